Background: an optimization exercise with open tools, aiming at small area. Do not read the settings as production practice.
The RTL was checked by simulation tests, not by an equivalence proof against the original design.
The runs stand in the order in which they began. Some may have run side by side, so a run need not build on the results above it, and the first need not be the original design.
The series may have gaps, and a smaller design here may also do less where the tests do not look.
No driver is modelled on the clock port, so clocking that relies on it looks cheaper here than on a real chip.

==> design.v <==
`default_nettype none
module pong(
	input logic clk_50M,
	input logic rst,
	input logic [16:0] sw,
	input logic [3:0] btns_b,
	output logic [17:0] ledr,
	output logic [8:0] ledg,
    output logic HS, VS,
    output logic [23:0] VGA_RGB,
    output logic VGA_clk,
    output logic VGA_blank
);
	logic [3:0] btns;
	assign btns = ~btns_b;
	logic clk;
	assign clk = clk_50M;
	logic lpad_up_btn, lpad_dn_btn;
	logic rpad_up_btn, rpad_dn_btn;
	logic do_stripes;
	logic put_into_play;
	assign lpad_dn_btn = btns[3];
	assign lpad_up_btn = btns[2];
	assign rpad_dn_btn = btns[1];
	assign rpad_up_btn = btns[0];
	assign put_into_play = sw[0];
	assign do_stripes = sw[16];
	logic in_play, in_play_n;
	logic [2:0] lpad_score, lpad_score_n;
	logic [2:0] rpad_score, rpad_score_n;
	logic [9:0] ball_pos_x, ball_pos_x_n;
	logic [9:0] ball_pos_y, ball_pos_y_n;
	logic ball_dir_x, ball_dir_x_n;
	logic ball_dir_y, ball_dir_y_n;
	logic [25:0] game_period, game_period_n;
	logic [25:0] cycle_count, cycle_count_n;
	logic [9:0] lpad_pos, lpad_pos_n;
	logic [9:0] rpad_pos, rpad_pos_n;
	logic [9:0] lpad_min, lpad_max;
	logic [9:0] rpad_min, rpad_max;
	assign lpad_min = lpad_pos;
	assign lpad_max = lpad_pos+10'd40;
	assign rpad_min = rpad_pos;
	assign rpad_max = rpad_pos+10'd40;
	logic do_update;
	assign do_update = (cycle_count == game_period);
	assign ledg = 'b0;
	assign ledr[2:0] = rpad_score;
	assign ledr[5:3] = lpad_score;
	assign ledr[17:6] = 'b0;
	logic display_done;  
	logic [9:0] vga_row;
	logic [9:0] vga_col;
	logic clk_25M;
    logic [2:0] stripes_color;
	vga v(.display_done(display_done), .HS(HS), .VS(VS), .VGA_clk(VGA_clk), .VGA_blank(VGA_blank),
	      .vga_row(vga_row), .vga_col(vga_col), .clk_25M(clk_25M), .clk_50M(clk_50M), .rst(rst));
	stripes s(.vga_color(stripes_color), .vga_row(vga_row), .vga_col(vga_col));
	logic in_lpad_ver, in_lpad_hor;
	logic in_rpad_ver, in_rpad_hor;
	logic in_ball_ver, in_ball_hor;
	logic in_lpad, in_rpad, in_ball;
	range_check #(.W(10)) lpad_ver_rc(.is_between(in_lpad_ver), .val(vga_row), .low(lpad_min), .high(lpad_max));
	range_check #(.W(10)) lpad_hor_rc(.is_between(in_lpad_hor), .val(vga_col), .low(10'd10-4'd5), .high(10'd10));
	range_check #(.W(10)) rpad_ver_rc(.is_between(in_rpad_ver), .val(vga_row), .low(rpad_min), .high(rpad_max));
	range_check #(.W(10)) rpad_hor_rc(.is_between(in_rpad_hor), .val(vga_col), .low(10'd629-4'd5), .high(10'd629));
	range_check #(.W(10)) ball_ver_rc(.is_between(in_ball_ver), .val(vga_row), .low(ball_pos_y), .high(ball_pos_y+4'd10));
	range_check #(.W(10)) ball_hor_rc(.is_between(in_ball_hor), .val(vga_col), .low(ball_pos_x), .high(ball_pos_x+4'd10));
	assign in_lpad = in_lpad_ver & in_lpad_hor;
	assign in_rpad = in_rpad_ver & in_rpad_hor;
	assign in_ball = in_ball_ver & in_ball_hor;
	always_comb begin
		VGA_RGB = 24'b0;
		if(do_stripes) begin
			VGA_RGB = {stripes_color[2], 7'b0, stripes_color[1], 7'b0, stripes_color[0], 7'b0};
		end else begin
			if(in_lpad)
				VGA_RGB = 24'hFF_FF_FF;
			if(in_rpad)
				VGA_RGB = 24'hFF_FF_FF;
			if(in_ball)
				VGA_RGB = 24'hFF_FF_FF;
		end
	end
	ff_ar #(.W(1), .RV(1'b0)) in_play_ff(.q(in_play), .d(in_play_n), .clk(clk), .rst(rst));
	ff_ar #(.W(26), .RV(26'd1000)) game_period_reg(.q(game_period), .d(game_period_n), .clk(clk), .rst(rst));
	ff_ar #(.W(26), .RV(26'd0)) cycle_count_reg(.q(cycle_count), .d(cycle_count_n), .clk(clk), .rst(rst));
	ff_ar #(.W(3)) lpad_score_reg(.q(lpad_score), .d(lpad_score_n), .clk(clk), .rst(rst));
	ff_ar #(.W(3)) rpad_score_reg(.q(rpad_score), .d(rpad_score_n), .clk(clk), .rst(rst));
	ff_ar #(.W(10), .RV((10'd640 >> 1))) ball_pos_x_reg(.q(ball_pos_x), .d(ball_pos_x_n), .clk(clk), .rst(rst));
	ff_ar #(.W(10), .RV((10'd480 >> 1))) ball_pos_y_reg(.q(ball_pos_y), .d(ball_pos_y_n), .clk(clk), .rst(rst));
	ff_ar #(.W(1), .RV(1'b0)) ball_dir_x_ff(.q(ball_dir_x), .d(ball_dir_x_n), .clk(clk), .rst(rst));
	ff_ar #(.W(1), .RV(1'b0  )) ball_dir_y_ff(.q(ball_dir_y), .d(ball_dir_y_n), .clk(clk), .rst(rst));
	ff_ar #(.W(10), .RV((10'd240-(10'd40>>1)))) lpad_pos_reg(.q(lpad_pos), .d(lpad_pos_n), .clk(clk), .rst(rst));
	ff_ar #(.W(10), .RV((10'd240-(10'd40>>1)))) rpad_pos_reg(.q(rpad_pos), .d(rpad_pos_n), .clk(clk), .rst(rst));
	logic ball_hit_lpad;
	logic ball_hit_rpad;
	logic ball_hit_pad;
	logic ball_off_top;
	logic ball_off_bottom;
	logic ball_off_left;
	logic ball_off_right;
	logic ball_off_sides;
	logic ball_off_wall;
	assign ball_hit_lpad = (ball_pos_x == 10'd10) & (ball_pos_y >= lpad_pos) & (ball_pos_y <= (lpad_pos+10'd40));
	assign ball_hit_rpad = ((ball_pos_x + 4'd10) == (10'd629-4'd5)) & (ball_pos_y >= rpad_pos) & (ball_pos_y <= (rpad_pos+10'd40));
	assign ball_hit_pad = ball_hit_lpad | ball_hit_rpad;
	assign ball_off_top     = (ball_pos_y == 10'd0)                ? 1'b1 : 1'b0;
	assign ball_off_bottom  = (ball_pos_y == 10'd480-10'd1)  ? 1'b1 : 1'b0;
	assign ball_off_left    = (ball_pos_x == 10'd0)               ? 1'b1 : 1'b0;
	assign ball_off_right   = (ball_pos_x == 10'd640-10'd1) ? 1'b1 : 1'b0;
	assign ball_off_sides   = ball_off_left | ball_off_right;
	assign ball_off_wall    = ball_off_top | ball_off_bottom;
	always_comb begin
		in_play_n = in_play;
		if(do_update) begin
			if(in_play & ball_off_sides)
				in_play_n = 1'b0;
			if(~in_play & put_into_play)
				in_play_n = 1'b1;
		end
	end
	assign game_period_n = (do_update & ball_off_sides) ? game_period - (game_period >> 3) : game_period;
	assign cycle_count_n = (do_update) ? 26'd0 : (cycle_count + 1'd1);
	assign lpad_score_n = (do_update & ball_off_right) ? lpad_score + 1'b1 : lpad_score;
	assign rpad_score_n = (do_update & ball_off_left) ? rpad_score + 1'b1 : rpad_score;
	always_comb begin
		ball_pos_x_n = ball_pos_x;
		ball_pos_y_n = ball_pos_y;
		if(do_update) begin
			if(ball_off_sides) begin
				ball_pos_x_n = (10'd640 >> 1);
				ball_pos_y_n = (10'd480 >> 1);
			end
			else begin
				if(in_play) begin
					if(ball_dir_x_n == 1'b1)
						ball_pos_x_n = ball_pos_x+1'd1;
					if(ball_dir_x_n == 1'b0)
						ball_pos_x_n = ball_pos_x-1'd1;
					if(ball_dir_y_n == 1'b1)
						ball_pos_y_n = ball_pos_y+1'd1;
					if(ball_dir_y_n == 1'b0)
						ball_pos_y_n = ball_pos_y-1'd1;
				end
			end
		end
	end
	assign ball_dir_x_n = (do_update & (ball_hit_pad | ball_off_sides))?  ~ball_dir_x : ball_dir_x;
	assign ball_dir_y_n = (do_update & ball_off_wall)?                    ~ball_dir_y : ball_dir_y;
	always_comb begin
		lpad_pos_n = lpad_pos;
		if(do_update & in_play) begin
			case({lpad_up_btn,lpad_dn_btn})
				2'b00: lpad_pos_n = lpad_pos;
				2'b01: lpad_pos_n = lpad_pos + 1'b1;
				2'b10: lpad_pos_n = lpad_pos - 1'b1;
				default: lpad_pos_n = lpad_pos;
			endcase
			if(lpad_pos_n <= 'd0)
				lpad_pos_n = lpad_pos;
			if(lpad_pos_n+10'd40 >= 10'd480)
				lpad_pos_n = lpad_pos;
		end
	end
	always_comb begin
		rpad_pos_n = rpad_pos;
		if(do_update & in_play) begin
			case({rpad_up_btn,rpad_dn_btn})
				2'b00: rpad_pos_n = rpad_pos;
				2'b01: rpad_pos_n = rpad_pos + 1'b1;
				2'b10: rpad_pos_n = rpad_pos - 1'b1;
				default: rpad_pos_n = rpad_pos;
			endcase
			if(rpad_pos_n <= 'd0)
				rpad_pos_n = rpad_pos;
			if(rpad_pos_n+10'd40 >= 10'd480)
				rpad_pos_n = rpad_pos;
		end
	end
endmodule
module ff_ar #(parameter W=1, RV={W{1'b0}}) (
	input logic [W-1:0] d,
	output logic [W-1:0] q,
	input logic clk, rst);
	always_ff @(posedge clk, posedge rst) begin
		if(rst)
			q <= RV;
		else
			q <= d;
	end
endmodule
module vga(
    output logic display_done,
    output logic HS, VS,
    output logic VGA_clk,
    output logic VGA_blank,
    output logic [9:0] vga_row,
    output logic [9:0] vga_col,
    output logic clk_25M,
    input logic clk_50M, rst);
    logic clr_clk, clr_line, inc_line;
    logic HS_b, VS_b;
    logic [9:0] clk_cnt;
    logic [9:0] line_cnt;
    logic max_line;
    logic clr_line_50M;
    assign display_done = clr_line && ~clr_line_50M;
    always @(posedge clk_50M, posedge rst) begin
        if(rst)    clr_line_50M <= 1'b0;
        else        clr_line_50M <= clr_line;
    end
    assign HS = ~HS_b;
    assign VS = ~VS_b;
    assign clr_clk = inc_line;
    assign clr_line = clr_clk && max_line;
    always_ff @(posedge clk_50M, posedge rst) begin
        if(rst)    clk_25M <= 1'b0;
        else        clk_25M <= ~clk_25M;
    end
    logic HS_porch_b, VS_porch_b;
    range_check #(10) VS_portch_rc(.is_between(VS_porch_b), .val(vga_row), .low(10'd0), .high(10'd480-1'b1));
    range_check #(10) HS_portch_rc(.is_between(HS_porch_b), .val(vga_col), .low(10'd0), .high(10'd640-1'b1));
    assign VGA_blank = ~(~HS_porch_b | ~VS_porch_b);  
    assign VGA_clk = ~clk_25M;
    logic pix_en;
    assign pix_en = ~clk_25M;
    counter #(10,10'd0) clk_counter(.cnt(clk_cnt), .clk(clk_50M), .rst(rst), .inc(pix_en), .clr(clr_clk & pix_en));
    counter #(10,10'd0) line_counter(.cnt(line_cnt), .clk(clk_50M), .rst(rst), .inc(inc_line & pix_en), .clr(clr_line & pix_en));
    compare #(10) cmp_clk(.eq(inc_line), .aGT(), .bGT(), .a(clk_cnt), .b(((10'd96 + 10'd48)+10'd640+10'd16)-1'b1));
    compare #(10) cmp_line(.eq(max_line), .aGT(), .bGT(), .a(line_cnt), .b(((10'd2 + 10'd29)+10'd480+10'd10)-1'b1));
    range_check #(10) HS_rc(.is_between(HS_b), .val(clk_cnt), .low(10'd0), .high(10'd96-1'b1));
    addSub #(10) col_offset(.result(vga_col), .z(), .n(), .a(clk_cnt), .b((10'd96 + 10'd48)), .add(1'b0));
    range_check #(10) VS_rc(.is_between(VS_b), .val(line_cnt), .low(10'd0), .high(10'd2-1'b1));
    addSub #(10) row_offset(.result(vga_row), .z(), .n(), .a(line_cnt), .b((10'd2 + 10'd29)), .add(1'b0));
endmodule
module stripes(
    output logic [2:0] vga_color,
    input logic [9:0] vga_row,
    input logic [9:0] vga_col);
    logic black, blue, green, cyan, red, purple, yellow, white;
    range_check #(10) black_rc    (black, vga_col,10'd0,  10'd79);
    range_check #(10) blue_rc     (blue,  vga_col,10'd80, 10'd159);
    range_check #(10) green_rc    (green, vga_col,10'd160,10'd239);
    range_check #(10) cyan_rc     (cyan,  vga_col,10'd240,10'd319);
    range_check #(10) red_rc      (red,   vga_col,10'd320,10'd399);
    range_check #(10) purple_rc   (purple,vga_col,10'd400,10'd479);
    range_check #(10) yellow_rc   (yellow,vga_col,10'd480,10'd559);
    range_check #(10) white_rc    (white, vga_col,10'd560,10'd639);
    assign vga_color[2] = red | purple | yellow | white;
    assign vga_color[1] = green | cyan | yellow | white;
    assign vga_color[0] = blue | cyan | purple | white;
endmodule
module compare
    #(parameter W=1) (
    output logic eq, aGT, bGT,
    input logic [W-1:0] a, b);
    assign eq = (a == b) ? 1'b1 : 1'b0;
    assign aGT = (a > b) ? 1'b1 : 1'b0;
    assign bGT = (b > a) ? 1'b1 : 1'b0;
endmodule
module addSub
    #(parameter W=1) (
    output logic [W-1:0] result,
    output logic z, n,
    input logic [W-1:0] a, b,
    input logic add);
    assign result = (add) ? (a+b) : (a-b);
    assign z = (result == 0) ? 1'b1 : 1'b0;
    assign n = result[W-1];
endmodule
module range_check
    #(parameter W=1) (
    output logic is_between,
    input logic [W-1:0] val, low, high);
    assign is_between = ((val >= low) && (val <= high)) ? 1'b1 : 1'b0;
endmodule
module counter #(parameter W=8, RV={W{1'b0}}) (
    output logic [W-1:0] cnt,
    input logic clr, inc,
    input logic clk, rst);
    logic [W-1:0] count_d;
    logic en;
    assign count_d = (clr) ? RV : (cnt+1'b1);
    assign en = inc || clr;
    ff_ar_en #(W, RV) count(.q(cnt), .d(count_d), .en(en), .clk(clk), .rst(rst));
endmodule
module ff_ar_en #(parameter W=1, RV={W{1'b0}}) (
    output logic [W-1:0] q,
    input logic [W-1:0] d,
    input logic en, clk, rst);
    logic [W-1:0] mux_out;
    assign mux_out = (en) ? d : q;
    ff_ar #(W,RV) ff(.q(q), .d(mux_out), .clk(clk), .rst(rst));
endmodule
==> run.sh <==
#!/bin/bash
# synth_recipe.tcl (not shown) runs the flow's synth.tcl, then flattens the netlist and writes it again
# the make line also repeats each setting of config.mk as NAME=value (left out here)
make -C /OpenROAD-flow-scripts/flow DESIGN_CONFIG=/design/flow/config.mk WORK_HOME=/design/flow/orfs CLKGATE_MAP_FILE= SYNTH_SCRIPT=/design/flow/synth_recipe.tcl finish
==> config.mk <==
export PLATFORM = sky130hd
export DESIGN_NAME = pong
export DESIGN_NICKNAME = pong
export VERILOG_FILES = /design/flow/design.v
export SDC_FILE = /design/flow/constraint.sdc
export NUM_CORES = 4
export LEC_CHECK = 0
export CAP_MARGIN = 20
export CORE_MARGIN = 2
export CORE_UTILIZATION = 40
export SLEW_MARGIN = 20
==> constraint.sdc <==
create_clock -name core_clock -period 20.0 [get_ports {clk_50M}]
set_input_delay 4.0000 -clock core_clock [delete_from_list [all_inputs] [get_ports {clk_50M}]]
set_output_delay 4.0000 -clock core_clock [all_outputs]
set_load 0.01 [all_outputs]
==> results of run 1 <==
[state kept, by name, indices dropped and copies added, names as in the netlist, 3 cells and up]
register,cells
cycle_count_reg.q,26
game_period_reg.q,26
ball_pos_x_reg.q,10
ball_pos_y_reg.q,10
lpad_pos_reg.q,10
rpad_pos_reg.q,10
v.clk_counter.count.ff.q,10
v.line_counter.count.ff.q,10
lpad_score_reg.q,3
rpad_score_reg.q,3
[layout make-up]
cell class	count	area share [%]
Sequential cell	122	22.4
Clock buffer	18	3.19
Timing Repair Buffer	46	3.25
Clock inverter	14	0.999
Inverter	107	2.93
Multi-Input combinational cell	1192	63.6
Tap cell	402	3.65
[stage by stage]
stage / setup WS, ns / std cells
finish: 9.20 / 1901
global route: 9.23 / 1901
CTS: 9.35 / 1901
detailed placement: 9.35 / 1869
global placement: 9.43 / 1869
floorplan: 9.90 / 1496
[per-layer routing]
layer	GRT usage [%]	up-vias	share of wire [%]
met2	31.6	136	46
met3	2.49	24	2.4
met4	4.49	0	1.3
li1	-	5303	-
met1	26.0	5042	50
met5	0	-	0
[logic make-up (layout without fill, tap and decap cells)]
group	count (synthesis)	count (layout)	share of synthesized area (%)
and+or+nand+nor	450	450	18.7
AOI/OAI and AO/OA	377	377	19.9
buffers and inverters	182	185	6.79
adders and majority gates	179	179	17.9
xor gates and xnor gates	140	140	10.0
DFF	122	122	24.4
muxes	25	25	2.20
other	1	21	0.0297
[synth_stat cells (5+ instances only)]
cell	number
a211oi_1	15
a21o_1	50
a21oi_1	73
a22o_1	5
a22oi_1	7
a31o_2	5
a31oi_1	16
a41oi_1	5
and2_1	13
and3_1	20
and4_1	6
buf_2	6
buf_4	44
clkbuf_1	23
dfrtp_1	100
dfstp_2	22
ha_1	170
inv_1	105
maj3_1	5
mux2_1	5
mux2_2	9
mux2i_1	9
nand2_1	109
nand2b_1	16
nand3_1	41
nand4_1	29
nor2_1	93
nor2b_1	17
nor3_1	29
nor3b_1	8
nor4_1	18
o2111ai_1	6
o21a_1	19
o21ai_0	97
o21ai_1	6
o21bai_1	13
o22ai_1	6
o31ai_1	6
or2_2	5
or3_1	14
xnor2_1	73
xor2_1	64
[path summary, 6_finish.rpt]
| path | slack [ns] | depth (start not counted) | end | start |
|---|---|---|---|---|
| worst max-delay path | 9.20 | 7 | VGA_RGB[7] | sw[16] |
| worst min-delay path | 0.48 | 1 | lpad_score_reg.q[2] | lpad_score_reg.q[2] |
| worst max register to register | 15.29 | 14 | lpad_pos_reg.q[1] | lpad_pos_reg.q[0] |
| min in group asynchronous | 4.06 | 2 | lpad_score_reg.q[0] | rst |
| worst min register to register | 0.48 | 1 | lpad_score_reg.q[2] | lpad_score_reg.q[2] |
| max in group asynchronous | 14.56 | 3 | v.clk_counter.count.ff.q[6] | rst |
[worst reg2reg max path, stage by stage, from the launching register on]
cell and delay [ns]:
dfrtp_1 0.50, fa_1 0.52, a211oi_2 0.30, o21bai_1 0.11, a21oi_1 0.15, mux2_2 0.40, nor4b_2 0.27, nand3_1 0.25
mux2_2 0.33, ha_1 0.24, or4b_1 0.46, o21a_1 0.15, a31oi_4 0.39, nand3_2 0.18, mux2_1 0.35
==> flow_summary.yaml, run 1 <==
finish:
  diodes: 0
  ff_latch_area_um2: 3080
  layout-drive-gt1-share_pct: 6.94
  fill_cells: 3068
  fin_nets: 1683
  final_cell_mix: "170 x ha_1, 109 x nand2_1, 104 x inv_1"
  multi_input_area_um2: 8770
  syn_to_final_growth_pct: 9.31
  final_core_util_pct: 44.0
  final_common_cell: "ha_1"
  fin_area_um2: 13800
synth:
  synthArstFlopShare_pct: 100
  synthTopCellsByArea: "dfrtp_1 20%, ha_1 17%, xnor2_1 5.1%, dfstp_2 4.6%, xor2_1 4.4%"
  synth-seq-area-share_pct: 24.4
  synth-edff-count: 0
  synth_cell_types: 95
  synthFlopType: "dfrtp_1"
  synthCells: 1476
  yosys_warnings: 10
  synth_seq_cells: 122
  syn_area_um2: 12600
  synth_top_area_share_pct: 19.8
  synth_top_cell_by_area: "dfrtp_1"
  syn_area_per_cell_um2: 8.54
route:
  drc: 0
  avgViaCountPerCell: 5.53
  drtIter0Drc: 714
  ant_nets: 0
  vias: 10505
  wl_per_cell_um: 16.0
  drt_wl_total_um: 30400
  firstDrtPassIters: 5
sta:
  slew_viol_final: 0
  rsz0062_at_grt: "no"
  hold_viol_final: 0
  fmax_mhz: 92.6
  setup_viol: 0
  slew_headroom_pct: 31.8
  fin_hold_ws_ns: 0.476
  fin_skew_ns: 0.0116
  finalCritPeriodShare_pct: 54.0
  setup_tns_ns: 0
  worstMarginPinSlew_ns: 1.02
  post-route-min-period_ns: 10.80
clock_tree:
  cts_tree: "done"
  root_buffer: "clkbuf_16"
  clk_latency_ns: 0.43
  cts_made_buffers: 17
  post_cts_resized: 0
  cts_buffer_depth: 2
  clkTransAtPathRegs_ns: 0.06
  post-cts-setup-buffers: 0
  cts_hold_buf: 0
  htree_num_levels: 4
  cts.sinks: 122
global_route:
  antenna_found_initial: 0
  grt.total_usage_pct: 18.9
  grt_max_degree: 65
  grt_pass1_vias: 10101
  grt_pass1_wl_um: 51400
  grt_overflow: 0
setup_path:
  crit_buf_inv: 3
  crit_chain: "clkdlybuf4s50_1, nor4_1, o221ai_1, o311ai_2, buf_4, o21bai_1, clkdlybuf4s50_1"
  cp_top_family: "buffers and inverters"
  required_ns: 16.00
  crit_path_end_kind: "output pin"
  path_class: "primary input to output pin"
  slowest_stage: "nor4_1"
  startpoint_type: "primary input"
  crit_fanout: 24
  slowest_delay_ns: 0.77
  worstPathArrival_ns: 6.80
  crit_top_cell: "clkdlybuf4s50_1"
outcome:
  status: "timing/DRC/antenna clean"
floorplan:
  start_util_pct: 40.3
  fp-row-count: 65
  die_y_um: 182
  core_area_um2: 31300
  top_level_ports: 78
  die_area_um2: 33000
  die_x_um: 182
placed_design:
  hpwl_um: 22600
  gp_congestion: 0.835
  place_area_um2: 13200
  portBuffers: 41
worst_hold_path:
  hold_path.class: "flop to flop"
flow_run:
  maxCapViolCount: 0
Power of run 1 is not shown: the default activity estimate is doubtful for this run.
==> run 2, diff against run 1 <==
==> design.v (replaced) <==
`default_nettype none
module pong(
	input logic clk_50M,
	input logic rst,
	input logic [16:0] sw,
	input logic [3:0] btns_b,
	output logic [17:0] ledr,
	output logic [8:0] ledg,
    output logic HS, VS,
    output logic [23:0] VGA_RGB,
    output logic VGA_clk,
    output logic VGA_blank
);
	logic clk;
	assign clk = clk_50M;
	logic       clk_25M;
	logic [9:0] hc, vc;
	logic       in_play;
	logic [2:0] lscore, rscore;
	logic [9:0] bx;
	logic [8:1] by_h;
	logic       dir_x, dir_y;
	logic [9:0] period, cnt;
	logic [8:0] lp, rp;
	logic [8:0] by;
	assign by = {by_h, ~bx[0]};
	assign ledg = 9'b0;
	assign ledr = {12'b0, lscore, rscore};
	logic h_end, v_end;
	assign h_end = (hc == 10'd799);
	assign v_end = (vc == 10'd520);
	always_ff @(posedge clk, posedge rst) begin
		if (rst) begin
			clk_25M <= 1'b0;
			hc <= 10'd0;
			vc <= 10'd0;
		end else begin
			clk_25M <= ~clk_25M;
			if (~clk_25M) begin
				hc <= h_end ? 10'd0 : hc + 10'd1;
				if (h_end)
					vc <= v_end ? 10'd0 : vc + 10'd1;
			end
		end
	end
	assign VGA_clk = ~clk_25M;
	assign HS = (hc > 10'd95);
	assign VS = (vc > 10'd1);
	assign VGA_blank = (hc >= 10'd144) & (hc <= 10'd783) & (vc >= 10'd31) & (vc <= 10'd510);
	logic [2:0] stripe;
	always_comb begin
		stripe = 3'd0;
		if (hc >= 10'd144 && hc <= 10'd783) begin
			if      (hc >= 10'd704) stripe = 3'd7;
			else if (hc >= 10'd624) stripe = 3'd6;
			else if (hc >= 10'd544) stripe = 3'd5;
			else if (hc >= 10'd464) stripe = 3'd4;
			else if (hc >= 10'd384) stripe = 3'd3;
			else if (hc >= 10'd304) stripe = 3'd2;
			else if (hc >= 10'd224) stripe = 3'd1;
			else                    stripe = 3'd0;
		end
	end
	logic [2:0] stripes_color;
	assign stripes_color = {stripe[2], stripe[1], stripe[0]};
	logic [9:0] dhx, dpv, dbv;
	logic [8:0] psel;
	assign psel = hc[9] ? rp : lp;
	assign dhx = hc - bx;
	assign dpv = vc - {1'b0, psel};
	assign dbv = vc - {1'b0, by};
	logic pad_hor, in_pad, in_ball, white;
	assign pad_hor = (hc >= 10'd149 && hc <= 10'd154) || (hc >= 10'd768 && hc <= 10'd773);
	assign in_pad = pad_hor & (dpv <= 10'd40);
	assign in_ball = (dhx <= 10'd10) & (dbv <= 10'd10);
	assign white = in_pad | in_ball;
	always_comb begin
		if (sw[16])
			VGA_RGB = {stripes_color[2], 7'b0, stripes_color[1], 7'b0, stripes_color[0], 7'b0};
		else
			VGA_RGB = {24{white}};
	end
	logic upd;
	assign upd = (cnt == 10'd0);
	logic off_left, off_right, off_sides, off_top, off_bottom, off_wall;
	assign off_left   = (bx == 10'd144);
	assign off_right  = (bx == 10'd783);
	assign off_sides  = off_left | off_right;
	assign off_top    = (by == 9'd31);
	assign off_bottom = (by == 9'd510);
	assign off_wall   = off_top | off_bottom;
	logic [8:0] hsel, dhit;
	assign hsel = bx[9] ? rp : lp;
	assign dhit = by - hsel;
	logic hit_pad;
	assign hit_pad = ((bx == 10'd154) | (bx == 10'd758)) & (dhit <= 9'd40);
	logic dir_x_n, dir_y_n;
	assign dir_x_n = (upd & (hit_pad | off_sides)) ? ~dir_x : dir_x;
	assign dir_y_n = (upd & off_wall) ? ~dir_y : dir_y;
	logic [9:0] period_n;
	assign period_n = off_sides ? period - {3'b0, period[9:3]} : period;
	logic lbtn_dn, lbtn_up, rbtn_dn, rbtn_up;
	assign lbtn_dn = ~btns_b[3];
	assign lbtn_up = ~btns_b[2];
	assign rbtn_dn = ~btns_b[1];
	assign rbtn_up = ~btns_b[0];
	always_ff @(posedge clk, posedge rst) begin
		if (rst) begin
			in_play <= 1'b0;
			lscore <= 3'd0;
			rscore <= 3'd0;
			bx <= 10'd464;
			by_h <= 8'd135;
			dir_x <= 1'b0;
			dir_y <= 1'b0;
			period <= 10'd1000;
			cnt <= 10'd1000;
			lp <= 9'd251;
			rp <= 9'd251;
		end else begin
			cnt <= upd ? period_n : cnt - 10'd1;
			if (upd) begin
				dir_x <= dir_x_n;
				dir_y <= dir_y_n;
				period <= period_n;
				if (off_right) lscore <= lscore + 3'd1;
				if (off_left)  rscore <= rscore + 3'd1;
				if (in_play) begin
					if (off_sides) in_play <= 1'b0;
				end else if (sw[0])
					in_play <= 1'b1;
				if (off_sides) begin
					bx <= 10'd464;
					by_h <= 8'd135;
				end else if (in_play) begin
					bx <= dir_x_n ? bx + 10'd1 : bx - 10'd1;
					by_h <= dir_y_n ? by_h + {7'd0, by[0]} : by_h - {7'd0, ~by[0]};
				end
				if (in_play) begin
					if (lbtn_dn & ~lbtn_up & (lp <= 9'd469)) lp <= lp + 9'd1;
					if (lbtn_up & ~lbtn_dn & (lp >= 9'd33))  lp <= lp - 9'd1;
					if (rbtn_dn & ~rbtn_up & (rp <= 9'd469)) rp <= rp + 9'd1;
					if (rbtn_up & ~rbtn_dn & (rp >= 9'd33))  rp <= rp - 9'd1;
				end
			end
		end
	end
endmodule
==> run 2 against run 1 <==
  * Worst setup slack got worse by 0.20 ns
  * Clock skew fell by 0.0058 ns
  * Synthesized cell count fell by 38%
  * Critical endpoint is now VGA_RGB[12]
==> flow_summary.yaml, run 2 <==
global_route:
  grt_overflow: 0
  grt_max_degree: 56
  grt_pass1_vias: 5985
  grt_pass1_wl_um: 29900
  grt.total_usage_pct: 18.0
  antenna_found_initial: 0
sta:
  slew_viol_final: 0
  fmax_mhz: 90.9
  rsz0062_at_grt: "no"
  setup_viol: 0
  fin_skew_ns: 0.00583
  setup_tns_ns: 0
  slew_headroom_pct: 47.1
  worstMarginPinSlew_ns: 0.774
  post-route-min-period_ns: 11.01
  hold_viol_final: 0
  finalCritPeriodShare_pct: 55.0
flow_run:
  maxCapViolCount: 0
worst_hold_path:
  hold_path.class: "flop to flop"
finish:
  fin_nets: 1029
  final_cell_mix: "82 x inv_1, 77 x ha_1, 72 x o21ai_0"
  layout-drive-gt1-share_pct: 9.16
  final_common_cell: "inv_1"
  diodes: 0
  syn_to_final_growth_pct: 9.20
floorplan:
  top_level_ports: 78
  fp-row-count: 50
  core_area_um2: 18900
  start_util_pct: 41.1
  die_y_um: 143
  die_x_um: 143
  die_area_um2: 20500
synth:
  synth_cell_types: 78
  synth-seq-area-share_pct: 28.3
  synthArstFlopShare_pct: 100
  synth_seq_cells: 86
  synth-edff-count: 0
  synthCells: 913
  synth_top_cell_by_area: "dfrtp_1"
  yosys-top-cells-count: "83 x inv_1, 77 x ha_1, 72 x o21ai_0"
  synth_top_area_share_pct: 16.8
  syn_area_um2: 7770
  yosys_warnings: 1
  synthTopCellsByArea: "dfrtp_1 17%, ha_1 12%, dfstp_2 12%, o21ai_0 4.6%, xnor2_1 4.6%"
  synthMostInstantiatedCell: "inv_1"
  syn_area_per_cell_um2: 8.51
  synthFlopType: "dfrtp_1"
clock_tree:
  clkTransAtPathRegs_ns: 0.07
  post-cts-setup-buffers: 0
  post_cts_resized: 0
  clk_latency_ns: 0.35
  cts_hold_buf: 0
  cts.sinks: 86
  root_buffer: "clkbuf_16"
  cts_buffer_depth: 2
  cts_made_buffers: 9
  cts_tree: "done"
  htree_num_levels: 3
placed_design:
  hpwl_um: 12700
  gp_congestion: 0.799
  portBuffers: 41
setup_path:
  required_ns: 16.00
  slowest_stage: "clkdlybuf4s50_1"
  startpoint_type: "primary input"
  slowest_delay_ns: 0.64
  crit_path_end_kind: "output pin"
  worstPathArrival_ns: 7.01
  path_class: "primary input to output pin"
  crit_fanout: 21
  crit_chain: "clkdlybuf4s50_1, a221o_1, a2111oi_0, o211ai_1, a2111oi_0, a41oi_1, inv_1, clkdlybuf4s50_1"
route:
  ant_nets: 0
  drt_wl_total_um: 17200
  vias: 6213
  avgViaCountPerCell: 5.23
  drc: 0
  drtIter0Drc: 259
  wl_per_cell_um: 14.4
  firstDrtPassIters: 4
outcome:
  status: "timing/DRC/antenna clean"
run 2: cell count changes after synthesis, moves of 25 or more:
| cell | previous run | this run |
|---|---|---|
| ha_1 | 170 | 77 |
| dfrtp_1 | 100 | 52 |
| nor2_1 | 93 | 48 |
| xor2_1 | 64 | 23 |
| nand2_1 | 109 | 69 |
| a21o_1 | 50 | 11 |
| xnor2_1 | 73 | 41 |
| o21ai_0 | 97 | 72 |
run 2: layer usage:
layer  part of all wire, %  global-route usage, %  vias up  routed length, µm
met1                    51                   25.9     2935               8790
met5                     0                      0        -                  0
li1                      -                      -     3190                  -
met3                   2.6                   2.57       11                454
met2                    45                   28.5       77               7740
met4                   1.1                   4.33        0                181
run 2: worst paths after layout:
kind	depth (start not counted)	from	end	slack, ns
worst max-delay path	8	sw[16]	VGA_RGB[12]	8.99
worst min-delay path	1	rscore[2]	rscore[2]	0.47
worst max register to register	16	bx[9]	bx[6]	15.12
worst min register to register	1	rscore[2]	rscore[2]	0.47
max in group asynchronous	3	rst	vc[3]	14.83
min in group asynchronous	2	rst	cnt[1]	4.00
run 2: area by class of cell:
type	instances	area (µm²)
well taps	260	325
clock inverters	5	61.3
multi-input cells	697	4880
clock buffers	11	264
inverters	83	313
repair buffers	46	448
fillers	1907	10400
flip-flops and latches	86	2190
run 2: logic make-up (layout without fill, tap and decap cells):
| logic type | Yosys count | in the layout | share of synthesized area, % |
|---|---|---|---|
| XOR/XNOR | 65 | 65 | 7.57 |
| AO/OA/AOI/OAI | 231 | 231 | 18.2 |
| buffers and inverters | 150 | 145 | 10.0 |
| other | 1 | 21 | 0.0483 |
| flip-flops | 86 | 86 | 28.3 |
| multiplexers | 28 | 28 | 3.67 |
| AND/OR/NAND/NOR | 269 | 269 | 18.3 |
| adder cells (fa/ha/maj) | 83 | 83 | 13.9 |
run 2: critical path: cells and delay by family:
family	cells	cell delay [ns]
AOI/OAI and AO/OA	5	1.45
buffers and inverters	3	1.55
run 2: metrics by stage:
stage               area (µm²)  util, %  setup slack (ns)  std cells  hold slack (ns)
finish                    8480     44.9              8.99       1188            0.470
global route              8480     44.9              8.66       1188            0.497
CTS                       8480     44.9              8.92       1188            0.476
detailed placement        8160     43.2              8.89       1172            0.462
global placement          8160     43.2              9.03       1172            0.461
floorplan                 7840        -             10.18        933            0.444
Power of run 2 is not shown: the default activity estimate is doubtful for this run.
==> run 3, diff against run 2 <==
--- a/config.mk
+++ b/config.mk
@@ -7,5 +7,5 @@
 export LEC_CHECK = 0
 export CAP_MARGIN = 20
 export CORE_MARGIN = 2
-export CORE_UTILIZATION = 40
+export CORE_UTILIZATION = 70
 export SLEW_MARGIN = 20
==> run 3 against run 2 <==
  * Core utilization grew 31 points
  * Still clean
  * Clock skew grew 0.0025 ns
  * Count of clock-buffer cells in the layout grew 1
  * Hold slack gained 0.0061 ns
  * Wire length grew 0.73%
==> flow_summary.yaml, run 3 <==
outcome:
  status: "timing/DRC/antenna clean"
clock_tree:
  htree_num_levels: 3
  cts.sinks: 86
  cts_tree: "done"
  cts_hold_buf: 0
  cts_made_buffers: 9
  post_cts_resized: 0
  clk_latency_ns: 0.38
  cts_buffer_depth: 2
  clkTransAtPathRegs_ns: 0.09
  post-cts-setup-buffers: 0
  root_buffer: "clkbuf_8"
synth:
  synth_top_area_share_pct: 16.8
  synth-seq-area-share_pct: 28.3
  synthArstFlopShare_pct: 100
  synthTopCellsByArea: "dfrtp_1 17%, ha_1 12%, dfstp_2 12%, o21ai_0 4.6%, xnor2_1 4.6%"
  syn_area_um2: 7770
  synth_top_cell_by_area: "dfrtp_1"
  syn_area_per_cell_um2: 8.51
  synthFlopType: "dfrtp_1"
  yosys_warnings: 1
  synth-edff-count: 0
  yosys-top-cells-count: "83 x inv_1, 77 x ha_1, 72 x o21ai_0"
  synthCells: 913
  synth_seq_cells: 86
  synth_cell_types: 78
  synthMostInstantiatedCell: "inv_1"
global_route:
  grt_pass1_wl_um: 29100
  grt.total_usage_pct: 30.5
  grt_max_degree: 51
  antenna_found_initial: 0
  grt_overflow: 0
  grt_pass1_vias: 6238
sta:
  fin_skew_ns: 0.00834
  hold_viol_final: 0
  setup_ws_ns: 8.96
  finalCritPeriodShare_pct: 55.2
  worstMarginPinSlew_ns: 0.874
  slew_headroom_pct: 41.3
  setup_tns_ns: 0
  slew_viol_final: 0
  fmax_mhz: 90.6
  setup_viol: 0
  rsz0062_at_grt: "no"
  post-route-min-period_ns: 11.04
setup_path:
  crit_path_end_kind: "output pin"
  worstPathArrival_ns: 7.04
  r2r_setup_slack_ns: 14.81
  crit_fanout: 21
  startpoint_type: "primary input"
  rr_endpoint: "bx[6]"
  required_ns: 16.00
  path_class: "primary input to output pin"
  r2r_cells: 15
  r2r_start: "bx[9]"
finish:
  syn_to_final_growth_pct: 5.46
  fin_nets: 1027
  fin_area_um2: 8190
  layout-drive-gt1-share_pct: 8.86
  final_common_cell: "inv_1"
  fill_cells: 791
  diodes: 0
  final_cell_mix: "82 x inv_1, 77 x ha_1, 72 x o21ai_0"
route:
  drtIter0Drc: 524
  drc: 0
  avgViaCountPerCell: 6.12
  wl_per_cell_um: 16.2
  firstDrtPassIters: 5
  ant_nets: 0
  vias: 6528
  drt_wl_total_um: 17300
worst_hold_path:
  hold_path.class: "flop to flop"
  min_to: "lscore[2]"
  hp-start: "lscore[2]"
  whs_path_depth: 1
floorplan:
  die_x_um: 109
  core_area_um2: 10800
  start_util_pct: 71.7
  die_area_um2: 12000
  fp-row-count: 38
  die_y_um: 109
  top_level_ports: 78
placed_design:
  gp_congestion: 0.894
  portBuffers: 41
  hpwl_um: 12900
  place_area_um2: 7990
  dp_worst_setup_slack_ns: 8.90
flow_run:
  maxCapViolCount: 0
## run 3: kinds of logic after synthesis
kind of cell	share of synthesized area (%)
AND/OR/NAND/NOR	18.3
AO/OA/AOI/OAI	18.2
buffers and inverters	10.0
flip-flops	28.3
adder cells (fa/ha/maj)	13.9
XOR/XNOR	7.57
multiplexers	3.67
other	0.0483
## run 3: worst max-delay path by stage
stage | startpoint | to
after floorplan | sw[16] | VGA_RGB[10]
after global placement | sw[16] | VGA_RGB[10]
after detailed placement | sw[16] | VGA_RGB[6]
after CTS | sw[16] | VGA_RGB[6]
after global routing | sw[16] | VGA_RGB[6]
final | sw[16] | VGA_RGB[6]
## run 3: worst max-delay path: stages
cell and delay (ns):
clkdlybuf4s50_1 0.48, a221o_1 0.27, a2111oi_0 0.29, o211ai_1 0.14, a2111oi_0 0.45, a41oi_1 0.33, inv_1 0.45, clkdlybuf4s50_1 0.64
## run 3: per-layer routing
| metal | wire length, µm | global-route usage [%] | up-vias | share of wire [%] |
|---|---|---|---|---|
| li1 | - | - | 3182 | - |
| met1 | 7790 | 40.2 | 3109 | 45 |
| met2 | 8350 | 51.7 | 201 | 48 |
| met3 | 794 | 3.44 | 36 | 4.6 |
| met4 | 355 | 11.3 | 0 | 2.1 |
| met5 | 0 | 0 | - | 0 |
## run 3: stage by stage
stage	instances	util [%]	hold WS [ns]
3_5_place_dp	1050	73.7	0.468
3_3_place_gp	1050	73.7	0.461
2_1_floorplan	933	-	0.444
4_1_cts	1066	75.6	0.482
5_1_grt	1066	75.6	0.504
6_report	1066	75.6	0.476
## run 3: area by class of cell
class	count	area (µm²)	area share [%]
Tap cell	140	175	2.14
Inverter	83	313	3.82
Multi-Input combinational cell	697	4880	59.5
Sequential cell	86	2190	26.8
Timing Repair Buffer	44	433	5.28
Clock inverter	4	45.0	0.550
Clock buffer	12	155	1.89
Power of run 3 is not shown: the default activity estimate is doubtful for this run.
==> run 4, diff against run 3 <==
--- a/design.v
+++ b/design.v
@@ -26,9 +26,15 @@
 	assign by = {by_h, ~bx[0]};
 	assign ledg = 9'b0;
 	assign ledr = {12'b0, lscore, rscore};
+	function automatic [9:0] step(input [9:0] v, input en, input down);
+		logic [9:0] t;
+		t[0] = en;
+		for (int i = 1; i < 10; i++) t[i] = t[i-1] & (v[i-1] ^ down);
+		step = v ^ t;
+	endfunction
 	logic h_end, v_end;
-	assign h_end = (hc == 10'd799);
-	assign v_end = (vc == 10'd520);
+	assign h_end = hc[9] & hc[8] & (&hc[4:0]);
+	assign v_end = vc[9] & vc[3];
 	always_ff @(posedge clk, posedge rst) begin
 		if (rst) begin
 			clk_25M <= 1'b0;
@@ -36,11 +42,8 @@
 			vc <= 10'd0;
 		end else begin
 			clk_25M <= ~clk_25M;
-			if (~clk_25M) begin
-				hc <= h_end ? 10'd0 : hc + 10'd1;
-				if (h_end)
-					vc <= v_end ? 10'd0 : vc + 10'd1;
-			end
+			hc <= (~clk_25M & h_end) ? 10'd0 : step(hc, ~clk_25M, 1'b0);
+			vc <= (~clk_25M & h_end & v_end) ? 10'd0 : step(vc, ~clk_25M & h_end, 1'b0);
 		end
 	end
 	assign VGA_clk = ~clk_25M;
@@ -81,7 +84,7 @@
 			VGA_RGB = {24{white}};
 	end
 	logic upd;
-	assign upd = (cnt == 10'd0);
+	assign upd = ~|cnt;
 	logic off_left, off_right, off_sides, off_top, off_bottom, off_wall;
 	assign off_left   = (bx == 10'd144);
 	assign off_right  = (bx == 10'd783);
@@ -104,6 +107,12 @@
 	assign lbtn_up = ~btns_b[2];
 	assign rbtn_dn = ~btns_b[1];
 	assign rbtn_up = ~btns_b[0];
+	logic [9:0] lp_s, rp_s, bx_s, by_s, cnt_s;
+	assign lp_s = step({1'b0, lp}, upd & in_play & ((lbtn_dn & ~lbtn_up & (lp != 9'd470)) | (lbtn_up & ~lbtn_dn & (lp != 9'd32))), lbtn_up);
+	assign rp_s = step({1'b0, rp}, upd & in_play & ((rbtn_dn & ~rbtn_up & (rp != 9'd470)) | (rbtn_up & ~rbtn_dn & (rp != 9'd32))), rbtn_up);
+	assign bx_s = step(bx, upd & in_play, ~dir_x_n);
+	assign by_s = step({1'b0, by}, upd & in_play, ~dir_y_n);
+	assign cnt_s = step(cnt, 1'b1, 1'b1);
 	always_ff @(posedge clk, posedge rst) begin
 		if (rst) begin
 			in_play <= 1'b0;
@@ -118,7 +127,16 @@
 			lp <= 9'd251;
 			rp <= 9'd251;
 		end else begin
-			cnt <= upd ? period_n : cnt - 10'd1;
+			cnt <= upd ? period_n : cnt_s;
+			lp <= lp_s[8:0];
+			rp <= rp_s[8:0];
+			if (upd & off_sides) begin
+				bx <= 10'd464;
+				by_h <= 8'd135;
+			end else begin
+				bx <= bx_s;
+				by_h <= by_s[8:1];
+			end
 			if (upd) begin
 				dir_x <= dir_x_n;
 				dir_y <= dir_y_n;
@@ -129,19 +147,6 @@
 					if (off_sides) in_play <= 1'b0;
 				end else if (sw[0])
 					in_play <= 1'b1;
-				if (off_sides) begin
-					bx <= 10'd464;
-					by_h <= 8'd135;
-				end else if (in_play) begin
-					bx <= dir_x_n ? bx + 10'd1 : bx - 10'd1;
-					by_h <= dir_y_n ? by_h + {7'd0, by[0]} : by_h - {7'd0, ~by[0]};
-				end
-				if (in_play) begin
-					if (lbtn_dn & ~lbtn_up & (lp <= 9'd469)) lp <= lp + 9'd1;
-					if (lbtn_up & ~lbtn_dn & (lp >= 9'd33))  lp <= lp - 9'd1;
-					if (rbtn_dn & ~rbtn_up & (rp <= 9'd469)) rp <= rp + 9'd1;
-					if (rbtn_up & ~rbtn_dn & (rp >= 9'd33))  rp <= rp - 9'd1;
-				end
 			end
 		end
 	end
==> run 4 against run 3 <==
  * Die area is 6.9% lower
  * Core utilization is 0.56 points lower
  * Design area shrank 7.2%
  * Synthesized cell count fell by 9.4%
  * Worst setup slack worse by 0.069 ns
  * Largest cell class unchanged
  * Sequential cell count stayed put
  * Still clean on timing, DRC and antenna
  * Critical path depth up 2
  * Clock skew is 0.00066 ns higher
  * Wire length decreased by 11%
  * First-iteration DRC count fell by 50%
==> flow_summary.yaml, run 4 <==
finish:
  final_common_cell: "ha_1"
  syn_to_final_growth_pct: 5.50
  diodes: 0
  fin_nets: 923
  final_cell_mix: "71 x ha_1, 61 x inv_1, 61 x nor2_1"
  layout-drive-gt1-share_pct: 8.54
sta:
  post-route-min-period_ns: 11.11
  fin_skew_ns: 0.00901
  fmax_mhz: 90.0
  rsz0062_at_grt: "no"
  hold_viol_final: 0
  finalCritPeriodShare_pct: 55.6
  setup_tns_ns: 0
  slew_viol_final: 0
  worstMarginPinSlew_ns: 0.857
  setup_viol: 0
  slew_headroom_pct: 42.7
setup_path:
  worstPathArrival_ns: 7.11
  startpoint_type: "primary input"
  startpoint: "sw[16]"
  crit_chain: "clkdlybuf4s50_1, a221o_1, a21oi_1, o21ai_0, a2111oi_0, o311ai_0, nor4_1, a41oi_1, inv_1, clkdlybuf4s50_1"
  required_ns: 16.00
  crit_end: "VGA_RGB[18]"
  slowest_delay_ns: 0.64
  r2r_start: "bx[9]"
  cp_top_family: "buffers and inverters"
  path_class: "primary input to output pin"
  crit_top_cell: "clkdlybuf4s50_1"
  slowest_stage: "clkdlybuf4s50_1"
  rr_endpoint: "bx[3]"
  crit_buf_inv: 3
  r2r_setup_slack_ns: 15.91
  crit_path_end_kind: "output pin"
  worstSetupPathDepth: 10
  crit_fanout: 21
  r2r_cells: 11
global_route:
  grt_pass1_wl_um: 26300
  antenna_found_initial: 0
  grt_pass1_vias: 5603
  grt.total_usage_pct: 29.5
  grt_max_degree: 61
  grt_overflow: 0
route:
  ant_nets: 0
  vias: 5862
  drtIter0Drc: 263
  firstDrtPassIters: 5
  drt_wl_total_um: 15400
  drc: 0
  avgViaCountPerCell: 6.06
  wl_per_cell_um: 15.9
synth:
  syn_area_um2: 7210
  synthArstFlopShare_pct: 100
  synth_cell_types: 73
  synth_top_area_share_pct: 18.1
  synth_top_cell_by_area: "dfrtp_1"
  synth_seq_cells: 86
  synthTopCellsByArea: "dfrtp_1 18%, dfstp_2 12%, ha_1 12%, xnor2_1 4.5%, buf_4 4.3%"
  synth-seq-area-share_pct: 30.4
  yosys_warnings: 1
  yosys-top-cells-count: "71 x ha_1, 62 x inv_1, 61 x nor2_1"
  synthFlopType: "dfrtp_1"
  syn_area_per_cell_um2: 8.72
  synthCells: 827
  synth-edff-count: 0
  synthMostInstantiatedCell: "ha_1"
clock_tree:
  clkTransAtPathRegs_ns: 0.08
  cts.sinks: 86
  htree_num_levels: 3
  post_cts_resized: 0
  root_buffer: "clkbuf_8"
  cts_tree: "done"
  cts_buffer_depth: 2
  clk_latency_ns: 0.38
  cts_hold_buf: 0
  cts_made_buffers: 9
  post-cts-setup-buffers: 0
placed_design:
  portBuffers: 41
  gp_congestion: 0.927
  hpwl_um: 11600
floorplan:
  top_level_ports: 78
  core_area_um2: 10100
  die_y_um: 105
  start_util_pct: 71.1
  fp-row-count: 37
  die_x_um: 105
  die_area_um2: 11100
flow_run:
  maxCapViolCount: 0
outcome:
  status: "timing/DRC/antenna clean"
worst_hold_path:
  hold_path.class: "flop to flop"
-- run 4: cell count changes after synthesis, moves of 6 or more --
cell	previous run	this run
clkbuf_1	15	30
nor3b_1	7	1
nor4_1	2	10
a21boi_0	8	1
o22ai_1	9	1
inv_1	83	62
ha_1	77	71
nor2b_1	13	25
nor2_1	48	61
a21oi_1	71	49
o21ai_0	72	41
nand2_1	69	44
-- run 4: how the worst min path moves through the flow --
stage / slack (ns) / startpoint / cells after the start / endpoint
2_1_floorplan: 0.42 / cnt[0] / 1 / cnt[0]
6_report: 0.44 / clk_25M / 1 / clk_25M
3_5_place_dp: 0.43 / clk_25M / 1 / clk_25M
4_1_cts: 0.44 / clk_25M / 1 / clk_25M
3_3_place_gp: 0.43 / cnt[0] / 1 / cnt[0]
5_1_grt: 0.47 / clk_25M / 1 / clk_25M
-- run 4: cell families (layout without fill, tap and decap cells) --
logic type | Yosys count | in the layout | share of synthesized area (%)
AOI/OAI and AO/OA | 166 | 166 | 14.9
xor gates and xnor gates | 63 | 63 | 7.76
adders and majority gates | 75 | 75 | 13.3
buffers and inverters | 140 | 124 | 9.70
DFF | 86 | 86 | 30.4
muxes | 34 | 34 | 4.91
other | 1 | 21 | 0.0520
and+or+nand+nor | 262 | 262 | 19.0
-- run 4: through the flow --
step                hold WS, ns  instance area [µm²]  utilization [%]  setup slack (ns)  instances
global placement          0.429                 7440             73.4              8.99        951
floorplan                 0.417                 7280                -             10.14        847
CTS                       0.445                 7600             75.0              8.87        967
detailed placement        0.432                 7440             73.4              8.89        951
global route              0.472                 7600             75.0              8.47        967
finish                    0.444                 7600             75.0              8.89        967
-- run 4: layout make-up --
| type | instances | area (µm²) |
|---|---|---|
| clock buffers | 11 | 131 |
| clock inverters | 5 | 36.3 |
| fillers | 755 | 2530 |
| inverters | 63 | 243 |
| multi-input cells | 621 | 4390 |
| flip-flops and latches | 86 | 2190 |
| well taps | 136 | 170 |
| repair buffers | 45 | 440 |
-- run 4: routing by layer --
layer  global-route usage, %  vias up  part of all wire, %
met1                    39.2     2809                   44
met3                    4.51       28                  4.7
li1                        -     2865                    -
met4                    12.4        0                  2.4
met5                       0        -                    0
met2                    48.0      160                   48
Power of run 4 is not shown: the default activity estimate is doubtful for this run.
==> run 5, diff against run 4 <==
--- a/config.mk
+++ b/config.mk
@@ -7,5 +7,6 @@
 export LEC_CHECK = 0
 export CAP_MARGIN = 20
 export CORE_MARGIN = 2
-export CORE_UTILIZATION = 70
+export CORE_UTILIZATION = 85
+export PLACE_DENSITY = 0.9
 export SLEW_MARGIN = 20
==> run 5 against run 4 <==
  * Still clean
  * Wire length grew 24%
  * Non-clock buffer count shrank 2
  * Hold slack gained 0.017 ns
  * Count of clock-buffer cells in the layout shrank 2
  * Critical path depth is the same
  * Sequential cell count is the same
  * Die area shrank 17%
  * First-iteration DRC count grew to 2.8 times the previous value
  * Fmax shrank 0.94%
  * Critical endpoint is now VGA_RGB[22]
==> flow_summary.yaml, run 5 <==
synth:
  synth-edff-count: 0
  synth_seq_cells: 86
  synth_top_cell_by_area: "dfrtp_1"
  syn_area_per_cell_um2: 8.72
  synth-seq-area-share_pct: 30.4
  synthArstFlopShare_pct: 100
  synth_cell_types: 73
  synthTopCellsByArea: "dfrtp_1 18%, dfstp_2 12%, ha_1 12%, xnor2_1 4.5%, buf_4 4.3%"
  synth_top_area_share_pct: 18.1
  synthFlopType: "dfrtp_1"
  synthCells: 827
  synthMostInstantiatedCell: "ha_1"
  yosys-top-cells-count: "71 x ha_1, 62 x inv_1, 61 x nor2_1"
  yosys_warnings: 1
  syn_area_um2: 7210
outcome:
  status: "timing/DRC/antenna clean"
sta:
  setup_viol: 0
  slew_viol_final: 0
  worstMarginPinSlew_ns: 0.992
  rsz0062_at_grt: "no"
  hold_viol_final: 0
  fmax_mhz: 89.1
  finalCritPeriodShare_pct: 56.1
  slew_headroom_pct: 33.3
  fin_skew_ns: 0.0179
  setup_tns_ns: 0
  post-route-min-period_ns: 11.22
setup_path:
  worstSetupPathDepth: 10
  rr_endpoint: "bx[3]"
  crit_fanout: 21
  r2r_setup_slack_ns: 15.68
  crit_top_cell: "clkdlybuf4s50_1"
  slowest_stage: "clkdlybuf4s50_1"
  startpoint_type: "primary input"
  startpoint: "sw[16]"
  worstPathArrival_ns: 7.22
  crit_buf_inv: 3
  crit_chain: "clkdlybuf4s50_1, a221o_1, a21oi_1, o21ai_0, a2111oi_0, o311ai_0, nor4_1, a41oi_1, inv_1, clkdlybuf4s50_1"
  required_ns: 16.00
  slowest_delay_ns: 0.65
  path_class: "primary input to output pin"
  crit_path_end_kind: "output pin"
  cp_top_family: "buffers and inverters"
  r2r_cells: 11
  r2r_start: "bx[9]"
floorplan:
  core_area_um2: 8220
  die_area_um2: 9230
  fp-row-count: 33
  top_level_ports: 78
  start_util_pct: 87.7
  die_x_um: 96.1
  die_y_um: 96.1
clock_tree:
  htree_num_levels: 3
  root_buffer: "clkbuf_8"
  cts_made_buffers: 9
  cts_hold_buf: 0
  post-cts-setup-buffers: 0
  cts_tree: "done"
  clk_latency_ns: 0.38
  clkTransAtPathRegs_ns: 0.09
  cts.sinks: 86
  cts_buffer_depth: 2
  post_cts_resized: 0
finish:
  final_common_cell: "ha_1"
  fin_nets: 921
  layout-drive-gt1-share_pct: 8.56
  final_cell_mix: "71 x ha_1, 61 x inv_1, 61 x nor2_1"
  syn_to_final_growth_pct: 5.22
  multi_input_area_um2: 4390
  diodes: 0
  fill_cells: 327
  ff_latch_area_um2: 2190
global_route:
  grt_max_degree: 66
  grt_pass1_wl_um: 30400
  grt_overflow: 0
  antenna_found_initial: 0
  grt_pass1_vias: 6509
  grt.total_usage_pct: 42.8
flow_run:
  maxCapViolCount: 0
route:
  wl_per_cell_um: 20.5
  firstDrtPassIters: 6
  drt_wl_total_um: 19100
  avgViaCountPerCell: 7.09
  drtIter0Drc: 741
  drc: 0
  vias: 6619
  ant_nets: 0
worst_hold_path:
  hp-start: "clk_25M"
  min_to: "clk_25M"
  hold_path.class: "flop to flop"
  whs_path_depth: 1
placed_design:
  hpwl_um: 13100
  portBuffers: 41
  gp_congestion: 0.917
## run 5: cell type report
class                      count  area share (%)
multi-input combinational    621            57.9
clock buffer                   9            1.63
timing repair buffer          43            5.61
clock inverter                 7            1.02
sequential                    86            28.9
tap                          105            1.73
inverter                      63            3.20
## run 5: metal layers
| layer | GRT usage, % | part of all wire (%) | vias up |
|---|---|---|---|
| met3 | 10.7 | 9.4 | 133 |
| met2 | 71.9 | 49 | 512 |
| li1 | - | - | 2862 |
| met1 | 49.4 | 36 | 3112 |
| met5 | 0 | 0 | - |
| met4 | 24.8 | 5.3 | 0 |
## run 5: cell families (layout without fill, tap and decap cells)
group,after synthesis,count (layout),share of synthesized area [%]
buffers and inverters,140,122,9.70
adder cells (fa/ha/maj),75,75,13.3
AO/OA/AOI/OAI,166,166,14.9
flip-flops,86,86,30.4
other,1,21,0.0520
AND/OR/NAND/NOR,262,262,19.0
XOR/XNOR,63,63,7.76
multiplexers,34,34,4.91
## run 5: worst max-delay path by stage
| stage | end | slack [ns] |
|---|---|---|
| after floorplan | VGA_RGB[10] | 10.14 |
| after global placement | VGA_RGB[17] | 9.04 |
| after detailed placement | VGA_RGB[22] | 8.89 |
| after CTS | VGA_RGB[22] | 8.87 |
| after global routing | VGA_RGB[8] | 8.54 |
| final | VGA_RGB[22] | 8.78 |
## run 5: stage by stage
stage          utilization [%]  hold slack [ns]  setup slack [ns]  cells  instance area, µm²
3_3_place_gp              89.9            0.430              9.04    918                7380
5_1_grt                   92.3            0.479              8.54    934                7580
2_1_floorplan                -            0.417             10.14    847                7280
3_5_place_dp              89.9            0.439              8.89    918                7380
4_1_cts                   92.3            0.462              8.87    934                7580
6_report                  92.3            0.461              8.78    934                7580
Power of run 5 is not shown: the default activity estimate is doubtful for this run.
==> run 6, diff against run 5 <==
==> flow/run.sh (new file) <==
#!/bin/bash
# The standard ORFS layout, except that synthesis maps the logic with an
# area-oriented ABC script and leaves adders to ABC (no full/half-adder
# extraction). All output goes to standard.log; ORFS keeps per-step logs
# under orfs/logs.
set -euo pipefail
here=$(pwd)
export AREA_ABC_SCRIPT=$here/flow/area.abc
bash standard.sh SYNTH_SCRIPT=$here/flow/synth.tcl ADDER_MAP_FILE= finish > standard.log 2>&1
==> flow/area.abc (new file) <==
strash
&get -n
&fraig -x
&put
scorr
dc2
balance -l
resub -K 6 -l
rewrite -l
resub -K 6 -N 2 -l
refactor -l
resub -K 8 -l
balance -l
resub -K 8 -N 2 -l
rewrite -l
resub -K 10 -l
rewrite -z -l
resub -K 10 -N 2 -l
balance -l
resub -K 12 -l
refactor -z -l
resub -K 12 -N 2 -l
rewrite -z -l
balance -l
strash
&get -n
&dch -f
&nf -R 1000
&put
==> flow/synth.tcl (new file) <==
# The standard synthesis (synth_recipe.tcl), with ABC run on an area-oriented
# script instead of ORFS's delay-oriented one. Everything before ABC, and so
# every register's name and cell, is unchanged.
proc synth {args} { yosys synth -nofsm -noshare {*}$args }
proc abc {args} {
  set i [lsearch -exact $args -script]
  if { $i >= 0 } { set args [lreplace $args [expr {$i+1}] [expr {$i+1}] $::env(AREA_ABC_SCRIPT)] }
  yosys abc {*}$args
}
source $::env(SCRIPTS_DIR)/synth.tcl
# left out here: clear keep_hierarchy, flatten, clean up, hide names made inside functions, write 1_2_yosys.v
==> standard.sh (new file) <==
#!/bin/bash
# synth_recipe.tcl (not shown) runs the flow's synth.tcl, then flattens the netlist and writes it again
# the make line also repeats each setting of config.mk as NAME=value (left out here)
make -C /OpenROAD-flow-scripts/flow DESIGN_CONFIG=/design/flow/config.mk WORK_HOME=/design/flow/orfs CLKGATE_MAP_FILE= SYNTH_SCRIPT=/design/flow/synth_recipe.tcl "${@:-finish}"
--- a/config.mk
+++ b/config.mk
@@ -7,6 +7,5 @@
 export LEC_CHECK = 0
 export CAP_MARGIN = 20
 export CORE_MARGIN = 2
-export CORE_UTILIZATION = 85
-export PLACE_DENSITY = 0.9
+export CORE_UTILIZATION = 70
 export SLEW_MARGIN = 20
removed: run.sh
==> run 6 against run 5 <==
  * Critical endpoint is now VGA_RGB[14]
  * Clock skew down 0.0087 ns
  * Hold slack better by 0.016 ns
  * Fmax up 15%
  * Non-clock buffer count up 1
  * Critical path type unchanged
==> flow_summary.yaml, run 6 <==
sta:
  finalCritPeriodShare_pct: 48.8
  fmax_mhz: 103
  setup_tns_ns: 0
  worstMarginPinSlew_ns: 0.793
  hold_viol_final: 0
  rsz0062_at_grt: "no"
  setup_viol: 0
  slew_headroom_pct: 46.9
  slew_viol_final: 0
  fin_skew_ns: 0.00914
  post-route-min-period_ns: 9.75
floorplan:
  die_y_um: 95.6
  start_util_pct: 71.9
  fp-row-count: 33
  die_area_um2: 9140
  die_x_um: 95.6
  core_area_um2: 8180
  top_level_ports: 78
synth:
  synth-seq-area-share_pct: 37.3
  synth_fa_ha_area_share_pct: 0.511
  synth_compound_area_share_pct: 18.5
  synthSimpleGateAreaFrac_pct: 20.4
  yosys_warnings: 1
  synth_top_family_by_area: "simple AND/OR/NAND/NOR gates"
  synthFlopType: "dfrtp_1"
  synthArstFlopShare_pct: 100
  synth_xor_area_share_pct: 13.1
  syn_area_um2: 5880
  synth_top_area_share_pct: 22.1
  synthTopCellsByArea: "dfrtp_1 22%, dfstp_2 15%, xnor2_1 7.7%, o21ai_0 6.6%, xor2_1 5.4%"
  synth_cell_types: 50
  synth_seq_cells: 86
  synthCells: 702
  yosys-top-cells-count: "77 x o21ai_0, 74 x nand2_1, 63 x nor2_1"
  synthMuxAreaShare_pct: 3.26
  syn_area_per_cell_um2: 8.37
  synthMostInstantiatedCell: "o21ai_0"
  synth-edff-count: 0
  synth_top_cell_by_area: "dfrtp_1"
global_route:
  grt_max_degree: 87
  grt_pass1_wl_um: 21400
  antenna_found_initial: 0
  grt.total_usage_pct: 29.6
  grt_pass1_vias: 4759
  grt_overflow: 0
setup_path:
  path_class: "primary input to output pin"
  startpoint_type: "primary input"
  r2r_cells: 23
  required_ns: 16.00
  worstPathArrival_ns: 5.75
  crit_fanout: 21
  crit_path_end_kind: "output pin"
clock_tree:
  root_buffer: "clkbuf_8"
  post-cts-setup-buffers: 0
  cts_made_buffers: 9
  cts_hold_buf: 0
  cts_tree: "done"
  post_cts_resized: 0
  cts.sinks: 86
  clkTransAtPathRegs_ns: 0.09
  clk_latency_ns: 0.37
  cts_buffer_depth: 2
  htree_num_levels: 3
finish:
  syn_to_final_growth_pct: 9.13
  final_cell_mix: "77 x o21ai_0, 74 x nand2_1, 63 x nor2_1"
  layout-drive-gt1-share_pct: 7.29
  final_common_cell: "o21ai_0"
  diodes: 0
  fill_cells: 589
  fin_nets: 759
  fin_area_um2: 6410
placed_design:
  portBuffers: 41
  place_area_um2: 6210
  gp_congestion: 0.914
  hpwl_um: 9250
route:
  drtIter0Drc: 277
  drt_wl_total_um: 12800
  ant_nets: 0
  wl_per_cell_um: 15.2
  firstDrtPassIters: 5
  vias: 5155
  drc: 0
  avgViaCountPerCell: 6.09
outcome:
  status: "timing/DRC/antenna clean"
worst_hold_path:
  whs_path_depth: 1
  hold_path.class: "flop to flop"
flow_run:
  maxCapViolCount: 0
run 6: changes by cell type after synthesis, moves of 7 or more:
cell and change:
ha_1 -71, inv_1 -62, o21ai_0 +36, clkbuf_1 -30, nand2_1 +30, clkinv_1 +25, xnor2_1 +15, nor2b_1 -13
xor2_1 +11, mux2i_1 -10, nand2b_1 +7, o211ai_1 +7
run 6: cells by family after synthesis:
logic type	Yosys count
AOI/OAI and AO/OA	184
xor gates and xnor gates	88
adders and majority gates	3
buffers and inverters	66
DFF	86
muxes	19
other	1
and+or+nand+nor	255
run 6: path summary, 6_finish.rpt:
| path | slack [ns] | endpoint | startpoint |
|---|---|---|---|
| max in group asynchronous | 15.32 | vc[0] | rst |
| min in group asynchronous | 4.15 | lscore[1] | rst |
| worst max-delay path | 10.25 | VGA_RGB[14] | sw[16] |
| worst min-delay path | 0.48 | lscore[2] | lscore[2] |
| worst min register to register | 0.48 | lscore[2] | lscore[2] |
| worst max register to register | 13.93 | bx[9] | bx[9] |
run 6: final cells by class:
type,instances,area [µm²],area share (%)
Clock inverter,5,37.5,0.585
Timing Repair Buffer,44,437,6.81
Clock buffer,11,163,2.54
Sequential cell,86,2190,34.2
Multi-Input combinational cell,570,3360,52.3
Inverter,25,95.1,1.48
Tap cell,105,131,2.05
run 6: through the flow:
step / util (%) / hold slack, ns / worst slack, ns / cells
finish: 78.5 / 0.477 / 10.25 / 846
global route: 78.5 / 0.502 / 10.12 / 846
CTS: 78.4 / 0.480 / 10.24 / 846
detailed placement: 76.0 / 0.465 / 10.23 / 830
global placement: 76.0 / 0.459 / 10.32 / 830
floorplan: - / 0.445 / 11.24 / 722
run 6: critical path, cell delays in order:
cell and delay (ns):
clkdlybuf4s50_1 0.49, a21o_1 0.20, clkinv_1 0.42, clkdlybuf4s50_1 0.64
run 6: layer usage:
layer | vias to the layer above | GRT usage, % | share of wire [%] | routed length (µm)
met2 | 176 | 49.5 | 49 | 6230
met5 | - | 0 | 0 | 0
met3 | 33 | 4.98 | 5.4 | 699
met1 | 2442 | 38.6 | 44 | 5610
met4 | 0 | 10.8 | 2.2 | 288
li1 | 2504 | - | - | -
Power of run 6 is not shown: the default activity estimate is doubtful for this run.
==> run 7, diff against run 6 <==
==> flow/run.sh (replaced) <==
#!/bin/bash
# The standard ORFS layout, except that:
#  - synthesis maps the logic with an area-oriented ABC script and leaves
#    adders to ABC (no full/half-adder extraction); registers are unchanged;
#  - each port gets the smallest buffer (buf_1) instead of the default;
#  - the clock tree is built from clkbuf_8 cells without dummy loads.
# All output goes to standard.log; ORFS keeps per-step logs under orfs/logs.
set -euo pipefail
here=$(pwd)
export AREA_ABC_SCRIPT=$here/flow/area.abc
export BUFFER_PORTS_ARGS="-buffer_cell sky130_fd_sc_hd__buf_1"
export CTS_ARGS="-sink_clustering_enable -repair_clock_nets -buf_list sky130_fd_sc_hd__clkbuf_8 -dont_use_dummy_load"
bash standard.sh SYNTH_SCRIPT=$here/flow/synth.tcl ADDER_MAP_FILE= finish > standard.log 2>&1
==> run 7 against run 6 <==
  * Highest routed layer unchanged
  * Critical endpoint is now VGA_RGB[9]
  * Non-clock buffer count up 1
  * Sequential share of layout area increased by 1.8 points
  * Register-to-register slack improved by 0.13 ns
  * Design area fell by 5.1%
  * Core utilization decreased by 4.0 points
  * Area after synthesis unchanged
  * Synthesized cell count unchanged
==> flow_summary.yaml, run 7 <==
sta:
  worstMarginPinSlew_ns: 0.794
  slew_headroom_pct: 46.9
  hold_viol_final: 0
  post-route-min-period_ns: 8.97
  finalCritPeriodShare_pct: 44.9
  rsz0062_at_grt: "no"
  slew_viol_final: 0
  fmax_mhz: 111
  setup_viol: 0
  fin_skew_ns: 0.0305
  setup_tns_ns: 0
clock_tree:
  post_cts_resized: 0
  cts.sinks: 86
  cts_tree: "done"
  cts_hold_buf: 0
  cts_buffer_depth: 2
  clkTransAtPathRegs_ns: 0.09
  cts_made_buffers: 9
  root_buffer: "clkbuf_8"
  htree_num_levels: 3
  post-cts-setup-buffers: 0
  clk_latency_ns: 0.37
placed_design:
  place_inst: 831
  portBuffers: 41
  hpwl_um: 9350
  place_area_um2: 5960
  gp_congestion: 0.910
route:
  vias: 5080
  drtIter0Drc: 313
  drc: 0
  firstDrtPassIters: 5
  wl_per_cell_um: 15.4
  avgViaCountPerCell: 6.05
  drt_wl_total_um: 12900
  ant_nets: 0
finish:
  ff_latch_area_um2: 2190
  final_core_util_pct: 74.5
  diodes: 0
  layoutNonFillerInstCount: 840
  fill_cells: 660
  fin_nets: 760
  final_common_cell: "o21ai_0"
  syn_to_final_growth_pct: 3.60
  multi_input_area_um2: 3360
  layout-drive-gt1-share_pct: 6.53
  final_cell_mix: "77 x o21ai_0, 74 x nand2_1, 63 x nor2_1"
  fin_area_um2: 6090
synth:
  yosys_warnings: 1
  yosys-top-cells-count: "77 x o21ai_0, 74 x nand2_1, 63 x nor2_1"
  synth_cell_types: 50
  synthMostInstantiatedCell: "o21ai_0"
  synth-seq-area-share_pct: 37.3
  synthCells: 702
  synthFlopType: "dfrtp_1"
  syn_area_per_cell_um2: 8.37
  syn_area_um2: 5880
  synthArstFlopShare_pct: 100
  synth_top_area_share_pct: 22.1
  synth-edff-count: 0
  synth_seq_cells: 86
  synthTopCellsByArea: "dfrtp_1 22%, dfstp_2 15%, xnor2_1 7.7%, o21ai_0 6.6%, xor2_1 5.4%"
  synth_top_cell_by_area: "dfrtp_1"
global_route:
  grt_pass1_vias: 4798
  grt_overflow: 0
  grt_max_degree: 87
  grt_pass1_wl_um: 21600
  antenna_found_initial: 0
  grt.total_usage_pct: 29.9
setup_path:
  startpoint: "sw[16]"
  startpoint_type: "primary input"
  r2r_start: "bx[9]"
  required_ns: 16.00
  worstPathArrival_ns: 4.97
  path_class: "primary input to output pin"
  crit_path_end_kind: "output pin"
  crit_fanout: 21
flow_run:
  maxCapViolCount: 0
worst_hold_path:
  hold_path.class: "flop to flop"
  hp-start: "rscore[2]"
floorplan:
  die_x_um: 95.6
  top_level_ports: 78
  start_util_pct: 71.9
  die_y_um: 95.6
  die_area_um2: 9140
  fp-row-count: 33
  core_area_um2: 8180
outcome:
  status: "timing/DRC/antenna clean"
## run 7: cell type report
cell class | instances | share of cell area [%]
well taps | 105 | 2.16
inverters | 25 | 1.56
multi-input cells | 570 | 55.1
clock buffers | 9 | 2.03
repair buffers | 45 | 3.08
flip-flops and latches | 86 | 36.0
## run 7: logic make-up (layout without fill, tap and decap cells)
family,count (synthesis),after routing,share of synthesized area (%)
compound gates,184,184,18.5
fa+ha+maj,3,3,0.511
mux,19,19,3.26
xor+xnor,88,88,13.1
other cells,1,21,0.0638
simple gates,255,255,20.4
buf+inv,66,79,6.83
flops,86,86,37.3
## run 7: metrics by stage
stage	setup WS, ns	hold WS, ns
final	11.03	0.481
after global routing	10.91	0.505
after CTS	11.04	0.483
after detailed placement	11.03	0.467
after global placement	11.06	0.459
after floorplan	11.24	0.445
## run 7: worst paths after layout
check	depth (start not counted)	end	slack (ns)
min	1	rscore[2]	0.48
max reg2reg	23	bx[9]	14.06
min reg2reg	1	rscore[2]	0.48
max in group asynchronous	3	vc[4]	15.63
min in group asynchronous	3	lscore[1]	3.82
max	4	VGA_RGB[9]	11.03
## run 7: worst max-delay path: stages
cell	delay, ns
buf_1	0.11
a21o_1	0.21
clkinv_1	0.40
buf_1	0.25
## run 7: per-layer routing
metal | global-route usage (%) | routed length (µm) | up-vias
li1 | - | - | 2493
met1 | 39.0 | 5750 | 2416
met2 | 50.3 | 6390 | 153
met3 | 6.01 | 637 | 18
met4 | 8.81 | 147 | 0
met5 | 0 | 0 | -
Power of run 7 is not shown: the default activity estimate is doubtful for this run.
==> run 8, diff against run 7 <==
==> flow/run.sh (replaced) <==
#!/bin/bash
# The standard ORFS layout, except that:
#  - synthesis maps the logic with several area-oriented ABC scripts, keeps
#    the smallest result, and leaves adders to ABC (no full/half-adder
#    extraction); the registers are those of the standard synthesis;
#  - each port gets the smallest buffer (buf_1) instead of the default;
#  - the clock tree is built without dummy loads.
# All output goes to standard.log; ORFS keeps per-step logs under orfs/logs.
set -euo pipefail
here=$(pwd)
export AREA_ABC_SCRIPTS="$(ls $here/flow/abc_*.script | tr '\n' ' ')"
export BUFFER_PORTS_ARGS="-buffer_cell sky130_fd_sc_hd__buf_1"
export CTS_ARGS="-sink_clustering_enable -repair_clock_nets -buf_list sky130_fd_sc_hd__clkbuf_8 -dont_use_dummy_load"
bash standard.sh SYNTH_SCRIPT=$here/flow/synth.tcl ADDER_MAP_FILE= finish > standard.log 2>&1
==> flow/abc_e2.script (new file) <==
strash
&get -n
&fraig -x
&put
scorr
dc2
balance -l
resub -K 6 -l
rewrite -l
resub -K 6 -N 2 -l
refactor -l
resub -K 8 -l
balance -l
resub -K 8 -N 2 -l
rewrite -l
resub -K 10 -l
rewrite -z -l
resub -K 10 -N 2 -l
balance -l
resub -K 12 -l
refactor -z -l
resub -K 12 -N 2 -l
rewrite -z -l
balance -l
strash
&get -n
&dch -f
&nf -R 1000
&put
==> flow/abc_e3.script (new file) <==
strash
&get -n
&fraig -x
&put
scorr
dc2
balance -l
resub -K 6 -l
rewrite -l
resub -K 6 -N 2 -l
refactor -l
resub -K 8 -l
balance -l
resub -K 8 -N 2 -l
rewrite -l
resub -K 10 -l
rewrite -z -l
resub -K 10 -N 2 -l
balance -l
resub -K 12 -l
refactor -z -l
resub -K 12 -N 2 -l
rewrite -z -l
balance -l
balance -l
resub -K 6 -l
rewrite -l
resub -K 6 -N 2 -l
refactor -l
resub -K 8 -l
balance -l
resub -K 8 -N 2 -l
rewrite -l
resub -K 10 -l
rewrite -z -l
resub -K 10 -N 2 -l
balance -l
resub -K 12 -l
refactor -z -l
resub -K 12 -N 2 -l
rewrite -z -l
balance -l
strash
&get -n
&dch -f
&nf -R 1000
&put
==> flow/abc_g5.script (new file) <==
strash
&get -n
&fraig -x
&put
scorr
dc2
balance -l
resub -K 6 -l
rewrite -l
resub -K 6 -N 2 -l
refactor -l
resub -K 8 -l
balance -l
resub -K 8 -N 2 -l
rewrite -l
resub -K 10 -l
rewrite -z -l
resub -K 10 -N 2 -l
balance -l
resub -K 12 -l
refactor -z -l
resub -K 12 -N 2 -l
rewrite -z -l
balance -l
balance -l
resub -K 6 -l
rewrite -l
resub -K 6 -N 2 -l
refactor -l
resub -K 8 -l
balance -l
resub -K 8 -N 2 -l
rewrite -l
resub -K 10 -l
rewrite -z -l
resub -K 10 -N 2 -l
balance -l
resub -K 12 -l
refactor -z -l
resub -K 12 -N 2 -l
rewrite -z -l
balance -l
balance -l
resub -K 6 -l
rewrite -l
resub -K 6 -N 2 -l
refactor -l
resub -K 8 -l
balance -l
resub -K 8 -N 2 -l
rewrite -l
resub -K 10 -l
rewrite -z -l
resub -K 10 -N 2 -l
balance -l
resub -K 12 -l
refactor -z -l
resub -K 12 -N 2 -l
rewrite -z -l
balance -l
strash
&get -n
&dch -f
&nf -R 1000
&put
==> flow/abc_h1.script (new file) <==
strash
&get -n
&fraig -x
&put
scorr
dc2
balance -l
resub -K 6 -l
rewrite -l
resub -K 6 -N 2 -l
refactor -l
resub -K 8 -l
balance -l
resub -K 8 -N 2 -l
rewrite -l
resub -K 10 -l
rewrite -z -l
resub -K 10 -N 2 -l
balance -l
resub -K 12 -l
refactor -z -l
resub -K 12 -N 2 -l
rewrite -z -l
balance -l
strash
dch -f
amap -m
==> flow/abc_h2.script (new file) <==
strash
&get -n
&fraig -x
&put
scorr
dc2
balance -l
resub -K 6 -l
rewrite -l
resub -K 6 -N 2 -l
refactor -l
resub -K 8 -l
balance -l
resub -K 8 -N 2 -l
rewrite -l
resub -K 10 -l
rewrite -z -l
resub -K 10 -N 2 -l
balance -l
resub -K 12 -l
refactor -z -l
resub -K 12 -N 2 -l
rewrite -z -l
balance -l
strash
dch -f
amap -F 4 -A 8
==> flow/abc_h3.script (new file) <==
strash
&get -n
&fraig -x
&put
scorr
dc2
balance -l
resub -K 6 -l
rewrite -l
resub -K 6 -N 2 -l
refactor -l
resub -K 8 -l
balance -l
resub -K 8 -N 2 -l
rewrite -l
resub -K 10 -l
rewrite -z -l
resub -K 10 -N 2 -l
balance -l
resub -K 12 -l
refactor -z -l
resub -K 12 -N 2 -l
rewrite -z -l
balance -l
strash
dch -f
amap -m -F 4 -A 8
==> flow/abc_h4.script (new file) <==
strash
&get -n
&fraig -x
&put
scorr
dc2
balance -l
resub -K 6 -l
rewrite -l
resub -K 6 -N 2 -l
refactor -l
resub -K 8 -l
balance -l
resub -K 8 -N 2 -l
rewrite -l
resub -K 10 -l
rewrite -z -l
resub -K 10 -N 2 -l
balance -l
resub -K 12 -l
refactor -z -l
resub -K 12 -N 2 -l
rewrite -z -l
balance -l
balance -l
resub -K 6 -l
rewrite -l
resub -K 6 -N 2 -l
refactor -l
resub -K 8 -l
balance -l
resub -K 8 -N 2 -l
rewrite -l
resub -K 10 -l
rewrite -z -l
resub -K 10 -N 2 -l
balance -l
resub -K 12 -l
refactor -z -l
resub -K 12 -N 2 -l
rewrite -z -l
balance -l
strash
dch -f
amap
==> flow/abc_h8.script (new file) <==
strash
&get -n
&fraig -x
&put
scorr
dc2
balance -l
resub -K 6 -l
rewrite -l
resub -K 6 -N 2 -l
refactor -l
resub -K 8 -l
balance -l
resub -K 8 -N 2 -l
rewrite -l
resub -K 10 -l
rewrite -z -l
resub -K 10 -N 2 -l
balance -l
resub -K 12 -l
refactor -z -l
resub -K 12 -N 2 -l
rewrite -z -l
balance -l
strash
amap
==> flow/synth.tcl (replaced) <==
# The standard synthesis (synth_recipe.tcl), except for the ABC step: the
# logic is mapped with each of the area-oriented ABC scripts listed in
# AREA_ABC_SCRIPTS and the smallest result is kept. Everything before ABC,
# and so every register's name and cell, is unchanged.
proc synth {args} { yosys synth -nofsm -noshare {*}$args }
proc abc {args} {
  set i [lsearch -exact $args -script]
  set lib [lindex $::env(LIB_FILES) 0]
  set stat_file $::env(OBJECTS_DIR)/abc_area_pick.txt
  yosys design -save pre_abc
  set best_area ""
  set best_script ""
  foreach script $::env(AREA_ABC_SCRIPTS) {
    yosys design -load pre_abc
    yosys abc {*}[lreplace $args [expr {$i+1}] [expr {$i+1}] $script]
    yosys tee -q -o $stat_file stat -liberty $lib
    set fh [open $stat_file r]; set txt [read $fh]; close $fh
    regexp {Chip area for module[^:]*:\s*([0-9.]+)} $txt -> area
    puts "ABC script $script: area $area"
    if { $best_area eq "" || $area < $best_area } { set best_area $area; set best_script $script }
  }
  puts "ABC script picked: $best_script ($best_area)"
  yosys design -load pre_abc
  yosys abc {*}[lreplace $args [expr {$i+1}] [expr {$i+1}] $best_script]
}
source $::env(SCRIPTS_DIR)/synth.tcl
# left out here: clear keep_hierarchy, flatten, clean up, hide names made inside functions, write 1_2_yosys.v
removed: flow/area.abc
==> run 8 against run 7 <==
  * Still clean on timing, DRC and antenna
  * Sequential share of layout area up 1.3 points
  * Register-to-register slack worse by 0.64 ns
  * Clock skew up 0.00070 ns
  * Core utilization up 0.75 points
  * Cell count up 4.5%
  * Design area down 3.5%
  * Die area down 3.2%
  * Via count up 11%
  * Hold slack worse by 0.014 ns
  * First-iteration DRC count up 47%
  * Wire length up 5.2%
  * Critical endpoint is now VGA_RGB[23]
  * Largest cell class unchanged
  * Highest routed layer unchanged
==> flow_summary.yaml, run 8 <==
setup_path:
  crit_chain: "buf_1, nor2_1, clkinv_1, o21ai_0, buf_1"
  crit_top_cell: "buf_1"
  worstPathArrival_ns: 5.39
  crit_fanout: 22
  slowest_delay_ns: 0.74
  rr_endpoint: "bx[8]"
  path_class: "primary input to output pin"
  startpoint_type: "primary input"
  r2r_cells: 33
  cp_top_family: "simple AND/OR/NAND/NOR gates"
  r2r_setup_slack_ns: 13.42
  crit_buf_inv: 3
  crit_path_end_kind: "output pin"
  r2r_start: "cnt[0]"
  slowest_stage: "nor2_1"
  required_ns: 16.00
route:
  drt_wl_total_um: 13600
  firstDrtPassIters: 5
  drc: 0
  avgViaCountPerCell: 6.41
  vias: 5624
  drtIter0Drc: 460
  wl_per_cell_um: 15.5
  ant_nets: 0
global_route:
  grt_overflow: 0
  grt.total_usage_pct: 32.8
  grt_max_degree: 87
  grt_pass1_wl_um: 23500
  grt_pass1_vias: 5297
  antenna_found_initial: 0
synth:
  syn_area_per_cell_um2: 7.62
  synth-edff-count: 0
  synthCells: 745
  synthArstFlopShare_pct: 100
  syn_area_um2: 5680
  yosys-top-cells-count: "116 x clkinv_1, 105 x nor2_1, 71 x o21ai_0"
  synthMostInstantiatedCell: "clkinv_1"
  synth_seq_cells: 86
  synth_cell_types: 40
  synthFlopType: "dfrtp_1"
  synth-seq-area-share_pct: 38.6
  synth_top_area_share_pct: 22.9
  synth_top_cell_by_area: "dfrtp_1"
  yosys_warnings: 1
  synthTopCellsByArea: "dfrtp_1 23%, dfstp_2 16%, clkinv_1 7.7%, nor2_1 6.9%, o22ai_1 6.3%"
placed_design:
  portBuffers: 41
  hpwl_um: 10000
  dp_worst_setup_slack_ns: 10.59
  gp_congestion: 0.926
finish:
  diodes: 0
  syn_to_final_growth_pct: 3.39
  final_common_cell: "clkinv_1"
  fill_cells: 595
  final_cell_mix: "115 x clkinv_1, 105 x nor2_1, 71 x o21ai_0"
  layout-drive-gt1-share_pct: 5.93
  fin_nets: 801
clock_tree:
  clkTransAtPathRegs_ns: 0.08
  post-cts-setup-buffers: 0
  clk_latency_ns: 0.36
  post_cts_resized: 0
  cts_made_buffers: 9
  htree_num_levels: 3
  cts_hold_buf: 0
  cts.sinks: 86
  cts_tree: "done"
  root_buffer: "clkbuf_8"
  cts_buffer_depth: 2
flow_run:
  maxCapViolCount: 0
floorplan:
  top_level_ports: 78
  die_y_um: 94.1
  start_util_pct: 72.8
  die_x_um: 94.1
  fp-row-count: 32
  core_area_um2: 7810
  die_area_um2: 8850
sta:
  hold_viol_final: 0
  worstMarginPinSlew_ns: 1.03
  rsz0062_at_grt: "no"
  setup_tns_ns: 0
  finalCritPeriodShare_pct: 46.9
  slew_headroom_pct: 31.0
  post-route-min-period_ns: 9.39
  setup_viol: 0
  fmax_mhz: 107
  fin_skew_ns: 0.0312
  slew_viol_final: 0
  setup_ws_ns: 10.61
worst_hold_path:
  hold_path.class: "flop to flop"
  hp-start: "rscore[2]"
  whs_path_depth: 1
  min_to: "rscore[2]"
outcome:
  status: "timing/DRC/antenna clean"
run 8: cell count changes in the layout (fill, tap and decap cells not counted), moves of 12 or more:
cell and change:
a211oi_1 +12, nor2_1 +42, o221ai_1 +26, o22ai_1 +54, xnor2_1 -52, nand2b_1 -16, clkinv_1 +91, xor2_1 -35
nand2_1 -29, mux2i_1 -18, nand3_1 -12
run 8: final cells by class:
type                            count  area [µm²]  share of cell area [%]
Tap cell                          102         128                    2.17
Clock buffer                        9         124                    2.11
Inverter                          116         437                    7.44
Multi-Input combinational cell    522        2820                    48.0
Timing Repair Buffer               43         173                    2.94
Sequential cell                    86        2190                    37.4
run 8: how the worst max path moves through the flow:
stage               cells past startpoint          end   start  slack, ns
global route                            5  VGA_RGB[15]  sw[16]      10.35
floorplan                               3  VGA_RGB[23]  sw[16]      10.74
CTS                                     5  VGA_RGB[15]  sw[16]      10.58
detailed placement                      5  VGA_RGB[15]  sw[16]      10.59
finish                                  5  VGA_RGB[23]  sw[16]      10.61
global placement                        5   VGA_RGB[7]  sw[16]      10.69
run 8: cells by family (layout without fill, tap and decap cells):
| family | count (synthesis) | in the layout | share of synthesized area [%] |
|---|---|---|---|
| xor+xnor | 1 | 1 | 0.154 |
| compound gates | 289 | 289 | 31.9 |
| other cells | 1 | 21 | 0.0660 |
| buf+inv | 157 | 168 | 13.1 |
| simple gates | 211 | 211 | 16.1 |
| flops | 86 | 86 | 38.6 |
run 8: per-stage QoR:
stage | utilization [%] | hold slack, ns | cells | cell area [µm²]
global placement | 73.6 | 0.449 | 869 | 5750
global route | 75.2 | 0.487 | 878 | 5870
CTS | 75.2 | 0.469 | 878 | 5870
finish | 75.2 | 0.467 | 878 | 5870
detailed placement | 73.6 | 0.457 | 869 | 5750
floorplan | - | 0.455 | 765 | 5760
run 8: metal layers:
metal | up-vias | part of all wire (%) | track usage, %
met1 | 2586 | 42 | 43.2
met3 | 28 | 7.6 | 5.14
met4 | 0 | 1.9 | 13.9
met5 | - | 0 | 0
li1 | 2725 | - | -
met2 | 285 | 48 | 54.0
Power of run 8 is not shown: the default activity estimate is doubtful for this run.
==> run 9, diff against run 8 <==
--- a/design.v
+++ b/design.v
@@ -17,11 +17,17 @@
 	logic [9:0] hc, vc;
 	logic       in_play;
 	logic [2:0] lscore, rscore;
-	logic [9:0] bx;
-	logic [8:1] by_h;
+	logic [9:0] bx, bx_q;
+	logic [8:1] by_h, by_h_q;
 	logic       dir_x, dir_y;
-	logic [9:0] period, cnt;
-	logic [8:0] lp, rp;
+	logic [9:0] period, cnt, period_q, cnt_q;
+	logic [8:0] lp, rp, lp_q, rp_q;
+	assign bx = bx_q ^ 10'd464;
+	assign by_h = by_h_q ^ 8'd135;
+	assign period = period_q ^ 10'd1000;
+	assign cnt = cnt_q ^ 10'd1000;
+	assign lp = lp_q ^ 9'd251;
+	assign rp = rp_q ^ 9'd251;
 	logic [8:0] by;
 	assign by = {by_h, ~bx[0]};
 	assign ledg = 9'b0;
@@ -118,29 +124,29 @@
 			in_play <= 1'b0;
 			lscore <= 3'd0;
 			rscore <= 3'd0;
-			bx <= 10'd464;
-			by_h <= 8'd135;
+			bx_q <= 10'd0;
+			by_h_q <= 8'd0;
 			dir_x <= 1'b0;
 			dir_y <= 1'b0;
-			period <= 10'd1000;
-			cnt <= 10'd1000;
-			lp <= 9'd251;
-			rp <= 9'd251;
+			period_q <= 10'd0;
+			cnt_q <= 10'd0;
+			lp_q <= 9'd0;
+			rp_q <= 9'd0;
 		end else begin
-			cnt <= upd ? period_n : cnt_s;
-			lp <= lp_s[8:0];
-			rp <= rp_s[8:0];
+			cnt_q <= (upd ? period_n : cnt_s) ^ 10'd1000;
+			lp_q <= lp_s[8:0] ^ 9'd251;
+			rp_q <= rp_s[8:0] ^ 9'd251;
 			if (upd & off_sides) begin
-				bx <= 10'd464;
-				by_h <= 8'd135;
+				bx_q <= 10'd0;
+				by_h_q <= 8'd0;
 			end else begin
-				bx <= bx_s;
-				by_h <= by_s[8:1];
+				bx_q <= bx_s ^ 10'd464;
+				by_h_q <= by_s[8:1] ^ 8'd135;
 			end
 			if (upd) begin
 				dir_x <= dir_x_n;
 				dir_y <= dir_y_n;
-				period <= period_n;
+				period_q <= period_n ^ 10'd1000;
 				if (off_right) lscore <= lscore + 3'd1;
 				if (off_left)  rscore <= rscore + 3'd1;
 				if (in_play) begin
==> run 9 against run 8 <==
  * Still clean on timing, DRC and antenna
  * Hold slack improved by 0.0019 ns
  * Area after synthesis is 0.77% lower
  * Clock skew up 0.0014 ns
  * Count of clock-buffer cells in the layout unchanged
  * Sequential cell count did not move
  * Cell count is 0.23% higher
  * Global-route usage down 0.66 points
  * Design area down 0.62%
  * Core utilization is 0.079 points lower
==> flow_summary.yaml, run 9 <==
sta:
  rsz0062_at_grt: "no"
  slew_headroom_pct: 49.0
  fmax_mhz: 109
  worstMarginPinSlew_ns: 0.765
  fin_skew_ns: 0.0325
  hold_viol_final: 0
  post-route-min-period_ns: 9.17
  setup_tns_ns: 0
  setup_viol: 0
  finalCritPeriodShare_pct: 45.9
  slew_viol_final: 0
setup_path:
  startpoint: "sw[16]"
  crit_chain: "buf_1, nor2_2, clkinv_1, o21ai_0, buf_1"
  slowest_stage: "nor2_2"
  crit_buf_inv: 3
  required_ns: 16.00
  worstPathArrival_ns: 5.17
  slowest_delay_ns: 0.56
  startpoint_type: "primary input"
  crit_path_end_kind: "output pin"
  r2r_start: "bx_q[9]"
  crit_top_cell: "buf_1"
  path_class: "primary input to output pin"
  cp_top_family: "simple AND/OR/NAND/NOR gates"
  crit_fanout: 22
finish:
  final_cell_mix: "126 x nor2_1, 97 x clkinv_1, 86 x dfrtp_1"
  layout-drive-gt1-share_pct: 1.80
  fin_area_um2: 5840
  diodes: 0
  final_common_cell: "nor2_1"
  fin_nets: 803
  syn_to_final_growth_pct: 3.55
synth:
  synth_top_cell_by_area: "dfrtp_1"
  synthMostInstantiatedCell: "nor2_1"
  synthCells: 747
  synthFlopType: "dfrtp_1"
  synth-seq-area-share_pct: 38.2
  synthArstFlopShare_pct: 100
  yosys_warnings: 1
  synth_seq_cells: 86
  synth_top_area_share_pct: 38.2
  syn_area_um2: 5640
  synth_cell_types: 38
  yosys-top-cells-count: "127 x nor2_1, 98 x clkinv_1, 86 x dfrtp_1"
  synth-edff-count: 0
  syn_area_per_cell_um2: 7.55
  synthTopCellsByArea: "dfrtp_1 38%, nor2_1 8.5%, o21ai_0 6.8%, clkinv_1 6.5%, o22ai_1 6.1%"
placed_design:
  place_area_um2: 5700
  gp_congestion: 0.895
  portBuffers: 41
  hpwl_um: 10100
global_route:
  antenna_found_initial: 0
  grt.total_usage_pct: 32.2
  grt_max_degree: 87
  grt_pass1_vias: 5045
  grt_overflow: 0
  grt_pass1_wl_um: 22700
worst_hold_path:
  hp-start: "rscore[2]"
  hold_path.class: "flop to flop"
route:
  ant_nets: 0
  drc: 0
  vias: 5643
  wl_per_cell_um: 15.5
  drt_wl_total_um: 13600
  drtIter0Drc: 460
  firstDrtPassIters: 6
  avgViaCountPerCell: 6.41
clock_tree:
  clkTransAtPathRegs_ns: 0.07
  cts.sinks: 86
  post-cts-setup-buffers: 0
  root_buffer: "clkbuf_8"
  cts_tree: "done"
  htree_num_levels: 3
  clk_latency_ns: 0.37
  cts_made_buffers: 9
  cts_hold_buf: 0
  cts_buffer_depth: 2
  post_cts_resized: 0
floorplan:
  die_x_um: 93.7
  core_area_um2: 7770
  fp-row-count: 32
  die_area_um2: 8790
  top_level_ports: 78
  start_util_pct: 72.6
  die_y_um: 93.7
flow_run:
  maxCapViolCount: 0
outcome:
  status: "timing/DRC/antenna clean"
-- run 9: changes by cell type in the layout (fill, tap and decap cells not counted), sizes merged, moves of 7 or more --
cell	change
nor3	-7
clkinv	-18
dfstp	-34
dfrtp	+34
nor2	+22
o221ai	-7
-- run 9: path summary, 6_finish.rpt --
path / end / slack [ns] / cells past startpoint
worst max register to register: bx_q[8] / 14.13 / 29
worst min register to register: rscore[2] / 0.47 / 1
max in group asynchronous: by_h_q[4] / 15.65 / 3
worst max-delay path: VGA_RGB[7] / 10.83 / 5
min in group asynchronous: cnt_q[8] / 3.82 / 3
worst min-delay path: rscore[2] / 0.47 / 1
-- run 9: per-layer routing --
metal | share of wire [%] | vias to the layer above | wire (µm) | global-route usage (%)
met5 | 0 | - | 0 | 0
met4 | 1.8 | 0 | 240 | 10.3
met1 | 42 | 2621 | 5780 | 44.5
li1 | - | 2728 | - | -
met2 | 47 | 261 | 6370 | 51.9
met3 | 9.0 | 33 | 1220 | 5.38
-- run 9: through the flow --
stage	cells	hold slack, ns	util, %	setup WS [ns]
2_1_floorplan	767	0.454	-	10.76
3_3_place_gp	871	0.449	73.4	10.59
3_5_place_dp	871	0.462	73.4	10.50
4_1_cts	880	0.470	75.0	10.49
5_1_grt	880	0.499	75.1	10.65
6_report	880	0.469	75.1	10.83
-- run 9: logic make-up after synthesis --
kind of cell           count (synthesis)  share of synthesized area [%]
and+or+nand+nor                      240                           18.5
AOI/OAI and AO/OA                    281                           31.3
buffers and inverters                139                           12.0
DFF                                   86                           38.2
other                                  1                         0.0665
-- run 9: final cells by class --
type | count | area [µm²]
multi-input combinational | 542 | 2890
sequential | 86 | 2150
fill | 614 | 1930
inverter | 98 | 369
timing repair buffer | 43 | 173
tap | 102 | 128
clock buffer | 9 | 124
Power of run 9 is not shown: the default activity estimate is doubtful for this run.
==> run 10, diff against run 9 <==
--- a/flow/run.sh
+++ b/flow/run.sh
@@ -1,6 +1,7 @@
 #!/bin/bash
 # The standard ORFS layout, except that:
-#  - synthesis maps the logic with several area-oriented ABC scripts, keeps
+#  - synthesis maps the logic with several area-oriented ABC scripts (some
+#    using &deepsyn with a time limit), keeps
 #    the smallest result, and leaves adders to ABC (no full/half-adder
 #    extraction); the registers are those of the standard synthesis;
 #  - each port gets the smallest buffer (buf_1) instead of the default;
==> flow/abc_ds1.script (new file) <==
strash
&get -n
&fraig -x
&put
scorr
dc2
&get -n
&deepsyn -T 20 -S 1
&put
strash
dch -f
amap -m -F 4 -A 8
==> flow/abc_ds2.script (new file) <==
strash
&get -n
&fraig -x
&put
scorr
dc2
&get -n
&deepsyn -T 20 -S 2
&put
strash
dch -f
amap -m -F 4 -A 8
==> flow/abc_ds3.script (new file) <==
strash
&get -n
&fraig -x
&put
scorr
dc2
&get -n
&deepsyn -T 20 -S 3
&put
strash
dch -f
amap -m -F 4 -A 8
==> flow/abc_ds4.script (new file) <==
strash
&get -n
&fraig -x
&put
scorr
dc2
&get -n
&deepsyn -T 20 -S 4
&put
strash
dch -f
amap -m -F 4 -A 8
==> flow/abc_ds5.script (new file) <==
strash
&get -n
&fraig -x
&put
scorr
dc2
&get -n
&deepsyn -T 20 -S 5
&put
strash
dch -f
amap -m -F 4 -A 8
==> flow/abc_ds6.script (new file) <==
strash
&get -n
&fraig -x
&put
scorr
dc2
&get -n
&deepsyn -T 20 -S 6
&put
strash
dch -f
amap -m -F 4 -A 8
--- a/flow/synth.tcl
+++ b/flow/synth.tcl
@@ -12,16 +12,21 @@
   set best_script ""
   foreach script $::env(AREA_ABC_SCRIPTS) {
     yosys design -load pre_abc
-    yosys abc {*}[lreplace $args [expr {$i+1}] [expr {$i+1}] $script]
+    if { [catch { yosys abc {*}[lreplace $args [expr {$i+1}] [expr {$i+1}] $script] } err] } {
+      puts "ABC script $script failed: $err"
+      continue
+    }
     yosys tee -q -o $stat_file stat -liberty $lib
     set fh [open $stat_file r]; set txt [read $fh]; close $fh
     regexp {Chip area for module[^:]*:\s*([0-9.]+)} $txt -> area
     puts "ABC script $script: area $area"
-    if { $best_area eq "" || $area < $best_area } { set best_area $area; set best_script $script }
+    if { $best_area eq "" || $area < $best_area } {
+      set best_area $area; set best_script $script
+      yosys design -save best_abc
+    }
   }
   puts "ABC script picked: $best_script ($best_area)"
-  yosys design -load pre_abc
-  yosys abc {*}[lreplace $args [expr {$i+1}] [expr {$i+1}] $best_script]
+  yosys design -load best_abc
 }
 source $::env(SCRIPTS_DIR)/synth.tcl
 # left out here: clear keep_hierarchy, flatten, clean up, hide names made inside functions, write 1_2_yosys.v
==> run 10 against run 9 <==
  * Sequential cell count unchanged
  * Clock skew grew 0.00059 ns
  * Still clean on timing, DRC and antenna
  * Design area shrank 3.0%
  * Critical path depth unchanged
  * Register-to-register slack lost 0.29 ns
  * Sequential share of layout area rose by 1.1 points
  * Area after synthesis decreased by 2.9%
  * Worst setup slack better by 0.016 ns
==> flow_summary.yaml, run 10 <==
synth:
  yosys-top-cells-count: "117 x nor2_1, 104 x clkinv_1, 86 x dfrtp_1"
  synthFlopType: "dfrtp_1"
  synth_cell_types: 44
  syn_area_per_cell_um2: 7.68
  synth_top_area_share_pct: 39.3
  synthCells: 713
  synthTopCellsByArea: "dfrtp_1 39%, nor2_1 8.0%, clkinv_1 7.1%, buf_4 5.6%, o21ai_0 5.5%"
  syn_area_um2: 5480
  yosys_warnings: 1
  synth-seq-area-share_pct: 39.3
  synth_seq_cells: 86
  synth_top_cell_by_area: "dfrtp_1"
  synthMostInstantiatedCell: "nor2_1"
  synth-edff-count: 0
  synthArstFlopShare_pct: 100
finish:
  fill_cells: 635
  diodes: 0
  layout-drive-gt1-share_pct: 1.62
  final_cell_mix: "116 x nor2_1, 103 x clkinv_1, 86 x dfrtp_1"
  fin_nets: 768
  syn_to_final_growth_pct: 3.43
  final_common_cell: "nor2_1"
  fin_area_um2: 5660
clock_tree:
  post-cts-setup-buffers: 0
  clk_latency_ns: 0.37
  post_cts_resized: 0
  clkTransAtPathRegs_ns: 0.07
  root_buffer: "clkbuf_8"
  cts_made_buffers: 9
  cts_buffer_depth: 2
  cts_tree: "done"
  htree_num_levels: 3
  cts_hold_buf: 0
  cts.sinks: 86
route:
  drc: 0
  vias: 5338
  drtIter0Drc: 502
  wl_per_cell_um: 15.7
  ant_nets: 0
  firstDrtPassIters: 5
  avgViaCountPerCell: 6.32
  drt_wl_total_um: 13300
sta:
  finalCritPeriodShare_pct: 45.8
  post-route-min-period_ns: 9.16
  fin_skew_ns: 0.0331
  setup_tns_ns: 0
  hold_viol_final: 0
  worstMarginPinSlew_ns: 0.968
  slew_viol_final: 0
  slew_headroom_pct: 34.6
  rsz0062_at_grt: "no"
  fmax_mhz: 109
  setup_viol: 0
placed_design:
  portBuffers: 41
  hpwl_um: 9740
  place_area_um2: 5530
  gp_congestion: 0.937
global_route:
  grt.total_usage_pct: 32.4
  antenna_found_initial: 0
  grt_overflow: 0
  grt_pass1_wl_um: 22600
  grt_max_degree: 87
  grt_pass1_vias: 4875
outcome:
  status: "timing/DRC/antenna clean"
setup_path:
  path_class: "primary input to output pin"
  crit_path_end_kind: "output pin"
  required_ns: 16.00
  startpoint_type: "primary input"
  crit_fanout: 22
  worstPathArrival_ns: 5.16
floorplan:
  die_area_um2: 8550
  top_level_ports: 78
  die_y_um: 92.4
  start_util_pct: 71.6
  fp-row-count: 32
  die_x_um: 92.4
  core_area_um2: 7650
flow_run:
  maxCapViolCount: 0
worst_hold_path:
  hold_path.class: "flop to flop"
==> run 10: worst paths after layout <==
check	startpoint	endpoint	slack, ns	cells past startpoint
setup / recovery	sw[16]	VGA_RGB[15]	10.84	5
hold / removal	lscore[2]	lscore[2]	0.47	1
setup reg to reg	cnt_q[0]	bx_q[9]	13.84	23
hold reg to reg	lscore[2]	lscore[2]	0.47	1
max in group asynchronous	rst	rscore[2]	15.60	3
min in group asynchronous	rst	cnt_q[0]	3.81	3
==> run 10: worst max-delay path: stages <==
cell,delay [ns]
buf_1,0.10
nor2_2,0.53
clkinv_1,0.22
o21ai_0,0.13
buf_1,0.17
==> run 10: layer usage <==
| layer | part of all wire, % | global-route usage (%) | up-vias |
|---|---|---|---|
| li1 | - | - | 2571 |
| met1 | 43 | 44.0 | 2506 |
| met2 | 48 | 52.8 | 229 |
| met3 | 6.7 | 4.96 | 32 |
| met4 | 2.1 | 12.4 | 0 |
| met5 | 0 | 0 | - |
==> run 10: metrics by stage <==
step	hold WS, ns	util [%]	setup slack, ns	std cells
final	0.473	74.1	10.84	845
after global routing	0.504	74.1	10.68	845
after CTS	0.477	74.0	10.47	845
after detailed placement	0.467	72.3	10.46	836
after global placement	0.429	72.3	10.65	836
after floorplan	0.417	-	10.76	733
==> run 10: logic make-up (layout without fill, tap and decap cells) <==
group                     count (synthesis)  in the layout  share of synthesized area (%)
and+or+nand+nor                         239            239                           18.9
AOI/OAI and AO/OA                       239            239                           28.5
buffers and inverters                   145            155                           12.8
DFF                                      86             86                           39.3
xor gates and xnor gates                  3              3                          0.480
other                                     1             21                         0.0685
==> run 10: final cells by class <==
| type | count | area (µm²) | share of cell area (%) |
|---|---|---|---|
| clock buffer | 9 | 124 | 2.19 |
| tap | 102 | 128 | 2.25 |
| multi-input combinational | 502 | 2700 | 47.7 |
| sequential | 86 | 2150 | 38.0 |
| timing repair buffer | 42 | 165 | 2.92 |
| inverter | 104 | 392 | 6.92 |
Power of run 10 is not shown: the default activity estimate is doubtful for this run.
==> run 11, diff against run 10 <==
==> flow/run.sh (replaced) <==
#!/bin/bash
# The standard ORFS layout, except that:
#  - synthesis maps the logic with several area-oriented ABC scripts, keeps
#    the smallest result, and leaves adders to ABC (no full/half-adder
#    extraction); the registers are those of the standard synthesis;
#  - each port gets the smallest buffer (buf_1) instead of the default;
#  - the clock tree is built without dummy loads.
# All output goes to standard.log; ORFS keeps per-step logs under orfs/logs.
set -euo pipefail
here=$(pwd)
export AREA_ABC_SCRIPTS="$(ls $here/flow/abc_*.script | tr '\n' ' ')"
export BUFFER_PORTS_ARGS="-buffer_cell sky130_fd_sc_hd__buf_1"
export CTS_ARGS="-sink_clustering_enable -repair_clock_nets -buf_list sky130_fd_sc_hd__clkbuf_16 -dont_use_dummy_load"
bash standard.sh SYNTH_SCRIPT=$here/flow/synth.tcl ADDER_MAP_FILE= finish > standard.log 2>&1
--- a/flow/synth.tcl
+++ b/flow/synth.tcl
@@ -12,21 +12,16 @@
   set best_script ""
   foreach script $::env(AREA_ABC_SCRIPTS) {
     yosys design -load pre_abc
-    if { [catch { yosys abc {*}[lreplace $args [expr {$i+1}] [expr {$i+1}] $script] } err] } {
-      puts "ABC script $script failed: $err"
-      continue
-    }
+    yosys abc {*}[lreplace $args [expr {$i+1}] [expr {$i+1}] $script]
     yosys tee -q -o $stat_file stat -liberty $lib
     set fh [open $stat_file r]; set txt [read $fh]; close $fh
     regexp {Chip area for module[^:]*:\s*([0-9.]+)} $txt -> area
     puts "ABC script $script: area $area"
-    if { $best_area eq "" || $area < $best_area } {
-      set best_area $area; set best_script $script
-      yosys design -save best_abc
-    }
+    if { $best_area eq "" || $area < $best_area } { set best_area $area; set best_script $script }
   }
   puts "ABC script picked: $best_script ($best_area)"
-  yosys design -load best_abc
+  yosys design -load pre_abc
+  yosys abc {*}[lreplace $args [expr {$i+1}] [expr {$i+1}] $best_script]
 }
 source $::env(SCRIPTS_DIR)/synth.tcl
 # left out here: clear keep_hierarchy, flatten, clean up, hide names made inside functions, write 1_2_yosys.v
removed: flow/abc_ds1.script
removed: flow/abc_ds2.script
removed: flow/abc_ds3.script
removed: flow/abc_ds4.script
removed: flow/abc_ds5.script
removed: flow/abc_ds6.script
==> run 11 against run 10 <==
  * Still clean
  * Hold slack lost 0.0057 ns
  * Worst setup slack lost 0.0041 ns
  * Global-route usage grew 0.38 points
  * Highest routed layer unchanged
==> flow_summary.yaml, run 11 <==
floorplan:
  die_x_um: 93.7
  start_util_pct: 72.6
  top_level_ports: 78
  die_area_um2: 8790
  fp-row-count: 32
  die_y_um: 93.7
  core_area_um2: 7770
synth:
  synth_top_area_share_pct: 38.2
  syn_area_um2: 5640
  synth_top_cell_by_area: "dfrtp_1"
  syn_area_per_cell_um2: 7.55
  synthMostInstantiatedCell: "nor2_1"
  synth-edff-count: 0
  synthArstFlopShare_pct: 100
  yosys-top-cells-count: "127 x nor2_1, 98 x clkinv_1, 86 x dfrtp_1"
  synthCells: 747
  synth-seq-area-share_pct: 38.2
  synthFlopType: "dfrtp_1"
  synth_seq_cells: 86
  synth_cell_types: 38
  synthTopCellsByArea: "dfrtp_1 38%, nor2_1 8.5%, o21ai_0 6.8%, clkinv_1 6.5%, o22ai_1 6.1%"
  yosys_warnings: 1
clock_tree:
  cts_hold_buf: 0
  htree_num_levels: 3
  clkTransAtPathRegs_ns: 0.05
  cts.sinks: 86
  root_buffer: "clkbuf_16"
  post_cts_resized: 0
  post-cts-setup-buffers: 0
  cts_tree: "done"
  cts_made_buffers: 9
  cts_buffer_depth: 2
  clk_latency_ns: 0.34
setup_path:
  required_ns: 16.00
  startpoint_type: "primary input"
  crit_fanout: 22
  path_class: "primary input to output pin"
  worstPathArrival_ns: 5.16
  crit_path_end_kind: "output pin"
route:
  drtIter0Drc: 471
  firstDrtPassIters: 6
  avgViaCountPerCell: 6.49
  ant_nets: 0
  wl_per_cell_um: 15.7
  drc: 0
  drt_wl_total_um: 13800
  vias: 5713
sta:
  hold_viol_final: 0
  worstMarginPinSlew_ns: 0.771
  setup_viol: 0
  rsz0062_at_grt: "no"
  setup_tns_ns: 0
  fmax_mhz: 109
  fin_skew_ns: 0.0177
  post-route-min-period_ns: 9.16
  slew_headroom_pct: 48.6
  finalCritPeriodShare_pct: 45.8
  setup_ws_ns: 10.84
  slew_viol_final: 0
global_route:
  antenna_found_initial: 0
  grt_max_degree: 87
  grt_pass1_wl_um: 23100
  grt.total_usage_pct: 32.8
  grt_overflow: 0
  grt_pass1_vias: 5127
placed_design:
  dp_worst_setup_slack_ns: 10.50
  portBuffers: 41
  hpwl_um: 10100
  gp_congestion: 0.895
  place_area_um2: 5700
flow_run:
  maxCapViolCount: 0
finish:
  layout-drive-gt1-share_pct: 1.80
  diodes: 0
  fin_area_um2: 5940
  fin_nets: 803
  final_core_util_pct: 76.4
  syn_to_final_growth_pct: 5.35
  final_common_cell: "nor2_1"
  final_cell_mix: "126 x nor2_1, 97 x clkinv_1, 86 x dfrtp_1"
worst_hold_path:
  hold_path.class: "flop to flop"
outcome:
  status: "timing/DRC/antenna clean"
==> run 11: cell count changes in the layout (fill, tap and decap cells not counted), sizes merged, moves of 4 or more <==
cell	change
clkinv	-6
nor3	-18
o32ai	-4
a21oi	+17
a31oi	-4
a211oi	-6
o22ai	+18
o21ai	+17
o221ai	+7
nor2b	+5
nand3	-5
nor2	+10
==> run 11: cell families (layout without fill, tap and decap cells) <==
family	after synthesis	after routing	synth area share, %
AOI/OAI and AO/OA	281	281	31.3
and+or+nand+nor	240	240	18.5
buffers and inverters	139	150	12.0
DFF	86	86	38.2
other	1	21	0.0665
==> run 11: cell type report <==
class / instances / area [µm²]
Inverter: 98 / 369
Sequential cell: 86 / 2150
Timing Repair Buffer: 43 / 173
Tap cell: 102 / 128
Multi-Input combinational cell: 542 / 2890
Fill cell: 589 / 1830
Clock buffer: 9 / 225
==> run 11: worst paths after layout <==
kind                            from          to  slack, ns  cells past startpoint
setup reg to reg             bx_q[9]     bx_q[8]      14.03                     29
max in group asynchronous        rst       vc[6]      15.62                      3
hold reg to reg            lscore[2]   lscore[2]       0.47                      1
setup / recovery              sw[16]  VGA_RGB[7]      10.84                      5
hold / removal             lscore[2]   lscore[2]       0.47                      1
min in group asynchronous        rst     lp_q[0]       3.83                      3
==> run 11: stage by stage <==
step / std cells / hold WS (ns)
after floorplan: 767 / 0.454
after global placement: 871 / 0.449
after detailed placement: 871 / 0.462
after CTS: 880 / 0.472
after global routing: 880 / 0.490
final: 880 / 0.467
==> run 11: critical path: stages <==
cell,delay [ns]
buf_1,0.09
nor2_2,0.56
clkinv_1,0.22
o21ai_0,0.12
buf_1,0.18
==> run 11: routing by layer <==
layer | vias up | share of wire, % | GRT usage, %
li1 | 2729 | - | -
met1 | 2683 | 42 | 44.9
met2 | 262 | 47 | 53.5
met3 | 39 | 7.9 | 5.38
met4 | 0 | 2.3 | 10.4
met5 | - | 0 | 0
Power of run 11 is not shown: the default activity estimate is doubtful for this run.
==> run 12, diff against run 11 <==
--- a/design.v
+++ b/design.v
@@ -17,19 +17,20 @@
 	logic [9:0] hc, vc;
 	logic       in_play;
 	logic [2:0] lscore, rscore;
-	logic [9:0] bx, bx_q;
-	logic [8:1] by_h, by_h_q;
+	logic [9:0] bx_q;
+	logic [8:1] by_q;
 	logic       dir_x, dir_y;
-	logic [9:0] period, cnt, period_q, cnt_q;
-	logic [8:0] lp, rp, lp_q, rp_q;
+	logic [9:0] period_q, cnt_q;
+	logic [8:0] lp_q, rp_q;
+	logic       upd_d, pv_r, hit_r;
+	logic [9:0] bx, period, cnt;
+	logic [8:0] by, lp, rp;
 	assign bx = bx_q ^ 10'd464;
-	assign by_h = by_h_q ^ 8'd135;
+	assign by = {by_q ^ 8'd135, ~bx[0]};
 	assign period = period_q ^ 10'd1000;
 	assign cnt = cnt_q ^ 10'd1000;
 	assign lp = lp_q ^ 9'd251;
 	assign rp = rp_q ^ 9'd251;
-	logic [8:0] by;
-	assign by = {by_h, ~bx[0]};
 	assign ledg = 9'b0;
 	assign ledr = {12'b0, lscore, rscore};
 	function automatic [9:0] step(input [9:0] v, input en, input down);
@@ -38,20 +39,11 @@
 		for (int i = 1; i < 10; i++) t[i] = t[i-1] & (v[i-1] ^ down);
 		step = v ^ t;
 	endfunction
+	logic upd;
+	assign upd = ~|cnt;
 	logic h_end, v_end;
 	assign h_end = hc[9] & hc[8] & (&hc[4:0]);
 	assign v_end = vc[9] & vc[3];
-	always_ff @(posedge clk, posedge rst) begin
-		if (rst) begin
-			clk_25M <= 1'b0;
-			hc <= 10'd0;
-			vc <= 10'd0;
-		end else begin
-			clk_25M <= ~clk_25M;
-			hc <= (~clk_25M & h_end) ? 10'd0 : step(hc, ~clk_25M, 1'b0);
-			vc <= (~clk_25M & h_end & v_end) ? 10'd0 : step(vc, ~clk_25M & h_end, 1'b0);
-		end
-	end
 	assign VGA_clk = ~clk_25M;
 	assign HS = (hc > 10'd95);
 	assign VS = (vc > 10'd1);
@@ -70,27 +62,28 @@
 			else                    stripe = 3'd0;
 		end
 	end
-	logic [2:0] stripes_color;
-	assign stripes_color = {stripe[2], stripe[1], stripe[0]};
-	logic [9:0] dhx, dpv, dbv;
-	logic [8:0] psel;
-	assign psel = hc[9] ? rp : lp;
+	logic [9:0] dhx, dbv;
 	assign dhx = hc - bx;
-	assign dpv = vc - {1'b0, psel};
 	assign dbv = vc - {1'b0, by};
-	logic pad_hor, in_pad, in_ball, white;
+	logic in_ball;
+	assign in_ball = (dhx <= 10'd10) & (dbv <= 10'd10);
+	logic pad_hor, job_pic, sub_le;
+	logic [8:0] sub_a, sub_b, sub_d;
 	assign pad_hor = (hc >= 10'd149 && hc <= 10'd154) || (hc >= 10'd768 && hc <= 10'd773);
-	assign in_pad = pad_hor & (dpv <= 10'd40);
-	assign in_ball = (dhx <= 10'd10) & (dbv <= 10'd10);
+	assign job_pic = pad_hor & (clk_25M | upd_d);
+	assign sub_a = job_pic ? vc[8:0] : by;
+	assign sub_b = (job_pic ? hc[9] : bx[9]) ? rp : lp;
+	assign sub_d = sub_a - sub_b;
+	assign sub_le = (sub_d <= 9'd40);
+	logic in_pad, white;
+	assign in_pad = pad_hor & (job_pic ? sub_le : pv_r);
 	assign white = in_pad | in_ball;
 	always_comb begin
 		if (sw[16])
-			VGA_RGB = {stripes_color[2], 7'b0, stripes_color[1], 7'b0, stripes_color[0], 7'b0};
+			VGA_RGB = {stripe[2], 7'b0, stripe[1], 7'b0, stripe[0], 7'b0};
 		else
 			VGA_RGB = {24{white}};
 	end
-	logic upd;
-	assign upd = ~|cnt;
 	logic off_left, off_right, off_sides, off_top, off_bottom, off_wall;
 	assign off_left   = (bx == 10'd144);
 	assign off_right  = (bx == 10'd783);
@@ -98,11 +91,8 @@
 	assign off_top    = (by == 9'd31);
 	assign off_bottom = (by == 9'd510);
 	assign off_wall   = off_top | off_bottom;
-	logic [8:0] hsel, dhit;
-	assign hsel = bx[9] ? rp : lp;
-	assign dhit = by - hsel;
 	logic hit_pad;
-	assign hit_pad = ((bx == 10'd154) | (bx == 10'd758)) & (dhit <= 9'd40);
+	assign hit_pad = ((bx == 10'd154) | (bx == 10'd758)) & (job_pic ? hit_r : sub_le);
 	logic dir_x_n, dir_y_n;
 	assign dir_x_n = (upd & (hit_pad | off_sides)) ? ~dir_x : dir_x;
 	assign dir_y_n = (upd & off_wall) ? ~dir_y : dir_y;
@@ -121,11 +111,28 @@
 	assign cnt_s = step(cnt, 1'b1, 1'b1);
 	always_ff @(posedge clk, posedge rst) begin
 		if (rst) begin
+			clk_25M <= 1'b0;
+			hc <= 10'd0;
+			vc <= 10'd0;
+			upd_d <= 1'b0;
+			pv_r <= 1'b0;
+			hit_r <= 1'b0;
+		end else begin
+			clk_25M <= ~clk_25M;
+			hc <= (~clk_25M & h_end) ? 10'd0 : step(hc, ~clk_25M, 1'b0);
+			vc <= (~clk_25M & h_end & v_end) ? 10'd0 : step(vc, ~clk_25M & h_end, 1'b0);
+			upd_d <= upd;
+			if (job_pic) pv_r <= sub_le;
+			else         hit_r <= sub_le;
+		end
+	end
+	always_ff @(posedge clk, posedge rst) begin
+		if (rst) begin
 			in_play <= 1'b0;
 			lscore <= 3'd0;
 			rscore <= 3'd0;
 			bx_q <= 10'd0;
-			by_h_q <= 8'd0;
+			by_q <= 8'd0;
 			dir_x <= 1'b0;
 			dir_y <= 1'b0;
 			period_q <= 10'd0;
@@ -138,10 +145,10 @@
 			rp_q <= rp_s[8:0] ^ 9'd251;
 			if (upd & off_sides) begin
 				bx_q <= 10'd0;
-				by_h_q <= 8'd0;
+				by_q <= 8'd0;
 			end else begin
 				bx_q <= bx_s ^ 10'd464;
-				by_h_q <= by_s[8:1] ^ 8'd135;
+				by_q <= by_s[8:1] ^ 8'd135;
 			end
 			if (upd) begin
 				dir_x <= dir_x_n;
==> flow/run.sh (replaced) <==
#!/bin/bash
# The standard ORFS layout, except that:
#  - synthesis maps the logic with several area-oriented ABC scripts (some
#    using &deepsyn with a time limit), keeps
#    the smallest result, and leaves adders to ABC (no full/half-adder
#    extraction); the registers are those of the standard synthesis;
#  - each port gets the smallest buffer (buf_1) instead of the default;
#  - the clock tree is built without dummy loads.
# All output goes to standard.log; ORFS keeps per-step logs under orfs/logs.
set -euo pipefail
here=$(pwd)
export AREA_ABC_SCRIPTS="$(ls $here/flow/abc_*.script | tr '\n' ' ')"
export BUFFER_PORTS_ARGS="-buffer_cell sky130_fd_sc_hd__buf_1"
export CTS_ARGS="-sink_clustering_enable -repair_clock_nets -buf_list sky130_fd_sc_hd__clkbuf_8 -dont_use_dummy_load"
bash standard.sh SYNTH_SCRIPT=$here/flow/synth.tcl ADDER_MAP_FILE= finish > standard.log 2>&1
==> flow/abc_ds1.script (new file) <==
strash
&get -n
&fraig -x
&put
scorr
dc2
&get -n
&deepsyn -T 20 -S 1
&put
strash
dch -f
amap -m -F 4 -A 8
==> flow/abc_ds2.script (new file) <==
strash
&get -n
&fraig -x
&put
scorr
dc2
&get -n
&deepsyn -T 20 -S 2
&put
strash
dch -f
amap -m -F 4 -A 8
==> flow/abc_ds3.script (new file) <==
strash
&get -n
&fraig -x
&put
scorr
dc2
&get -n
&deepsyn -T 20 -S 3
&put
strash
dch -f
amap -m -F 4 -A 8
==> flow/abc_ds4.script (new file) <==
strash
&get -n
&fraig -x
&put
scorr
dc2
&get -n
&deepsyn -T 20 -S 4
&put
strash
dch -f
amap -m -F 4 -A 8
==> flow/abc_ds5.script (new file) <==
strash
&get -n
&fraig -x
&put
scorr
dc2
&get -n
&deepsyn -T 20 -S 5
&put
strash
dch -f
amap -m -F 4 -A 8
==> flow/abc_ds6.script (new file) <==
strash
&get -n
&fraig -x
&put
scorr
dc2
&get -n
&deepsyn -T 20 -S 6
&put
strash
dch -f
amap -m -F 4 -A 8
--- a/flow/synth.tcl
+++ b/flow/synth.tcl
@@ -12,16 +12,21 @@
   set best_script ""
   foreach script $::env(AREA_ABC_SCRIPTS) {
     yosys design -load pre_abc
-    yosys abc {*}[lreplace $args [expr {$i+1}] [expr {$i+1}] $script]
+    if { [catch { yosys abc {*}[lreplace $args [expr {$i+1}] [expr {$i+1}] $script] } err] } {
+      puts "ABC script $script failed: $err"
+      continue
+    }
     yosys tee -q -o $stat_file stat -liberty $lib
     set fh [open $stat_file r]; set txt [read $fh]; close $fh
     regexp {Chip area for module[^:]*:\s*([0-9.]+)} $txt -> area
     puts "ABC script $script: area $area"
-    if { $best_area eq "" || $area < $best_area } { set best_area $area; set best_script $script }
+    if { $best_area eq "" || $area < $best_area } {
+      set best_area $area; set best_script $script
+      yosys design -save best_abc
+    }
   }
   puts "ABC script picked: $best_script ($best_area)"
-  yosys design -load pre_abc
-  yosys abc {*}[lreplace $args [expr {$i+1}] [expr {$i+1}] $best_script]
+  yosys design -load best_abc
 }
 source $::env(SCRIPTS_DIR)/synth.tcl
 # left out here: clear keep_hierarchy, flatten, clean up, hide names made inside functions, write 1_2_yosys.v
==> run 12 against run 11 <==
  * Critical path type is now flop to output pin
  * Still clean
  * Design area shrank 5.5%
  * Via count decreased by 10%
  * Global-route usage down 2.1 points
  * Sequential cell count rose by 3
  * Largest cell class unchanged
  * Clock skew up 0.016 ns
==> flow_summary.yaml, run 12 <==
outcome:
  status: "timing/DRC/antenna clean"
sta:
  fin_skew_ns: 0.0342
  post-route-min-period_ns: 10.83
  worstMarginPinSlew_ns: 0.989
  fmax_mhz: 92.4
  hold_viol_final: 0
  setup_tns_ns: 0
  setup_viol: 0
  rsz0062_at_grt: "no"
  slew_viol_final: 0
  slew_headroom_pct: 33.8
  finalCritPeriodShare_pct: 54.1
global_route:
  grt.total_usage_pct: 30.7
  grt_pass1_wl_um: 21000
  grt_max_degree: 90
  grt_pass1_vias: 4612
  antenna_found_initial: 0
  grt_overflow: 0
worst_hold_path:
  whs_path_depth: 1
  hp-start: "cnt_q[0]"
  hold_path.class: "flop to flop"
  min_to: "cnt_q[0]"
synth:
  synth_cell_types: 44
  yosys-top-cells-count: "114 x nor2_1, 105 x clkinv_1, 89 x dfrtp_1"
  synthCells: 696
  synth_top_area_share_pct: 41.1
  synthTopCellsByArea: "dfrtp_1 41%, nor2_1 7.9%, clkinv_1 7.3%, o21ai_0 6.0%, buf_4 5.7%"
  synthMostInstantiatedCell: "nor2_1"
  synth-seq-area-share_pct: 41.1
  yosys_warnings: 1
  synth_seq_cells: 89
  synth_top_cell_by_area: "dfrtp_1"
  syn_area_um2: 5420
  syn_area_per_cell_um2: 7.79
  synthArstFlopShare_pct: 100
  synthFlopType: "dfrtp_1"
  synth-edff-count: 0
route:
  drc: 0
  top_layer_used: "met4"
  drtIter0Drc: 387
  m1WireLength_um: 5610
  met3WireLength_um: 695
  wl_per_cell_um: 14.9
  vias: 5134
  avgViaCountPerCell: 6.19
  firstDrtPassIters: 5
  ant_nets: 0
  drt_wl_total_um: 12400
  wl_met2_um: 5830
floorplan:
  die_y_um: 92.0
  core_area_um2: 7610
  fp-row-count: 32
  start_util_pct: 71.2
  die_area_um2: 8460
  top_level_ports: 78
  die_x_um: 92.0
setup_path:
  r2r_cells: 30
  r2r_start: "hc[8]"
  path_class: "flop to output pin"
  rr_endpoint: "bx_q[9]"
  crit_path_end_kind: "output pin"
  startpoint_type: "flop"
  r2r_setup_slack_ns: 12.85
  required_ns: 16.00
  worstPathArrival_ns: 6.83
  crit_fanout: 22
placed_design:
  place_inst: 820
  gp_congestion: 0.911
  hpwl_um: 9290
  portBuffers: 41
finish:
  layoutNonFillerInstCount: 829
  final_common_cell: "nor2_1"
  fin_nets: 752
  fill_cells: 606
  final_cell_mix: "114 x nor2_1, 104 x clkinv_1, 89 x dfrtp_1"
  syn_to_final_growth_pct: 3.55
  diodes: 0
  layout-drive-gt1-share_pct: 1.65
clock_tree:
  cts_made_buffers: 9
  cts.sinks: 89
  clkTransAtPathRegs_ns: 0.10
  cts_buffer_depth: 2
  post_cts_resized: 0
  cts_hold_buf: 0
  post-cts-setup-buffers: 0
  root_buffer: "clkbuf_8"
  cts_tree: "done"
  htree_num_levels: 3
  clk_latency_ns: 0.38
flow_run:
  maxCapViolCount: 0
==> run 12: changes by cell type in the layout (fill, tap and decap cells not counted), moves of 6 or more <==
| cell | before | now |
|---|---|---|
| nor3_1 | 13 | 30 |
| o22ai_1 | 55 | 38 |
| nor2_1 | 126 | 114 |
| o21ai_0 | 77 | 65 |
| a21oi_1 | 55 | 44 |
| clkbuf_16 | 9 | 0 |
| clkbuf_8 | 0 | 9 |
| nand2_1 | 47 | 39 |
| clkinv_1 | 97 | 104 |
| nor4_1 | 11 | 5 |
==> run 12: routing by layer <==
metal	vias up	track usage, %
met2	217	49.1
met3	28	3.37
met1	2378	44.3
met5	-	0
li1	2511	-
met4	0	9.95
==> run 12: worst max path at each step <==
stage,end,cells after the start,from,slack (ns)
2_1_floorplan,VGA_RGB[15],20,hc[8],10.49
5_1_grt,VGA_RGB[23],23,hc[8],8.50
3_5_place_dp,VGA_RGB[7],23,hc[8],9.66
3_3_place_gp,VGA_RGB[7],23,hc[8],9.93
6_report,VGA_RGB[7],23,hc[8],9.17
4_1_cts,VGA_RGB[7],23,hc[8],9.24
==> run 12: cell type report <==
| cell class | instances | area [µm²] | share of cell area, % |
|---|---|---|---|
| Multi-Input combinational cell | 481 | 2570 | 45.7 |
| Tap cell | 102 | 128 | 2.27 |
| Sequential cell | 89 | 2230 | 39.7 |
| Timing Repair Buffer | 43 | 173 | 3.08 |
| Clock buffer | 9 | 124 | 2.21 |
| Inverter | 105 | 395 | 7.04 |
==> run 12: critical path: stages (launching register included) <==
cell and delay (ns):
dfrtp_1 0.49, clkinv_1 0.15, nand4_1 0.20, o22ai_1 0.21, a21oi_1 0.15, o21a_1 0.22, o21ai_0 0.12, buf_4 0.24
clkinv_1 0.31, o22ai_1 0.76, clkinv_1 0.45, o22ai_1 0.29, nor2_1 0.10, a21oi_1 0.24, a21oi_1 0.13, nor2_1 0.10
a21oi_1 0.05, or4_1 0.58, o21ai_0 0.24, a21oi_1 0.12, nor2_1 0.76, clkinv_1 0.23, o21ai_0 0.14, buf_1 0.17
==> run 12: cell families after synthesis <==
| kind of cell | after synthesis | synth area share (%) |
|---|---|---|
| AOI/OAI and AO/OA | 237 | 27.9 |
| and+or+nand+nor | 221 | 17.7 |
| xor gates and xnor gates | 2 | 0.323 |
| DFF | 89 | 41.1 |
| other | 1 | 0.0692 |
| buffers and inverters | 146 | 13.0 |
==> run 12: stage by stage <==
step	util, %	worst slack (ns)	hold WS [ns]	area, µm²
global placement	72.1	9.93	0.430	5490
detailed placement	72.1	9.66	0.443	5490
global route	73.8	8.50	0.464	5610
floorplan	-	10.49	0.417	5500
CTS	73.7	9.24	0.458	5610
finish	73.8	9.17	0.461	5610
Power of run 12 is not shown: the default activity estimate is doubtful for this run.
==> run 13, diff against run 12 <==
--- a/design.v
+++ b/design.v
@@ -97,7 +97,7 @@
 	assign dir_x_n = (upd & (hit_pad | off_sides)) ? ~dir_x : dir_x;
 	assign dir_y_n = (upd & off_wall) ? ~dir_y : dir_y;
 	logic [9:0] period_n;
-	assign period_n = off_sides ? period - {3'b0, period[9:3]} : period;
+	assign period_n = period - ({3'b0, period[9:3]} & {10{off_sides & upd}});
 	logic lbtn_dn, lbtn_up, rbtn_dn, rbtn_up;
 	assign lbtn_dn = ~btns_b[3];
 	assign lbtn_up = ~btns_b[2];
@@ -119,8 +119,8 @@
 			hit_r <= 1'b0;
 		end else begin
 			clk_25M <= ~clk_25M;
-			hc <= (~clk_25M & h_end) ? 10'd0 : step(hc, ~clk_25M, 1'b0);
-			vc <= (~clk_25M & h_end & v_end) ? 10'd0 : step(vc, ~clk_25M & h_end, 1'b0);
+			hc <= step(hc, ~clk_25M, 1'b0) & ~{{2{~clk_25M & h_end}}, 2'b0, ~clk_25M & h_end, 5'b0};
+			vc <= step(vc, ~clk_25M & h_end, 1'b0) & ~{~clk_25M & h_end & v_end, 5'b0, ~clk_25M & h_end & v_end, 2'b0, ~clk_25M & h_end & v_end};
 			upd_d <= upd;
 			if (job_pic) pv_r <= sub_le;
 			else         hit_r <= sub_le;
@@ -140,7 +140,8 @@
 			lp_q <= 9'd0;
 			rp_q <= 9'd0;
 		end else begin
-			cnt_q <= (upd ? period_n : cnt_s) ^ 10'd1000;
+			period_q <= period_n ^ 10'd1000;
+			cnt_q <= (cnt_s & (period_n | {10{~upd}})) ^ 10'd1000;   
 			lp_q <= lp_s[8:0] ^ 9'd251;
 			rp_q <= rp_s[8:0] ^ 9'd251;
 			if (upd & off_sides) begin
@@ -153,7 +154,6 @@
 			if (upd) begin
 				dir_x <= dir_x_n;
 				dir_y <= dir_y_n;
-				period_q <= period_n ^ 10'd1000;
 				if (off_right) lscore <= lscore + 3'd1;
 				if (off_left)  rscore <= rscore + 3'd1;
 				if (in_play) begin
==> run 13 against run 12 <==
  * Still clean
  * Wire length decreased by 3.1%
  * Fmax up 2.4%
  * Design area is 0.18% lower
  * Sequential cell count unchanged
  * Global-route usage shrank 1.0 points
  * Sequential share of layout area grew 0.071 points
  * Critical path type unchanged
==> flow_summary.yaml, run 13 <==
outcome:
  status: "timing/DRC/antenna clean"
finish:
  layout-drive-gt1-share_pct: 1.77
  fin_nets: 760
  fill_cells: 625
  final_common_cell: "nor2_1"
  syn_to_final_growth_pct: 3.63
  ff_latch_area_um2: 2230
  final_cell_mix: "123 x nor2_1, 109 x clkinv_1, 89 x dfrtp_1"
  fin_area_um2: 5600
  layoutNonFillerInstCount: 837
  diodes: 0
  multi_input_area_um2: 2530
synth:
  synthMostInstantiatedCell: "nor2_1"
  synth_cell_types: 44
  syn_area_per_cell_um2: 7.69
  synth-seq-area-share_pct: 41.2
  synthTopCellsByArea: "dfrtp_1 41%, nor2_1 8.5%, clkinv_1 7.6%, buf_4 5.7%, o21ai_0 5.3%"
  yosys_warnings: 1
  synthFlopType: "dfrtp_1"
  synth_top_area_share_pct: 41.2
  synth_top_cell_by_area: "dfrtp_1"
  synthCells: 703
  syn_area_um2: 5410
  yosys-top-cells-count: "123 x nor2_1, 110 x clkinv_1, 89 x dfrtp_1"
  synth-edff-count: 0
  synth_seq_cells: 89
  synthArstFlopShare_pct: 100
sta:
  setup_viol: 0
  setup_ws_ns: 9.43
  rsz0062_at_grt: "no"
  finalCritPeriodShare_pct: 52.9
  setup_tns_ns: 0
  fmax_mhz: 94.6
  fin_skew_ns: 0.0364
  slew_headroom_pct: 35.8
  slew_viol_final: 0
  post-route-min-period_ns: 10.57
  hold_viol_final: 0
  worstMarginPinSlew_ns: 0.960
route:
  firstDrtPassIters: 7
  drtIter0Drc: 366
  vias: 5091
  drc: 0
  drt_wl_total_um: 12000
  avgViaCountPerCell: 6.08
  ant_nets: 0
  wl_per_cell_um: 14.3
floorplan:
  die_area_um2: 8440
  die_y_um: 91.9
  fp-row-count: 32
  top_level_ports: 78
  start_util_pct: 71.1
  die_x_um: 91.9
  core_area_um2: 7610
setup_path:
  path_class: "flop to output pin"
  slowest_delay_ns: 0.80
  r2r_cells: 37
  worstSetupPathDepth: 23
  crit_fanout: 22
  r2r_setup_slack_ns: 12.12
  crit_end: "VGA_RGB[15]"
  required_ns: 16.00
  cp_top_family: "compound AO/OA/AOI/OAI gates"
  crit_buf_inv: 6
  crit_path_end_kind: "output pin"
  slowest_stage: "o22ai_1"
  crit_top_cell: "o21ai_0"
  r2r_start: "hc[8]"
  crit_chain: "clkinv_1, nand2_1, nor4b_1, o221a_1, o21ai_0, buf_4, clkinv_1, o22ai_1, clkinv_1, o22ai_1, a21oi_1, o22ai_1, o21ai_0, a31oi_1, o21ai_0, a21oi_1, o211ai_1, o21ai_0, a22oi_1, nor2_1, clkinv_1, o21ai_0, buf_1"
  worstPathArrival_ns: 6.57
  startpoint_type: "flop"
  rr_endpoint: "bx_q[9]"
  startpoint: "hc[8]"
placed_design:
  portBuffers: 41
  place_area_um2: 5480
  place_inst: 828
  gp_congestion: 0.914
  hpwl_um: 9010
  dp_worst_setup_slack_ns: 9.90
global_route:
  grt_pass1_vias: 4520
  grt_max_degree: 68
  met1_usage_pct: 40.3
  met2_usage_pct: 48.0
  grt_overflow: 0
  antenna_found_initial: 0
  grt_pass1_wl_um: 20400
  busiest_layer: "met2"
  use_met3_pct: 4.93
  grt.total_usage_pct: 29.7
clock_tree:
  cts_made_buffers: 9
  clkTransAtPathRegs_ns: 0.10
  cts.sinks: 89
  root_buffer: "clkbuf_8"
  htree_num_levels: 3
  post-cts-setup-buffers: 0
  cts_buffer_depth: 2
  post_cts_resized: 0
  cts_hold_buf: 0
  clk_latency_ns: 0.37
  cts_tree: "done"
worst_hold_path:
  whs_path_depth: 1
  hold_path.class: "flop to flop"
flow_run:
  maxCapViolCount: 0
-- run 13: changes by cell type after synthesis, sizes merged, moves of 3 or more --
cell    previous run  this run
nor2             114       123
o21ai             65        57
clkinv           105       110
nor3              30        23
a211oi            17        10
and3               5         2
a31oi              7        10
or2                2         5
nor4               5         8
a21oi             44        55
nand2             39        44
-- run 13: per-stage QoR --
step	hold slack, ns	util [%]
floorplan	0.417	-
global placement	0.431	72.0
detailed placement	0.439	72.0
CTS	0.453	73.7
global route	0.478	73.7
finish	0.453	73.7
-- run 13: kinds of logic (layout without fill, tap and decap cells) --
kind of cell / after synthesis / count (layout) / share of synthesized area, %
simple gates: 229 / 229 / 18.3
flops: 89 / 89 / 41.2
xor+xnor: 1 / 1 / 0.162
mux: 1 / 1 / 0.185
buf+inv: 151 / 163 / 13.3
other cells: 1 / 21 / 0.0694
compound gates: 231 / 231 / 26.8
-- run 13: area by class of cell --
type	count	share of cell area, %
Multi-Input combinational cell	483	45.2
Sequential cell	89	39.7
Inverter	110	7.39
Timing Repair Buffer	44	3.15
Tap cell	102	2.28
Clock buffer	9	2.21
-- run 13: how the worst min path moves through the flow --
stage                  start       end  slack (ns)
floorplan           cnt_q[0]  cnt_q[0]        0.42
global placement    cnt_q[0]  cnt_q[0]        0.43
detailed placement  cnt_q[0]  cnt_q[0]        0.44
CTS                 cnt_q[0]  cnt_q[0]        0.45
global route        cnt_q[0]  cnt_q[0]        0.48
finish              cnt_q[0]  cnt_q[0]        0.45
-- run 13: worst register-to-register path, delay by kind of cell (launching register included) --
family / cells / cell delay, ns
XOR/XNOR: 1 / 0.41
AND/OR/NAND/NOR: 5 / 0.68
buffers and inverters: 9 / 1.86
flip-flops: 1 / 0.45
AO/OA/AOI/OAI: 22 / 4.38
-- run 13: routing by layer --
layer	share of wire, %	wire, µm
met1	44	5280
met2	47	5630
met3	6.8	817
met4	2.3	282
met5	0	0
Power of run 13 is not shown: the default activity estimate is doubtful for this run.
==> run 14, diff against run 13 <==
--- a/design.v
+++ b/design.v
@@ -47,11 +47,13 @@
 	assign VGA_clk = ~clk_25M;
 	assign HS = (hc > 10'd95);
 	assign VS = (vc > 10'd1);
-	assign VGA_blank = (hc >= 10'd144) & (hc <= 10'd783) & (vc >= 10'd31) & (vc <= 10'd510);
+	logic h_vis;
+	assign h_vis = (hc >= 10'd144) & ~(hc[9] & hc[8] & hc[4]);
+	assign VGA_blank = h_vis & (vc >= 10'd31) & (vc <= 10'd510);
 	logic [2:0] stripe;
 	always_comb begin
 		stripe = 3'd0;
-		if (hc >= 10'd144 && hc <= 10'd783) begin
+		if (h_vis) begin
 			if      (hc >= 10'd704) stripe = 3'd7;
 			else if (hc >= 10'd624) stripe = 3'd6;
 			else if (hc >= 10'd544) stripe = 3'd5;
@@ -85,14 +87,14 @@
 			VGA_RGB = {24{white}};
 	end
 	logic off_left, off_right, off_sides, off_top, off_bottom, off_wall;
-	assign off_left   = (bx == 10'd144);
-	assign off_right  = (bx == 10'd783);
+	assign off_left   = ((bx & 10'd879) == 10'd0);
+	assign off_right  = ((bx & 10'd783) == 10'd783);
 	assign off_sides  = off_left | off_right;
-	assign off_top    = (by == 9'd31);
-	assign off_bottom = (by == 9'd510);
+	assign off_top    = ((by & 9'd480) == 9'd0);
+	assign off_bottom = ((by & 9'd510) == 9'd510);
 	assign off_wall   = off_top | off_bottom;
 	logic hit_pad;
-	assign hit_pad = ((bx == 10'd154) | (bx == 10'd758)) & (job_pic ? hit_r : sub_le);
+	assign hit_pad = (((bx & 10'd879) == 10'd10) | ((bx & 10'd767) == 10'd758)) & (job_pic ? hit_r : sub_le);
 	logic dir_x_n, dir_y_n;
 	assign dir_x_n = (upd & (hit_pad | off_sides)) ? ~dir_x : dir_x;
 	assign dir_y_n = (upd & off_wall) ? ~dir_y : dir_y;
@@ -104,8 +106,8 @@
 	assign rbtn_dn = ~btns_b[1];
 	assign rbtn_up = ~btns_b[0];
 	logic [9:0] lp_s, rp_s, bx_s, by_s, cnt_s;
-	assign lp_s = step({1'b0, lp}, upd & in_play & ((lbtn_dn & ~lbtn_up & (lp != 9'd470)) | (lbtn_up & ~lbtn_dn & (lp != 9'd32))), lbtn_up);
-	assign rp_s = step({1'b0, rp}, upd & in_play & ((rbtn_dn & ~rbtn_up & (rp != 9'd470)) | (rbtn_up & ~rbtn_dn & (rp != 9'd32))), rbtn_up);
+	assign lp_s = step({1'b0, lp}, upd & in_play & ((lbtn_dn & ~lbtn_up & ~((lp & 9'd470) == 9'd470)) | (lbtn_up & ~lbtn_dn & ~((lp & 9'd479) == 9'd0))), lbtn_up);
+	assign rp_s = step({1'b0, rp}, upd & in_play & ((rbtn_dn & ~rbtn_up & ~((rp & 9'd470) == 9'd470)) | (rbtn_up & ~rbtn_dn & ~((rp & 9'd479) == 9'd0))), rbtn_up);
 	assign bx_s = step(bx, upd & in_play, ~dir_x_n);
 	assign by_s = step({1'b0, by}, upd & in_play, ~dir_y_n);
 	assign cnt_s = step(cnt, 1'b1, 1'b1);
==> flow/abc_dsc1.script (new file) <==
strash
&get -n
&fraig -x
&put
scorr
dc2
&get -n
&deepsyn -T 20 -S 1
&put
balance -l
resub -K 6 -l
rewrite -l
resub -K 6 -N 2 -l
refactor -l
resub -K 8 -l
balance -l
resub -K 8 -N 2 -l
rewrite -l
resub -K 10 -l
rewrite -z -l
resub -K 10 -N 2 -l
balance -l
resub -K 12 -l
refactor -z -l
resub -K 12 -N 2 -l
rewrite -z -l
balance -l
strash
dch -f
amap -m -F 4 -A 8
==> flow/abc_dsc10.script (new file) <==
strash
&get -n
&fraig -x
&put
scorr
dc2
&get -n
&deepsyn -T 20 -S 10
&put
balance -l
resub -K 6 -l
rewrite -l
resub -K 6 -N 2 -l
refactor -l
resub -K 8 -l
balance -l
resub -K 8 -N 2 -l
rewrite -l
resub -K 10 -l
rewrite -z -l
resub -K 10 -N 2 -l
balance -l
resub -K 12 -l
refactor -z -l
resub -K 12 -N 2 -l
rewrite -z -l
balance -l
strash
dch -f
amap -m -F 4 -A 8
==> flow/abc_dsc2.script (new file) <==
strash
&get -n
&fraig -x
&put
scorr
dc2
&get -n
&deepsyn -T 20 -S 2
&put
balance -l
resub -K 6 -l
rewrite -l
resub -K 6 -N 2 -l
refactor -l
resub -K 8 -l
balance -l
resub -K 8 -N 2 -l
rewrite -l
resub -K 10 -l
rewrite -z -l
resub -K 10 -N 2 -l
balance -l
resub -K 12 -l
refactor -z -l
resub -K 12 -N 2 -l
rewrite -z -l
balance -l
strash
dch -f
amap -m -F 4 -A 8
==> flow/abc_dsc3.script (new file) <==
strash
&get -n
&fraig -x
&put
scorr
dc2
&get -n
&deepsyn -T 20 -S 3
&put
balance -l
resub -K 6 -l
rewrite -l
resub -K 6 -N 2 -l
refactor -l
resub -K 8 -l
balance -l
resub -K 8 -N 2 -l
rewrite -l
resub -K 10 -l
rewrite -z -l
resub -K 10 -N 2 -l
balance -l
resub -K 12 -l
refactor -z -l
resub -K 12 -N 2 -l
rewrite -z -l
balance -l
strash
dch -f
amap -m -F 4 -A 8
==> flow/abc_dsc4.script (new file) <==
strash
&get -n
&fraig -x
&put
scorr
dc2
&get -n
&deepsyn -T 20 -S 4
&put
balance -l
resub -K 6 -l
rewrite -l
resub -K 6 -N 2 -l
refactor -l
resub -K 8 -l
balance -l
resub -K 8 -N 2 -l
rewrite -l
resub -K 10 -l
rewrite -z -l
resub -K 10 -N 2 -l
balance -l
resub -K 12 -l
refactor -z -l
resub -K 12 -N 2 -l
rewrite -z -l
balance -l
strash
dch -f
amap -m -F 4 -A 8
==> flow/abc_dsc5.script (new file) <==
strash
&get -n
&fraig -x
&put
scorr
dc2
&get -n
&deepsyn -T 20 -S 5
&put
balance -l
resub -K 6 -l
rewrite -l
resub -K 6 -N 2 -l
refactor -l
resub -K 8 -l
balance -l
resub -K 8 -N 2 -l
rewrite -l
resub -K 10 -l
rewrite -z -l
resub -K 10 -N 2 -l
balance -l
resub -K 12 -l
refactor -z -l
resub -K 12 -N 2 -l
rewrite -z -l
balance -l
strash
dch -f
amap -m -F 4 -A 8
==> flow/abc_dsc6.script (new file) <==
strash
&get -n
&fraig -x
&put
scorr
dc2
&get -n
&deepsyn -T 20 -S 6
&put
balance -l
resub -K 6 -l
rewrite -l
resub -K 6 -N 2 -l
refactor -l
resub -K 8 -l
balance -l
resub -K 8 -N 2 -l
rewrite -l
resub -K 10 -l
rewrite -z -l
resub -K 10 -N 2 -l
balance -l
resub -K 12 -l
refactor -z -l
resub -K 12 -N 2 -l
rewrite -z -l
balance -l
strash
dch -f
amap -m -F 4 -A 8
==> flow/abc_dsc7.script (new file) <==
strash
&get -n
&fraig -x
&put
scorr
dc2
&get -n
&deepsyn -T 20 -S 7
&put
balance -l
resub -K 6 -l
rewrite -l
resub -K 6 -N 2 -l
refactor -l
resub -K 8 -l
balance -l
resub -K 8 -N 2 -l
rewrite -l
resub -K 10 -l
rewrite -z -l
resub -K 10 -N 2 -l
balance -l
resub -K 12 -l
refactor -z -l
resub -K 12 -N 2 -l
rewrite -z -l
balance -l
strash
dch -f
amap -m -F 4 -A 8
==> flow/abc_dsc8.script (new file) <==
strash
&get -n
&fraig -x
&put
scorr
dc2
&get -n
&deepsyn -T 20 -S 8
&put
balance -l
resub -K 6 -l
rewrite -l
resub -K 6 -N 2 -l
refactor -l
resub -K 8 -l
balance -l
resub -K 8 -N 2 -l
rewrite -l
resub -K 10 -l
rewrite -z -l
resub -K 10 -N 2 -l
balance -l
resub -K 12 -l
refactor -z -l
resub -K 12 -N 2 -l
rewrite -z -l
balance -l
strash
dch -f
amap -m -F 4 -A 8
==> flow/abc_dsc9.script (new file) <==
strash
&get -n
&fraig -x
&put
scorr
dc2
&get -n
&deepsyn -T 20 -S 9
&put
balance -l
resub -K 6 -l
rewrite -l
resub -K 6 -N 2 -l
refactor -l
resub -K 8 -l
balance -l
resub -K 8 -N 2 -l
rewrite -l
resub -K 10 -l
rewrite -z -l
resub -K 10 -N 2 -l
balance -l
resub -K 12 -l
refactor -z -l
resub -K 12 -N 2 -l
rewrite -z -l
balance -l
strash
dch -f
amap -m -F 4 -A 8
removed: flow/abc_e2.script
removed: flow/abc_e3.script
removed: flow/abc_g5.script
==> run 14 against run 13 <==
  * Critical path depth fell by 2
  * Sequential cell count unchanged
  * Design area down 0.96%
  * First-iteration DRC count increased by 32%
  * Count of clock-buffer cells in the layout stayed put
  * Wire length up 4.8%
  * Die area is 0.83% lower
  * Worst setup slack gained 0.043 ns
  * Critical endpoint is now VGA_RGB[7]
  * Largest cell class unchanged
==> flow_summary.yaml, run 14 <==
finish:
  layout-drive-gt1-share_pct: 1.66
  final_cell_mix: "127 x nor2_1, 98 x clkinv_1, 89 x dfrtp_1"
  diodes: 0
  fin_nets: 749
  syn_to_final_growth_pct: 3.52
  final_common_cell: "nor2_1"
flow_run:
  maxCapViolCount: 0
setup_path:
  crit_buf_inv: 6
  cp_top_family: "compound AO/OA/AOI/OAI gates"
  crit_top_cell: "clkinv_1"
  startpoint_type: "flop"
  crit_chain: "clkinv_1, o2111ai_1, o41ai_1, o2111a_1, o21ai_0, buf_4, clkinv_1, o22ai_1, clkinv_1, o22ai_1, nor2_1, a21oi_1, clkinv_1, o31a_1, or3_1, o21ai_0, a22oi_1, nor2_1, a31o_1, o21a_1, buf_1"
  slowest_stage: "nor2_1"
  path_class: "flop to output pin"
  slowest_delay_ns: 0.81
  worstPathArrival_ns: 6.53
  crit_path_end_kind: "output pin"
  required_ns: 16.00
  crit_fanout: 23
synth:
  synthFlopType: "dfrtp_1"
  synth-seq-area-share_pct: 41.5
  syn_area_um2: 5360
  synth-edff-count: 0
  yosys_warnings: 1
  synthCells: 693
  synth_cell_types: 41
  synthTopCellsByArea: "dfrtp_1 42%, nor2_1 8.9%, clkinv_1 6.9%, buf_4 5.7%, o21ai_0 5.7%"
  synthArstFlopShare_pct: 100
  synth_top_area_share_pct: 41.5
  syn_area_per_cell_um2: 7.73
  synth_top_cell_by_area: "dfrtp_1"
  synth_seq_cells: 89
  yosys-top-cells-count: "127 x nor2_1, 99 x clkinv_1, 89 x dfrtp_1"
  synthMostInstantiatedCell: "nor2_1"
global_route:
  grt_pass1_wl_um: 21000
  antenna_found_initial: 0
  grt.total_usage_pct: 30.8
  grt_pass1_vias: 4802
  grt_max_degree: 90
  grt_overflow: 0
worst_hold_path:
  hold_path.class: "flop to flop"
route:
  vias: 5119
  drtIter0Drc: 483
  wl_per_cell_um: 15.3
  avgViaCountPerCell: 6.22
  ant_nets: 0
  drt_wl_total_um: 12600
  firstDrtPassIters: 5
  drc: 0
sta:
  slew_headroom_pct: 31.1
  worstMarginPinSlew_ns: 1.03
  rsz0062_at_grt: "no"
  hold_viol_final: 0
  finalCritPeriodShare_pct: 52.6
  setup_viol: 0
  fin_skew_ns: 0.0380
  fmax_mhz: 95.0
  slew_viol_final: 0
  setup_tns_ns: 0
  post-route-min-period_ns: 10.53
clock_tree:
  cts_made_buffers: 9
  root_buffer: "clkbuf_8"
  post-cts-setup-buffers: 0
  cts_hold_buf: 0
  post_cts_resized: 0
  clkTransAtPathRegs_ns: 0.11
  cts.sinks: 89
  clk_latency_ns: 0.37
  cts_buffer_depth: 2
  cts_tree: "done"
  htree_num_levels: 3
floorplan:
  fp-row-count: 31
  top_level_ports: 78
  core_area_um2: 7330
  die_area_um2: 8370
  start_util_pct: 73.1
  die_y_um: 91.5
  die_x_um: 91.5
placed_design:
  gp_congestion: 0.892
  portBuffers: 41
  hpwl_um: 9220
outcome:
  status: "timing/DRC/antenna clean"
==> run 14: cell count changes in the layout (fill, tap and decap cells not counted), sizes merged, moves of 4 or more <==
cell	delta
clkinv	-11
a22oi	+8
nand2	-8
o221ai	-8
nor3	-5
nand3	+4
nand4	-4
nor2	+4
o21ai	+4
==> run 14: final cells by class <==
| type | count | area (µm²) |
|---|---|---|
| tap | 99 | 124 |
| multi-input combinational | 484 | 2530 |
| timing repair buffer | 43 | 173 |
| fill | 591 | 1780 |
| inverter | 99 | 373 |
| sequential | 89 | 2230 |
| clock buffer | 9 | 124 |
==> run 14: through the flow <==
| step | util, % | instances | worst slack, ns | hold WS (ns) | instance area, µm² |
|---|---|---|---|---|---|
| detailed placement | 74.0 | 814 | 10.01 | 0.440 | 5420 |
| global route | 75.7 | 823 | 8.94 | 0.482 | 5550 |
| global placement | 74.0 | 814 | 10.19 | 0.429 | 5420 |
| floorplan | - | 713 | 10.60 | 0.417 | 5440 |
| CTS | 75.6 | 823 | 9.62 | 0.455 | 5550 |
| finish | 75.7 | 823 | 9.47 | 0.451 | 5550 |
==> run 14: logic make-up after synthesis <==
| logic type | share of synthesized area (%) |
|---|---|
| compound gates | 28.3 |
| xor+xnor | 0.327 |
| buf+inv | 12.7 |
| other cells | 0.0700 |
| simple gates | 17.1 |
| flops | 41.6 |
==> run 14: final timing paths <==
check	cells after the start	slack, ns	startpoint	to
max	21	9.47	hc[4]	VGA_RGB[7]
min	1	0.45	cnt_q[0]	cnt_q[0]
max reg2reg	27	13.26	hc[4]	bx_q[7]
min reg2reg	1	0.45	cnt_q[0]	cnt_q[0]
max in group asynchronous	3	15.58	rst	lscore[2]
min in group asynchronous	3	3.79	rst	cnt_q[0]
==> run 14: routing by layer <==
| layer | up-vias | global-route usage, % | part of all wire [%] |
|---|---|---|---|
| met1 | 2328 | 39.0 | 41 |
| met2 | 264 | 53.0 | 49 |
| met5 | - | 0 | 0 |
| met3 | 40 | 6.06 | 7.6 |
| met4 | 0 | 10.2 | 2.5 |
| li1 | 2487 | - | - |
Power of run 14 is not shown: the default activity estimate is doubtful for this run.
==> run 15, diff against run 14 <==
--- a/flow/run.sh
+++ b/flow/run.sh
@@ -5,11 +5,13 @@
 #    the smallest result, and leaves adders to ABC (no full/half-adder
 #    extraction); the registers are those of the standard synthesis;
 #  - each port gets the smallest buffer (buf_1) instead of the default;
-#  - the clock tree is built without dummy loads.
+#  - the clock tree is built without dummy loads, and its clkbuf_8 cells
+#    become clkbuf_4 where the clock-pin slew stays low (cts_downsize.tcl).
 # All output goes to standard.log; ORFS keeps per-step logs under orfs/logs.
 set -euo pipefail
 here=$(pwd)
 export AREA_ABC_SCRIPTS="$(ls $here/flow/abc_*.script | tr '\n' ' ')"
 export BUFFER_PORTS_ARGS="-buffer_cell sky130_fd_sc_hd__buf_1"
+export POST_CTS_TCL=$here/flow/cts_downsize.tcl
 export CTS_ARGS="-sink_clustering_enable -repair_clock_nets -buf_list sky130_fd_sc_hd__clkbuf_8 -dont_use_dummy_load"
 bash standard.sh SYNTH_SCRIPT=$here/flow/synth.tcl ADDER_MAP_FILE= finish > standard.log 2>&1
==> flow/cts_downsize.tcl (new file) <==
proc cts_worst_clk_slew {} {
  set worst 0
  foreach pin [get_pins -hierarchical */CLK] {
    foreach p {slew_max_rise slew_max_fall} {
      set s [get_property $pin $p]
      if {$s > $worst} { set worst $s }
    }
  }
  return $worst
}
estimate_parasitics -placement
puts "cts_downsize: worst clock pin slew before [cts_worst_clk_slew]"
foreach inst [get_cells *] {
  if { [get_property $inst ref_name] ne "sky130_fd_sc_hd__clkbuf_8" } { continue }
  set name [get_full_name $inst]
  replace_cell $inst sky130_fd_sc_hd__clkbuf_4
  estimate_parasitics -placement
  set w [cts_worst_clk_slew]
  if { $w > 0.110 } {
    replace_cell $inst sky130_fd_sc_hd__clkbuf_8
    estimate_parasitics -placement
    puts "cts_downsize: $name stays clkbuf_8 ($w)"
  } else {
    puts "cts_downsize: $name -> clkbuf_4 ($w)"
  }
}
puts "cts_downsize: worst clock pin slew after [cts_worst_clk_slew]"
==> run 15 against run 14 <==
  * First-iteration DRC count increased by 4.3%
  * Wire length decreased by 0.23%
  * Worst setup slack got worse by 0.083 ns
  * Area after synthesis unchanged
  * Clock skew increased by 0.0029 ns
  * Register-to-register slack improved by 0.04 ns
  * Core utilization decreased by 0.34 points
  * Global-route usage about the same
  * Critical path type unchanged
  * Hold slack about the same
  * Non-clock buffer count unchanged
  * Count of clock-buffer cells in the layout unchanged
==> flow_summary.yaml, run 15 <==
outcome:
  status: "timing/DRC/antenna clean"
synth:
  synth_top_cell_by_area: "dfrtp_1"
  synthCells: 693
  synth_cell_types: 41
  yosys_warnings: 1
  synth_seq_cells: 89
  synthFlopType: "dfrtp_1"
  yosys-top-cells-count: "127 x nor2_1, 99 x clkinv_1, 89 x dfrtp_1"
  synth_top_area_share_pct: 41.5
  synth-seq-area-share_pct: 41.5
  syn_area_per_cell_um2: 7.73
  synthMostInstantiatedCell: "nor2_1"
  synthArstFlopShare_pct: 100
  syn_area_um2: 5360
  synth-edff-count: 0
  synthTopCellsByArea: "dfrtp_1 42%, nor2_1 8.9%, clkinv_1 6.9%, buf_4 5.7%, o21ai_0 5.7%"
setup_path:
  crit_buf_inv: 5
  path_class: "flop to output pin"
  rr_endpoint: "bx_q[7]"
  cp_top_family: "compound AO/OA/AOI/OAI gates"
  crit_path_end_kind: "output pin"
  r2r_start: "hc[9]"
  r2r_setup_slack_ns: 13.30
  startpoint_type: "flop"
  worstPathArrival_ns: 6.61
  required_ns: 16.00
  crit_fanout: 23
  slowest_stage: "nor2_1"
  startpoint: "hc[9]"
  r2r_cells: 27
  slowest_delay_ns: 0.81
  crit_chain: "clkinv_1, nor2_1, o2111ai_1, o41ai_1, o2111a_1, o21ai_0, buf_4, o22ai_1, clkinv_1, o22ai_1, nor2_1, a21oi_1, clkinv_1, o31a_1, or3_1, o21ai_0, a22oi_1, nor2_1, a31o_1, o21a_1, buf_1"
sta:
  finalCritPeriodShare_pct: 53.1
  worstMarginPinSlew_ns: 1.03
  slew_headroom_pct: 31.1
  setup_viol: 0
  post-route-min-period_ns: 10.61
  fmax_mhz: 94.2
  fin_hold_ws_ns: 0.451
  setup_tns_ns: 0
  fin_skew_ns: 0.0409
  rsz0062_at_grt: "no"
  slew_viol_final: 0
  hold_viol_final: 0
global_route:
  antenna_found_initial: 0
  grt.total_usage_pct: 30.8
  grt_max_degree: 90
  grt_pass1_wl_um: 21000
  grt_pass1_vias: 4799
  grt_overflow: 0
flow_run:
  maxCapViolCount: 0
floorplan:
  start_util_pct: 73.1
  core_area_um2: 7330
  die_x_um: 91.5
  top_level_ports: 78
  die_area_um2: 8370
  fp-row-count: 31
  die_y_um: 91.5
route:
  drtIter0Drc: 504
  avgViaCountPerCell: 6.21
  ant_nets: 0
  wl_per_cell_um: 15.2
  vias: 5108
  firstDrtPassIters: 8
  drt_wl_total_um: 12600
  drc: 0
finish:
  syn_to_final_growth_pct: 3.06
  fin_area_um2: 5520
  final_cell_mix: "127 x nor2_1, 98 x clkinv_1, 89 x dfrtp_1"
  diodes: 0
  fin_nets: 749
  layout-drive-gt1-share_pct: 1.66
  fill_cells: 599
  final_common_cell: "nor2_1"
worst_hold_path:
  hold_path.class: "flop to flop"
  hp-start: "cnt_q[0]"
  whs_path_depth: 1
  min_to: "cnt_q[0]"
placed_design:
  portBuffers: 41
  gp_congestion: 0.892
  place_area_um2: 5420
  hpwl_um: 9220
clock_tree:
  cts_tree: "done"
  cts.sinks: 89
  clk_latency_ns: 0.44
  clkTransAtPathRegs_ns: 0.11
## run 15: cell count changes in the layout (fill, tap and decap cells not counted)
cell	delta
clkbuf_8	-4
clkbuf_4	+4
## run 15: area by class of cell
class                           count  area (µm²)  area share, %
Inverter                           99         373           6.75
Clock buffer                        9        98.8           1.79
Tap cell                           99         124           2.24
Multi-Input combinational cell    484        2530           45.8
Sequential cell                    89        2230           40.3
Timing Repair Buffer               43         173           3.13
## run 15: cell families after synthesis
group	synth area share [%]
compound gates	28.3
xor+xnor	0.327
buf+inv	12.7
flops	41.6
other cells	0.0700
simple gates	17.1
## run 15: worst max-delay path by stage
stage / end / slack, ns / depth (start not counted)
floorplan: VGA_RGB[15] / 10.60 / 19
global placement: VGA_RGB[23] / 10.19 / 21
detailed placement: VGA_RGB[7] / 10.01 / 21
global route: VGA_RGB[15] / 8.84 / 21
finish: VGA_RGB[7] / 9.39 / 21
## run 15: through the flow
stage                     util [%]  cells  worst slack (ns)
after floorplan                  -    713             10.60
after global placement        74.0    814             10.19
after detailed placement      74.0    814             10.01
after global routing          75.4    823              8.84
final                         75.4    823              9.39
## run 15: metal layers
| layer | part of all wire [%] | track usage (%) |
|---|---|---|
| met1 | 41 | 38.9 |
| met2 | 49 | 53.0 |
| met3 | 7.7 | 6.06 |
| met4 | 2.6 | 10.2 |
| met5 | 0 | 0 |
Power of run 15 is not shown: the default activity estimate is doubtful for this run.
==> run 16, diff against run 15 <==
--- a/flow/cts_downsize.tcl
+++ b/flow/cts_downsize.tcl
@@ -16,7 +16,7 @@
   replace_cell $inst sky130_fd_sc_hd__clkbuf_4
   estimate_parasitics -placement
   set w [cts_worst_clk_slew]
-  if { $w > 0.110 } {
+  if { $w > 0.105 } {
     replace_cell $inst sky130_fd_sc_hd__clkbuf_8
     estimate_parasitics -placement
     puts "cts_downsize: $name stays clkbuf_8 ($w)"
==> run 16 against run 15 <==
  * Clock skew is 0.0029 ns lower
  * Sequential cell count stayed put
  * Global-route usage hardly changed
  * Critical path depth stayed put
  * Area after synthesis stayed put
  * Count of clock-buffer cells in the layout stayed put
  * Worst setup slack better by 0.083 ns
  * Synthesized cell count stayed put
  * Die area stayed put
  * Core utilization is 0.34 points higher
  * Cell count stayed put
  * Critical path type unchanged
  * Largest cell class unchanged
==> flow_summary.yaml, run 16 <==
outcome:
  status: "timing/DRC/antenna clean"
synth:
  synth_top_cell_by_area: "dfrtp_1"
  yosys-top-cells-count: "127 x nor2_1, 99 x clkinv_1, 89 x dfrtp_1"
  synth_seq_cells: 89
  synthTopCellsByArea: "dfrtp_1 42%, nor2_1 8.9%, clkinv_1 6.9%, buf_4 5.7%, o21ai_0 5.7%"
  synth_top_area_share_pct: 41.5
  synthArstFlopShare_pct: 100
  synth_cell_types: 41
  yosys_warnings: 1
  synthFlopType: "dfrtp_1"
  synthMostInstantiatedCell: "nor2_1"
  synth-edff-count: 0
  synth-seq-area-share_pct: 41.5
  syn_area_per_cell_um2: 7.73
  syn_area_um2: 5360
  synthCells: 693
route:
  avgViaCountPerCell: 6.22
  vias: 5119
  drc: 0
  drt_wl_total_um: 12600
  drtIter0Drc: 483
  firstDrtPassIters: 5
  wl_per_cell_um: 15.3
  ant_nets: 0
floorplan:
  fp-row-count: 31
  die_y_um: 91.5
  core_area_um2: 7330
  top_level_ports: 78
  start_util_pct: 73.1
  die_area_um2: 8370
  die_x_um: 91.5
finish:
  fin_area_um2: 5550
  syn_to_final_growth_pct: 3.52
  final_common_cell: "nor2_1"
  ff_latch_area_um2: 2230
  final_core_util_pct: 75.7
  diodes: 0
  fin_nets: 749
  final_cell_mix: "127 x nor2_1, 98 x clkinv_1, 89 x dfrtp_1"
  layout-drive-gt1-share_pct: 1.66
  multi_input_area_um2: 2530
  fill_cells: 591
setup_path:
  required_ns: 16.00
  crit_path_end_kind: "output pin"
  startpoint_type: "flop"
  path_class: "flop to output pin"
  worstPathArrival_ns: 6.53
  crit_fanout: 23
clock_tree:
  clkTransAtPathRegs_ns: 0.11
  cts_tree: "done"
  cts.sinks: 89
  clk_latency_ns: 0.37
sta:
  finalCritPeriodShare_pct: 52.6
  fin_skew_ns: 0.0380
  setup_ws_ns: 9.47
  worstMarginPinSlew_ns: 1.03
  post-route-min-period_ns: 10.53
  rsz0062_at_grt: "no"
  slew_headroom_pct: 31.1
  fmax_mhz: 95.0
  setup_viol: 0
  hold_viol_final: 0
  slew_viol_final: 0
  setup_tns_ns: 0
placed_design:
  place_area_um2: 5420
  portBuffers: 41
  gp_congestion: 0.892
  hpwl_um: 9220
  dp_worst_setup_slack_ns: 10.01
flow_run:
  maxCapViolCount: 0
global_route:
  use_met3_pct: 6.06
  grt.total_usage_pct: 30.8
  grt_max_degree: 90
  grt_pass1_vias: 4802
  grt_overflow: 0
  met1_usage_pct: 39.0
  antenna_found_initial: 0
  busiest_layer: "met2"
  grt_pass1_wl_um: 21000
  met2_usage_pct: 53.0
worst_hold_path:
  hold_path.class: "flop to flop"
==> run 16: metrics by stage <==
step	hold slack, ns	std cells
finish	0.451	823
global placement	0.429	814
floorplan	0.417	713
detailed placement	0.440	814
global route	0.482	823
==> run 16: worst paths after layout <==
path	slack [ns]	from	depth (start not counted)	end
max	9.47	hc[4]	21	VGA_RGB[7]
min	0.45	cnt_q[0]	1	cnt_q[0]
max reg2reg	13.26	hc[4]	27	bx_q[7]
min reg2reg	0.45	cnt_q[0]	1	cnt_q[0]
max in group asynchronous	15.58	rst	3	lscore[2]
min in group asynchronous	3.79	rst	3	cnt_q[0]
==> run 16: metal layers <==
metal,up-vias,part of all wire (%)
met4,0,2.5
li1,2487,-
met1,2328,41
met5,-,0
met3,40,7.6
met2,264,49
==> run 16: worst max-delay path: stages (launching register included) <==
cell and delay [ns]:
dfrtp_1 0.51, clkinv_1 0.28, o2111ai_1 0.16, o41ai_1 0.10
o2111a_1 0.17, o21ai_0 0.09, buf_4 0.22, clkinv_1 0.29
o22ai_1 0.76, clkinv_1 0.48, o22ai_1 0.31, nor2_1 0.10
a21oi_1 0.18, clkinv_1 0.12, o31a_1 0.30, or3_1 0.35
o21ai_0 0.25, a22oi_1 0.16, nor2_1 0.81, a31o_1 0.24
o21a_1 0.14, buf_1 0.14
==> run 16: cell type report <==
class                      instances  share of cell area, %
timing repair buffer              43                   3.11
sequential                        89                   40.1
inverter                          99                   6.72
clock buffer                       9                   2.23
tap                               99                   2.23
multi-input combinational        484                   45.6
==> run 16: cell families after synthesis <==
kind of cell / synth area share, %
other: 0.0700
and+or+nand+nor: 17.1
xor gates and xnor gates: 0.327
DFF: 41.6
buffers and inverters: 12.7
AOI/OAI and AO/OA: 28.3
Power of run 16 is not shown: the default activity estimate is doubtful for this run.
==> run 17, diff against run 16 <==
--- a/flow/cts_downsize.tcl
+++ b/flow/cts_downsize.tcl
@@ -9,14 +9,15 @@
   return $worst
 }
 estimate_parasitics -placement
-puts "cts_downsize: worst clock pin slew before [cts_worst_clk_slew]"
+set start [cts_worst_clk_slew]
+puts "cts_downsize: worst clock pin slew before $start"
 foreach inst [get_cells *] {
   if { [get_property $inst ref_name] ne "sky130_fd_sc_hd__clkbuf_8" } { continue }
   set name [get_full_name $inst]
   replace_cell $inst sky130_fd_sc_hd__clkbuf_4
   estimate_parasitics -placement
   set w [cts_worst_clk_slew]
-  if { $w > 0.105 } {
+  if { $w > $start + 0.001 || $w > 0.112 } {
     replace_cell $inst sky130_fd_sc_hd__clkbuf_8
     estimate_parasitics -placement
     puts "cts_downsize: $name stays clkbuf_8 ($w)"
==> run 17 against run 16 <==
  * Still clean
  * Critical path depth did not move
  * Die area stayed put
  * Global-route usage about the same
  * Synthesized cell count did not move
  * Design area fell by 0.45%
  * Sequential share of layout area is 0.18 points higher
  * Core utilization decreased by 0.34 points
  * Worst setup slack worse by 0.083 ns
  * First-iteration DRC count is 4.3% higher
==> flow_summary.yaml, run 17 <==
clock_tree:
  cts_tree: "done"
  cts.sinks: 89
  clk_latency_ns: 0.44
  clkTransAtPathRegs_ns: 0.11
route:
  ant_nets: 0
  wl_per_cell_um: 15.2
  drtIter0Drc: 504
  drt_wl_total_um: 12600
  drc: 0
  avgViaCountPerCell: 6.21
  firstDrtPassIters: 8
  vias: 5108
floorplan:
  die_x_um: 91.5
  die_area_um2: 8370
  fp-row-count: 31
  start_util_pct: 73.1
  top_level_ports: 78
  die_y_um: 91.5
  core_area_um2: 7330
synth:
  yosys-top-cells-count: "127 x nor2_1, 99 x clkinv_1, 89 x dfrtp_1"
  synth_compound_area_share_pct: 28.3
  synth_seq_cells: 89
  yosys_warnings: 1
  synth_top_family_by_area: "compound AO/OA/AOI/OAI gates"
  synthTopCellsByArea: "dfrtp_1 42%, nor2_1 8.9%, clkinv_1 6.9%, buf_4 5.7%, o21ai_0 5.7%"
  synthArstFlopShare_pct: 100
  synth_fa_ha_area_share_pct: 0
  synthMuxAreaShare_pct: 0
  syn_area_um2: 5360
  synthFlopType: "dfrtp_1"
  synthSimpleGateAreaFrac_pct: 17.1
  synth_top_cell_by_area: "dfrtp_1"
  synth_xor_area_share_pct: 0.327
  synth_cell_types: 41
  synth_top_area_share_pct: 41.5
  synth-seq-area-share_pct: 41.5
  syn_area_per_cell_um2: 7.73
  synth-edff-count: 0
  synthCells: 693
  synthMostInstantiatedCell: "nor2_1"
global_route:
  grt_overflow: 0
  grt_pass1_vias: 4799
  grt.total_usage_pct: 30.8
  antenna_found_initial: 0
  grt_max_degree: 90
  grt_pass1_wl_um: 21000
setup_path:
  crit_path_end_kind: "output pin"
  crit_fanout: 23
  path_class: "flop to output pin"
  startpoint_type: "flop"
  required_ns: 16.00
  worstPathArrival_ns: 6.61
sta:
  fin_skew_ns: 0.0409
  post-route-min-period_ns: 10.61
  fin_hold_ws_ns: 0.451
  setup_viol: 0
  slew_headroom_pct: 31.1
  fmax_mhz: 94.2
  rsz0062_at_grt: "no"
  hold_viol_final: 0
  worstMarginPinSlew_ns: 1.03
  slew_viol_final: 0
  finalCritPeriodShare_pct: 53.1
  setup_tns_ns: 0
finish:
  final_cell_mix: "127 x nor2_1, 98 x clkinv_1, 89 x dfrtp_1"
  syn_to_final_growth_pct: 3.06
  layout-drive-gt1-share_pct: 1.66
  fin_nets: 749
  final_common_cell: "nor2_1"
  final_core_util_pct: 75.4
  diodes: 0
worst_hold_path:
  hold_path.class: "flop to flop"
outcome:
  status: "timing/DRC/antenna clean"
placed_design:
  hpwl_um: 9220
  portBuffers: 41
  gp_congestion: 0.892
flow_run:
  maxCapViolCount: 0
run 17: cell counts after synthesis:
Identical to the previous run, type by type.
run 17: path summary, 6_finish.rpt:
check / start / endpoint / slack, ns / cells past startpoint
worst max-delay path: hc[9] / VGA_RGB[7] / 9.39 / 21
worst min-delay path: cnt_q[0] / cnt_q[0] / 0.45 / 1
worst max register to register: hc[9] / bx_q[7] / 13.30 / 27
worst min register to register: cnt_q[0] / cnt_q[0] / 0.45 / 1
max in group asynchronous: rst / rscore[2] / 15.66 / 3
min in group asynchronous: rst / cnt_q[2] / 3.73 / 3
run 17: critical path, cell delays in order (launching register included):
cell,delay (ns)
dfrtp_1,0.54
clkinv_1,0.25
nor2_1,0.31
o2111ai_1,0.15
o41ai_1,0.09
o2111a_1,0.29
o21ai_0,0.10
buf_4,0.19
o22ai_1,0.65
clkinv_1,0.47
o22ai_1,0.31
nor2_1,0.10
a21oi_1,0.18
clkinv_1,0.12
o31a_1,0.30
or3_1,0.36
o21ai_0,0.26
a22oi_1,0.16
nor2_1,0.81
a31o_1,0.24
o21a_1,0.14
buf_1,0.14
run 17: cell type report:
class                           instances  area (µm²)
Fill cell                             599        1810
Tap cell                               99         124
Sequential cell                        89        2230
Inverter                               99         373
Clock buffer                            9        98.8
Timing Repair Buffer                   43         173
Multi-Input combinational cell        484        2530
run 17: per-layer routing:
metal / vias to the layer above / wire length, µm / share of wire [%] / global-route usage (%)
li1: 2489 / - / - / -
met1: 2322 / 5140 / 41 / 38.9
met2: 265 / 6110 / 49 / 53.0
met3: 32 / 964 / 7.7 / 6.06
met4: 0 / 330 / 2.6 / 10.2
met5: - / 0 / 0 / 0
run 17: logic make-up (layout without fill, tap and decap cells):
group	Yosys count	in the layout
and+or+nand+nor	217	217
other	1	21
AOI/OAI and AO/OA	244	244
DFF	89	89
buffers and inverters	140	151
xor gates and xnor gates	2	2
run 17: metrics by stage:
| stage | worst slack [ns] | area [µm²] | instances |
|---|---|---|---|
| after floorplan | 10.60 | 5440 | 713 |
| after global placement | 10.19 | 5420 | 814 |
| after detailed placement | 10.01 | 5420 | 814 |
| after global routing | 8.84 | 5520 | 823 |
| final | 9.39 | 5520 | 823 |
Power of run 17 is not shown: the default activity estimate is doubtful for this run.
==> run 18, diff against run 17 <==
--- a/flow/run.sh
+++ b/flow/run.sh
@@ -10,7 +10,11 @@
 # All output goes to standard.log; ORFS keeps per-step logs under orfs/logs.
 set -euo pipefail
 here=$(pwd)
-export AREA_ABC_SCRIPTS="$(ls $here/flow/abc_*.script | tr '\n' ' ')"
+# deepsyn scripts, one per random seed, from the two templates
+mkdir -p $here/abc_gen
+for seed in 1 2 3 4 5 6; do sed "s/SEED/$seed/" $here/flow/deepsyn_a.tmpl > $here/abc_gen/a$seed.script; done
+for seed in $(seq 1 20); do sed "s/SEED/$seed/" $here/flow/deepsyn_b.tmpl > $here/abc_gen/b$seed.script; done
+export AREA_ABC_SCRIPTS="$(ls $here/flow/abc_*.script $here/abc_gen/*.script | tr '\n' ' ')"
 export BUFFER_PORTS_ARGS="-buffer_cell sky130_fd_sc_hd__buf_1"
 export POST_CTS_TCL=$here/flow/cts_downsize.tcl
 export CTS_ARGS="-sink_clustering_enable -repair_clock_nets -buf_list sky130_fd_sc_hd__clkbuf_8 -dont_use_dummy_load"
==> flow/deepsyn_a.tmpl (new file) <==
strash
&get -n
&fraig -x
&put
scorr
dc2
&get -n
&deepsyn -T 20 -S SEED
&put
strash
dch -f
amap -m -F 4 -A 8
==> flow/deepsyn_b.tmpl (new file) <==
strash
&get -n
&fraig -x
&put
scorr
dc2
&get -n
&deepsyn -T 20 -S SEED
&put
balance -l
resub -K 6 -l
rewrite -l
resub -K 6 -N 2 -l
refactor -l
resub -K 8 -l
balance -l
resub -K 8 -N 2 -l
rewrite -l
resub -K 10 -l
rewrite -z -l
resub -K 10 -N 2 -l
balance -l
resub -K 12 -l
refactor -z -l
resub -K 12 -N 2 -l
rewrite -z -l
balance -l
strash
dch -f
amap -m -F 4 -A 8
removed: flow/abc_ds1.script
removed: flow/abc_ds2.script
removed: flow/abc_ds3.script
removed: flow/abc_ds4.script
removed: flow/abc_ds5.script
removed: flow/abc_ds6.script
removed: flow/abc_dsc1.script
removed: flow/abc_dsc10.script
removed: flow/abc_dsc2.script
removed: flow/abc_dsc3.script
removed: flow/abc_dsc4.script
removed: flow/abc_dsc5.script
removed: flow/abc_dsc6.script
removed: flow/abc_dsc7.script
removed: flow/abc_dsc8.script
removed: flow/abc_dsc9.script
==> run 18 against run 17 <==
  * Clock skew is 0.023 ns lower
  * First-iteration DRC count is 2.8% higher
  * Critical endpoint is now VGA_RGB[15]
  * Sequential cell count stayed put
  * Critical path type unchanged
==> flow_summary.yaml, run 18 <==
synth:
  syn_area_um2: 5340
  synthArstFlopShare_pct: 100
  synthCells: 688
  synth_cell_types: 41
  yosys-top-cells-count: "125 x nor2_1, 97 x clkinv_1, 89 x dfrtp_1"
  synthMostInstantiatedCell: "nor2_1"
  yosys_warnings: 1
  synth-edff-count: 0
  synthTopCellsByArea: "dfrtp_1 42%, nor2_1 8.8%, clkinv_1 6.8%, a21oi_1 6.3%, buf_4 5.8%"
  synth_top_cell_by_area: "dfrtp_1"
  syn_area_per_cell_um2: 7.75
  synth-seq-area-share_pct: 41.7
  synthFlopType: "dfrtp_1"
  synth_seq_cells: 89
  synth_top_area_share_pct: 41.7
floorplan:
  die_y_um: 91.3
  fp-row-count: 31
  top_level_ports: 78
  die_area_um2: 8340
  die_x_um: 91.3
  core_area_um2: 7330
  start_util_pct: 72.8
setup_path:
  required_ns: 16.00
  crit_path_end_kind: "output pin"
  worstPathArrival_ns: 6.30
  crit_fanout: 22
  startpoint_type: "flop"
  path_class: "flop to output pin"
outcome:
  status: "timing/DRC/antenna clean"
worst_hold_path:
  hold_path.class: "flop to flop"
route:
  wl_per_cell_um: 15.6
  drc: 0
  ant_nets: 0
  avgViaCountPerCell: 6.30
  firstDrtPassIters: 5
  vias: 5163
  drt_wl_total_um: 12800
  drtIter0Drc: 518
sta:
  fin_skew_ns: 0.0177
  worstMarginPinSlew_ns: 0.819
  slew_viol_final: 0
  fin_hold_ws_ns: 0.452
  rsz0062_at_grt: "no"
  post-route-min-period_ns: 10.30
  finalCritPeriodShare_pct: 51.5
  slew_headroom_pct: 45.4
  fmax_mhz: 97.1
  setup_tns_ns: 0
  setup_viol: 0
  hold_viol_final: 0
finish:
  layoutNonFillerInstCount: 820
  syn_to_final_growth_pct: 3.75
  layout-drive-gt1-share_pct: 2.08
  diodes: 0
  final_cell_mix: "124 x nor2_1, 96 x clkinv_1, 89 x dfrtp_1"
  fin_nets: 746
  final_common_cell: "nor2_1"
clock_tree:
  clk_latency_ns: 0.44
  cts_tree: "done"
  cts.sinks: 89
  clkTransAtPathRegs_ns: 0.09
flow_run:
  maxCapViolCount: 0
global_route:
  grt_overflow: 0
  grt_max_degree: 90
  antenna_found_initial: 0
  grt.total_usage_pct: 31.4
  grt_pass1_wl_um: 21300
  grt_pass1_vias: 4749
placed_design:
  hpwl_um: 9320
  place_inst: 811
  gp_congestion: 0.966
  portBuffers: 41
## run 18: cell count changes in the layout (fill, tap and decap cells not counted), moves of 4 or more
| cell | delta |
|---|---|
| o21ai_0 | -7 |
| nor4_1 | +5 |
| a21oi_1 | +10 |
| a22oi_1 | -4 |
| nor3_1 | -4 |
| o21a_1 | -6 |
| nand4_1 | +4 |
| a31oi_1 | -5 |
## run 18: worst paths after layout
| kind | cells after the start | end | from | slack [ns] |
|---|---|---|---|---|
| max in group asynchronous | 3 | by_q[8] | rst | 15.68 |
| min in group asynchronous | 3 | cnt_q[0] | rst | 3.75 |
| setup reg to reg | 27 | bx_q[9] | hc[7] | 13.41 |
| setup / recovery | 21 | VGA_RGB[15] | hc[7] | 9.70 |
| hold / removal | 1 | cnt_q[0] | cnt_q[0] | 0.45 |
| hold reg to reg | 1 | cnt_q[0] | cnt_q[0] | 0.45 |
## run 18: final cells by class
| cell class | count | area (µm²) |
|---|---|---|
| Fill cell | 569 | 1800 |
| Multi-Input combinational cell | 481 | 2510 |
| Clock buffer | 9 | 118 |
| Tap cell | 99 | 124 |
| Timing Repair Buffer | 45 | 188 |
| Sequential cell | 89 | 2230 |
| Inverter | 97 | 365 |
## run 18: per-stage QoR
step	area, µm²	util [%]	setup slack [ns]
6_report	5540	75.5	9.70
5_1_grt	5540	75.5	9.08
3_5_place_dp	5410	73.8	9.96
3_3_place_gp	5410	73.8	10.15
2_1_floorplan	5410	-	10.69
## run 18: cells by family after synthesis
logic type,Yosys count,share of synthesized area (%)
flip-flops,89,41.7
AO/OA/AOI/OAI,228,26.2
other,1,0.0703
AND/OR/NAND/NOR,229,18.9
XOR/XNOR,3,0.493
buffers and inverters,138,12.6
## run 18: critical path, cell delays in order, from the launching register on
cell and delay (ns):
dfrtp_1 0.44, clkinv_1 0.29, o2111ai_1 0.20, o41ai_1 0.11, o2111a_1 0.18, o21ai_0 0.09
buf_4 0.23, clkinv_1 0.32, o22ai_1 0.75, clkinv_1 0.45, o22ai_1 0.31, nor2_1 0.10
o21a_1 0.20, o21a_1 0.11, o41ai_1 0.40, o211ai_1 0.19, o21ai_0 0.27, a21oi_1 0.15
nor2_2 0.53, clkinv_1 0.24, o31ai_1 0.13, buf_1 0.18
## run 18: routing by layer
layer / vias to the layer above / global-route usage, % / share of wire, %
met2: 275 / 51.9 / 47
li1: 2467 / - / -
met1: 2392 / 42.5 / 43
met4: 0 / 12.4 / 1.9
met5: - / 0 / 0
met3: 29 / 3.90 / 7.7
Power of run 18 is not shown: the default activity estimate is doubtful for this run.

re-timing with driven ports:
In the flow no input, the clock included, has a driving cell. The finished layouts below were timed again as built, in two steps. Step 1: set_driving_cell puts a clkbuf_16 on clk_50M and a buf_2 on each other input, an assumption about the parent block. Step 2, shift: input delay + t, output delay - t, t = (earliest + latest rising clock arrival at the registers) / 2. This alone moves slack from input paths to output paths. Slacks: ideal ports / drivers / drivers and shift; pairs: ideal ports / drivers.
run	t (ns)	setup WS [ns]	slew at the worst register clock pin (ns)	worst data-port slew with drivers (ns)
run 1	0.475	9.197 / 9.171 / 9.171	0.07 / 0.07	0.03
run 2	0.398	8.993 / 8.970 / 8.970	0.07 / 0.07	0.03
run 3	0.408	8.956 / 8.933 / 8.933	0.09 / 0.09	0.03
run 4	0.411	8.888 / 8.868 / 8.868	0.09 / 0.09	0.03
run 5	0.406	8.783 / 8.761 / 8.761	0.11 / 0.11	0.03
run 6	0.400	10.250 / 10.227 / 10.227	0.09 / 0.09	0.03
run 7	0.388	11.027 / 10.993 / 10.993	0.10 / 0.10	0.03
run 8	0.378	10.613 / 10.593 / 10.593	0.09 / 0.09	0.03
run 9	0.385	10.828 / 10.809 / 10.809	0.10 / 0.10	0.03
run 10	0.388	10.845 / 10.821 / 10.821	0.10 / 0.10	0.03
run 11	0.368	10.841 / 10.821 / 10.821	0.07 / 0.07	0.03
run 12	0.388	9.172 / 9.144 / 9.532	0.10 / 0.10	0.03
run 13	0.389	9.430 / 9.395 / 9.784	0.10 / 0.10	0.03
run 14	0.385	9.472 / 9.438 / 9.823	0.11 / 0.11	0.03
run 15	0.457	9.389 / 9.357 / 9.814	0.12 / 0.12	0.03
run 16	0.385	9.472 / 9.438 / 9.823	0.11 / 0.11	0.03
run 17	0.457	9.389 / 9.357 / 9.814	0.12 / 0.12	0.03
run 18	0.463	9.698 / 9.666 / 10.129	0.09 / 0.09	0.03
After both steps every run listed still meets setup and hold. For run 7, which loses most, drivers alone change the setup slack by -0.034 ns; drivers and shift together by -0.034 ns.
